From an optimization exercise on the open Yosys and OpenROAD flow, aimed at small area and a short achievable clock period; shortcuts taken in it are not production practice. At most, simulation tests tie the RTL to the original design; equivalence was not proved. Order is by start time. A run may have started before the one above it ended, and the first run may already hold edits. Not every run is shown, and edits may drop behaviour that the tests do not exercise. Function not checked in run 2: the RTL went through the layout flow alone. Power and IR drop assume default switching activity.

==> design/flow/design.v <==
`timescale 1ns / 1ps
module CORDICROT
#(	parameter   ODAT_W	= 16,
	parameter   SHIFT		= 1)
(
	input	Clk_i,
	input	Rst_i,
	input	signed  [ODAT_W-1:0]	X_i,
	input	signed  [ODAT_W-1:0]	Y_i,
	input	Val_i,
	input	Sign_i,
	output	reg	signed	[ODAT_W-1:0]	X_o,
	output	reg	signed	[ODAT_W-1:0]	Y_o,
	output	reg	Val_o
);
    wire    [ODAT_W-1:0]    shiftedInX;
    wire    [ODAT_W-1:0]    shiftedInY;
    assign  shiftedInX    =   X_i >>> SHIFT;
    assign  shiftedInY    =   Y_i >>> SHIFT;
always @(posedge Clk_i) begin
    if (Rst_i) begin
        Val_o	<= 1'b0;
    end else if	(Val_i)	begin
        Val_o	<= Val_i;
    end	else	begin
		Val_o	<=	1'b0;
	end
end
always @(posedge Clk_i) begin
    if (Rst_i) begin
        X_o   <= {ODAT_W{1'b0}};
        Y_o   <= {ODAT_W{1'b0}};
    end else if (Val_i) begin
        if (Sign_i) begin
            X_o   <= X_i + shiftedInY;
            Y_o   <= Y_i - shiftedInX; 
        end else begin
            X_o   <= X_i - shiftedInY;
            Y_o   <= Y_i + shiftedInX;
        end
    end
end
endmodule
module CORDICNCO (
    clk_i,
    rst_i,
    val_i,
    phase_inc_i,
    cos_o,
    sin_o,
    val_o
    );
    parameter                   ODAT_W              = 16;
    parameter                   P_INC_W             = 16;
    parameter                   ITER_NUM            = 16;
    parameter                   EN_SIN_N            = 0;
    localparam  [P_INC_W-1:0]   ANGLE_270_DEGREE    = 3<<(P_INC_W-2);
    localparam  [P_INC_W-1:0]   ANGLE_180_DEGREE    = 1<<(P_INC_W-1);
    localparam  [P_INC_W-1:0]   ANGLE_90_DEGREE     = 1<<(P_INC_W-2);
    localparam [15:0] INIT_VALUE = 16'h4CCC;
    input                           clk_i;
    input                           rst_i;
    input                           val_i;
    input           [P_INC_W-1:0]   phase_inc_i;
    output  reg     [ODAT_W-1:0]    cos_o;
    output  reg     [ODAT_W-1:0]    sin_o;
    output  reg                     val_o;
    wire    [P_INC_W-1:0]           precompAngle[ODAT_W-1:0];
    wire    [ODAT_W-1:0]            x_pipe[ITER_NUM:0];
    wire    [ODAT_W-1:0]            y_pipe[ITER_NUM:0];
    wire    [ITER_NUM:0]            val_pipe;
    reg     [P_INC_W-1:0]           phase_diff_pipe[ITER_NUM-1:0];
    reg     [1:0]                   sc_sign_pipe[ITER_NUM-1:0];
    reg     [P_INC_W-1:0]           phase_accumulator;
    reg     [P_INC_W-1:0]           current_phase;
    reg     [1:0]                   sc_sign_prev;
    reg     [1:0]                   sc_sign;
    reg     [2:0]                   val_sr;
    genvar  g;
    integer i;
    assign  x_pipe[0]   = INIT_VALUE;
    assign  y_pipe[0]   = INIT_VALUE;
    assign  val_pipe[0] = val_sr[2];
always @(posedge clk_i or posedge rst_i) begin
    if (rst_i) begin
        phase_accumulator   <= {P_INC_W{1'b0}};
    end else if (val_i) begin
        phase_accumulator   <= phase_accumulator + phase_inc_i;
    end
end
assign precompAngle [0] = 16'd8190;   
assign precompAngle [1] = 16'd4834;    
assign precompAngle [2] = 16'd2554;    
assign precompAngle [3] = 16'd1296;    
assign precompAngle [4] = 16'd650;     
assign precompAngle [5] = 16'd325;     
assign precompAngle [6] = 16'd162;     
assign precompAngle [7] = 16'd81;     
assign precompAngle [8] = 16'd40;      
assign precompAngle [9] = 16'd20;      
assign precompAngle [10] = 16'd10;     
assign precompAngle [11] = 16'd5;      
assign precompAngle [12] = 16'd2;      
assign precompAngle [13] = 16'd1;      
assign precompAngle [14] = 16'd0;      
assign precompAngle [15] = 16'd0;      
always @(posedge clk_i or posedge rst_i) begin
    if (rst_i) begin
        current_phase   <= {P_INC_W{1'b0}};
        sc_sign         <= 2'b0;
    end else begin
        if (phase_accumulator > ANGLE_270_DEGREE) begin
            current_phase   <= {P_INC_W{1'b0}} - phase_accumulator;
            sc_sign         <= 2'b10;
        end else if (phase_accumulator > ANGLE_180_DEGREE) begin
            current_phase   <= phase_accumulator - ANGLE_180_DEGREE;
            sc_sign         <= 2'b11;
        end else if (phase_accumulator > ANGLE_90_DEGREE) begin
            current_phase   <= ANGLE_180_DEGREE - phase_accumulator;
            sc_sign         <= 2'b01;
        end else begin
            current_phase   <= phase_accumulator;
            sc_sign         <= 2'b00;
        end
    end
end
always @(posedge clk_i or posedge rst_i) begin
    if (rst_i) begin
        val_sr <= 3'b0;
    end else begin
        val_sr <= {val_sr[1:0], val_i};
    end
end
always @(posedge clk_i) begin
    phase_diff_pipe[0]  <= current_phase - precompAngle[0];
    sc_sign_pipe[0]     <= sc_sign;
    for(i=1; i<ITER_NUM; i=i+1) begin
        sc_sign_pipe[i] <= sc_sign_pipe[i-1];
        if (phase_diff_pipe[i-1][P_INC_W-1]) begin
            phase_diff_pipe[i] <= phase_diff_pipe[i-1] + precompAngle[i];
        end else begin
            phase_diff_pipe[i] <= phase_diff_pipe[i-1] - precompAngle[i];
        end
    end
end
generate
    for (g = 0; g < ITER_NUM; g = g + 1) begin : cordic_pipe
        CORDICROT #(
            .ODAT_W     (ODAT_W),
            .SHIFT      (g+1)
        ) cordic_rotation_inst (
            .Clk_i      (clk_i),
            .Rst_i      (rst_i),
            .X_i        (x_pipe[g]),
            .Y_i        (y_pipe[g]),
            .Val_i      (val_pipe[g]),
            .Sign_i     (phase_diff_pipe[g][P_INC_W-1]),
            .X_o        (x_pipe[g+1]),
            .Y_o        (y_pipe[g+1]),
            .Val_o      (val_pipe[g+1])
            );
    end
endgenerate
generate 
    if (EN_SIN_N) begin
        always @(posedge clk_i or posedge rst_i) begin
            if (rst_i) begin
                sin_o       <= {ODAT_W{1'b0}};
            end else begin
                if (sc_sign_prev[1]) begin
                    sin_o   <=  y_pipe[ITER_NUM];
                end else begin
                    sin_o   <= ~y_pipe[ITER_NUM] + {{(ODAT_W-1){1'b0}}, 1'b1};
                end
            end
        end
    end else begin
        always @(posedge clk_i or posedge rst_i) begin
            if (rst_i) begin
                sin_o       <= {ODAT_W{1'b0}};
            end else begin
                if (sc_sign_prev[1]) begin
                    sin_o   <= ~y_pipe[ITER_NUM] + {{(ODAT_W-1){1'b0}}, 1'b1};
                end else begin
                    sin_o   <=  y_pipe[ITER_NUM];
                end
            end
        end
    end
endgenerate
always @(posedge clk_i or posedge rst_i) begin
    if (rst_i) begin
        cos_o           <= {ODAT_W{1'b0}};
        sc_sign_prev    <= 2'b0;
        val_o           <= 1'b0;
    end else begin
        if (sc_sign_prev[0]) begin
            cos_o   <= ~x_pipe[ITER_NUM] + {{(ODAT_W-1){1'b0}}, 1'b1};
        end else begin
            cos_o   <= x_pipe[ITER_NUM];
        end
        sc_sign_prev    <= sc_sign_pipe[ITER_NUM-1];
        val_o           <= val_pipe[ITER_NUM];
    end
end
endmodule
==> design/flow/run.sh <==
#!/bin/bash
# synth_recipe.tcl (not shown) runs the flow's synth.tcl, then flattens the netlist and writes it again
# the make line also repeats each setting of config.mk as NAME=value (left out here)
make -C /OpenROAD-flow-scripts/flow DESIGN_CONFIG=/design/flow/config.mk WORK_HOME=/design/flow/orfs CLKGATE_MAP_FILE= SYNTH_SCRIPT=/design/flow/synth_recipe.tcl finish
==> design/flow/config.mk <==
export PLATFORM = sky130hd
export DESIGN_NAME = CORDICNCO
export DESIGN_NICKNAME = CORDICNCO
export VERILOG_FILES = /design/flow/design.v
export SDC_FILE = /design/flow/constraint.sdc
export NUM_CORES = 4
export LEC_CHECK = 0
export CAP_MARGIN = 20
export CORE_MARGIN = 2
export CORE_UTILIZATION = 40
export SLEW_MARGIN = 20
==> design/flow/constraint.sdc <==
create_clock -name core_clock -period 4.0 [get_ports {clk_i}]
set_input_delay 0.8000 -clock core_clock [delete_from_list [all_inputs] [get_ports {clk_i}]]
set_output_delay 0.8000 -clock core_clock [all_outputs]
set_load 0.01 [all_outputs]
==> reports/results.txt, run 1 <==
Status: timing/DRC/antenna clean
Port Buf Inserts: 51
Synth Area per Inst: 8.592 sq um
Max incr delay on CP: 0.56 ns
Maxcap violations: 0
Final instance count without filler cells: 8,661
Worst Tran Pin Value: 1.010 ns
Number of buffers created by CTS: 94
CTS root buffer: clkbuf_16
Synth Flop Type: dfxtp_1
Minimum clock period: 3.761 ns
Via count: 45,910
FFs w/ async S/R, synth: 8.845%
Std cell rows: 138
Ys Warns: 21
Cells along the critical path: or4_1 -> or4_1 -> ha_1 -> mux2i_1 -> ha_1 -> a21oi_1 -> o31ai_1 -> a2111o_1 -> and3_1 -> or4_1 -> a31oi_1 -> nor2_1
WS Path Type: register to register
DRC: 0
Boundary Pins: 52
Post-route clock period utilization: 94.03%
WL final: 139.6 mm
Worst skew pair latency: 0.71 ns
Chip width: 382.1 um
Clk pin slew, worst setup/hold paths: 0.06 ns
Worst Hold Path Cells: 0
Critical Path RT: 4.55 ns
Crit-path max FO: 6
Area grow syn2layout: 10.56%
Power density over the cells: 570.4 mW/mm^2
Vias/cell: 5.301
Mapped Cells: 6,655
Endpoint class of the critical path: register
Clock Power Share: 24.8%
Fin Clk Skew: 0.03657 ns
Postcts setup bufs: 0
Worst setup SP type: register
Max VDD drop: 0.3940 mV
Final Max Tran Viols: 0
Origin of the critical flop-to-flop path: cordic_pipe[6].cordic_rotation_inst.Y_o[11]
Number of H-tree levels: 3
Layout cell share with drive strength beyond 1: 4.845%
Sequential area share after synthesis: 29.13%
Reg2Reg Capture Point: cordic_pipe[7].cordic_rotation_inst.X_o[14]
GRT Total Usage: 18.81%
Pwr Total: 36.06 mW
Clock Sinks: 814
Final setup fails: 0
Crit-path leading delay family: simple AND/OR/NAND/NOR gates
Global-route wire length before repair: 229.8 mm
Internal Pwr Total: 22.26 mW
Slowest-stage cell, CP: or4_1
Mapped Area: 0.05718 sq mm
Routability cong.: 0.8878
Grt total ovfl: 0
Setup ws final: 0.2389 ns
Final ANT Viol Nets: 0
Hold crit path type: register to register
Initial antenna violation count: 3
CORE AREA: 0.1418 sq mm
Dpl ws: 0.2162 ns
Combinational share of power: 44.6%
Reg power frac: 30.6%
Unrepaired setup endpoints after global routing: false
Largest net degree at the start of global routing: 158
Dpl cells: 8,483
CTS tree: built
Layout Nets: 7,443
EDFF count, synth: 0
Netlist cell types: 92
Pre-Repair DR Iteration Count: 6
FF+latch count, synth: 814
DP HPWL: 107.8 mm
Die ar.: 0.1460 sq mm
FF-to-FF setup slack: 0.24 ns
Data arrival time of the critical path: 4.31 ns
Number of DRC markers in iteration 0: 2,305
Max Clk Rate: 265.9 MHz
Worst Path Buf+Inv: 0
TNS Setup: 0 ns
Switching pwr: 13.80 mW
Worst-case reg-to-reg path depth: 12
WL/cell: 16.12 um
Min-Delay Startpoint: sc_sign_pipe[9][0]
Syn Nets: 7,409
Endpoints failing hold: 0
Clock Path Buffers: 3
Initial core utilization: 40.33%
Relative slew margins: 32.67%
Leak pwr: 27.57 nW
Vias in the first global route: 44,596
Crit-path most repeated cell: or4_1
Die height: 382.1 um
Worst Hold End: sc_sign_pipe[10][0]
Sw Ratio: 38.28%
## sequential cells by signal, summed over array words and instances (netlist names)
name	flops
val_o	1
cordic_pipe.cordic_rotation_inst.X_o	240
phase_accumulator	16
current_phase	16
cordic_pipe.cordic_rotation_inst.Y_o	243
sc_sign	2
phase_diff_pipe	211
sc_sign_prev	2
sin_o	16
cos_o	16
cordic_pipe.cordic_rotation_inst.Val_o	16
sc_sign_pipe	32
val_sr	3
## worst max path at each step
stage          depth (start not counted)                                           to                                   startpoint
2_1_floorplan                         16  cordic_pipe[1].cordic_rotation_inst.Y_o[15]                       phase_diff_pipe[1][15]
3_3_place_gp                          12  cordic_pipe[5].cordic_rotation_inst.X_o[12]   cordic_pipe[4].cordic_rotation_inst.Y_o[6]
3_5_place_dp                          12  cordic_pipe[5].cordic_rotation_inst.X_o[12]   cordic_pipe[4].cordic_rotation_inst.Y_o[6]
4_1_cts                               12  cordic_pipe[5].cordic_rotation_inst.X_o[12]   cordic_pipe[4].cordic_rotation_inst.Y_o[6]
5_1_grt                               12  cordic_pipe[7].cordic_rotation_inst.X_o[14]  cordic_pipe[6].cordic_rotation_inst.Y_o[11]
6_report                              12  cordic_pipe[7].cordic_rotation_inst.X_o[14]  cordic_pipe[6].cordic_rotation_inst.Y_o[11]
## power groups by stage
stage               Combinational (mW)  Clock, mW  Sequential, mW
floorplan                         12.6          0            10.7
CTS                               16.2       9.18            11.1
detailed placement                16.0          0            11.2
global route                      18.0       9.49            11.2
global placement                  15.8          0            11.2
finish                            16.1       8.94            11.0
## synthesized netlist by cell type, types with 16 or more instances
cell type	instances	share of area, %
a2111oi_0	17	0.26
a211oi_1	149	2.0
a21o_1	207	2.7
a21oi_1	516	4.5
a311oi_1	19	0.29
a31oi_1	75	0.82
and2_1	17	0.19
and3_1	44	0.48
buf_1	40	0.26
clkbuf_1	154	1.0
dfrtp_1	72	3.2
dfxtp_1	742	26
fa_1	42	1.5
ha_1	693	15
inv_1	322	2.1
mux2_2	33	0.65
mux2i_1	274	4.8
nand2_1	366	2.4
nand2b_1	122	1.3
nand3_1	65	0.57
nand4_1	46	0.50
nor2_1	749	4.9
nor2b_1	89	0.97
nor3_1	132	1.2
nor3b_1	20	0.26
nor4_1	16	0.18
nor4b_1	16	0.25
o211ai_1	24	0.32
o21a_1	98	1.3
o21ai_0	228	2.0
o21ai_1	89	0.78
o21bai_1	72	0.95
o22ai_1	51	0.56
o31a_1	18	0.28
o31ai_1	62	0.81
or2_2	16	0.18
or3_1	41	0.45
xnor2_1	462	7.1
xor2_1	218	3.3
## layout by cell type (no fill, tap or decap), types with 46 or more instances in the layout
cell type / synthesis / layout
a211oi_1: 149 / 149
a21o_1: 207 / 207
a21oi_1: 516 / 516
a31oi_1: 75 / 75
buf_4: 1 / 82
clkbuf_16: 0 / 94
clkdlybuf4s50_1: 0 / 50
dfrtp_1: 72 / 72
dfxtp_1: 742 / 734
ha_1: 693 / 693
inv_1: 322 / 322
mux2i_1: 274 / 274
nand2_1: 366 / 366
nand2b_1: 122 / 122
nand3_1: 65 / 65
nand4_1: 46 / 46
nor2_1: 749 / 749
nor2b_1: 89 / 89
nor3_1: 132 / 132
o21a_1: 98 / 98
o21ai_0: 228 / 228
o21ai_1: 89 / 89
o21bai_1: 72 / 72
o22ai_1: 51 / 51
o31ai_1: 62 / 62
xnor2_1: 462 / 462
xor2_1: 218 / 218
## cell families (layout without fill, tap and decap cells)
group                    count (synthesis)  count (layout)  synth area share, %
AO/OA/AOI/OAI                         1788            1788                20.11
XOR/XNOR                               680             680                10.42
adder cells (fa/ha/maj)                735             735                16.64
buffers and inverters                  526             641                3.464
flip-flops                             814             814                29.13
multiplexers                           308             308                5.466
other                                    0               1                    0
AND/OR/NAND/NOR                       1804            1804                14.78
## metrics by stage
stage                     cell area [sq um]  hold slack, ns  util (%)
after global placement                59980          0.3102     42.31
after global routing                  63220          0.3259     44.59
final                                 63220          0.3185     44.60
after floorplan                       57180          0.3096         -
after detailed placement              59980          0.3121     42.31
after CTS                             63210          0.3127     44.59
## layer usage
layer / GRT usage [%] / vias to the layer above / share of wire, %
met5: 0 / - / 0
met4: 4.907 / 0 / 2.4
met3: 2.181 / 173 / 2.7
met2: 31.76 / 517 / 46
met1: 25.35 / 21285 / 49
li1: - / 23935 / -
## cell type report
class	instances	area [sq um]
sequential	814	16670
tap	1890	2365
inverter	329	1240
clock inverter	61	679.4
antenna	1	2.502
clock buffer	116	2545
timing repair buffer	135	1171
fill	13887	78540
multi-input combinational	5315	38550
## what timing repair did
action                                  4_1_cts  5_1_grt
endpoints found under the setup margin        0        2
resized for setup                             0        3
hold buffers                                  0        0
==> inputs of run 2 (changes only) <==
==> design/flow/design.v (replaced) <==
module CORDICROT (
    input  [31:0] xy_i,    
    input         d_i,     
    input         s_i,     
    input  [1:0]  q_i,     
    output [15:0] cos_o,
    output [15:0] sin_o
);
    wire signed [15:0] x = xy_i[31:16];
    wire signed [15:0] y = xy_i[15:0];
    wire signed [2:0] sx = {x[15], x[15:14]};
    wire signed [2:0] sy = {y[15], y[15:14]};
    wire signed [2:0] esx = d_i ? -sx : sx;
    wire signed [2:0] esy = d_i ? -sy : sy;
    function lt(input [15:0] v, input signed [2:0] k);
        reg z, m1, p1, m2;
        begin
            z  = (v == 16'd0);  m1 = (v == 16'hFFFF);
            p1 = (v == 16'd1);  m2 = (v == 16'hFFFE);
            case (k)
                -3'sd2: lt = v[15] & ~m1 & ~m2;
                -3'sd1: lt = v[15] & ~m1;
                3'sd0:  lt = v[15];
                3'sd1:  lt = v[15] | z;
                default: lt = v[15] | z | p1;
            endcase
        end
    endfunction
    wire yn14 = lt(y, -esx);
    wire xn14 = lt(x, esy);
    wire signed [2:0] ey14 = d_i ? -{2'b0, yn14} : {2'b0, yn14};
    wire signed [2:0] ex14 = d_i ? -{2'b0, xn14} : {2'b0, xn14};
    wire yn15 = lt(y, -esx + ex14);
    wire xn15 = lt(x, esy - ey14);
    wire signed [2:0] ey15 = d_i ? -{2'b0, yn15} : {2'b0, yn15};
    wire signed [2:0] ex15 = d_i ? -{2'b0, xn15} : {2'b0, xn15};
    wire signed [3:0] cx = -esy + ey14 + ey15;
    wire signed [3:0] cy = esx - ex14 - ex15;
    wire [15:0] bc = s_i ? y : x;
    wire [15:0] bs = s_i ? x : y;
    wire signed [3:0] kc = s_i ? cy : cx;
    wire signed [3:0] ks = s_i ? cx : cy;
    wire signed [3:0] kcn = q_i[0] ? 4'sd1 - kc : kc;
    wire signed [3:0] ksn = q_i[1] ? 4'sd1 - ks : ks;
    assign cos_o = (bc ^ {16{q_i[0]}}) + {{12{kcn[3]}}, kcn};
    assign sin_o = (bs ^ {16{q_i[1]}}) + {{12{ksn[3]}}, ksn};
endmodule
module CORDICNCO (clk_i, rst_i, val_i, phase_inc_i, cos_o, sin_o, val_o);
    input clk_i; input rst_i; input val_i; input [15:0] phase_inc_i;
    output reg [15:0] cos_o; output reg [15:0] sin_o; output val_o;
    function [31:0] lut(input [6:0] i);
        case (i)
            7'd1: lut = {16'd10229, 16'd30715};
            7'd2: lut = {16'd2594, 16'd32269};
            7'd3: lut = {16'd17474, 16'd27253};
            7'd5: lut = {16'd13972, 16'd29204};
            7'd6: lut = {16'd6590, 16'd31696};
            7'd7: lut = {16'd20732, 16'd24867};
            7'd9: lut = {16'd12125, 16'd30017};
            7'd10: lut = {16'd4603, 16'd32045};
            7'd11: lut = {16'd19141, 16'd26111};
            7'd12: lut = {16'd607, 16'd32367};
            7'd13: lut = {16'd15768, 16'd28277};
            7'd14: lut = {16'd8557, 16'd31222};
            7'd15: lut = {16'd22244, 16'd23525};
            7'd17: lut = {16'd11183, 16'd30383};
            7'd18: lut = {16'd3599, 16'd32173};
            7'd19: lut = {16'd18317, 16'd26695};
            7'd21: lut = {16'd14876, 16'd28754};
            7'd22: lut = {16'd7577, 16'd31476};
            7'd23: lut = {16'd21497, 16'd24208};
            7'd25: lut = {16'd13056, 16'd29624};
            7'd26: lut = {16'd5601, 16'd31887};
            7'd27: lut = {16'd19946, 16'd25501};
            7'd28: lut = {16'd1617, 16'd32333};
            7'd29: lut = {16'd16642, 16'd27771};
            7'd30: lut = {16'd9527, 16'd30942};
            7'd31: lut = {16'd22966, 16'd22820};
            7'd33: lut = {16'd10707, 16'd30553};
            7'd34: lut = {16'd3097, 16'd32225};
            7'd35: lut = {16'd17897, 16'd26979};
            7'd37: lut = {16'd14425, 16'd28983};
            7'd38: lut = {16'd7084, 16'd31590};
            7'd39: lut = {16'd21117, 16'd24540};
            7'd41: lut = {16'd12592, 16'd29825};
            7'd42: lut = {16'd5102, 16'd31971};
            7'd43: lut = {16'd19546, 16'd25810};
            7'd44: lut = {16'd1111, 16'd32355};
            7'd45: lut = {16'd16207, 16'd28028};
            7'd46: lut = {16'd9043, 16'd31086};
            7'd47: lut = {16'd22607, 16'd23176};
            7'd49: lut = {16'd11656, 16'd30204};
            7'd50: lut = {16'd4101, 16'd32113};
            7'd51: lut = {16'd18731, 16'd26407};
            7'd52: lut = {16'd101, 16'd32375};
            7'd53: lut = {16'd15323, 16'd28520};
            7'd54: lut = {16'd8067, 16'd31353};
            7'd55: lut = {16'd21873, 16'd23869};
            7'd57: lut = {16'd13517, 16'd29418};
            7'd58: lut = {16'd6097, 16'd31797};
            7'd59: lut = {16'd20341, 16'd25186};
            7'd60: lut = {16'd2121, 16'd32305};
            7'd61: lut = {16'd17073, 16'd27509};
            7'd62: lut = {16'd10007, 16'd30790};
            7'd65: lut = {16'd10467, 16'd30635};
            7'd66: lut = {16'd2846, 16'd32249};
            7'd67: lut = {16'd17686, 16'd27117};
            7'd69: lut = {16'd14198, 16'd29094};
            7'd70: lut = {16'd6836, 16'd31644};
            7'd71: lut = {16'd20924, 16'd24705};
            7'd73: lut = {16'd12359, 16'd29923};
            7'd74: lut = {16'd4853, 16'd32009};
            7'd75: lut = {16'd19343, 16'd25961};
            7'd76: lut = {16'd859, 16'd32363};
            7'd77: lut = {16'd15988, 16'd28153};
            7'd78: lut = {16'd8799, 16'd31156};
            7'd79: lut = {16'd22426, 16'd23351};
            7'd81: lut = {16'd11419, 16'd30295};
            7'd82: lut = {16'd3849, 16'd32145};
            7'd83: lut = {16'd18525, 16'd26553};
            7'd85: lut = {16'd15100, 16'd28638};
            7'd86: lut = {16'd7821, 16'd31416};
            7'd87: lut = {16'd21685, 16'd24040};
            7'd89: lut = {16'd13286, 16'd29522};
            7'd90: lut = {16'd5849, 16'd31843};
            7'd91: lut = {16'd20144, 16'd25345};
            7'd92: lut = {16'd1869, 16'd32321};
            7'd93: lut = {16'd16858, 16'd27641};
            7'd94: lut = {16'd9767, 16'd30868};
            7'd97: lut = {16'd10945, 16'd30469};
            7'd98: lut = {16'd3347, 16'd32201};
            7'd99: lut = {16'd18107, 16'd26839};
            7'd101: lut = {16'd14649, 16'd28871};
            7'd102: lut = {16'd7330, 16'd31534};
            7'd103: lut = {16'd21307, 16'd24376};
            7'd105: lut = {16'd12824, 16'd29727};
            7'd106: lut = {16'd5350, 16'd31931};
            7'd107: lut = {16'd19746, 16'd25658};
            7'd108: lut = {16'd1363, 16'd32347};
            7'd109: lut = {16'd16425, 16'd27902};
            7'd110: lut = {16'd9285, 16'd31016};
            7'd111: lut = {16'd22787, 16'd23000};
            7'd113: lut = {16'd11890, 16'd30114};
            7'd114: lut = {16'd4351, 16'd32081};
            7'd115: lut = {16'd18935, 16'd26261};
            7'd116: lut = {16'd353, 16'd32375};
            7'd117: lut = {16'd15545, 16'd28400};
            7'd118: lut = {16'd8311, 16'd31291};
            7'd119: lut = {16'd22057, 16'd23699};
            7'd121: lut = {16'd13745, 16'd29312};
            7'd122: lut = {16'd6345, 16'd31749};
            7'd123: lut = {16'd20537, 16'd25028};
            7'd124: lut = {16'd2373, 16'd32289};
            7'd125: lut = {16'd17287, 16'd27375};
            7'd126: lut = {16'd10247, 16'd30712};
            default: lut = 32'bx;
        endcase
    endfunction
    function [31:0] rot9(input [31:0] xy, input d);
        reg signed [15:0] x, y, xs, ys; begin x = xy[31:16]; y = xy[15:0]; xs = x >>> 9; ys = y >>> 9;
        rot9 = {x + (ys ^ {16{~d}}) + {15'd0, ~d}, y + (xs ^ {16{d}}) + {15'd0, d}}; end
    endfunction
    function [31:0] rot10(input [31:0] xy, input d);
        reg signed [15:0] x, y, xs, ys; begin x = xy[31:16]; y = xy[15:0]; xs = x >>> 10; ys = y >>> 10;
        rot10 = {x + (ys ^ {16{~d}}) + {15'd0, ~d}, y + (xs ^ {16{d}}) + {15'd0, d}}; end
    endfunction
    function [31:0] rot11(input [31:0] xy, input d);
        reg signed [15:0] x, y, xs, ys; begin x = xy[31:16]; y = xy[15:0]; xs = x >>> 11; ys = y >>> 11;
        rot11 = {x + (ys ^ {16{~d}}) + {15'd0, ~d}, y + (xs ^ {16{d}}) + {15'd0, d}}; end
    endfunction
    function [31:0] rot12(input [31:0] xy, input d);
        reg signed [15:0] x, y, xs, ys; begin x = xy[31:16]; y = xy[15:0]; xs = x >>> 12; ys = y >>> 12;
        rot12 = {x + (ys ^ {16{~d}}) + {15'd0, ~d}, y + (xs ^ {16{d}}) + {15'd0, d}}; end
    endfunction
    function [31:0] rot13(input [31:0] xy, input d);
        reg signed [15:0] x, y, xs, ys; begin x = xy[31:16]; y = xy[15:0]; xs = x >>> 13; ys = y >>> 13;
        rot13 = {x + (ys ^ {16{~d}}) + {15'd0, ~d}, y + (xs ^ {16{d}}) + {15'd0, d}}; end
    endfunction
    reg [15:0] nb_c1;
    always @(posedge clk_i or posedge rst_i)
        if (rst_i) nb_c1 <= 16'd0; else if (val_i) nb_c1 <= nb_c1 - phase_inc_i;
    reg [10:0] val_sr;
    always @(posedge clk_i or posedge rst_i)
        if (rst_i) val_sr <= 11'd0; else val_sr <= {val_sr[9:0], val_i};
    assign val_o = val_sr[10];
    wire [14:0] r0_c1 = {1'b0, {14{~nb_c1[14]}} ^ ~nb_c1[13:0]} - (15'd8189 + {14'd0, ~nb_c1[14]});
    wire [1:0] q_c1 = {~nb_c1[15] & (|nb_c1[14:0]), nb_c1[15] ^ nb_c1[14]};
    wire [13:0] r1_c1 = r0_c1[14] ? r0_c1[13:0] + 14'd4834 : r0_c1[13:0] - 14'd4834;
    wire [12:0] r2_c2 = r1_c2[13] ? r1_c2[12:0] + 13'd2554 : r1_c2[12:0] - 13'd2554;
    wire [11:0] r3_c2 = r2_c2[12] ? r2_c2[11:0] + 12'd1296 : r2_c2[11:0] - 12'd1296;
    wire [10:0] r4_c2 = r3_c2[11] ? r3_c2[10:0] + 11'd650 : r3_c2[10:0] - 11'd650;
    wire [9:0] r5_c3 = r4_c3[10] ? r4_c3[9:0] + 10'd325 : r4_c3[9:0] - 10'd325;
    wire [8:0] r6_c3 = r5_c3[9] ? r5_c3[8:0] + 9'd162 : r5_c3[8:0] - 9'd162;
    wire [7:0] r7_c3 = r6_c3[8] ? r6_c3[7:0] + 8'd81 : r6_c3[7:0] - 8'd81;
    wire [6:0] r8_c4 = r7_c4[7] ? r7_c4[6:0] + 7'd40 : r7_c4[6:0] - 7'd40;
    wire [5:0] r9_c4 = r8_c4[6] ? r8_c4[5:0] + 6'd20 : r8_c4[5:0] - 6'd20;
    wire [4:0] r10_c4 = r9_c4[5] ? r9_c4[4:0] + 5'd10 : r9_c4[4:0] - 5'd10;
    wire [3:0] r11_c5 = r10_c5[4] ? r10_c5[3:0] + 4'd5 : r10_c5[3:0] - 4'd5;
    wire [3:0] r12_c5 = r11_c5[3] ? r11_c5[3:0] + 4'd2 : r11_c5[3:0] - 4'd2;
    wire [2:0] r13_c5 = r12_c5[3] ? r12_c5[2:0] + 3'd1 : r12_c5[2:0] - 3'd1;
    wire [0:0] d0_c1 = r0_c1[14];
    wire [0:0] dp1_c1 = r1_c1[13] ^ d0_c1;
    wire [0:0] dp2_c2 = r2_c2[12] ^ d0_c2;
    wire [0:0] dp3_c2 = r3_c2[11] ^ d0_c2;
    wire [0:0] dp4_c2 = r4_c2[10] ^ d0_c2;
    wire [0:0] dp5_c3 = r5_c3[9] ^ d0_c3;
    wire [0:0] dp6_c3 = r6_c3[8] ^ d0_c3;
    wire [0:0] dp7_c3 = r7_c3[7] ^ d0_c3;
    wire [0:0] dp8_c4 = r8_c4[6] ^ d0_c4;
    wire [0:0] dp9_c4 = r9_c4[5] ^ d0_c4;
    wire [0:0] dp10_c4 = r10_c4[4] ^ d0_c4;
    wire [0:0] dp11_c5 = r11_c5[3] ^ d0_c5;
    wire [0:0] dp12_c5 = r12_c5[3] ^ d0_c5;
    wire [0:0] dp13_c5 = r13_c5[2] ^ d0_c5;
    wire [6:0] lidx_c4 = {dp7_c4, dp6_c4, dp5_c4, dp4_c4, dp3_c4, dp2_c4, dp1_c4};
    wire [31:0] xy8_c4 = lut(lidx_c4);
    wire [31:0] xy9_c5 = rot9(xy8_c5, dp8_c5);
    wire [31:0] xy10_c6 = rot10(xy9_c6, dp9_c6);
    wire [31:0] xy11_c7 = rot11(xy10_c7, dp10_c7);
    wire [31:0] xy12_c8 = rot12(xy11_c8, dp11_c8);
    wire [31:0] xy13_c9 = rot13(xy12_c9, dp12_c9);
    reg  [1:0] q_c2;
    always @(posedge clk_i) q_c2 <= q_c1;
    reg  [1:0] q_c3;
    always @(posedge clk_i) q_c3 <= q_c2;
    reg  [1:0] q_c4;
    always @(posedge clk_i) q_c4 <= q_c3;
    reg  [1:0] q_c5;
    always @(posedge clk_i) q_c5 <= q_c4;
    reg  [1:0] q_c6;
    always @(posedge clk_i) q_c6 <= q_c5;
    reg  [1:0] q_c7;
    always @(posedge clk_i) q_c7 <= q_c6;
    reg  [1:0] q_c8;
    always @(posedge clk_i) q_c8 <= q_c7;
    reg  [1:0] q_c9;
    always @(posedge clk_i) q_c9 <= q_c8;
    reg  [1:0] q_c10;
    always @(posedge clk_i) q_c10 <= q_c9;
    reg  [13:0] r1_c2;
    always @(posedge clk_i) r1_c2 <= r1_c1;
    reg  [10:0] r4_c3;
    always @(posedge clk_i) r4_c3 <= r4_c2;
    reg  [7:0] r7_c4;
    always @(posedge clk_i) r7_c4 <= r7_c3;
    reg  [4:0] r10_c5;
    always @(posedge clk_i) r10_c5 <= r10_c4;
    reg  [0:0] d0_c2;
    always @(posedge clk_i) d0_c2 <= d0_c1;
    reg  [0:0] d0_c3;
    always @(posedge clk_i) d0_c3 <= d0_c2;
    reg  [0:0] d0_c4;
    always @(posedge clk_i) d0_c4 <= d0_c3;
    reg  [0:0] d0_c5;
    always @(posedge clk_i) d0_c5 <= d0_c4;
    reg  [0:0] d0_c6;
    always @(posedge clk_i) d0_c6 <= d0_c5;
    reg  [0:0] d0_c7;
    always @(posedge clk_i) d0_c7 <= d0_c6;
    reg  [0:0] d0_c8;
    always @(posedge clk_i) d0_c8 <= d0_c7;
    reg  [0:0] d0_c9;
    always @(posedge clk_i) d0_c9 <= d0_c8;
    reg  [0:0] d0_c10;
    always @(posedge clk_i) d0_c10 <= d0_c9;
    reg  [0:0] dp1_c2;
    always @(posedge clk_i) dp1_c2 <= dp1_c1;
    reg  [0:0] dp1_c3;
    always @(posedge clk_i) dp1_c3 <= dp1_c2;
    reg  [0:0] dp1_c4;
    always @(posedge clk_i) dp1_c4 <= dp1_c3;
    reg  [0:0] dp2_c3;
    always @(posedge clk_i) dp2_c3 <= dp2_c2;
    reg  [0:0] dp2_c4;
    always @(posedge clk_i) dp2_c4 <= dp2_c3;
    reg  [0:0] dp3_c3;
    always @(posedge clk_i) dp3_c3 <= dp3_c2;
    reg  [0:0] dp3_c4;
    always @(posedge clk_i) dp3_c4 <= dp3_c3;
    reg  [0:0] dp4_c3;
    always @(posedge clk_i) dp4_c3 <= dp4_c2;
    reg  [0:0] dp4_c4;
    always @(posedge clk_i) dp4_c4 <= dp4_c3;
    reg  [0:0] dp5_c4;
    always @(posedge clk_i) dp5_c4 <= dp5_c3;
    reg  [0:0] dp6_c4;
    always @(posedge clk_i) dp6_c4 <= dp6_c3;
    reg  [0:0] dp7_c4;
    always @(posedge clk_i) dp7_c4 <= dp7_c3;
    reg  [0:0] dp8_c5;
    always @(posedge clk_i) dp8_c5 <= dp8_c4;
    reg  [0:0] dp9_c5;
    always @(posedge clk_i) dp9_c5 <= dp9_c4;
    reg  [0:0] dp9_c6;
    always @(posedge clk_i) dp9_c6 <= dp9_c5;
    reg  [0:0] dp10_c5;
    always @(posedge clk_i) dp10_c5 <= dp10_c4;
    reg  [0:0] dp10_c6;
    always @(posedge clk_i) dp10_c6 <= dp10_c5;
    reg  [0:0] dp10_c7;
    always @(posedge clk_i) dp10_c7 <= dp10_c6;
    reg  [0:0] dp11_c6;
    always @(posedge clk_i) dp11_c6 <= dp11_c5;
    reg  [0:0] dp11_c7;
    always @(posedge clk_i) dp11_c7 <= dp11_c6;
    reg  [0:0] dp11_c8;
    always @(posedge clk_i) dp11_c8 <= dp11_c7;
    reg  [0:0] dp12_c6;
    always @(posedge clk_i) dp12_c6 <= dp12_c5;
    reg  [0:0] dp12_c7;
    always @(posedge clk_i) dp12_c7 <= dp12_c6;
    reg  [0:0] dp12_c8;
    always @(posedge clk_i) dp12_c8 <= dp12_c7;
    reg  [0:0] dp12_c9;
    always @(posedge clk_i) dp12_c9 <= dp12_c8;
    reg  [0:0] dp13_c6;
    always @(posedge clk_i) dp13_c6 <= dp13_c5;
    reg  [0:0] dp13_c7;
    always @(posedge clk_i) dp13_c7 <= dp13_c6;
    reg  [0:0] dp13_c8;
    always @(posedge clk_i) dp13_c8 <= dp13_c7;
    reg  [0:0] dp13_c9;
    always @(posedge clk_i) dp13_c9 <= dp13_c8;
    reg  [0:0] dp13_c10;
    always @(posedge clk_i) dp13_c10 <= dp13_c9;
    reg  [31:0] xy8_c5;
    always @(posedge clk_i) xy8_c5 <= xy8_c4;
    reg  [31:0] xy9_c6;
    always @(posedge clk_i) xy9_c6 <= xy9_c5;
    reg  [31:0] xy10_c7;
    always @(posedge clk_i) xy10_c7 <= xy10_c6;
    reg  [31:0] xy11_c8;
    always @(posedge clk_i) xy11_c8 <= xy11_c7;
    reg  [31:0] xy12_c9;
    always @(posedge clk_i) xy12_c9 <= xy12_c8;
    reg  [31:0] xy13_c10;
    always @(posedge clk_i) xy13_c10 <= xy13_c9;
    wire [15:0] cos_w, sin_w;
    CORDICROT tail (.xy_i(xy13_c10), .d_i(dp13_c10), .s_i(d0_c10), .q_i(q_c10), .cos_o(cos_w), .sin_o(sin_w));
    always @(posedge clk_i) begin cos_o <= cos_w; sin_o <= sin_w; end
endmodule
==> reports/results.txt, run 2 <==
Status: finished with violations
Layout Check Failures: setup timing
Area contributors post-synth: dfxtp_1, ha_1, xnor2_1, a21oi_1, xor2_1
Routability cong.: 0.9944
Fill cells: 5,490
Layout Nets: 3,746
Synth Area per Inst: 8.620 sq um
Wire length on met1: 30.45 mm
Data arrival time of the critical path: 8.53 ns
Commonest cells after routing, fill and taps aside: buf_4, dfxtp_1, ha_1, a21oi_1, xnor2_1
Grt total ovfl: 0
Endpoint class of the critical path: register
Origin of the critical flop-to-flop path: xy13_c10[15]
TNS Setup: -106.12 ns
Port Buf Inserts: 51
CTS root buffer: clkbuf_16
Area leader, netlist: dfxtp_1
Number of DRC markers in iteration 0: 1,408
Worst hold margin: 0.3077 ns
CTS hold repair buffers: 0
Max incr delay on CP: 0.38 ns
Top cells by count, synth: dfxtp_1, ha_1, a21oi_1, xnor2_1, inv_1
Min-Delay Startpoint: q_c5[1]
WS Path Type: register to register
Hold crit path type: register to register
Clk pin slew, worst setup/hold paths: 0.07 ns
Syn Nets: 3,229
Final ANT Viol Nets: 0
Post-route clock period utilization: 201.5%
Worst Tran Pin Value: 0.9308 ns
Critical Path RT: 4.48 ns
Most common cell in the netlist: dfxtp_1
GRT Total Usage: 24.12%
Maxcap violations: 0
Die height: 253.4 um
Vias in the first global route: 23,521
Worst skew pair latency: 0.59 ns
Top-area cell type share of the netlist area: 25.42%
Largest net degree at the start of global routing: 99
FF+latch count, synth: 343
Vias/cell: 5.332
Pre-Repair DR Iteration Count: 6
Global-route wire length before repair: 123.1 mm
Mapped Cells: 2,887
WL final: 77.79 mm
Std cell rows: 91
Diode count: 0
CTS tree: built
Crit-path max FO: 7
Via count: 22,789
Netlist cell types: 95
Fin Clk Skew: 0.02636 ns
Slowest-stage cell, CP: dfxtp_4
FF-to-FF setup slack: -4.06 ns
Synth Flop Type: dfxtp_1
DP HPWL: 59.26 mm
Die ar.: 0.06423 sq mm
WL/cell: 18.20 um
Top routing layer used: met4
Unrepaired setup endpoints after global routing: true
Ys Warns: 2
FFs w/ async S/R, synth: 7.872%
Final Max Tran Viols: 0
EDFF count, synth: 0
Clock Sinks: 343
Clock Path Buffers: 3
Setup crit end: cos_o[15]
Number of buffers created by CTS: 42
Number of H-tree levels: 2
Routed wl met3: 3.856 mm
Worst setup SP type: register
Setup crit start: xy13_c10[15]
Setup ws final: -4.058 ns
Max Clk Rate: 124.1 MHz
CORE AREA: 0.06160 sq mm
Minimum clock period: 8.058 ns
Chip width: 253.4 um
Final setup fails: 57
Initial antenna violation count: 0
Relative slew margins: 37.88%
Reg2Reg Capture Point: cos_o[15]
Layout cell share with drive strength beyond 1: 25.57%
Boundary Pins: 52
Initial core utilization: 40.40%
Sequential area share after synthesis: 28.13%
Mapped Area: 0.02489 sq mm
Commonest non-fill, non-tap cell in the layout: buf_4
Endpoints failing hold: 0
Crit-path most repeated cell: ha_4
Metal2 WL: 39.53 mm
Area grow syn2layout: 33.34%
Worst-case reg-to-reg path depth: 41
DRC: 0
==> run 2: cell families after synthesis <==
kind of cell,Yosys count,share of synthesized area (%)
buffers and inverters,338,5.229
AO/OA/AOI/OAI,835,21.85
adder cells (fa/ha/maj),323,17.14
multiplexers,63,2.876
XOR/XNOR,369,13.16
flip-flops,343,28.13
AND/OR/NAND/NOR,616,11.60
==> run 2: area by class of cell <==
class / instances / area (sq um) / share of cell area, %
well taps: 837 / 1047 / 3.156
clock buffers: 57 / 1177 / 3.548
flip-flops and latches: 343 / 7033 / 21.19
repair buffers: 583 / 4741 / 14.29
clock inverters: 20 / 197.7 / 0.5958
inverters: 228 / 894.6 / 2.696
multi-input cells: 2206 / 18090 / 54.52
==> run 2: stage by stage <==
| stage | instances | setup WS (ns) | instance area [sq um] | util (%) |
|---|---|---|---|---|
| final | 4274 | -4.058 | 33180 | 53.87 |
| after global placement | 4109 | -4.195 | 29850 | 48.46 |
| after floorplan | 2887 | -4.248 | 25410 | - |
| after global routing | 4274 | -4.352 | 33180 | 53.87 |
| after CTS | 4266 | -4.111 | 32670 | 53.04 |
| after detailed placement | 4109 | -4.414 | 29850 | 48.46 |
==> run 2: worst min-delay path by stage <==
| stage | to | slack [ns] | cells past startpoint |
|---|---|---|---|
| 2_1_floorplan | d0_c10 | 0.31 | 0 |
| 3_3_place_gp | dp12_c7 | 0.31 | 0 |
| 3_5_place_dp | dp12_c8 | 0.31 | 0 |
| 4_1_cts | q_c6[1] | 0.31 | 0 |
| 5_1_grt | d0_c7 | 0.33 | 0 |
| 6_report | q_c6[1] | 0.31 | 0 |
==> run 2: per-layer routing <==
| layer | up-vias | track usage (%) |
|---|---|---|
| li1 | 11168 | - |
| met4 | 0 | 11.95 |
| met1 | 10743 | 26.81 |
| met3 | 214 | 3.289 |
| met5 | - | 0 |
| met2 | 664 | 44.77 |
==> run 2: critical path: cells and delay by family, from the launching register on <==
| family | cells | cell delay, ns |
|---|---|---|
| AO/OA/AOI/OAI | 19 | 3.50 |
| XOR/XNOR | 4 | 0.64 |
| adder cells (fa/ha/maj) | 6 | 1.53 |
| buffers and inverters | 4 | 0.28 |
| flip-flops | 1 | 0.38 |
| multiplexers | 2 | 0.48 |
| AND/OR/NAND/NOR | 6 | 1.15 |
==> run 2: timing repair <==
item                       in CTS  in global routing
resized for setup             153                115
pin swaps                     112                 86
setup endpoints to repair      60                 75
buffers inserted               89                 35
gates cloned                    1                  0
Power of run 2 is left out: the tool's default activity adds up to more than one toggle a clock period on the data nets, which glitch-free logic cannot reach.
==> inputs of run 3 (changes only) <==
==> design/flow/design.v (replaced) <==
module CORDICROT (
    input  [31:0] xy_i,    
    input  [6:0]  f_i,     
    input         s_i,     
    input  [1:0]  q_i,     
    output [15:0] cos_o,
    output [15:0] sin_o
);
    reg [3:0] dx, dy, ndx, ndy;    
    always @* begin
        case (f_i)
            7'd4: begin dx = 4'hc; dy = 4'h0; ndx = 4'h5; ndy = 4'h1; end
            7'd5: begin dx = 4'he; dy = 4'h0; ndx = 4'h3; ndy = 4'h1; end
            7'd6: begin dx = 4'h2; dy = 4'h0; ndx = 4'hf; ndy = 4'h1; end
            7'd7: begin dx = 4'h4; dy = 4'h0; ndx = 4'hd; ndy = 4'h1; end
            7'd20: begin dx = 4'hc; dy = 4'h1; ndx = 4'h5; ndy = 4'h0; end
            7'd21: begin dx = 4'he; dy = 4'h1; ndx = 4'h3; ndy = 4'h0; end
            7'd22: begin dx = 4'h2; dy = 4'hf; ndx = 4'hf; ndy = 4'h2; end
            7'd23: begin dx = 4'h4; dy = 4'hf; ndx = 4'hd; ndy = 4'h2; end
            7'd32: begin dx = 4'hd; dy = 4'h3; ndx = 4'h4; ndy = 4'he; end
            7'd33: begin dx = 4'hf; dy = 4'h1; ndx = 4'h2; ndy = 4'h0; end
            7'd34: begin dx = 4'h1; dy = 4'hf; ndx = 4'h0; ndy = 4'h2; end
            7'd35: begin dx = 4'h3; dy = 4'hd; ndx = 4'he; ndy = 4'h4; end
            7'd36: begin dx = 4'hc; dy = 4'h3; ndx = 4'h5; ndy = 4'he; end
            7'd37: begin dx = 4'he; dy = 4'h1; ndx = 4'h3; ndy = 4'h0; end
            7'd38: begin dx = 4'h2; dy = 4'hf; ndx = 4'hf; ndy = 4'h2; end
            7'd39: begin dx = 4'h4; dy = 4'hd; ndx = 4'hd; ndy = 4'h4; end
            7'd116: begin dx = 4'hc; dy = 4'hc; ndx = 4'h5; ndy = 4'h5; end
            7'd117: begin dx = 4'he; dy = 4'h2; ndx = 4'h3; ndy = 4'hf; end
            7'd118: begin dx = 4'h2; dy = 4'he; ndx = 4'hf; ndy = 4'h3; end
            7'd119: begin dx = 4'h4; dy = 4'h4; ndx = 4'hd; ndy = 4'hd; end
            7'd124: begin dx = 4'hc; dy = 4'hc; ndx = 4'h5; ndy = 4'h5; end
            7'd125: begin dx = 4'he; dy = 4'h2; ndx = 4'h3; ndy = 4'hf; end
            7'd126: begin dx = 4'h2; dy = 4'h1; ndx = 4'hf; ndy = 4'h0; end
            7'd127: begin dx = 4'h4; dy = 4'h1; ndx = 4'hd; ndy = 4'h0; end
            default: begin dx = 4'hx; dy = 4'hx; ndx = 4'hx; ndy = 4'hx; end
        endcase
    end
    wire [15:0] bc = (s_i ? xy_i[15:0] : xy_i[31:16]) ^ {16{q_i[0]}};
    wire [15:0] bs = (s_i ? xy_i[31:16] : xy_i[15:0]) ^ {16{q_i[1]}};
    wire [3:0] kc = q_i[0] ? (s_i ? ndy : ndx) : (s_i ? dy : dx);
    wire [3:0] ks = q_i[1] ? (s_i ? ndx : ndy) : (s_i ? dx : dy);
    ADDK ac (.b_i(bc), .k_i(kc), .s_o(cos_o));
    ADDK as (.b_i(bs), .k_i(ks), .s_o(sin_o));
endmodule
module ADDK (
    input  [15:0] b_i,
    input  [3:0]  k_i,
    output [15:0] s_o
);
    reg [3:0] lo; reg up, dn;
    always @* begin
        case ({b_i[3:0], k_i})
            8'd0: begin lo = 4'h0; up = 1'b0; dn = 1'b0; end
            8'd1: begin lo = 4'h1; up = 1'b0; dn = 1'b0; end
            8'd2: begin lo = 4'h2; up = 1'b0; dn = 1'b0; end
            8'd3: begin lo = 4'h3; up = 1'b0; dn = 1'b0; end
            8'd4: begin lo = 4'h4; up = 1'b0; dn = 1'b0; end
            8'd5: begin lo = 4'h5; up = 1'b0; dn = 1'b0; end
            8'd6: begin lo = 4'h6; up = 1'b0; dn = 1'b0; end
            8'd7: begin lo = 4'h7; up = 1'b0; dn = 1'b0; end
            8'd8: begin lo = 4'h8; up = 1'b0; dn = 1'b1; end
            8'd9: begin lo = 4'h9; up = 1'b0; dn = 1'b1; end
            8'd10: begin lo = 4'ha; up = 1'b0; dn = 1'b1; end
            8'd11: begin lo = 4'hb; up = 1'b0; dn = 1'b1; end
            8'd12: begin lo = 4'hc; up = 1'b0; dn = 1'b1; end
            8'd13: begin lo = 4'hd; up = 1'b0; dn = 1'b1; end
            8'd14: begin lo = 4'he; up = 1'b0; dn = 1'b1; end
            8'd15: begin lo = 4'hf; up = 1'b0; dn = 1'b1; end
            8'd16: begin lo = 4'h1; up = 1'b0; dn = 1'b0; end
            8'd17: begin lo = 4'h2; up = 1'b0; dn = 1'b0; end
            8'd18: begin lo = 4'h3; up = 1'b0; dn = 1'b0; end
            8'd19: begin lo = 4'h4; up = 1'b0; dn = 1'b0; end
            8'd20: begin lo = 4'h5; up = 1'b0; dn = 1'b0; end
            8'd21: begin lo = 4'h6; up = 1'b0; dn = 1'b0; end
            8'd22: begin lo = 4'h7; up = 1'b0; dn = 1'b0; end
            8'd23: begin lo = 4'h8; up = 1'b0; dn = 1'b0; end
            8'd24: begin lo = 4'h9; up = 1'b0; dn = 1'b1; end
            8'd25: begin lo = 4'ha; up = 1'b0; dn = 1'b1; end
            8'd26: begin lo = 4'hb; up = 1'b0; dn = 1'b1; end
            8'd27: begin lo = 4'hc; up = 1'b0; dn = 1'b1; end
            8'd28: begin lo = 4'hd; up = 1'b0; dn = 1'b1; end
            8'd29: begin lo = 4'he; up = 1'b0; dn = 1'b1; end
            8'd30: begin lo = 4'hf; up = 1'b0; dn = 1'b1; end
            8'd31: begin lo = 4'h0; up = 1'b0; dn = 1'b0; end
            8'd32: begin lo = 4'h2; up = 1'b0; dn = 1'b0; end
            8'd33: begin lo = 4'h3; up = 1'b0; dn = 1'b0; end
            8'd34: begin lo = 4'h4; up = 1'b0; dn = 1'b0; end
            8'd35: begin lo = 4'h5; up = 1'b0; dn = 1'b0; end
            8'd36: begin lo = 4'h6; up = 1'b0; dn = 1'b0; end
            8'd37: begin lo = 4'h7; up = 1'b0; dn = 1'b0; end
            8'd38: begin lo = 4'h8; up = 1'b0; dn = 1'b0; end
            8'd39: begin lo = 4'h9; up = 1'b0; dn = 1'b0; end
            8'd40: begin lo = 4'ha; up = 1'b0; dn = 1'b1; end
            8'd41: begin lo = 4'hb; up = 1'b0; dn = 1'b1; end
            8'd42: begin lo = 4'hc; up = 1'b0; dn = 1'b1; end
            8'd43: begin lo = 4'hd; up = 1'b0; dn = 1'b1; end
            8'd44: begin lo = 4'he; up = 1'b0; dn = 1'b1; end
            8'd45: begin lo = 4'hf; up = 1'b0; dn = 1'b1; end
            8'd46: begin lo = 4'h0; up = 1'b0; dn = 1'b0; end
            8'd47: begin lo = 4'h1; up = 1'b0; dn = 1'b0; end
            8'd48: begin lo = 4'h3; up = 1'b0; dn = 1'b0; end
            8'd49: begin lo = 4'h4; up = 1'b0; dn = 1'b0; end
            8'd50: begin lo = 4'h5; up = 1'b0; dn = 1'b0; end
            8'd51: begin lo = 4'h6; up = 1'b0; dn = 1'b0; end
            8'd52: begin lo = 4'h7; up = 1'b0; dn = 1'b0; end
            8'd53: begin lo = 4'h8; up = 1'b0; dn = 1'b0; end
            8'd54: begin lo = 4'h9; up = 1'b0; dn = 1'b0; end
            8'd55: begin lo = 4'ha; up = 1'b0; dn = 1'b0; end
            8'd56: begin lo = 4'hb; up = 1'b0; dn = 1'b1; end
            8'd57: begin lo = 4'hc; up = 1'b0; dn = 1'b1; end
            8'd58: begin lo = 4'hd; up = 1'b0; dn = 1'b1; end
            8'd59: begin lo = 4'he; up = 1'b0; dn = 1'b1; end
            8'd60: begin lo = 4'hf; up = 1'b0; dn = 1'b1; end
            8'd61: begin lo = 4'h0; up = 1'b0; dn = 1'b0; end
            8'd62: begin lo = 4'h1; up = 1'b0; dn = 1'b0; end
            8'd63: begin lo = 4'h2; up = 1'b0; dn = 1'b0; end
            8'd64: begin lo = 4'h4; up = 1'b0; dn = 1'b0; end
            8'd65: begin lo = 4'h5; up = 1'b0; dn = 1'b0; end
            8'd66: begin lo = 4'h6; up = 1'b0; dn = 1'b0; end
            8'd67: begin lo = 4'h7; up = 1'b0; dn = 1'b0; end
            8'd68: begin lo = 4'h8; up = 1'b0; dn = 1'b0; end
            8'd69: begin lo = 4'h9; up = 1'b0; dn = 1'b0; end
            8'd70: begin lo = 4'ha; up = 1'b0; dn = 1'b0; end
            8'd71: begin lo = 4'hb; up = 1'b0; dn = 1'b0; end
            8'd72: begin lo = 4'hc; up = 1'b0; dn = 1'b1; end
            8'd73: begin lo = 4'hd; up = 1'b0; dn = 1'b1; end
            8'd74: begin lo = 4'he; up = 1'b0; dn = 1'b1; end
            8'd75: begin lo = 4'hf; up = 1'b0; dn = 1'b1; end
            8'd76: begin lo = 4'h0; up = 1'b0; dn = 1'b0; end
            8'd77: begin lo = 4'h1; up = 1'b0; dn = 1'b0; end
            8'd78: begin lo = 4'h2; up = 1'b0; dn = 1'b0; end
            8'd79: begin lo = 4'h3; up = 1'b0; dn = 1'b0; end
            8'd80: begin lo = 4'h5; up = 1'b0; dn = 1'b0; end
            8'd81: begin lo = 4'h6; up = 1'b0; dn = 1'b0; end
            8'd82: begin lo = 4'h7; up = 1'b0; dn = 1'b0; end
            8'd83: begin lo = 4'h8; up = 1'b0; dn = 1'b0; end
            8'd84: begin lo = 4'h9; up = 1'b0; dn = 1'b0; end
            8'd85: begin lo = 4'ha; up = 1'b0; dn = 1'b0; end
            8'd86: begin lo = 4'hb; up = 1'b0; dn = 1'b0; end
            8'd87: begin lo = 4'hc; up = 1'b0; dn = 1'b0; end
            8'd88: begin lo = 4'hd; up = 1'b0; dn = 1'b1; end
            8'd89: begin lo = 4'he; up = 1'b0; dn = 1'b1; end
            8'd90: begin lo = 4'hf; up = 1'b0; dn = 1'b1; end
            8'd91: begin lo = 4'h0; up = 1'b0; dn = 1'b0; end
            8'd92: begin lo = 4'h1; up = 1'b0; dn = 1'b0; end
            8'd93: begin lo = 4'h2; up = 1'b0; dn = 1'b0; end
            8'd94: begin lo = 4'h3; up = 1'b0; dn = 1'b0; end
            8'd95: begin lo = 4'h4; up = 1'b0; dn = 1'b0; end
            8'd96: begin lo = 4'h6; up = 1'b0; dn = 1'b0; end
            8'd97: begin lo = 4'h7; up = 1'b0; dn = 1'b0; end
            8'd98: begin lo = 4'h8; up = 1'b0; dn = 1'b0; end
            8'd99: begin lo = 4'h9; up = 1'b0; dn = 1'b0; end
            8'd100: begin lo = 4'ha; up = 1'b0; dn = 1'b0; end
            8'd101: begin lo = 4'hb; up = 1'b0; dn = 1'b0; end
            8'd102: begin lo = 4'hc; up = 1'b0; dn = 1'b0; end
            8'd103: begin lo = 4'hd; up = 1'b0; dn = 1'b0; end
            8'd104: begin lo = 4'he; up = 1'b0; dn = 1'b1; end
            8'd105: begin lo = 4'hf; up = 1'b0; dn = 1'b1; end
            8'd106: begin lo = 4'h0; up = 1'b0; dn = 1'b0; end
            8'd107: begin lo = 4'h1; up = 1'b0; dn = 1'b0; end
            8'd108: begin lo = 4'h2; up = 1'b0; dn = 1'b0; end
            8'd109: begin lo = 4'h3; up = 1'b0; dn = 1'b0; end
            8'd110: begin lo = 4'h4; up = 1'b0; dn = 1'b0; end
            8'd111: begin lo = 4'h5; up = 1'b0; dn = 1'b0; end
            8'd112: begin lo = 4'h7; up = 1'b0; dn = 1'b0; end
            8'd113: begin lo = 4'h8; up = 1'b0; dn = 1'b0; end
            8'd114: begin lo = 4'h9; up = 1'b0; dn = 1'b0; end
            8'd115: begin lo = 4'ha; up = 1'b0; dn = 1'b0; end
            8'd116: begin lo = 4'hb; up = 1'b0; dn = 1'b0; end
            8'd117: begin lo = 4'hc; up = 1'b0; dn = 1'b0; end
            8'd118: begin lo = 4'hd; up = 1'b0; dn = 1'b0; end
            8'd119: begin lo = 4'he; up = 1'b0; dn = 1'b0; end
            8'd120: begin lo = 4'hf; up = 1'b0; dn = 1'b1; end
            8'd121: begin lo = 4'h0; up = 1'b0; dn = 1'b0; end
            8'd122: begin lo = 4'h1; up = 1'b0; dn = 1'b0; end
            8'd123: begin lo = 4'h2; up = 1'b0; dn = 1'b0; end
            8'd124: begin lo = 4'h3; up = 1'b0; dn = 1'b0; end
            8'd125: begin lo = 4'h4; up = 1'b0; dn = 1'b0; end
            8'd126: begin lo = 4'h5; up = 1'b0; dn = 1'b0; end
            8'd127: begin lo = 4'h6; up = 1'b0; dn = 1'b0; end
            8'd128: begin lo = 4'h8; up = 1'b0; dn = 1'b0; end
            8'd129: begin lo = 4'h9; up = 1'b0; dn = 1'b0; end
            8'd130: begin lo = 4'ha; up = 1'b0; dn = 1'b0; end
            8'd131: begin lo = 4'hb; up = 1'b0; dn = 1'b0; end
            8'd132: begin lo = 4'hc; up = 1'b0; dn = 1'b0; end
            8'd133: begin lo = 4'hd; up = 1'b0; dn = 1'b0; end
            8'd134: begin lo = 4'he; up = 1'b0; dn = 1'b0; end
            8'd135: begin lo = 4'hf; up = 1'b0; dn = 1'b0; end
            8'd136: begin lo = 4'h0; up = 1'b0; dn = 1'b0; end
            8'd137: begin lo = 4'h1; up = 1'b0; dn = 1'b0; end
            8'd138: begin lo = 4'h2; up = 1'b0; dn = 1'b0; end
            8'd139: begin lo = 4'h3; up = 1'b0; dn = 1'b0; end
            8'd140: begin lo = 4'h4; up = 1'b0; dn = 1'b0; end
            8'd141: begin lo = 4'h5; up = 1'b0; dn = 1'b0; end
            8'd142: begin lo = 4'h6; up = 1'b0; dn = 1'b0; end
            8'd143: begin lo = 4'h7; up = 1'b0; dn = 1'b0; end
            8'd144: begin lo = 4'h9; up = 1'b0; dn = 1'b0; end
            8'd145: begin lo = 4'ha; up = 1'b0; dn = 1'b0; end
            8'd146: begin lo = 4'hb; up = 1'b0; dn = 1'b0; end
            8'd147: begin lo = 4'hc; up = 1'b0; dn = 1'b0; end
            8'd148: begin lo = 4'hd; up = 1'b0; dn = 1'b0; end
            8'd149: begin lo = 4'he; up = 1'b0; dn = 1'b0; end
            8'd150: begin lo = 4'hf; up = 1'b0; dn = 1'b0; end
            8'd151: begin lo = 4'h0; up = 1'b1; dn = 1'b0; end
            8'd152: begin lo = 4'h1; up = 1'b0; dn = 1'b0; end
            8'd153: begin lo = 4'h2; up = 1'b0; dn = 1'b0; end
            8'd154: begin lo = 4'h3; up = 1'b0; dn = 1'b0; end
            8'd155: begin lo = 4'h4; up = 1'b0; dn = 1'b0; end
            8'd156: begin lo = 4'h5; up = 1'b0; dn = 1'b0; end
            8'd157: begin lo = 4'h6; up = 1'b0; dn = 1'b0; end
            8'd158: begin lo = 4'h7; up = 1'b0; dn = 1'b0; end
            8'd159: begin lo = 4'h8; up = 1'b0; dn = 1'b0; end
            8'd160: begin lo = 4'ha; up = 1'b0; dn = 1'b0; end
            8'd161: begin lo = 4'hb; up = 1'b0; dn = 1'b0; end
            8'd162: begin lo = 4'hc; up = 1'b0; dn = 1'b0; end
            8'd163: begin lo = 4'hd; up = 1'b0; dn = 1'b0; end
            8'd164: begin lo = 4'he; up = 1'b0; dn = 1'b0; end
            8'd165: begin lo = 4'hf; up = 1'b0; dn = 1'b0; end
            8'd166: begin lo = 4'h0; up = 1'b1; dn = 1'b0; end
            8'd167: begin lo = 4'h1; up = 1'b1; dn = 1'b0; end
            8'd168: begin lo = 4'h2; up = 1'b0; dn = 1'b0; end
            8'd169: begin lo = 4'h3; up = 1'b0; dn = 1'b0; end
            8'd170: begin lo = 4'h4; up = 1'b0; dn = 1'b0; end
            8'd171: begin lo = 4'h5; up = 1'b0; dn = 1'b0; end
            8'd172: begin lo = 4'h6; up = 1'b0; dn = 1'b0; end
            8'd173: begin lo = 4'h7; up = 1'b0; dn = 1'b0; end
            8'd174: begin lo = 4'h8; up = 1'b0; dn = 1'b0; end
            8'd175: begin lo = 4'h9; up = 1'b0; dn = 1'b0; end
            8'd176: begin lo = 4'hb; up = 1'b0; dn = 1'b0; end
            8'd177: begin lo = 4'hc; up = 1'b0; dn = 1'b0; end
            8'd178: begin lo = 4'hd; up = 1'b0; dn = 1'b0; end
            8'd179: begin lo = 4'he; up = 1'b0; dn = 1'b0; end
            8'd180: begin lo = 4'hf; up = 1'b0; dn = 1'b0; end
            8'd181: begin lo = 4'h0; up = 1'b1; dn = 1'b0; end
            8'd182: begin lo = 4'h1; up = 1'b1; dn = 1'b0; end
            8'd183: begin lo = 4'h2; up = 1'b1; dn = 1'b0; end
            8'd184: begin lo = 4'h3; up = 1'b0; dn = 1'b0; end
            8'd185: begin lo = 4'h4; up = 1'b0; dn = 1'b0; end
            8'd186: begin lo = 4'h5; up = 1'b0; dn = 1'b0; end
            8'd187: begin lo = 4'h6; up = 1'b0; dn = 1'b0; end
            8'd188: begin lo = 4'h7; up = 1'b0; dn = 1'b0; end
            8'd189: begin lo = 4'h8; up = 1'b0; dn = 1'b0; end
            8'd190: begin lo = 4'h9; up = 1'b0; dn = 1'b0; end
            8'd191: begin lo = 4'ha; up = 1'b0; dn = 1'b0; end
            8'd192: begin lo = 4'hc; up = 1'b0; dn = 1'b0; end
            8'd193: begin lo = 4'hd; up = 1'b0; dn = 1'b0; end
            8'd194: begin lo = 4'he; up = 1'b0; dn = 1'b0; end
            8'd195: begin lo = 4'hf; up = 1'b0; dn = 1'b0; end
            8'd196: begin lo = 4'h0; up = 1'b1; dn = 1'b0; end
            8'd197: begin lo = 4'h1; up = 1'b1; dn = 1'b0; end
            8'd198: begin lo = 4'h2; up = 1'b1; dn = 1'b0; end
            8'd199: begin lo = 4'h3; up = 1'b1; dn = 1'b0; end
            8'd200: begin lo = 4'h4; up = 1'b0; dn = 1'b0; end
            8'd201: begin lo = 4'h5; up = 1'b0; dn = 1'b0; end
            8'd202: begin lo = 4'h6; up = 1'b0; dn = 1'b0; end
            8'd203: begin lo = 4'h7; up = 1'b0; dn = 1'b0; end
            8'd204: begin lo = 4'h8; up = 1'b0; dn = 1'b0; end
            8'd205: begin lo = 4'h9; up = 1'b0; dn = 1'b0; end
            8'd206: begin lo = 4'ha; up = 1'b0; dn = 1'b0; end
            8'd207: begin lo = 4'hb; up = 1'b0; dn = 1'b0; end
            8'd208: begin lo = 4'hd; up = 1'b0; dn = 1'b0; end
            8'd209: begin lo = 4'he; up = 1'b0; dn = 1'b0; end
            8'd210: begin lo = 4'hf; up = 1'b0; dn = 1'b0; end
            8'd211: begin lo = 4'h0; up = 1'b1; dn = 1'b0; end
            8'd212: begin lo = 4'h1; up = 1'b1; dn = 1'b0; end
            8'd213: begin lo = 4'h2; up = 1'b1; dn = 1'b0; end
            8'd214: begin lo = 4'h3; up = 1'b1; dn = 1'b0; end
            8'd215: begin lo = 4'h4; up = 1'b1; dn = 1'b0; end
            8'd216: begin lo = 4'h5; up = 1'b0; dn = 1'b0; end
            8'd217: begin lo = 4'h6; up = 1'b0; dn = 1'b0; end
            8'd218: begin lo = 4'h7; up = 1'b0; dn = 1'b0; end
            8'd219: begin lo = 4'h8; up = 1'b0; dn = 1'b0; end
            8'd220: begin lo = 4'h9; up = 1'b0; dn = 1'b0; end
            8'd221: begin lo = 4'ha; up = 1'b0; dn = 1'b0; end
            8'd222: begin lo = 4'hb; up = 1'b0; dn = 1'b0; end
            8'd223: begin lo = 4'hc; up = 1'b0; dn = 1'b0; end
            8'd224: begin lo = 4'he; up = 1'b0; dn = 1'b0; end
            8'd225: begin lo = 4'hf; up = 1'b0; dn = 1'b0; end
            8'd226: begin lo = 4'h0; up = 1'b1; dn = 1'b0; end
            8'd227: begin lo = 4'h1; up = 1'b1; dn = 1'b0; end
            8'd228: begin lo = 4'h2; up = 1'b1; dn = 1'b0; end
            8'd229: begin lo = 4'h3; up = 1'b1; dn = 1'b0; end
            8'd230: begin lo = 4'h4; up = 1'b1; dn = 1'b0; end
            8'd231: begin lo = 4'h5; up = 1'b1; dn = 1'b0; end
            8'd232: begin lo = 4'h6; up = 1'b0; dn = 1'b0; end
            8'd233: begin lo = 4'h7; up = 1'b0; dn = 1'b0; end
            8'd234: begin lo = 4'h8; up = 1'b0; dn = 1'b0; end
            8'd235: begin lo = 4'h9; up = 1'b0; dn = 1'b0; end
            8'd236: begin lo = 4'ha; up = 1'b0; dn = 1'b0; end
            8'd237: begin lo = 4'hb; up = 1'b0; dn = 1'b0; end
            8'd238: begin lo = 4'hc; up = 1'b0; dn = 1'b0; end
            8'd239: begin lo = 4'hd; up = 1'b0; dn = 1'b0; end
            8'd240: begin lo = 4'hf; up = 1'b0; dn = 1'b0; end
            8'd241: begin lo = 4'h0; up = 1'b1; dn = 1'b0; end
            8'd242: begin lo = 4'h1; up = 1'b1; dn = 1'b0; end
            8'd243: begin lo = 4'h2; up = 1'b1; dn = 1'b0; end
            8'd244: begin lo = 4'h3; up = 1'b1; dn = 1'b0; end
            8'd245: begin lo = 4'h4; up = 1'b1; dn = 1'b0; end
            8'd246: begin lo = 4'h5; up = 1'b1; dn = 1'b0; end
            8'd247: begin lo = 4'h6; up = 1'b1; dn = 1'b0; end
            8'd248: begin lo = 4'h7; up = 1'b0; dn = 1'b0; end
            8'd249: begin lo = 4'h8; up = 1'b0; dn = 1'b0; end
            8'd250: begin lo = 4'h9; up = 1'b0; dn = 1'b0; end
            8'd251: begin lo = 4'ha; up = 1'b0; dn = 1'b0; end
            8'd252: begin lo = 4'hb; up = 1'b0; dn = 1'b0; end
            8'd253: begin lo = 4'hc; up = 1'b0; dn = 1'b0; end
            8'd254: begin lo = 4'hd; up = 1'b0; dn = 1'b0; end
            8'd255: begin lo = 4'he; up = 1'b0; dn = 1'b0; end
        endcase
    end
    wire [11:0] h = b_i[15:4];
    wire [11:0] inc, dec;
    genvar i;
    generate for (i = 0; i < 12; i = i + 1) begin : g
        if (i == 0) begin : b0
            assign inc[i] = ~h[i];
            assign dec[i] = ~h[i];
        end else begin : bn
            assign inc[i] = h[i] ^ (&h[i-1:0]);
            assign dec[i] = h[i] ^ ~(|h[i-1:0]);
        end
    end endgenerate
    assign s_o = {up ? inc : dn ? dec : h, lo};
endmodule
module CORDICNCO (clk_i, rst_i, val_i, phase_inc_i, cos_o, sin_o, val_o);
    input clk_i; input rst_i; input val_i; input [15:0] phase_inc_i;
    output reg [15:0] cos_o; output reg [15:0] sin_o; output val_o;
    function [31:0] lut(input [6:0] i);
        case (i)
            7'd1: lut = {16'd10229, 16'd30715};
            7'd2: lut = {16'd2594, 16'd32269};
            7'd3: lut = {16'd17474, 16'd27253};
            7'd5: lut = {16'd13972, 16'd29204};
            7'd6: lut = {16'd6590, 16'd31696};
            7'd7: lut = {16'd20732, 16'd24867};
            7'd9: lut = {16'd12125, 16'd30017};
            7'd10: lut = {16'd4603, 16'd32045};
            7'd11: lut = {16'd19141, 16'd26111};
            7'd12: lut = {16'd607, 16'd32367};
            7'd13: lut = {16'd15768, 16'd28277};
            7'd14: lut = {16'd8557, 16'd31222};
            7'd15: lut = {16'd22244, 16'd23525};
            7'd17: lut = {16'd11183, 16'd30383};
            7'd18: lut = {16'd3599, 16'd32173};
            7'd19: lut = {16'd18317, 16'd26695};
            7'd21: lut = {16'd14876, 16'd28754};
            7'd22: lut = {16'd7577, 16'd31476};
            7'd23: lut = {16'd21497, 16'd24208};
            7'd25: lut = {16'd13056, 16'd29624};
            7'd26: lut = {16'd5601, 16'd31887};
            7'd27: lut = {16'd19946, 16'd25501};
            7'd28: lut = {16'd1617, 16'd32333};
            7'd29: lut = {16'd16642, 16'd27771};
            7'd30: lut = {16'd9527, 16'd30942};
            7'd31: lut = {16'd22966, 16'd22820};
            7'd33: lut = {16'd10707, 16'd30553};
            7'd34: lut = {16'd3097, 16'd32225};
            7'd35: lut = {16'd17897, 16'd26979};
            7'd37: lut = {16'd14425, 16'd28983};
            7'd38: lut = {16'd7084, 16'd31590};
            7'd39: lut = {16'd21117, 16'd24540};
            7'd41: lut = {16'd12592, 16'd29825};
            7'd42: lut = {16'd5102, 16'd31971};
            7'd43: lut = {16'd19546, 16'd25810};
            7'd44: lut = {16'd1111, 16'd32355};
            7'd45: lut = {16'd16207, 16'd28028};
            7'd46: lut = {16'd9043, 16'd31086};
            7'd47: lut = {16'd22607, 16'd23176};
            7'd49: lut = {16'd11656, 16'd30204};
            7'd50: lut = {16'd4101, 16'd32113};
            7'd51: lut = {16'd18731, 16'd26407};
            7'd52: lut = {16'd101, 16'd32375};
            7'd53: lut = {16'd15323, 16'd28520};
            7'd54: lut = {16'd8067, 16'd31353};
            7'd55: lut = {16'd21873, 16'd23869};
            7'd57: lut = {16'd13517, 16'd29418};
            7'd58: lut = {16'd6097, 16'd31797};
            7'd59: lut = {16'd20341, 16'd25186};
            7'd60: lut = {16'd2121, 16'd32305};
            7'd61: lut = {16'd17073, 16'd27509};
            7'd62: lut = {16'd10007, 16'd30790};
            7'd65: lut = {16'd10467, 16'd30635};
            7'd66: lut = {16'd2846, 16'd32249};
            7'd67: lut = {16'd17686, 16'd27117};
            7'd69: lut = {16'd14198, 16'd29094};
            7'd70: lut = {16'd6836, 16'd31644};
            7'd71: lut = {16'd20924, 16'd24705};
            7'd73: lut = {16'd12359, 16'd29923};
            7'd74: lut = {16'd4853, 16'd32009};
            7'd75: lut = {16'd19343, 16'd25961};
            7'd76: lut = {16'd859, 16'd32363};
            7'd77: lut = {16'd15988, 16'd28153};
            7'd78: lut = {16'd8799, 16'd31156};
            7'd79: lut = {16'd22426, 16'd23351};
            7'd81: lut = {16'd11419, 16'd30295};
            7'd82: lut = {16'd3849, 16'd32145};
            7'd83: lut = {16'd18525, 16'd26553};
            7'd85: lut = {16'd15100, 16'd28638};
            7'd86: lut = {16'd7821, 16'd31416};
            7'd87: lut = {16'd21685, 16'd24040};
            7'd89: lut = {16'd13286, 16'd29522};
            7'd90: lut = {16'd5849, 16'd31843};
            7'd91: lut = {16'd20144, 16'd25345};
            7'd92: lut = {16'd1869, 16'd32321};
            7'd93: lut = {16'd16858, 16'd27641};
            7'd94: lut = {16'd9767, 16'd30868};
            7'd97: lut = {16'd10945, 16'd30469};
            7'd98: lut = {16'd3347, 16'd32201};
            7'd99: lut = {16'd18107, 16'd26839};
            7'd101: lut = {16'd14649, 16'd28871};
            7'd102: lut = {16'd7330, 16'd31534};
            7'd103: lut = {16'd21307, 16'd24376};
            7'd105: lut = {16'd12824, 16'd29727};
            7'd106: lut = {16'd5350, 16'd31931};
            7'd107: lut = {16'd19746, 16'd25658};
            7'd108: lut = {16'd1363, 16'd32347};
            7'd109: lut = {16'd16425, 16'd27902};
            7'd110: lut = {16'd9285, 16'd31016};
            7'd111: lut = {16'd22787, 16'd23000};
            7'd113: lut = {16'd11890, 16'd30114};
            7'd114: lut = {16'd4351, 16'd32081};
            7'd115: lut = {16'd18935, 16'd26261};
            7'd116: lut = {16'd353, 16'd32375};
            7'd117: lut = {16'd15545, 16'd28400};
            7'd118: lut = {16'd8311, 16'd31291};
            7'd119: lut = {16'd22057, 16'd23699};
            7'd121: lut = {16'd13745, 16'd29312};
            7'd122: lut = {16'd6345, 16'd31749};
            7'd123: lut = {16'd20537, 16'd25028};
            7'd124: lut = {16'd2373, 16'd32289};
            7'd125: lut = {16'd17287, 16'd27375};
            7'd126: lut = {16'd10247, 16'd30712};
            default: lut = 32'bx;
        endcase
    endfunction
    function [31:0] rot9(input [31:0] xy, input d);
        reg signed [15:0] x, y, xs, ys; begin x = xy[31:16]; y = xy[15:0]; xs = x >>> 9; ys = y >>> 9;
        rot9 = {x + (ys ^ {16{~d}}) + {15'd0, ~d}, y + (xs ^ {16{d}}) + {15'd0, d}}; end
    endfunction
    function [31:0] rot10(input [31:0] xy, input d);
        reg signed [15:0] x, y, xs, ys; begin x = xy[31:16]; y = xy[15:0]; xs = x >>> 10; ys = y >>> 10;
        rot10 = {x + (ys ^ {16{~d}}) + {15'd0, ~d}, y + (xs ^ {16{d}}) + {15'd0, d}}; end
    endfunction
    function [31:0] rot11(input [31:0] xy, input d);
        reg signed [15:0] x, y, xs, ys; begin x = xy[31:16]; y = xy[15:0]; xs = x >>> 11; ys = y >>> 11;
        rot11 = {x + (ys ^ {16{~d}}) + {15'd0, ~d}, y + (xs ^ {16{d}}) + {15'd0, d}}; end
    endfunction
    function [31:0] rot12(input [31:0] xy, input d);
        reg signed [15:0] x, y, xs, ys; begin x = xy[31:16]; y = xy[15:0]; xs = x >>> 12; ys = y >>> 12;
        rot12 = {x + (ys ^ {16{~d}}) + {15'd0, ~d}, y + (xs ^ {16{d}}) + {15'd0, d}}; end
    endfunction
    reg [15:0] nb_c1;
    always @(posedge clk_i or posedge rst_i)
        if (rst_i) nb_c1 <= 16'd0; else if (val_i) nb_c1 <= nb_c1 - phase_inc_i;
    reg [11:0] val_sr;
    always @(posedge clk_i or posedge rst_i)
        if (rst_i) val_sr <= 12'd0; else val_sr <= {val_sr[10:0], val_i};
    assign val_o = val_sr[11];
    wire [14:0] r0_c1 = {1'b0, {14{nb_c1[14]}} ^ nb_c1[13:0]} - (15'd8189 + {14'd0, ~nb_c1[14]});
    wire [1:0] q_c1 = {~nb_c1[15] & (|nb_c1[14:0]), nb_c1[15] ^ nb_c1[14]};
    wire [0:0] d0_c1 = r0_c1[14];
    wire signed [14:0] rs0_x2 = r0_c2;
    reg dr1_x2;
    always @* case ({r0_c2[14]}) 1'd0: dr1_x2 = (rs0_x2 < 16'sd4834); 1'd1: dr1_x2 = (rs0_x2 < -16'sd4834); endcase
    wire [0:0] dr1_c2 = dr1_x2;
    reg [12:0] cr2_x2;
    always @* case ({dr1_c2, r0_c2[14]}) 2'd0: cr2_x2 = 13'd804; 2'd1: cr2_x2 = 13'd2280; 2'd2: cr2_x2 = 13'd5912; 2'd3: cr2_x2 = 13'd7388; endcase
    wire [12:0] r2_c2 = r0_c2[12:0] + cr2_x2;
    wire [0:0] dp1_c2 = dr1_c2 ^ d0_c2;
    wire [0:0] dp2_c2 = r2_c2[12] ^ d0_c2;
    wire signed [12:0] rs2_x3 = r2_c3;
    reg dr3_x3;
    always @* case ({r2_c3[12]}) 1'd0: dr3_x3 = (rs2_x3 < 14'sd1296); 1'd1: dr3_x3 = (rs2_x3 < -14'sd1296); endcase
    wire [0:0] dr3_c3 = dr3_x3;
    reg [10:0] cr4_x3;
    always @* case ({dr3_c3, r2_c3[12]}) 2'd0: cr4_x3 = 11'd102; 2'd1: cr4_x3 = 11'd646; 2'd2: cr4_x3 = 11'd1402; 2'd3: cr4_x3 = 11'd1946; endcase
    wire [10:0] r4_c3 = r2_c3[10:0] + cr4_x3;
    wire [0:0] dp3_c3 = dr3_c3 ^ d0_c3;
    wire [0:0] dp4_c3 = r4_c3[10] ^ d0_c3;
    wire signed [10:0] rs4_x4 = r4_c4;
    reg dr5_x4;
    always @* case ({r4_c4[10]}) 1'd0: dr5_x4 = (rs4_x4 < 12'sd325); 1'd1: dr5_x4 = (rs4_x4 < -12'sd325); endcase
    wire [0:0] dr5_c4 = dr5_x4;
    reg [8:0] cr6_x4;
    always @* case ({dr5_c4, r4_c4[10]}) 2'd0: cr6_x4 = 9'd25; 2'd1: cr6_x4 = 9'd163; 2'd2: cr6_x4 = 9'd349; 2'd3: cr6_x4 = 9'd487; endcase
    wire [8:0] r6_c4 = r4_c4[8:0] + cr6_x4;
    wire [0:0] dp5_c4 = dr5_c4 ^ d0_c4;
    wire [0:0] dp6_c4 = r6_c4[8] ^ d0_c4;
    wire signed [8:0] rs6_x5 = r6_c5;
    reg dr7_x5;
    always @* case ({r6_c5[8]}) 1'd0: dr7_x5 = (rs6_x5 < 10'sd81); 1'd1: dr7_x5 = (rs6_x5 < -10'sd81); endcase
    wire [0:0] dr7_c5 = dr7_x5;
    reg [6:0] cr8_x5;
    always @* case ({dr7_c5, r6_c5[8]}) 2'd0: cr8_x5 = 7'd7; 2'd1: cr8_x5 = 7'd41; 2'd2: cr8_x5 = 7'd87; 2'd3: cr8_x5 = 7'd121; endcase
    wire [6:0] r8_c5 = r6_c5[6:0] + cr8_x5;
    wire [0:0] dp7_c5 = dr7_c5 ^ d0_c5;
    wire [0:0] dp8_c5 = r8_c5[6] ^ d0_c5;
    wire signed [6:0] rs8_x6 = r8_c6;
    reg dr9_x6;
    always @* case ({r8_c6[6]}) 1'd0: dr9_x6 = (rs8_x6 < 8'sd20); 1'd1: dr9_x6 = (rs8_x6 < -8'sd20); endcase
    wire [0:0] dr9_c6 = dr9_x6;
    reg [4:0] cr10_x6;
    always @* case ({dr9_c6, r8_c6[6]}) 2'd0: cr10_x6 = 5'd2; 2'd1: cr10_x6 = 5'd10; 2'd2: cr10_x6 = 5'd22; 2'd3: cr10_x6 = 5'd30; endcase
    wire [4:0] r10_c6 = r8_c6[4:0] + cr10_x6;
    wire [0:0] dp9_c6 = dr9_c6 ^ d0_c6;
    wire [0:0] dp10_c6 = r10_c6[4] ^ d0_c6;
    wire signed [4:0] rs10_x7 = r10_c7;
    reg dr11_x7;
    always @* case ({r10_c7[4]}) 1'd0: dr11_x7 = (rs10_x7 < 6'sd5); 1'd1: dr11_x7 = (rs10_x7 < -6'sd5); endcase
    wire [0:0] dr11_c7 = dr11_x7;
    reg dr12_x7;
    always @* case ({dr11_c7, r10_c7[4]}) 2'd0: dr12_x7 = (rs10_x7 < 6'sd7); 2'd1: dr12_x7 = (rs10_x7 < -6'sd3); 2'd2: dr12_x7 = (rs10_x7 < 6'sd3); 2'd3: dr12_x7 = (rs10_x7 < -6'sd7); endcase
    wire [0:0] dr12_c7 = dr12_x7;
    reg [2:0] cr13_x7;
    always @* case ({dr12_c7, dr11_c7, r10_c7[4]}) 3'd0: cr13_x7 = 3'd0; 3'd1: cr13_x7 = 3'd2; 3'd2: cr13_x7 = 3'd4; 3'd3: cr13_x7 = 3'd6; 3'd4: cr13_x7 = 3'd2; 3'd5: cr13_x7 = 3'd4; 3'd6: cr13_x7 = 3'd6; 3'd7: cr13_x7 = 3'd0; endcase
    wire [2:0] r13_c7 = r10_c7[2:0] + cr13_x7;
    wire [0:0] dp11_c7 = dr11_c7 ^ d0_c7;
    wire [0:0] dp12_c7 = dr12_c7 ^ d0_c7;
    wire [0:0] dp13_c7 = r13_c7[2] ^ d0_c7;
    wire [6:0] lidx_c6 = {dp7_c6, dp6_c6, dp5_c6, dp4_c6, dp3_c6, dp2_c6, dp1_c6};
    wire [31:0] xy8_c6 = lut(lidx_c6);
    wire [31:0] xy9_c7 = rot9(xy8_c7, dp8_c7);
    wire [31:0] xy10_c8 = rot10(xy9_c8, dp9_c8);
    wire [31:0] xy11_c9 = rot11(xy10_c9, dp10_c9);
    wire [31:0] xy12_c10 = rot12(xy11_c10, dp11_c10);
    wire [6:0] tf_c11 = {xy12_c11[31:29], &xy12_c11[31:16], xy12_c11[13], dp12_c11, dp13_c11};
    reg  [14:0] r0_c2;
    always @(posedge clk_i) r0_c2 <= r0_c1;
    reg  [1:0] q_c2;
    always @(posedge clk_i) q_c2 <= q_c1;
    reg  [1:0] q_c3;
    always @(posedge clk_i) q_c3 <= q_c2;
    reg  [1:0] q_c4;
    always @(posedge clk_i) q_c4 <= q_c3;
    reg  [1:0] q_c5;
    always @(posedge clk_i) q_c5 <= q_c4;
    reg  [1:0] q_c6;
    always @(posedge clk_i) q_c6 <= q_c5;
    reg  [1:0] q_c7;
    always @(posedge clk_i) q_c7 <= q_c6;
    reg  [1:0] q_c8;
    always @(posedge clk_i) q_c8 <= q_c7;
    reg  [1:0] q_c9;
    always @(posedge clk_i) q_c9 <= q_c8;
    reg  [1:0] q_c10;
    always @(posedge clk_i) q_c10 <= q_c9;
    reg  [1:0] q_c11;
    always @(posedge clk_i) q_c11 <= q_c10;
    reg  [0:0] d0_c2;
    always @(posedge clk_i) d0_c2 <= d0_c1;
    reg  [0:0] d0_c3;
    always @(posedge clk_i) d0_c3 <= d0_c2;
    reg  [0:0] d0_c4;
    always @(posedge clk_i) d0_c4 <= d0_c3;
    reg  [0:0] d0_c5;
    always @(posedge clk_i) d0_c5 <= d0_c4;
    reg  [0:0] d0_c6;
    always @(posedge clk_i) d0_c6 <= d0_c5;
    reg  [0:0] d0_c7;
    always @(posedge clk_i) d0_c7 <= d0_c6;
    reg  [0:0] d0_c8;
    always @(posedge clk_i) d0_c8 <= d0_c7;
    reg  [0:0] d0_c9;
    always @(posedge clk_i) d0_c9 <= d0_c8;
    reg  [0:0] d0_c10;
    always @(posedge clk_i) d0_c10 <= d0_c9;
    reg  [0:0] d0_c11;
    always @(posedge clk_i) d0_c11 <= d0_c10;
    reg  [12:0] r2_c3;
    always @(posedge clk_i) r2_c3 <= r2_c2;
    reg  [0:0] dp1_c3;
    always @(posedge clk_i) dp1_c3 <= dp1_c2;
    reg  [0:0] dp1_c4;
    always @(posedge clk_i) dp1_c4 <= dp1_c3;
    reg  [0:0] dp1_c5;
    always @(posedge clk_i) dp1_c5 <= dp1_c4;
    reg  [0:0] dp1_c6;
    always @(posedge clk_i) dp1_c6 <= dp1_c5;
    reg  [0:0] dp2_c3;
    always @(posedge clk_i) dp2_c3 <= dp2_c2;
    reg  [0:0] dp2_c4;
    always @(posedge clk_i) dp2_c4 <= dp2_c3;
    reg  [0:0] dp2_c5;
    always @(posedge clk_i) dp2_c5 <= dp2_c4;
    reg  [0:0] dp2_c6;
    always @(posedge clk_i) dp2_c6 <= dp2_c5;
    reg  [10:0] r4_c4;
    always @(posedge clk_i) r4_c4 <= r4_c3;
    reg  [0:0] dp3_c4;
    always @(posedge clk_i) dp3_c4 <= dp3_c3;
    reg  [0:0] dp3_c5;
    always @(posedge clk_i) dp3_c5 <= dp3_c4;
    reg  [0:0] dp3_c6;
    always @(posedge clk_i) dp3_c6 <= dp3_c5;
    reg  [0:0] dp4_c4;
    always @(posedge clk_i) dp4_c4 <= dp4_c3;
    reg  [0:0] dp4_c5;
    always @(posedge clk_i) dp4_c5 <= dp4_c4;
    reg  [0:0] dp4_c6;
    always @(posedge clk_i) dp4_c6 <= dp4_c5;
    reg  [8:0] r6_c5;
    always @(posedge clk_i) r6_c5 <= r6_c4;
    reg  [0:0] dp5_c5;
    always @(posedge clk_i) dp5_c5 <= dp5_c4;
    reg  [0:0] dp5_c6;
    always @(posedge clk_i) dp5_c6 <= dp5_c5;
    reg  [0:0] dp6_c5;
    always @(posedge clk_i) dp6_c5 <= dp6_c4;
    reg  [0:0] dp6_c6;
    always @(posedge clk_i) dp6_c6 <= dp6_c5;
    reg  [6:0] r8_c6;
    always @(posedge clk_i) r8_c6 <= r8_c5;
    reg  [0:0] dp7_c6;
    always @(posedge clk_i) dp7_c6 <= dp7_c5;
    reg  [0:0] dp8_c6;
    always @(posedge clk_i) dp8_c6 <= dp8_c5;
    reg  [0:0] dp8_c7;
    always @(posedge clk_i) dp8_c7 <= dp8_c6;
    reg  [4:0] r10_c7;
    always @(posedge clk_i) r10_c7 <= r10_c6;
    reg  [0:0] dp9_c7;
    always @(posedge clk_i) dp9_c7 <= dp9_c6;
    reg  [0:0] dp9_c8;
    always @(posedge clk_i) dp9_c8 <= dp9_c7;
    reg  [0:0] dp10_c7;
    always @(posedge clk_i) dp10_c7 <= dp10_c6;
    reg  [0:0] dp10_c8;
    always @(posedge clk_i) dp10_c8 <= dp10_c7;
    reg  [0:0] dp10_c9;
    always @(posedge clk_i) dp10_c9 <= dp10_c8;
    reg  [0:0] dp11_c8;
    always @(posedge clk_i) dp11_c8 <= dp11_c7;
    reg  [0:0] dp11_c9;
    always @(posedge clk_i) dp11_c9 <= dp11_c8;
    reg  [0:0] dp11_c10;
    always @(posedge clk_i) dp11_c10 <= dp11_c9;
    reg  [0:0] dp12_c8;
    always @(posedge clk_i) dp12_c8 <= dp12_c7;
    reg  [0:0] dp12_c9;
    always @(posedge clk_i) dp12_c9 <= dp12_c8;
    reg  [0:0] dp12_c10;
    always @(posedge clk_i) dp12_c10 <= dp12_c9;
    reg  [0:0] dp12_c11;
    always @(posedge clk_i) dp12_c11 <= dp12_c10;
    reg  [0:0] dp13_c8;
    always @(posedge clk_i) dp13_c8 <= dp13_c7;
    reg  [0:0] dp13_c9;
    always @(posedge clk_i) dp13_c9 <= dp13_c8;
    reg  [0:0] dp13_c10;
    always @(posedge clk_i) dp13_c10 <= dp13_c9;
    reg  [0:0] dp13_c11;
    always @(posedge clk_i) dp13_c11 <= dp13_c10;
    reg  [31:0] xy8_c7;
    always @(posedge clk_i) xy8_c7 <= xy8_c6;
    reg  [31:0] xy9_c8;
    always @(posedge clk_i) xy9_c8 <= xy9_c7;
    reg  [31:0] xy10_c9;
    always @(posedge clk_i) xy10_c9 <= xy10_c8;
    reg  [31:0] xy11_c10;
    always @(posedge clk_i) xy11_c10 <= xy11_c9;
    reg  [31:0] xy12_c11;
    always @(posedge clk_i) xy12_c11 <= xy12_c10;
    wire [15:0] cos_w, sin_w;
    CORDICROT fin (.xy_i(xy12_c11), .f_i(tf_c11), .s_i(d0_c11), .q_i(q_c11), .cos_o(cos_w), .sin_o(sin_w));
    always @(posedge clk_i) begin cos_o <= cos_w; sin_o <= sin_w; end
endmodule
--- a/design/flow/config.mk
+++ b/design/flow/config.mk
@@ -8,4 +8,5 @@
 export CAP_MARGIN = 20
 export CORE_MARGIN = 2
 export CORE_UTILIZATION = 40
+export SETUP_SLACK_MARGIN = 1.0
 export SLEW_MARGIN = 20
==> reports/results.txt, run 3 <==
Met1 usage: 28.44%
Top cells by count, synth: dfxtp_1, a21oi_1, ha_1, nor2_1, xnor2_1
Endpoints failing hold: 0
Grt total ovfl: 0
TNS Setup: 0 ns
Unrepaired setup endpoints after global routing: true
Endpoint class of the critical path: register
Fin Clk Skew: 0.02879 ns
Vias/cell: 5.792
WS Path Type: register to register
Setup ws final: 0.4773 ns
Global-route wire length before repair: 113.4 mm
Most crowded layer after global routing: met2
WL/cell: 19.38 um
Sequential area share after synthesis: 29.75%
FF+latch count, synth: 343
Number of H-tree levels: 2
Area grow syn2layout: 26.07%
Synth Flop Type: dfxtp_1
CTS root buffer: clkbuf_16
Final setup fails: 0
Post-route clock period utilization: 88.07%
Top-area cell type share of the netlist area: 26.78%
CORE AREA: 0.05792 sq mm
Syn Nets: 3,056
Number of buffers created by CTS: 40
Clock Path Buffers: 3
Initial antenna violation count: 1
Commonest non-fill, non-tap cell in the layout: dfxtp_1
Setup crit start: xy12_c11[16]
Critical Path RT: 4.45 ns
Crit-path max FO: 8
Worst hold margin: 0.3233 ns
Die height: 246.6 um
Chip width: 246.6 um
Via count: 21,904
Final Max Tran Viols: 0
Ys Warns: 3
Routability cong.: 0.9996
Dpl ws: -0.05158 ns
Mapped Cells: 2,786
Relative slew margins: 11.19%
Final Cell Area: 0.02969 sq mm
Commonest cells after routing, fill and taps aside: dfxtp_1, a21oi_1, ha_1, nor2_1, xnor2_1
Placed instance area: 0.02544 sq mm
Clock Sinks: 343
Boundary Pins: 52
DP HPWL: 50.85 mm
CTS hold repair buffers: 0
DRC: 0
Layout Nets: 3,255
Initial core utilization: 40.66%
Minimum clock period: 3.523 ns
Met3 Usage GRT: 3.747%
GRT Total Usage: 23.17%
Origin of the critical flop-to-flop path: xy12_c11[16]
Pre-Repair DR Iteration Count: 6
Area contributors post-synth: dfxtp_1, ha_1, xnor2_1, a21oi_1, o21ai_0
Diode count: 0
Final ANT Viol Nets: 0
Clk pin slew, worst setup/hold paths: 0.06 ns
Die ar.: 0.06083 sq mm
Area leader, netlist: dfxtp_1
Status: timing/DRC/antenna clean
Min-Delay Startpoint: dp12_c10
Met2 Use GR: 39.28%
Number of DRC markers in iteration 0: 1,728
Max Clk Rate: 283.9 MHz
Mapped Area: 0.02355 sq mm
Port Buf Inserts: 51
Vias in the first global route: 21,042
EDFF count, synth: 0
Largest net degree at the start of global routing: 103
Fill cells: 5,367
Maxcap violations: 0
Netlist cell types: 100
Synth Area per Inst: 8.453 sq um
Worst skew pair latency: 0.58 ns
Worst setup SP type: register
FFs w/ async S/R, synth: 8.163%
Data arrival time of the critical path: 3.97 ns
Most common cell in the netlist: dfxtp_1
Hold crit path type: register to register
Worst Tran Pin Value: 1.323 ns
Layout cell share with drive strength beyond 1: 21.21%
WL final: 73.30 mm
CTS tree: built
Std cell rows: 88
[run 3: changes by cell type after synthesis, moves of 26 or more]
| cell | previous run | this run |
|---|---|---|
| nor3_1 | 36 | 97 |
| xor2_1 | 115 | 71 |
| nor2_1 | 175 | 207 |
| inv_1 | 227 | 167 |
| ha_1 | 293 | 236 |
| a21oi_1 | 288 | 251 |
| o21ai_0 | 119 | 169 |
| a31oi_1 | 22 | 48 |
| xnor2_1 | 251 | 196 |
| o21bai_1 | 98 | 41 |
| a21o_1 | 67 | 34 |
| nand2b_1 | 52 | 18 |
[run 3: path summary, 6_finish.rpt]
check	endpoint	slack [ns]	depth (start not counted)
min in group asynchronous	val_sr[6]	0.61	2
setup / recovery	sin_o[5]	0.48	16
hold reg to reg	dp12_c11	0.32	0
setup reg to reg	sin_o[5]	0.48	16
hold / removal	dp12_c11	0.32	0
max in group asynchronous	nb_c1[14]	2.97	2
[run 3: final cells by class]
| cell class | count | area (sq um) | share of cell area, % |
|---|---|---|---|
| clock buffers | 51 | 1094 | 3.683 |
| clock inverters | 23 | 326.6 | 1.100 |
| inverters | 175 | 713.2 | 2.402 |
| multi-input cells | 2149 | 17080 | 57.51 |
| flip-flops and latches | 343 | 7088 | 23.87 |
| well taps | 765 | 957.2 | 3.224 |
| repair buffers | 276 | 2435 | 8.201 |
[run 3: logic make-up after synthesis]
kind of cell / synth area share, %
buffers and inverters: 4.925
adders and majority gates: 13.81
xor gates and xnor gates: 10.03
muxes: 3.087
AOI/OAI and AO/OA: 23.82
and+or+nand+nor: 14.57
DFF: 29.75
[run 3: repair_timing]
item / in CTS / in global routing
buffers inserted: 94 / 60
pin swaps: 69 / 100
endpoints found under the setup margin: 84 / 79
cloned: 1 / 1
hold endpoints to repair: 0 / 0
gates resized for setup: 190 / 186
[run 3: worst max-delay path, cell delays in order, from the launching register on]
cell	delay [ns]
dfxtp_2	0.34
nand4_1	0.14
or4_4	0.67
a31oi_4	0.27
buf_6	0.15
buf_6	0.09
mux2i_2	0.07
mux2_4	0.35
clkinv_8	0.07
ha_4	0.13
a21oi_2	0.05
a22oi_2	0.22
o2111ai_4	0.15
o41ai_4	0.16
buf_6	0.23
nor2_2	0.05
o32a_1	0.28
[run 3: per-stage QoR]
stage          utilization [%]  std cells
5_1_grt                  51.26       3782
4_1_cts                  49.14       3721
3_5_place_dp             43.93       3552
2_1_floorplan                -       2786
3_3_place_gp             43.93       3552
6_report                 51.26       3782
[run 3: metal layers]
layer  vias up  part of all wire, %
li1      10491                    -
met1     10398                   41
met2       794                   47
met3       221                  6.2
met4         0                  5.1
met5         -                    0
Power of run 3 is left out for the same reason.
==> inputs of run 4 (changes only) <==
==> design/flow/design.v (replaced) <==
module CORDICROT (
    input  [31:0] xy_i,    
    input  [6:0]  f_i,     
    input         s_i,     
    input  [1:0]  q_i,     
    output [31:0] b_o,     
    output [7:0]  k_o      
);
    reg [3:0] dx, dy, ndx, ndy;    
    always @* begin
        case (f_i)
            7'd4: begin dx = 4'hc; dy = 4'h0; ndx = 4'h5; ndy = 4'h1; end
            7'd5: begin dx = 4'he; dy = 4'h0; ndx = 4'h3; ndy = 4'h1; end
            7'd6: begin dx = 4'h2; dy = 4'h0; ndx = 4'hf; ndy = 4'h1; end
            7'd7: begin dx = 4'h4; dy = 4'h0; ndx = 4'hd; ndy = 4'h1; end
            7'd20: begin dx = 4'hc; dy = 4'h1; ndx = 4'h5; ndy = 4'h0; end
            7'd21: begin dx = 4'he; dy = 4'h1; ndx = 4'h3; ndy = 4'h0; end
            7'd22: begin dx = 4'h2; dy = 4'hf; ndx = 4'hf; ndy = 4'h2; end
            7'd23: begin dx = 4'h4; dy = 4'hf; ndx = 4'hd; ndy = 4'h2; end
            7'd32: begin dx = 4'hd; dy = 4'h3; ndx = 4'h4; ndy = 4'he; end
            7'd33: begin dx = 4'hf; dy = 4'h1; ndx = 4'h2; ndy = 4'h0; end
            7'd34: begin dx = 4'h1; dy = 4'hf; ndx = 4'h0; ndy = 4'h2; end
            7'd35: begin dx = 4'h3; dy = 4'hd; ndx = 4'he; ndy = 4'h4; end
            7'd36: begin dx = 4'hc; dy = 4'h3; ndx = 4'h5; ndy = 4'he; end
            7'd37: begin dx = 4'he; dy = 4'h1; ndx = 4'h3; ndy = 4'h0; end
            7'd38: begin dx = 4'h2; dy = 4'hf; ndx = 4'hf; ndy = 4'h2; end
            7'd39: begin dx = 4'h4; dy = 4'hd; ndx = 4'hd; ndy = 4'h4; end
            7'd116: begin dx = 4'hc; dy = 4'hc; ndx = 4'h5; ndy = 4'h5; end
            7'd117: begin dx = 4'he; dy = 4'h2; ndx = 4'h3; ndy = 4'hf; end
            7'd118: begin dx = 4'h2; dy = 4'he; ndx = 4'hf; ndy = 4'h3; end
            7'd119: begin dx = 4'h4; dy = 4'h4; ndx = 4'hd; ndy = 4'hd; end
            7'd124: begin dx = 4'hc; dy = 4'hc; ndx = 4'h5; ndy = 4'h5; end
            7'd125: begin dx = 4'he; dy = 4'h2; ndx = 4'h3; ndy = 4'hf; end
            7'd126: begin dx = 4'h2; dy = 4'h1; ndx = 4'hf; ndy = 4'h0; end
            7'd127: begin dx = 4'h4; dy = 4'h1; ndx = 4'hd; ndy = 4'h0; end
            default: begin dx = 4'hx; dy = 4'hx; ndx = 4'hx; ndy = 4'hx; end
        endcase
    end
    wire [15:0] bc = (s_i ? xy_i[15:0] : xy_i[31:16]) ^ {16{q_i[0]}};
    wire [15:0] bs = (s_i ? xy_i[31:16] : xy_i[15:0]) ^ {16{q_i[1]}};
    wire [3:0] kc = q_i[0] ? (s_i ? ndy : ndx) : (s_i ? dy : dx);
    wire [3:0] ks = q_i[1] ? (s_i ? ndx : ndy) : (s_i ? dx : dy);
    assign b_o = {bc, bs};
    assign k_o = {kc, ks};
endmodule
module ADDK (
    input  [15:0] b_i,
    input  [3:0]  k_i,
    output [15:0] s_o
);
    wire [5:0] bl = {2'b00, b_i[3:0]};
    wire [5:0] kl = {{2{k_i[3]}}, k_i};
    wire [5:0] g0 = bl & kl, p0 = bl ^ kl;
    wire [5:0] g1 = {g0[5] | p0[5] & g0[4], g0[4], g0[3] | p0[3] & g0[2], g0[2], g0[1] | p0[1] & g0[0], g0[0]};
    wire [5:0] p1 = {p0[5] & p0[4], p0[4], p0[3] & p0[2], p0[2], p0[1] & p0[0], p0[0]};
    wire [5:0] g2 = {g1[5:4], g1[3] | p1[3] & g1[1], g1[2] | p1[2] & g1[1], g1[1:0]};
    wire [5:0] p2 = {p1[5:4], p1[3] & p1[1], p1[2] & p1[1], p1[1:0]};
    wire [5:0] g3 = {g2[5] | p2[5] & g2[3], g2[4] | p2[4] & g2[3], g2[3:0]};
    wire [5:0] c = {g3[4:0], 1'b0};
    wire [5:0] sm = p0 ^ c;
    wire [3:0] lo = sm[3:0];
    wire up = ~sm[5] & sm[4], dn = sm[5];
    wire [11:0] h = b_i[15:4];
    wire [11:0] inc, dec;
    genvar i;
    generate for (i = 0; i < 12; i = i + 1) begin : g
        if (i == 0) begin : b0
            assign inc[i] = ~h[i];
            assign dec[i] = ~h[i];
        end else begin : bn
            assign inc[i] = h[i] ^ (&h[i-1:0]);
            assign dec[i] = h[i] ^ ~(|h[i-1:0]);
        end
    end endgenerate
    assign s_o = {up ? inc : dn ? dec : h, lo};
endmodule
module CORDICNCO (clk_i, rst_i, val_i, phase_inc_i, cos_o, sin_o, val_o);
    input clk_i; input rst_i; input val_i; input [15:0] phase_inc_i;
    output reg [15:0] cos_o; output reg [15:0] sin_o; output val_o;
    function [31:0] lut(input [6:0] i);
        case (i)
            7'd1: lut = {16'd10229, 16'd30715};
            7'd2: lut = {16'd2594, 16'd32269};
            7'd3: lut = {16'd17474, 16'd27253};
            7'd5: lut = {16'd13972, 16'd29204};
            7'd6: lut = {16'd6590, 16'd31696};
            7'd7: lut = {16'd20732, 16'd24867};
            7'd9: lut = {16'd12125, 16'd30017};
            7'd10: lut = {16'd4603, 16'd32045};
            7'd11: lut = {16'd19141, 16'd26111};
            7'd12: lut = {16'd607, 16'd32367};
            7'd13: lut = {16'd15768, 16'd28277};
            7'd14: lut = {16'd8557, 16'd31222};
            7'd15: lut = {16'd22244, 16'd23525};
            7'd17: lut = {16'd11183, 16'd30383};
            7'd18: lut = {16'd3599, 16'd32173};
            7'd19: lut = {16'd18317, 16'd26695};
            7'd21: lut = {16'd14876, 16'd28754};
            7'd22: lut = {16'd7577, 16'd31476};
            7'd23: lut = {16'd21497, 16'd24208};
            7'd25: lut = {16'd13056, 16'd29624};
            7'd26: lut = {16'd5601, 16'd31887};
            7'd27: lut = {16'd19946, 16'd25501};
            7'd28: lut = {16'd1617, 16'd32333};
            7'd29: lut = {16'd16642, 16'd27771};
            7'd30: lut = {16'd9527, 16'd30942};
            7'd31: lut = {16'd22966, 16'd22820};
            7'd33: lut = {16'd10707, 16'd30553};
            7'd34: lut = {16'd3097, 16'd32225};
            7'd35: lut = {16'd17897, 16'd26979};
            7'd37: lut = {16'd14425, 16'd28983};
            7'd38: lut = {16'd7084, 16'd31590};
            7'd39: lut = {16'd21117, 16'd24540};
            7'd41: lut = {16'd12592, 16'd29825};
            7'd42: lut = {16'd5102, 16'd31971};
            7'd43: lut = {16'd19546, 16'd25810};
            7'd44: lut = {16'd1111, 16'd32355};
            7'd45: lut = {16'd16207, 16'd28028};
            7'd46: lut = {16'd9043, 16'd31086};
            7'd47: lut = {16'd22607, 16'd23176};
            7'd49: lut = {16'd11656, 16'd30204};
            7'd50: lut = {16'd4101, 16'd32113};
            7'd51: lut = {16'd18731, 16'd26407};
            7'd52: lut = {16'd101, 16'd32375};
            7'd53: lut = {16'd15323, 16'd28520};
            7'd54: lut = {16'd8067, 16'd31353};
            7'd55: lut = {16'd21873, 16'd23869};
            7'd57: lut = {16'd13517, 16'd29418};
            7'd58: lut = {16'd6097, 16'd31797};
            7'd59: lut = {16'd20341, 16'd25186};
            7'd60: lut = {16'd2121, 16'd32305};
            7'd61: lut = {16'd17073, 16'd27509};
            7'd62: lut = {16'd10007, 16'd30790};
            7'd65: lut = {16'd10467, 16'd30635};
            7'd66: lut = {16'd2846, 16'd32249};
            7'd67: lut = {16'd17686, 16'd27117};
            7'd69: lut = {16'd14198, 16'd29094};
            7'd70: lut = {16'd6836, 16'd31644};
            7'd71: lut = {16'd20924, 16'd24705};
            7'd73: lut = {16'd12359, 16'd29923};
            7'd74: lut = {16'd4853, 16'd32009};
            7'd75: lut = {16'd19343, 16'd25961};
            7'd76: lut = {16'd859, 16'd32363};
            7'd77: lut = {16'd15988, 16'd28153};
            7'd78: lut = {16'd8799, 16'd31156};
            7'd79: lut = {16'd22426, 16'd23351};
            7'd81: lut = {16'd11419, 16'd30295};
            7'd82: lut = {16'd3849, 16'd32145};
            7'd83: lut = {16'd18525, 16'd26553};
            7'd85: lut = {16'd15100, 16'd28638};
            7'd86: lut = {16'd7821, 16'd31416};
            7'd87: lut = {16'd21685, 16'd24040};
            7'd89: lut = {16'd13286, 16'd29522};
            7'd90: lut = {16'd5849, 16'd31843};
            7'd91: lut = {16'd20144, 16'd25345};
            7'd92: lut = {16'd1869, 16'd32321};
            7'd93: lut = {16'd16858, 16'd27641};
            7'd94: lut = {16'd9767, 16'd30868};
            7'd97: lut = {16'd10945, 16'd30469};
            7'd98: lut = {16'd3347, 16'd32201};
            7'd99: lut = {16'd18107, 16'd26839};
            7'd101: lut = {16'd14649, 16'd28871};
            7'd102: lut = {16'd7330, 16'd31534};
            7'd103: lut = {16'd21307, 16'd24376};
            7'd105: lut = {16'd12824, 16'd29727};
            7'd106: lut = {16'd5350, 16'd31931};
            7'd107: lut = {16'd19746, 16'd25658};
            7'd108: lut = {16'd1363, 16'd32347};
            7'd109: lut = {16'd16425, 16'd27902};
            7'd110: lut = {16'd9285, 16'd31016};
            7'd111: lut = {16'd22787, 16'd23000};
            7'd113: lut = {16'd11890, 16'd30114};
            7'd114: lut = {16'd4351, 16'd32081};
            7'd115: lut = {16'd18935, 16'd26261};
            7'd116: lut = {16'd353, 16'd32375};
            7'd117: lut = {16'd15545, 16'd28400};
            7'd118: lut = {16'd8311, 16'd31291};
            7'd119: lut = {16'd22057, 16'd23699};
            7'd121: lut = {16'd13745, 16'd29312};
            7'd122: lut = {16'd6345, 16'd31749};
            7'd123: lut = {16'd20537, 16'd25028};
            7'd124: lut = {16'd2373, 16'd32289};
            7'd125: lut = {16'd17287, 16'd27375};
            7'd126: lut = {16'd10247, 16'd30712};
            default: lut = 32'bx;
        endcase
    endfunction
    function [2:0] add3(input [2:0] a, input [2:0] b, input ci);
        reg [3:0] g, p, gn, pn; integer l, i, j;
        begin
            g = {a & b, ci}; p = {a ^ b, 1'b0};
            for (l = 0; l < 2; l = l + 1) begin
                gn = g; pn = p;
                for (i = 0; i < 4; i = i + 1)
                    if ((i >> l) & 1) begin
                        j = ((i >> l) << l) - 1;
                        gn[i] = g[i] | (p[i] & g[j]); pn[i] = p[i] & p[j];
                    end
                g = gn; p = pn;
            end
            add3 = (a ^ b) ^ g[2:0];
        end
    endfunction
    function [4:0] add5(input [4:0] a, input [4:0] b, input ci);
        reg [5:0] g, p, gn, pn; integer l, i, j;
        begin
            g = {a & b, ci}; p = {a ^ b, 1'b0};
            for (l = 0; l < 3; l = l + 1) begin
                gn = g; pn = p;
                for (i = 0; i < 6; i = i + 1)
                    if ((i >> l) & 1) begin
                        j = ((i >> l) << l) - 1;
                        gn[i] = g[i] | (p[i] & g[j]); pn[i] = p[i] & p[j];
                    end
                g = gn; p = pn;
            end
            add5 = (a ^ b) ^ g[4:0];
        end
    endfunction
    function [5:0] add6(input [5:0] a, input [5:0] b, input ci);
        reg [6:0] g, p, gn, pn; integer l, i, j;
        begin
            g = {a & b, ci}; p = {a ^ b, 1'b0};
            for (l = 0; l < 3; l = l + 1) begin
                gn = g; pn = p;
                for (i = 0; i < 7; i = i + 1)
                    if ((i >> l) & 1) begin
                        j = ((i >> l) << l) - 1;
                        gn[i] = g[i] | (p[i] & g[j]); pn[i] = p[i] & p[j];
                    end
                g = gn; p = pn;
            end
            add6 = (a ^ b) ^ g[5:0];
        end
    endfunction
    function [6:0] add7(input [6:0] a, input [6:0] b, input ci);
        reg [7:0] g, p, gn, pn; integer l, i, j;
        begin
            g = {a & b, ci}; p = {a ^ b, 1'b0};
            for (l = 0; l < 3; l = l + 1) begin
                gn = g; pn = p;
                for (i = 0; i < 8; i = i + 1)
                    if ((i >> l) & 1) begin
                        j = ((i >> l) << l) - 1;
                        gn[i] = g[i] | (p[i] & g[j]); pn[i] = p[i] & p[j];
                    end
                g = gn; p = pn;
            end
            add7 = (a ^ b) ^ g[6:0];
        end
    endfunction
    function [7:0] add8(input [7:0] a, input [7:0] b, input ci);
        reg [8:0] g, p, gn, pn; integer l, i, j;
        begin
            g = {a & b, ci}; p = {a ^ b, 1'b0};
            for (l = 0; l < 4; l = l + 1) begin
                gn = g; pn = p;
                for (i = 0; i < 9; i = i + 1)
                    if ((i >> l) & 1) begin
                        j = ((i >> l) << l) - 1;
                        gn[i] = g[i] | (p[i] & g[j]); pn[i] = p[i] & p[j];
                    end
                g = gn; p = pn;
            end
            add8 = (a ^ b) ^ g[7:0];
        end
    endfunction
    function [8:0] add9(input [8:0] a, input [8:0] b, input ci);
        reg [9:0] g, p, gn, pn; integer l, i, j;
        begin
            g = {a & b, ci}; p = {a ^ b, 1'b0};
            for (l = 0; l < 4; l = l + 1) begin
                gn = g; pn = p;
                for (i = 0; i < 10; i = i + 1)
                    if ((i >> l) & 1) begin
                        j = ((i >> l) << l) - 1;
                        gn[i] = g[i] | (p[i] & g[j]); pn[i] = p[i] & p[j];
                    end
                g = gn; p = pn;
            end
            add9 = (a ^ b) ^ g[8:0];
        end
    endfunction
    function [10:0] add11(input [10:0] a, input [10:0] b, input ci);
        reg [11:0] g, p, gn, pn; integer l, i, j;
        begin
            g = {a & b, ci}; p = {a ^ b, 1'b0};
            for (l = 0; l < 4; l = l + 1) begin
                gn = g; pn = p;
                for (i = 0; i < 12; i = i + 1)
                    if ((i >> l) & 1) begin
                        j = ((i >> l) << l) - 1;
                        gn[i] = g[i] | (p[i] & g[j]); pn[i] = p[i] & p[j];
                    end
                g = gn; p = pn;
            end
            add11 = (a ^ b) ^ g[10:0];
        end
    endfunction
    function [12:0] add13(input [12:0] a, input [12:0] b, input ci);
        reg [13:0] g, p, gn, pn; integer l, i, j;
        begin
            g = {a & b, ci}; p = {a ^ b, 1'b0};
            for (l = 0; l < 4; l = l + 1) begin
                gn = g; pn = p;
                for (i = 0; i < 14; i = i + 1)
                    if ((i >> l) & 1) begin
                        j = ((i >> l) << l) - 1;
                        gn[i] = g[i] | (p[i] & g[j]); pn[i] = p[i] & p[j];
                    end
                g = gn; p = pn;
            end
            add13 = (a ^ b) ^ g[12:0];
        end
    endfunction
    function [14:0] add15(input [14:0] a, input [14:0] b, input ci);
        reg [15:0] g, p, gn, pn; integer l, i, j;
        begin
            g = {a & b, ci}; p = {a ^ b, 1'b0};
            for (l = 0; l < 4; l = l + 1) begin
                gn = g; pn = p;
                for (i = 0; i < 16; i = i + 1)
                    if ((i >> l) & 1) begin
                        j = ((i >> l) << l) - 1;
                        gn[i] = g[i] | (p[i] & g[j]); pn[i] = p[i] & p[j];
                    end
                g = gn; p = pn;
            end
            add15 = (a ^ b) ^ g[14:0];
        end
    endfunction
    function [15:0] add16(input [15:0] a, input [15:0] b, input ci);
        reg [16:0] g, p, gn, pn; integer l, i, j;
        begin
            g = {a & b, ci}; p = {a ^ b, 1'b0};
            for (l = 0; l < 5; l = l + 1) begin
                gn = g; pn = p;
                for (i = 0; i < 17; i = i + 1)
                    if ((i >> l) & 1) begin
                        j = ((i >> l) << l) - 1;
                        gn[i] = g[i] | (p[i] & g[j]); pn[i] = p[i] & p[j];
                    end
                g = gn; p = pn;
            end
            add16 = (a ^ b) ^ g[15:0];
        end
    endfunction
    function [16:0] add17(input [16:0] a, input [16:0] b, input ci);
        reg [17:0] g, p, gn, pn; integer l, i, j;
        begin
            g = {a & b, ci}; p = {a ^ b, 1'b0};
            for (l = 0; l < 5; l = l + 1) begin
                gn = g; pn = p;
                for (i = 0; i < 18; i = i + 1)
                    if ((i >> l) & 1) begin
                        j = ((i >> l) << l) - 1;
                        gn[i] = g[i] | (p[i] & g[j]); pn[i] = p[i] & p[j];
                    end
                g = gn; p = pn;
            end
            add17 = (a ^ b) ^ g[16:0];
        end
    endfunction
    function msb7(input [6:0] a, input [6:0] b);
        reg [6:0] t; begin t = add7(a, b, 1'b0); msb7 = t[6]; end
    endfunction
    function msb9(input [8:0] a, input [8:0] b);
        reg [8:0] t; begin t = add9(a, b, 1'b0); msb9 = t[8]; end
    endfunction
    function msb11(input [10:0] a, input [10:0] b);
        reg [10:0] t; begin t = add11(a, b, 1'b0); msb11 = t[10]; end
    endfunction
    function msb13(input [12:0] a, input [12:0] b);
        reg [12:0] t; begin t = add13(a, b, 1'b0); msb13 = t[12]; end
    endfunction
    function msb15(input [14:0] a, input [14:0] b);
        reg [14:0] t; begin t = add15(a, b, 1'b0); msb15 = t[14]; end
    endfunction
    function msb17(input [16:0] a, input [16:0] b);
        reg [16:0] t; begin t = add17(a, b, 1'b0); msb17 = t[16]; end
    endfunction
    function [15:0] sadd9(input [15:0] a, input [15:0] v, input m);
        reg [7:0] lo; reg [8:0] h, inc, dec; reg b; integer i;
        begin
            lo = add8({1'b0, a[6:0]}, {1'b0, v[15:9] ^ {7{m}}}, m);
            b = v[15] ^ m; h = a[15:7];
            for (i = 0; i < 9; i = i + 1) begin
                inc[i] = h[i] ^ ((h & ((9'd1 << i) - 9'd1)) == ((9'd1 << i) - 9'd1));
                dec[i] = h[i] ^ ((h & ((9'd1 << i) - 9'd1)) == 9'd0);
            end
            sadd9 = {(~b & lo[7]) ? inc : (b & ~lo[7]) ? dec : h, lo[6:0]};
        end
    endfunction
    function [31:0] rot9(input [31:0] xy, input d);
        rot9 = {sadd9(xy[31:16], xy[15:0], ~d), sadd9(xy[15:0], xy[31:16], d)};
    endfunction
    function [15:0] sadd10(input [15:0] a, input [15:0] v, input m);
        reg [6:0] lo; reg [9:0] h, inc, dec; reg b; integer i;
        begin
            lo = add7({1'b0, a[5:0]}, {1'b0, v[15:10] ^ {6{m}}}, m);
            b = v[15] ^ m; h = a[15:6];
            for (i = 0; i < 10; i = i + 1) begin
                inc[i] = h[i] ^ ((h & ((10'd1 << i) - 10'd1)) == ((10'd1 << i) - 10'd1));
                dec[i] = h[i] ^ ((h & ((10'd1 << i) - 10'd1)) == 10'd0);
            end
            sadd10 = {(~b & lo[6]) ? inc : (b & ~lo[6]) ? dec : h, lo[5:0]};
        end
    endfunction
    function [31:0] rot10(input [31:0] xy, input d);
        rot10 = {sadd10(xy[31:16], xy[15:0], ~d), sadd10(xy[15:0], xy[31:16], d)};
    endfunction
    function [15:0] sadd11(input [15:0] a, input [15:0] v, input m);
        reg [5:0] lo; reg [10:0] h, inc, dec; reg b; integer i;
        begin
            lo = add6({1'b0, a[4:0]}, {1'b0, v[15:11] ^ {5{m}}}, m);
            b = v[15] ^ m; h = a[15:5];
            for (i = 0; i < 11; i = i + 1) begin
                inc[i] = h[i] ^ ((h & ((11'd1 << i) - 11'd1)) == ((11'd1 << i) - 11'd1));
                dec[i] = h[i] ^ ((h & ((11'd1 << i) - 11'd1)) == 11'd0);
            end
            sadd11 = {(~b & lo[5]) ? inc : (b & ~lo[5]) ? dec : h, lo[4:0]};
        end
    endfunction
    function [31:0] rot11(input [31:0] xy, input d);
        rot11 = {sadd11(xy[31:16], xy[15:0], ~d), sadd11(xy[15:0], xy[31:16], d)};
    endfunction
    function [15:0] sadd12(input [15:0] a, input [15:0] v, input m);
        reg [4:0] lo; reg [11:0] h, inc, dec; reg b; integer i;
        begin
            lo = add5({1'b0, a[3:0]}, {1'b0, v[15:12] ^ {4{m}}}, m);
            b = v[15] ^ m; h = a[15:4];
            for (i = 0; i < 12; i = i + 1) begin
                inc[i] = h[i] ^ ((h & ((12'd1 << i) - 12'd1)) == ((12'd1 << i) - 12'd1));
                dec[i] = h[i] ^ ((h & ((12'd1 << i) - 12'd1)) == 12'd0);
            end
            sadd12 = {(~b & lo[4]) ? inc : (b & ~lo[4]) ? dec : h, lo[3:0]};
        end
    endfunction
    function [31:0] rot12(input [31:0] xy, input d);
        rot12 = {sadd12(xy[31:16], xy[15:0], ~d), sadd12(xy[15:0], xy[31:16], d)};
    endfunction
    reg [15:0] nb_c1;
    always @(posedge clk_i or posedge rst_i)
        if (rst_i) nb_c1 <= 16'd0; else if (val_i) nb_c1 <= add16(nb_c1, ~phase_inc_i, 1'b1);
    reg [12:0] val_sr;
    always @(posedge clk_i or posedge rst_i)
        if (rst_i) val_sr <= 13'd0; else val_sr <= {val_sr[11:0], val_i};
    assign val_o = val_sr[12];
    wire [14:0] r0_c1 = add15({1'b0, {14{nb_c1[14]}} ^ nb_c1[13:0]}, nb_c1[14] ? 15'd24578 : 15'd24577, 1'b1);
    wire [1:0] q_c1 = {~nb_c1[15] & (|nb_c1[14:0]), nb_c1[15] ^ nb_c1[14]};
    wire [0:0] d0_c1 = r0_c1[14];
    wire signed [14:0] rs0_x2 = r0_c2;
    reg dr1_x2;
    always @* case ({r0_c2[14]}) 1'd0: dr1_x2 = msb17({{2{r0_c2[14]}}, r0_c2}, 17'd126238); 1'd1: dr1_x2 = msb17({{2{r0_c2[14]}}, r0_c2}, 17'd4834); endcase
    wire [0:0] dr1_c2 = dr1_x2;
    wire [12:0] cr2_0_x2 = r0_c2[14] ? 13'd2280 : 13'd804;
    wire [12:0] rc2_0_x2 = add13(r0_c2[12:0], cr2_0_x2, 1'b0);
    wire [12:0] cr2_1_x2 = r0_c2[14] ? 13'd7388 : 13'd5912;
    wire [12:0] rc2_1_x2 = add13(r0_c2[12:0], cr2_1_x2, 1'b0);
    wire [12:0] r2_c2 = dr1_c2 ? rc2_1_x2 : rc2_0_x2;
    wire [0:0] dp1_c2 = dr1_c2 ^ d0_c2;
    wire [0:0] dp2_c2 = r2_c2[12] ^ d0_c2;
    wire signed [12:0] rs2_x3 = r2_c3;
    reg dr3_x3;
    always @* case ({r2_c3[12]}) 1'd0: dr3_x3 = msb15({{2{r2_c3[12]}}, r2_c3}, 15'd31472); 1'd1: dr3_x3 = msb15({{2{r2_c3[12]}}, r2_c3}, 15'd1296); endcase
    wire [0:0] dr3_c3 = dr3_x3;
    wire [10:0] cr4_0_x3 = r2_c3[12] ? 11'd646 : 11'd102;
    wire [10:0] rc4_0_x3 = add11(r2_c3[10:0], cr4_0_x3, 1'b0);
    wire [10:0] cr4_1_x3 = r2_c3[12] ? 11'd1946 : 11'd1402;
    wire [10:0] rc4_1_x3 = add11(r2_c3[10:0], cr4_1_x3, 1'b0);
    wire [10:0] r4_c3 = dr3_c3 ? rc4_1_x3 : rc4_0_x3;
    wire [0:0] dp3_c3 = dr3_c3 ^ d0_c3;
    wire [0:0] dp4_c3 = r4_c3[10] ^ d0_c3;
    wire signed [10:0] rs4_x4 = r4_c4;
    reg dr5_x4;
    always @* case ({r4_c4[10]}) 1'd0: dr5_x4 = msb13({{2{r4_c4[10]}}, r4_c4}, 13'd7867); 1'd1: dr5_x4 = msb13({{2{r4_c4[10]}}, r4_c4}, 13'd325); endcase
    wire [0:0] dr5_c4 = dr5_x4;
    wire [8:0] cr6_0_x4 = r4_c4[10] ? 9'd163 : 9'd25;
    wire [8:0] rc6_0_x4 = add9(r4_c4[8:0], cr6_0_x4, 1'b0);
    wire [8:0] cr6_1_x4 = r4_c4[10] ? 9'd487 : 9'd349;
    wire [8:0] rc6_1_x4 = add9(r4_c4[8:0], cr6_1_x4, 1'b0);
    wire [8:0] r6_c4 = dr5_c4 ? rc6_1_x4 : rc6_0_x4;
    wire [0:0] dp5_c4 = dr5_c4 ^ d0_c4;
    wire [0:0] dp6_c4 = r6_c4[8] ^ d0_c4;
    wire signed [8:0] rs6_x5 = r6_c5;
    reg dr7_x5;
    always @* case ({r6_c5[8]}) 1'd0: dr7_x5 = msb11({{2{r6_c5[8]}}, r6_c5}, 11'd1967); 1'd1: dr7_x5 = msb11({{2{r6_c5[8]}}, r6_c5}, 11'd81); endcase
    wire [0:0] dr7_c5 = dr7_x5;
    wire [6:0] cr8_0_x5 = r6_c5[8] ? 7'd41 : 7'd7;
    wire [6:0] rc8_0_x5 = add7(r6_c5[6:0], cr8_0_x5, 1'b0);
    wire [6:0] cr8_1_x5 = r6_c5[8] ? 7'd121 : 7'd87;
    wire [6:0] rc8_1_x5 = add7(r6_c5[6:0], cr8_1_x5, 1'b0);
    wire [6:0] r8_c5 = dr7_c5 ? rc8_1_x5 : rc8_0_x5;
    wire [0:0] dp7_c5 = dr7_c5 ^ d0_c5;
    wire [0:0] dp8_c5 = r8_c5[6] ^ d0_c5;
    wire signed [6:0] rs8_x6 = r8_c6;
    reg dr9_x6;
    always @* case ({r8_c6[6]}) 1'd0: dr9_x6 = msb9({{2{r8_c6[6]}}, r8_c6}, 9'd492); 1'd1: dr9_x6 = msb9({{2{r8_c6[6]}}, r8_c6}, 9'd20); endcase
    wire [0:0] dr9_c6 = dr9_x6;
    wire [4:0] cr10_0_x6 = r8_c6[6] ? 5'd10 : 5'd2;
    wire [4:0] rc10_0_x6 = add5(r8_c6[4:0], cr10_0_x6, 1'b0);
    wire [4:0] cr10_1_x6 = r8_c6[6] ? 5'd30 : 5'd22;
    wire [4:0] rc10_1_x6 = add5(r8_c6[4:0], cr10_1_x6, 1'b0);
    wire [4:0] r10_c6 = dr9_c6 ? rc10_1_x6 : rc10_0_x6;
    wire [0:0] dp9_c6 = dr9_c6 ^ d0_c6;
    wire [0:0] dp10_c6 = r10_c6[4] ^ d0_c6;
    wire signed [4:0] rs10_x7 = r10_c7;
    reg dr11_x7;
    always @* case ({r10_c7[4]}) 1'd0: dr11_x7 = msb7({{2{r10_c7[4]}}, r10_c7}, 7'd123); 1'd1: dr11_x7 = msb7({{2{r10_c7[4]}}, r10_c7}, 7'd5); endcase
    wire [0:0] dr11_c7 = dr11_x7;
    reg dr12_x7;
    always @* case ({dr11_c7, r10_c7[4]}) 2'd0: dr12_x7 = msb7({{2{r10_c7[4]}}, r10_c7}, 7'd121); 2'd1: dr12_x7 = msb7({{2{r10_c7[4]}}, r10_c7}, 7'd3); 2'd2: dr12_x7 = msb7({{2{r10_c7[4]}}, r10_c7}, 7'd125); 2'd3: dr12_x7 = msb7({{2{r10_c7[4]}}, r10_c7}, 7'd7); endcase
    wire [0:0] dr12_c7 = dr12_x7;
    reg [2:0] cr13_x7;
    always @* case ({dr12_c7, dr11_c7, r10_c7[4]}) 3'd0: cr13_x7 = 3'd0; 3'd1: cr13_x7 = 3'd2; 3'd2: cr13_x7 = 3'd4; 3'd3: cr13_x7 = 3'd6; 3'd4: cr13_x7 = 3'd2; 3'd5: cr13_x7 = 3'd4; 3'd6: cr13_x7 = 3'd6; 3'd7: cr13_x7 = 3'd0; endcase
    wire [2:0] r13_c7 = add3(r10_c7[2:0], cr13_x7, 1'b0);
    wire [0:0] dp11_c7 = dr11_c7 ^ d0_c7;
    wire [0:0] dp12_c7 = dr12_c7 ^ d0_c7;
    wire [0:0] dp13_c7 = r13_c7[2] ^ d0_c7;
    wire [6:0] lidx_c6 = {dp7_c6, dp6_c6, dp5_c6, dp4_c6, dp3_c6, dp2_c6, dp1_c6};
    wire [31:0] xy8_c6 = lut(lidx_c6);
    wire [31:0] xy9_c7 = rot9(xy8_c7, dp8_c7);
    wire [31:0] xy10_c8 = rot10(xy9_c8, dp9_c8);
    wire [31:0] xy11_c9 = rot11(xy10_c9, dp10_c9);
    wire [31:0] xy12_c10 = rot12(xy11_c10, dp11_c10);
    wire [6:0] tf_c11 = {xy12_c11[31:29], &xy12_c11[31:16], xy12_c11[13], dp12_c11, dp13_c11};
    wire [39:0] fo_x11;
    CORDICROT tail (.xy_i(xy12_c11), .f_i(tf_c11), .s_i(d0_c11), .q_i(q_c11), .b_o(fo_x11[39:8]), .k_o(fo_x11[7:0]));
    wire [39:0] fo_c11 = fo_x11;
    reg  [14:0] r0_c2;
    always @(posedge clk_i) r0_c2 <= r0_c1;
    reg  [1:0] q_c2;
    always @(posedge clk_i) q_c2 <= q_c1;
    reg  [1:0] q_c3;
    always @(posedge clk_i) q_c3 <= q_c2;
    reg  [1:0] q_c4;
    always @(posedge clk_i) q_c4 <= q_c3;
    reg  [1:0] q_c5;
    always @(posedge clk_i) q_c5 <= q_c4;
    reg  [1:0] q_c6;
    always @(posedge clk_i) q_c6 <= q_c5;
    reg  [1:0] q_c7;
    always @(posedge clk_i) q_c7 <= q_c6;
    reg  [1:0] q_c8;
    always @(posedge clk_i) q_c8 <= q_c7;
    reg  [1:0] q_c9;
    always @(posedge clk_i) q_c9 <= q_c8;
    reg  [1:0] q_c10;
    always @(posedge clk_i) q_c10 <= q_c9;
    reg  [1:0] q_c11;
    always @(posedge clk_i) q_c11 <= q_c10;
    reg  [0:0] d0_c2;
    always @(posedge clk_i) d0_c2 <= d0_c1;
    reg  [0:0] d0_c3;
    always @(posedge clk_i) d0_c3 <= d0_c2;
    reg  [0:0] d0_c4;
    always @(posedge clk_i) d0_c4 <= d0_c3;
    reg  [0:0] d0_c5;
    always @(posedge clk_i) d0_c5 <= d0_c4;
    reg  [0:0] d0_c6;
    always @(posedge clk_i) d0_c6 <= d0_c5;
    reg  [0:0] d0_c7;
    always @(posedge clk_i) d0_c7 <= d0_c6;
    reg  [0:0] d0_c8;
    always @(posedge clk_i) d0_c8 <= d0_c7;
    reg  [0:0] d0_c9;
    always @(posedge clk_i) d0_c9 <= d0_c8;
    reg  [0:0] d0_c10;
    always @(posedge clk_i) d0_c10 <= d0_c9;
    reg  [0:0] d0_c11;
    always @(posedge clk_i) d0_c11 <= d0_c10;
    reg  [12:0] r2_c3;
    always @(posedge clk_i) r2_c3 <= r2_c2;
    reg  [0:0] dp1_c3;
    always @(posedge clk_i) dp1_c3 <= dp1_c2;
    reg  [0:0] dp1_c4;
    always @(posedge clk_i) dp1_c4 <= dp1_c3;
    reg  [0:0] dp1_c5;
    always @(posedge clk_i) dp1_c5 <= dp1_c4;
    reg  [0:0] dp1_c6;
    always @(posedge clk_i) dp1_c6 <= dp1_c5;
    reg  [0:0] dp2_c3;
    always @(posedge clk_i) dp2_c3 <= dp2_c2;
    reg  [0:0] dp2_c4;
    always @(posedge clk_i) dp2_c4 <= dp2_c3;
    reg  [0:0] dp2_c5;
    always @(posedge clk_i) dp2_c5 <= dp2_c4;
    reg  [0:0] dp2_c6;
    always @(posedge clk_i) dp2_c6 <= dp2_c5;
    reg  [10:0] r4_c4;
    always @(posedge clk_i) r4_c4 <= r4_c3;
    reg  [0:0] dp3_c4;
    always @(posedge clk_i) dp3_c4 <= dp3_c3;
    reg  [0:0] dp3_c5;
    always @(posedge clk_i) dp3_c5 <= dp3_c4;
    reg  [0:0] dp3_c6;
    always @(posedge clk_i) dp3_c6 <= dp3_c5;
    reg  [0:0] dp4_c4;
    always @(posedge clk_i) dp4_c4 <= dp4_c3;
    reg  [0:0] dp4_c5;
    always @(posedge clk_i) dp4_c5 <= dp4_c4;
    reg  [0:0] dp4_c6;
    always @(posedge clk_i) dp4_c6 <= dp4_c5;
    reg  [8:0] r6_c5;
    always @(posedge clk_i) r6_c5 <= r6_c4;
    reg  [0:0] dp5_c5;
    always @(posedge clk_i) dp5_c5 <= dp5_c4;
    reg  [0:0] dp5_c6;
    always @(posedge clk_i) dp5_c6 <= dp5_c5;
    reg  [0:0] dp6_c5;
    always @(posedge clk_i) dp6_c5 <= dp6_c4;
    reg  [0:0] dp6_c6;
    always @(posedge clk_i) dp6_c6 <= dp6_c5;
    reg  [6:0] r8_c6;
    always @(posedge clk_i) r8_c6 <= r8_c5;
    reg  [0:0] dp7_c6;
    always @(posedge clk_i) dp7_c6 <= dp7_c5;
    reg  [0:0] dp8_c6;
    always @(posedge clk_i) dp8_c6 <= dp8_c5;
    reg  [0:0] dp8_c7;
    always @(posedge clk_i) dp8_c7 <= dp8_c6;
    reg  [4:0] r10_c7;
    always @(posedge clk_i) r10_c7 <= r10_c6;
    reg  [0:0] dp9_c7;
    always @(posedge clk_i) dp9_c7 <= dp9_c6;
    reg  [0:0] dp9_c8;
    always @(posedge clk_i) dp9_c8 <= dp9_c7;
    reg  [0:0] dp10_c7;
    always @(posedge clk_i) dp10_c7 <= dp10_c6;
    reg  [0:0] dp10_c8;
    always @(posedge clk_i) dp10_c8 <= dp10_c7;
    reg  [0:0] dp10_c9;
    always @(posedge clk_i) dp10_c9 <= dp10_c8;
    reg  [0:0] dp11_c8;
    always @(posedge clk_i) dp11_c8 <= dp11_c7;
    reg  [0:0] dp11_c9;
    always @(posedge clk_i) dp11_c9 <= dp11_c8;
    reg  [0:0] dp11_c10;
    always @(posedge clk_i) dp11_c10 <= dp11_c9;
    reg  [0:0] dp12_c8;
    always @(posedge clk_i) dp12_c8 <= dp12_c7;
    reg  [0:0] dp12_c9;
    always @(posedge clk_i) dp12_c9 <= dp12_c8;
    reg  [0:0] dp12_c10;
    always @(posedge clk_i) dp12_c10 <= dp12_c9;
    reg  [0:0] dp12_c11;
    always @(posedge clk_i) dp12_c11 <= dp12_c10;
    reg  [0:0] dp13_c8;
    always @(posedge clk_i) dp13_c8 <= dp13_c7;
    reg  [0:0] dp13_c9;
    always @(posedge clk_i) dp13_c9 <= dp13_c8;
    reg  [0:0] dp13_c10;
    always @(posedge clk_i) dp13_c10 <= dp13_c9;
    reg  [0:0] dp13_c11;
    always @(posedge clk_i) dp13_c11 <= dp13_c10;
    reg  [31:0] xy8_c7;
    always @(posedge clk_i) xy8_c7 <= xy8_c6;
    reg  [31:0] xy9_c8;
    always @(posedge clk_i) xy9_c8 <= xy9_c7;
    reg  [31:0] xy10_c9;
    always @(posedge clk_i) xy10_c9 <= xy10_c8;
    reg  [31:0] xy11_c10;
    always @(posedge clk_i) xy11_c10 <= xy11_c9;
    reg  [31:0] xy12_c11;
    always @(posedge clk_i) xy12_c11 <= xy12_c10;
    reg  [39:0] fo_c12;
    always @(posedge clk_i) fo_c12 <= fo_c11;
    wire [15:0] cos_w, sin_w;
    ADDK ac (.b_i(fo_c12[39:24]), .k_i(fo_c12[7:4]), .s_o(cos_w));
    ADDK as (.b_i(fo_c12[23:8]), .k_i(fo_c12[3:0]), .s_o(sin_w));
    always @(posedge clk_i) begin cos_o <= cos_w; sin_o <= sin_w; end
endmodule
--- a/design/flow/config.mk
+++ b/design/flow/config.mk
@@ -8,5 +8,5 @@
 export CAP_MARGIN = 20
 export CORE_MARGIN = 2
 export CORE_UTILIZATION = 40
-export SETUP_SLACK_MARGIN = 1.0
+export SETUP_SLACK_MARGIN = 1.5
 export SLEW_MARGIN = 20
==> reports/results.txt, run 4 <==
Endpoints failing hold: 0
Top-area cell type share of the netlist area: 31.83%
Port Buf Inserts: 51
Routability cong.: 0.9887
Max reg flops: 40
Fill cells: 5,223
Worst-case reg-to-reg path depth: 9
Placed instance area: 0.02384 sq mm
Critical Path RT: 4.46 ns
Netlist cell types: 86
Reg2Reg Capture Point: xy12_c11[31]
Origin of the critical flop-to-flop path: dp11_c10
Initial antenna violation count: 0
Unrepaired setup endpoints after global routing: true
Compound-Gate Fraction of Synth Area: 18.90%
Worst Tran Pin Value: 0.7577 ns
Area leader, netlist: dfxtp_1
Mapped Cells: 2,555
Setup ws final: 1.441 ns
Data arrival time of the critical path: 3.02 ns
Vias/cell: 5.488
Ys Warns: 2
Initial core utilization: 40.53%
FF-to-FF setup slack: 1.44 ns
Multiplexer area fraction after synthesis: 3.519%
Commonest cells after routing, fill and taps aside: dfxtp_1, inv_1, nor2_1, nand2_1, a21oi_1
WS Path Type: register to register
Boundary Pins: 52
Worst setup SP type: register
Clk pin slew, worst setup/hold paths: 0.06 ns
CORE AREA: 0.05509 sq mm
Worst Hold Path Cells: 0
Vias in the first global route: 18,318
Final setup fails: 0
WL/cell: 18.24 um
CTS hold repair buffers: 0
Std cell rows: 86
Area contributors post-synth: dfxtp_1, ha_1, xnor2_1, a21oi_1, o21ai_0
Final ANT Viol Nets: 0
DRC: 0
EDFF count, synth: 0
CTS tree: built
Main combinational cell family by area after synthesis: compound AO/OA/AOI/OAI gates
Synth Area per Inst: 8.738 sq um
Endpoint class of the critical path: register
Final Core Density: 47.61%
FF+latch count, synth: 384
Pre-Repair DR Iteration Count: 6
Sequential area share after synthesis: 35.08%
Top cells by count, synth: dfxtp_1, inv_1, nor2_1, nand2_1, a21oi_1
Worst skew pair latency: 0.58 ns
Crit-path max FO: 8
Die height: 240.3 um
Commonest non-fill, non-tap cell in the layout: dfxtp_1
Global-route wire length before repair: 98.01 mm
Diode count: 0
Synth Area in Adders: 13.37%
Number of DRC markers in iteration 0: 1,355
Number of H-tree levels: 2
Maxcap violations: 0
Post-route clock period utilization: 63.97%
Die ar.: 0.05772 sq mm
Min-Delay Startpoint: q_c6[0]
Clock Path Buffers: 3
Chip width: 240.3 um
Worst Hold End: q_c7[0]
Grt total ovfl: 0
Xor/xnor share of the synthesized area: 9.684%
FFs w/ async S/R, synth: 7.552%
Layout cell share with drive strength beyond 1: 12.00%
Layout Nets: 2,848
Most common cell in the netlist: dfxtp_1
Status: timing/DRC/antenna clean
Hold crit path type: register to register
Final Cell Area: 0.02623 sq mm
Largest net degree at the start of global routing: 107
Via count: 18,644
Most flops, register: fo_c12
DP HPWL: 44.63 mm
Mapped Area: 0.02233 sq mm
Fin Clk Skew: 0.02917 ns
Number of buffers created by CTS: 43
Minimum clock period: 2.559 ns
CTS root buffer: clkbuf_16
Post-synthesis simple-gate area fraction: 13.66%
Synth Flop Type: dfxtp_1
Dpl ws: 0.5851 ns
GRT Total Usage: 21.25%
Final Max Tran Viols: 0
TNS Setup: 0 ns
Max Clk Rate: 390.8 MHz
Area grow syn2layout: 17.47%
Syn Nets: 2,788
Relative slew margins: 49.06%
WL final: 61.95 mm
Clock Sinks: 384
[run 4: worst max path at each step]
stage / startpoint / endpoint / slack (ns) / cells after the start
6_report: dp11_c10 / xy12_c11[31] / 1.44 / 9
5_1_grt: dp11_c10 / xy12_c11[31] / 1.36 / 9
4_1_cts: dp11_c10 / xy12_c11[31] / 1.49 / 11
3_5_place_dp: phase_inc_i[1] / nb_c1[11] / 0.59 / 11
3_3_place_gp: phase_inc_i[1] / nb_c1[11] / 0.59 / 11
2_1_floorplan: phase_inc_i[1] / nb_c1[11] / 1.42 / 10
[run 4: timing repair]
item                       CTS  global route
buffers inserted            19            21
setup endpoints to repair  119            84
gates resized for setup     63            74
gates cloned                 0             2
pin swaps                   14            40
[run 4: routing by layer]
metal  vias to the layer above  global-route usage (%)  share of wire (%)
met2                       552                   38.20                 50
li1                       9081                       -                  -
met4                         0                   10.07                4.8
met5                         -                       0                  0
met1                      8848                   24.86                 40
met3                       163                   2.916                5.5
[run 4: logic make-up (layout without fill, tap and decap cells)]
kind of cell / count (synthesis) / in the layout
mux: 74 / 74
fa+ha+maj: 217 / 217
flops: 384 / 384
simple gates: 645 / 645
xor+xnor: 246 / 246
buf+inv: 331 / 425
compound gates: 658 / 658
[run 4: critical path, cell delays in order (launching register included)]
cell and delay [ns]:
dfxtp_4 0.39, xnor2_2 0.37, inv_2 0.19, fa_2 0.42, inv_2 0.11, nand2_4 0.08, or2_4 0.28, o32ai_4 0.33
nand3_2 0.11, xnor2_1 0.14
[run 4: cell type report]
| class | instances | area [sq um] | share of cell area [%] |
|---|---|---|---|
| Inverter | 193 | 742.0 | 2.829 |
| Timing Repair Buffer | 152 | 1363 | 5.195 |
| Sequential cell | 384 | 7874 | 30.02 |
| Tap cell | 748 | 935.9 | 3.568 |
| Clock inverter | 18 | 266.5 | 1.016 |
| Timing Repair inverter | 1 | 5.005 | 0.01908 |
| Multi-Input combinational cell | 1840 | 13770 | 52.49 |
| Clock buffer | 61 | 1276 | 4.866 |
[run 4: per-stage QoR]
stage / hold WS (ns) / std cells
floorplan: 0.3095 / 2555
global placement: 0.3112 / 3275
detailed placement: 0.3120 / 3276
CTS: 0.3049 / 3374
global route: 0.3143 / 3397
finish: 0.3082 / 3397
Power of run 4 is left out for the same reason.
==> inputs of run 5 (changes only) <==
--- a/design/flow/config.mk
+++ b/design/flow/config.mk
@@ -7,6 +7,8 @@
 export LEC_CHECK = 0
 export CAP_MARGIN = 20
 export CORE_MARGIN = 2
-export CORE_UTILIZATION = 40
+export CORE_UTILIZATION = 60
+export CTS_CLUSTER_DIAMETER = 100
+export CTS_CLUSTER_SIZE = 25
 export SETUP_SLACK_MARGIN = 1.5
 export SLEW_MARGIN = 20
==> reports/results.txt, run 5 <==
Status: timing/DRC/antenna clean
Worst-case reg-to-reg path depth: 9
Reg2Reg Capture Point: xy8_c7[7]
Initial antenna violation count: 2
Number of DRC markers in iteration 0: 1,741
Area grow syn2layout: 11.21%
Fill cells: 2,920
Synth Flop Type: dfxtp_1
WS Path Type: register to register
Final ANT Viol Nets: 0
Final Cell Area: 0.02483 sq mm
Routability cong.: 1.052
Pre-Repair DR Iteration Count: 6
Largest net degree at the start of global routing: 83
Die ar.: 0.03877 sq mm
Dpl cells: 2,983
Final setup fails: 0
Unrepaired setup endpoints after global routing: true
DP HPWL: 44.46 mm
Top cells by count, synth: dfxtp_1, inv_1, nor2_1, nand2_1, a21oi_1
Syn Nets: 2,788
Sequential area share after synthesis: 35.08%
Hold crit path type: register to register
CTS tree: built
Mapped Cells: 2,555
Minimum clock period: 2.508 ns
Synth Area per Inst: 8.738 sq um
Clock Sinks: 384
Fin Clk Skew: 0.01968 ns
Global-route wire length before repair: 95.98 mm
WL/cell: 19.99 um
Layout Nets: 2,823
CORE AREA: 0.03661 sq mm
Most common cell in the netlist: dfxtp_1
Vias in the first global route: 17,874
Max incr delay on CP: 0.43 ns
Worst setup SP type: register
Grt total ovfl: 0
Origin of the critical flop-to-flop path: dp1_c6
Worst Hold End: dp3_c6
Clk pin slew, worst setup/hold paths: 0.10 ns
Crit-path max FO: 8
Endpoints failing hold: 0
FFs w/ async S/R, synth: 7.552%
Die height: 196.9 um
Via count: 18,866
Std cell rows: 70
Relative slew margins: 42.78%
Max reg flops: 40
Post-route clock period utilization: 62.69%
Slowest-stage cell, CP: nor2_1
DRC: 0
FF-to-FF setup slack: 1.49 ns
Worst hold margin: 0.3107 ns
Top-area cell type share of the netlist area: 31.83%
Port Buf Inserts: 51
Endpoint class of the critical path: register
Number of H-tree levels: 1
TNS Setup: 0 ns
Critical Path RT: 4.42 ns
Most flops, register: fo_c12
Initial core utilization: 60.98%
Worst Tran Pin Value: 0.8571 ns
Area contributors post-synth: dfxtp_1, ha_1, xnor2_1, a21oi_1, o21ai_0
EDFF count, synth: 0
Crit-path leading delay family: compound AO/OA/AOI/OAI gates
Cells along the critical path: inv_1 -> ha_1 -> nor2_1 -> buf_4 -> nor2_1 -> a21boi_0 -> o21ai_0 -> o21ai_0 -> a21oi_1
Placed instance area: 0.02334 sq mm
Area leader, netlist: dfxtp_1
Data arrival time of the critical path: 2.93 ns
Worst Hold Path Cells: 0
Boundary Pins: 52
Commonest non-fill, non-tap cell in the layout: dfxtp_1
Max Clk Rate: 398.8 MHz
FF+latch count, synth: 384
Final instance count without filler cells: 3,064
Ys Warns: 2
Mapped Area: 0.02233 sq mm
Worst skew pair latency: 0.54 ns
Clock Path Buffers: 3
Maxcap violations: 0
WL final: 61.26 mm
Worst Path Buf+Inv: 2
GRT Total Usage: 31.13%
Chip width: 196.9 um
Vias/cell: 6.157
Layout cell share with drive strength beyond 1: 10.64%
Commonest cells after routing, fill and taps aside: dfxtp_1, inv_1, nand2_1, nor2_1, a21oi_1
Final Max Tran Viols: 0
Number of buffers created by CTS: 19
Min-Delay Startpoint: dp3_c5
Netlist cell types: 86
CTS root buffer: clkbuf_16
[run 5: cell counts after synthesis]
No cell type changed its count.
[run 5: through the flow]
stage                     setup slack, ns  util (%)
final                               1.492     67.82
after global routing                1.371     67.81
after CTS                           1.500     66.39
after detailed placement           0.5519     63.76
after global placement             0.5966     63.76
after floorplan                     1.423         -
[run 5: layout make-up]
type | count | area [sq um] | area share [%]
Tap cell | 468 | 585.6 | 2.358
Timing Repair Buffer | 150 | 1318 | 5.306
Inverter | 193 | 754.5 | 3.039
Timing Repair inverter | 1 | 5.005 | 0.02016
Antenna cell | 1 | 2.502 | 0.01008
Multi-Input combinational cell | 1841 | 13760 | 55.42
Clock buffer | 23 | 490.5 | 1.975
Sequential cell | 384 | 7884 | 31.75
Clock inverter | 3 | 28.78 | 0.1159
[run 5: worst max-delay path by stage]
| stage | start | end | slack [ns] | depth (start not counted) |
|---|---|---|---|---|
| global placement | phase_inc_i[1] | nb_c1[11] | 0.60 | 11 |
| detailed placement | phase_inc_i[1] | nb_c1[11] | 0.55 | 11 |
| global route | dp2_c6 | xy8_c7[26] | 1.37 | 10 |
| finish | dp1_c6 | xy8_c7[7] | 1.49 | 9 |
| CTS | xy8_c7[11] | xy9_c8[25] | 1.50 | 9 |
| floorplan | phase_inc_i[1] | nb_c1[11] | 1.42 | 10 |
[run 5: cell families after synthesis]
kind of cell               share of synthesized area, %
buffers and inverters                             5.783
xor gates and xnor gates                          9.684
adders and majority gates                         13.37
AOI/OAI and AO/OA                                 18.90
DFF                                               35.08
muxes                                             3.519
and+or+nand+nor                                   13.66
[run 5: per-layer routing]
layer | track usage [%] | wire length, um
met5 | 0 | 11
met4 | 13.90 | 2964
met3 | 4.928 | 5144
met2 | 50.37 | 27570
met1 | 41.19 | 25560
[run 5: repair_timing]
action                                  CTS  global route
buffers inserted                         28            24
resized for setup                        57            82
pin swaps                                17            22
cloned                                    1             1
endpoints found under the setup margin  115            89
hold buffers                              0             0
Power of run 5 is left out for the same reason.
==> inputs of run 6 (changes only) <==
--- a/design/flow/design.v
+++ b/design/flow/design.v
@@ -518,11 +518,16 @@
     wire [0:0] dp12_c7 = dr12_c7 ^ d0_c7;
     wire [0:0] dp13_c7 = r13_c7[2] ^ d0_c7;
     wire [6:0] lidx_c6 = {dp7_c6, dp6_c6, dp5_c6, dp4_c6, dp3_c6, dp2_c6, dp1_c6};
-    wire [31:0] xy8_c6 = lut(lidx_c6);
-    wire [31:0] xy9_c7 = rot9(xy8_c7, dp8_c7);
-    wire [31:0] xy10_c8 = rot10(xy9_c8, dp9_c8);
-    wire [31:0] xy11_c9 = rot11(xy10_c9, dp10_c9);
-    wire [31:0] xy12_c10 = rot12(xy11_c10, dp11_c10);
+    wire [31:0] xf8_w = lut(lidx_c6);
+    wire [31:0] xy8_c6 = {1'b0, xf8_w[30:16], 2'b01, xf8_w[13:0]};
+    wire [31:0] xf9_w = rot9(xy8_c7, dp8_c7);
+    wire [31:0] xy9_c7 = {1'b0, xf9_w[30:16], 2'b01, xf9_w[13:0]};
+    wire [31:0] xf10_w = rot10(xy9_c8, dp9_c8);
+    wire [31:0] xy10_c8 = {1'b0, xf10_w[30:16], 2'b01, xf10_w[13:0]};
+    wire [31:0] xf11_w = rot11(xy10_c9, dp10_c9);
+    wire [31:0] xy11_c9 = {xf11_w[31], xf11_w[30:16], 2'b01, xf11_w[13:0]};
+    wire [31:0] xf12_w = rot12(xy11_c10, dp11_c10);
+    wire [31:0] xy12_c10 = {xf12_w[31], xf12_w[30:16], 2'b01, xf12_w[13:0]};
     wire [6:0] tf_c11 = {xy12_c11[31:29], &xy12_c11[31:16], xy12_c11[13], dp12_c11, dp13_c11};
     wire [39:0] fo_x11;
     CORDICROT tail (.xy_i(xy12_c11), .f_i(tf_c11), .s_i(d0_c11), .q_i(q_c11), .b_o(fo_x11[39:8]), .k_o(fo_x11[7:0]));
==> reports/results.txt, run 6 <==
FFs w/ async S/R, synth: 7.754%
Status: timing/DRC/antenna clean
Initial core utilization: 61.28%
CTS root buffer: clkbuf_16
Vias in the first global route: 17,908
Final setup fails: 0
Area leader, netlist: dfxtp_1
Met2 Use GR: 50.62%
Ys Warns: 2
Global-route wire length before repair: 95.48 mm
Worst Tran Pin Value: 1.121 ns
Hold crit path type: register to register
Crit-path max FO: 11
Top Registers: fo_c12 x40, xy11_c10 x30, xy12_c11 x30
Clock Sinks: 374
Final ANT Viol Nets: 0
DRC: 0
Commonest non-fill, non-tap cell in the layout: dfxtp_1
Chip width: 195.1 um
Worst Path Buf+Inv: 3
Port Buf Inserts: 51
Post-route clock period utilization: 63.99%
Relative slew margins: 25.18%
Via count: 18,494
Unrepaired setup endpoints after global routing: true
GRT Total Usage: 31.15%
Setup crit start: dp2_c6
Syn Nets: 2,714
WL/cell: 20.49 um
Clock Path Buffers: 3
DP HPWL: 43.90 mm
Min-Delay Startpoint: dp8_c6
TNS Setup: 0 ns
Clk pin slew, worst setup/hold paths: 0.10 ns
WL final: 61.33 mm
Die height: 195.1 um
Worst skew pair latency: 0.54 ns
Area grow syn2layout: 12.27%
Die ar.: 0.03805 sq mm
Netlist cell types: 86
Sequential area share after synthesis: 34.85%
EDFF count, synth: 0
Std cell rows: 69
Vias/cell: 6.179
Layout Nets: 2,754
Met1 usage: 41.61%
Data arrival time of the critical path: 2.99 ns
Endpoint class of the critical path: register
Pre-Repair DR Iteration Count: 6
Initial antenna violation count: 2
Top cells by count, synth: dfxtp_1, nand2_1, nor2_1, a21oi_1, inv_1
WS Path Type: register to register
Synth Flop Type: dfxtp_1
CORE AREA: 0.03574 sq mm
Max incr delay on CP: 0.41 ns
Crit-path most repeated cell: buf_4
Area contributors post-synth: dfxtp_1, ha_1, xnor2_1, a21oi_1, fa_1
Number of H-tree levels: 1
Synth Area per Inst: 8.807 sq um
FF+latch count, synth: 374
Commonest cells after routing, fill and taps aside: dfxtp_1, nand2_1, nor2_1, a21oi_1, inv_1
Layout cell share with drive strength beyond 1: 12.17%
Worst setup SP type: register
Most common cell in the netlist: dfxtp_1
Met3 Usage GRT: 5.164%
Fill cells: 2,828
Mapped Area: 0.02190 sq mm
Most crowded layer after global routing: met2
Final Max Tran Viols: 0
Max reg flops: 40
Minimum clock period: 2.559 ns
Endpoints failing hold: 0
Cells along the critical path: buf_4 -> ha_1 -> nor2_2 -> a31oi_1 -> o221ai_1 -> inv_1 -> nor4_1 -> a211oi_2 -> buf_4
CTS tree: built
Storage element area: 0.007687 sq mm
Most flops, register: fo_c12
Grt total ovfl: 0
Top-area cell type share of the netlist area: 31.53%
Number of DRC markers in iteration 0: 1,615
Mapped Cells: 2,487
Critical Path RT: 4.43 ns
Largest net degree at the start of global routing: 58
Fin Clk Skew: 0.03623 ns
Number of buffers created by CTS: 18
Max Clk Rate: 390.7 MHz
Origin of the critical flop-to-flop path: dp2_c6
Routability cong.: 1.064
Crit-path leading delay family: simple AND/OR/NAND/NOR gates
Maxcap violations: 0
Area of the multi-input gates: 0.01360 sq mm
Slowest-stage cell, CP: dfxtp_4
Boundary Pins: 52
## run 6: changes by cell type after synthesis, moves of 9 or more
| cell | delta |
|---|---|
| a211oi_1 | -11 |
| and3_1 | -14 |
| clkbuf_1 | +10 |
| dfxtp_1 | -10 |
| inv_1 | -9 |
| mux2i_1 | +10 |
| nand2b_1 | +9 |
| nand3_1 | -15 |
| nor2b_1 | +12 |
| nor3_1 | -12 |
| o21ai_0 | -20 |
## run 6: per-layer routing
metal | routed length, um | vias to the layer above
li1 | - | 8770
met5 | 23 | -
met2 | 28030 | 769
met4 | 2628 | 4
met1 | 25830 | 8758
met3 | 4812 | 193
## run 6: cell families after synthesis
kind of cell | after synthesis | synth area share [%]
compound gates | 629 | 18.58
simple gates | 620 | 13.30
buf+inv | 328 | 5.758
fa+ha+maj | 209 | 13.20
flops | 374 | 34.85
xor+xnor | 234 | 9.420
mux | 93 | 4.901
## run 6: area by class of cell
class | count | area share, %
Multi-Input combinational cell | 1785 | 55.29
Sequential cell | 374 | 31.26
Timing Repair Buffer | 167 | 6.268
Inverter | 181 | 2.854
Tap cell | 461 | 2.346
Clock buffer | 23 | 1.908
Clock inverter | 1 | 0.06614
Antenna cell | 1 | 0.01018
## run 6: final timing paths
| check | endpoint | slack, ns | depth (start not counted) |
|---|---|---|---|
| max in group asynchronous | nb_c1[1] | 2.89 | 2 |
| min reg2reg | dp8_c7 | 0.30 | 0 |
| min in group asynchronous | nb_c1[4] | 0.67 | 2 |
| max reg2reg | xy8_c7[25] | 1.44 | 9 |
| min | dp8_c7 | 0.30 | 0 |
| max | xy8_c7[25] | 1.44 | 9 |
## run 6: worst register-to-register path: stages, from the launching register on
cell and delay [ns]:
dfxtp_4 0.41, buf_4 0.22, ha_1 0.39, nor2_2 0.39, a31oi_1 0.11, o221ai_1 0.23, inv_1 0.09, nor4_1 0.36
a211oi_2 0.11, buf_4 0.17
## run 6: per-stage QoR
| stage | utilization [%] | cells | cell area (sq um) | worst slack [ns] | hold WS [ns] |
|---|---|---|---|---|---|
| after floorplan | - | 2487 | 22150 | 1.272 | 0.3089 |
| after global placement | 64.44 | 2909 | 23030 | 0.5808 | 0.3109 |
| after detailed placement | 64.44 | 2909 | 23030 | 0.5087 | 0.3121 |
| after CTS | 67.11 | 2961 | 23990 | 1.373 | 0.3016 |
| after global routing | 68.80 | 2992 | 24590 | 1.334 | 0.3063 |
| final | 68.80 | 2993 | 24590 | 1.441 | 0.3018 |
## run 6: timing repair
item / 4_1_cts / 5_1_grt
setup buffers: 27 / 29
gates cloned: 1 / 2
pin swaps: 33 / 38
hold buffers: 0 / 0
endpoints found under the setup margin: 83 / 84
gates resized for setup: 61 / 98
Power of run 6 is left out for the same reason.

-- afterwards: timing with drivers on the ports --
No port has a modelled driver above. Below, the same layouts with a new extraction and two added sets of constraints. Step 1, drivers: a clkbuf_16 drives clk_i and a buf_2 each remaining input, both assumed. Step 2 moves the port delays by t, midway between the first and last clock arrival at a register: inputs arrive t later, outputs are due t later. That takes back most of the time a late clock gives input paths. Slacks: ideal / step 1 / step 2; pairs: ideal / step 1.
run | shift t [ns] | setup slack, ns | worst setup path at the end | cell pins on the clock port's net
run 1 | 0.765 | 0.239 / 0.239 / 0.239 | register to register | 1
run 2 | 0.644 | -4.058 / -4.058 / -4.058 | register to register | 1
run 3 | 0.623 | 0.477 / 0.477 / 0.477 | register to register | 1
run 4 | 0.621 | 1.441 / 1.441 / 0.957 | input to register | 1
run 5 | 0.584 | 1.492 / 1.492 / 1.003 | input to register | 1
run 6 | 0.577 | 1.441 / 1.441 / 0.993 | input to register | 1
For run 5, which loses most, drivers alone change the setup slack by 0.000 ns; drivers and shift together by -0.489 ns.
